What follows belongs to an exercise in optimizing a design on an open flow for small area and a short achievable clock period; a production flow would make more cautious choices. RTL that was checked went through simulation tests only; none was proved equivalent to the original. The runs stand in the order in which they began. Some may have run side by side, so a run need not build on the results above it, and the first need not be the original design. The series may have gaps, and a smaller design here may also do less where the tests do not look. Function not checked in runs 2 and 3: the RTL went through the layout flow alone. Power is estimated from default activity; no workload was simulated.

--- run.sh ---
#!/bin/bash
# synth_recipe.tcl (not shown) runs the flow's synth.tcl, then flattens the netlist and writes it again
# the make line also repeats each setting of config.mk as NAME=value (left out here)
make -C /OpenROAD-flow-scripts/flow DESIGN_CONFIG=/design/flow/config.mk WORK_HOME=/design/flow/orfs CLKGATE_MAP_FILE= SYNTH_SCRIPT=/design/flow/synth_recipe.tcl finish
--- config.mk ---
export PLATFORM = sky130hd
export DESIGN_NAME = exe_stage
export DESIGN_NICKNAME = exe_stage
export VERILOG_FILES = /design/flow/design.v
export SDC_FILE = /design/flow/constraint.sdc
export NUM_CORES = 4
export LEC_CHECK = 0
export CAP_MARGIN = 20
export CORE_MARGIN = 2
export CORE_UTILIZATION = 40
export PLACE_DENSITY = 0.6
export SLEW_MARGIN = 20
--- constraint.sdc ---
create_clock -name core_clock -period 9.0 [get_ports {clk}]
set_input_delay 1.8000 -clock core_clock [delete_from_list [all_inputs] [get_ports {clk}]]
set_output_delay 1.8000 -clock core_clock [all_outputs]
set_load 0.01 [all_outputs]
--- design.v ---
module detector_de_flags(
			Enable,
			Data,
			Signal_A,
			Signal_B,
			Signal_Result,
			Seletion_Sum_Sub,
			Overflow,
			Zero
			);
input wire [31:0] Data;
input wire Enable, Signal_A, Signal_B, Signal_Result, Seletion_Sum_Sub;
wire or_Data;
output wire Overflow, Zero;
assign Overflow = (
						~Signal_A & ~Signal_B & Signal_Result & ~Seletion_Sum_Sub |	
						Signal_A & Signal_B & ~Signal_Result & ~Seletion_Sum_Sub | 
						~Signal_A & Signal_B & Signal_Result & Seletion_Sum_Sub |
						Signal_A & ~Signal_B & ~Signal_Result & Seletion_Sum_Sub
						) & Enable;
assign or_Data = |Data[31:0];					
assign Zero = ~or_Data;
endmodule
module extensor_de_sinal(In, Out);
input wire [15:0] In;
output wire [31:0] Out;
localparam qtdBits = 16;
assign Out[31:0] = { {qtdBits{In[15]}} , In};
endmodule
module ula_32_bits(
			Selection,
			Enable,
			Data_A,
			Data_B,
			Data_out,
			Signal,
			Overflow,
			Carry_out,
			Zero,
			Ready,
			Data_prev,
			Signal_prev,
			Carry_prev
			);
parameter 
				Opcode_not 				= 5'd0,
				Opcode_and 				= 5'd1,
				Opcode_and_not_A 		= 5'd2,
				Opcode_and_not_B 		= 5'd3,
				Opcode_nand 			= 5'd4,
				Opcode_or 				= 5'd5,
				Opcode_or_not_A 		= 5'd6,
				Opcode_or_not_B 		= 5'd7,
				Opcode_nor 				= 5'd8,
				Opcode_xor 				= 5'd9,
				Opcode_xnor 			= 5'd10,
				Opcode_add 				= 5'd11,
				Opcode_add_inc 		= 5'd12,
				Opcode_inc_A 			= 5'd13,
				Opcode_sub 				= 5'd14,
				Opcode_sub_dec 		= 5'd15,
				Opcode_dec_A 			= 5'd16,
				Opcode_lsl 				= 5'd17,
				Opcode_rsl 				= 5'd18,
				Opcode_asr 				= 5'd19
				;
input [31:0] Data_A, Data_B;
input [4:0] Selection;
input Enable;
input [31:0] Data_prev;
input Signal_prev, Carry_prev;
reg [32:0] S;
reg Seletion_Sum_Sub_reg, Enable_overflow_reg;
wire Seletion_Sum_Sub, Enable_overflow, Overflow_wire, Zero_wire, Signal_A, Signal_B, Signal_Result;
output reg [31:0] Data_out;
output reg Overflow, Signal, Carry_out, Zero, Ready;
always @(*) begin
	if(Selection == Opcode_add | Selection == Opcode_add_inc | Selection == Opcode_inc_A | 
		Selection == Opcode_sub | Selection == Opcode_sub_dec |Selection == Opcode_dec_A) begin
		Enable_overflow_reg = 1'b1;
	end
	else begin
		Enable_overflow_reg = 1'b0;
	end
	if(Selection == Opcode_add | Selection == Opcode_add_inc | Selection == Opcode_inc_A) begin
		Seletion_Sum_Sub_reg = 1'b0;
	end
	else begin
		Seletion_Sum_Sub_reg = 1'b1;
	end
end
assign Enable_overflow = Enable_overflow_reg;
assign Seletion_Sum_Sub = Seletion_Sum_Sub_reg;
assign Signal_A = Data_A[31];
assign Signal_B = Data_B[31];
assign Signal_Result = Data_out[31];
detector_de_flags U1 (Enable_overflow, Data_out, Signal_A, Signal_B, Signal_Result, Seletion_Sum_Sub, 
				Overflow_wire, Zero_wire);
always @( * ) begin
	Overflow = Overflow_wire;
	Zero = Zero_wire;
	Data_out = Data_prev;
	Signal = Signal_prev;
	Carry_out = Carry_prev;
	S = 33'd0;
	if(Enable)begin
		case (Selection)
			Opcode_not: begin
				Data_out = ~Data_A;
			end
			Opcode_and: begin
				Data_out = Data_A & Data_B;
			end
			Opcode_and_not_A: begin
				Data_out = ~Data_A & Data_B;
			end
			Opcode_and_not_B: begin
				Data_out = Data_A & ~Data_B;
			end
			Opcode_nand: begin
				Data_out = ~(Data_A & Data_B);
			end
			Opcode_or: begin
				Data_out = Data_A | Data_B;
			end
			Opcode_or_not_A: begin
				Data_out = ~Data_A | Data_B;
			end
			Opcode_or_not_B: begin
				Data_out = Data_A | ~Data_B;
			end
			Opcode_nor: begin
				Data_out = ~(Data_A | Data_B);			
			end
			Opcode_xor: begin
				Data_out = Data_A ^ Data_B;
			end
			Opcode_xnor: begin
				Data_out = ~(Data_A ^ Data_B);
			end
			Opcode_add: begin
				S[32:0] = Data_A[31:0] + Data_B[31:0];
				Carry_out = S[32];
				Signal = S[31];
				Data_out[31:0] = S[31:0];
			end
			Opcode_add_inc: begin
				S[32:0] = Data_A[31:0] + Data_B[31:0] + 31'd1;
				Carry_out = S[32];		
				Signal = S[31];
				Data_out[31:0] = S[31:0];
			end
			Opcode_inc_A: begin
				S[32:0] = Data_A[31:0] + 31'd1;
				Carry_out = S[32];
				Signal = S[31];
				Data_out[31:0] = S[31:0];
				if(Data_A[31] == 0 && Data_out[31] == 1) begin
					Overflow = 1'b1;
				end
			end
			Opcode_sub: begin
				S[32:0] = Data_A[31:0] - Data_B[31:0];
				Carry_out = S[32];
				Signal = S[31];
				Data_out[31:0] = S[31:0];
			end
			Opcode_sub_dec: begin
				S[32:0] = Data_A[31:0] - Data_B[31:0] - 31'd1;
				Carry_out = S[32];		
				Signal = S[31];
				Data_out[31:0] = S[31:0];
			end
			Opcode_dec_A: begin
				S[32:0] = Data_A[31:0] - 31'd1;
				Carry_out = S[32];
				Signal = S[31];
				Data_out[31:0] = S[31:0];
				if(Data_A[31] == 1 && Data_out[31] == 0) begin
					Overflow = 1'b1;
				end
			end
			Opcode_lsl: begin
				Data_out[31:0] = Data_A[31:0] << Data_B[31:0];
			end
			Opcode_rsl: begin
				Data_out[31:0] = Data_A[31:0] >> Data_B[31:0];
			end			
			Opcode_rsl: begin
				Data_out[31:0] = Data_A[31:0] >>> Data_B[31:0];
			end
		endcase
		Ready = 1'b1;
	end
	else begin
		Ready = 1'b0;
	end
end	
endmodule
module unidade_de_controle_ULA(
			Opula,
			Selection,
			Selection_prev
			);
input wire [4:0] Opula;
output reg [4:0] Selection;
input wire [4:0] Selection_prev;
parameter
		Opula_add		= 5'b00000,
		Opula_addinc	= 5'b00001,
		Opula_inca		= 5'b00010,
		Opula_subdec	= 5'b00011,
		Opula_sub		= 5'b00100,
		Opula_deca		= 5'b00101,
		Opula_lsl		= 5'b00110,
		Opula_rsl		= 5'b00111,
		Opula_zeros		= 5'b01000,
		Opula_and		= 5'b01001,
		Opula_andnota	= 5'b01010,
		Opula_andnotb	= 5'b01011,
		Opula_passa		= 5'b01100,
		Opula_passb		= 5'b01101,
		Opula_xor		= 5'b01110,
		Opula_or			= 5'b01111,
		Opula_nand		= 5'b10000,
		Opula_xnor		= 5'b10001,
		Opula_passnota	= 5'b10010,
		Opula_ornota	= 5'b10011,
		Opula_ornotb	= 5'b10100,
		Opula_nor		= 5'b10101,
		Opula_ones		= 5'b10110,
		Opula_asr		= 5'b10110
		;
parameter 
		Opcode_not 				= 5'd0,
		Opcode_and 				= 5'd1,
		Opcode_and_not_A 		= 5'd2,
		Opcode_and_not_B 		= 5'd3,
		Opcode_nand 			= 5'd4,
		Opcode_or 				= 5'd5,
		Opcode_or_not_A 		= 5'd6,
		Opcode_or_not_B 		= 5'd7,
		Opcode_nor 				= 5'd8,
		Opcode_xor 				= 5'd9,
		Opcode_xnor 			= 5'd10,
		Opcode_add 				= 5'd11,
		Opcode_add_inc 		= 5'd12,
		Opcode_inc_A 			= 5'd13,
		Opcode_sub 				= 5'd14,
		Opcode_sub_dec 		= 5'd15,
		Opcode_dec_A 			= 5'd16,
		Opcode_lsl 				= 5'd17,
		Opcode_rsl 				= 5'd18,
		Opcode_asr				= 5'd19
		;	
always @( * ) begin
	Selection = Selection_prev;
	case(Opula)
		Opula_add: begin
			Selection = Opcode_add;
		end
		Opula_addinc: begin
			Selection = Opcode_add_inc;
		end
		Opula_inca: begin
			Selection = Opcode_inc_A;
		end
		Opula_subdec: begin
			Selection = Opcode_sub_dec;
		end
		Opula_sub: begin
			Selection = Opcode_sub;
		end
		Opula_deca: begin
			Selection = Opcode_dec_A;
		end
		Opula_lsl: begin
			Selection = Opcode_lsl;
		end
		Opula_rsl: begin
			Selection = Opcode_rsl;
		end
		Opula_zeros: begin
			Selection = Opcode_add;
		end
		Opula_and: begin
			Selection = Opcode_and;
		end
		Opula_andnota: begin
			Selection = Opcode_and_not_A;
		end
		Opula_andnotb: begin
			Selection = Opcode_and_not_B;
		end
		Opula_passa: begin
			Selection = Opcode_add;
		end
		Opula_passb: begin
			Selection = Opcode_or;
		end
		Opula_xor: begin
			Selection = Opcode_xor;
		end
		Opula_or: begin
			Selection = Opcode_or;
		end
		Opula_nand: begin
			Selection = Opcode_nand;
		end
		Opula_xnor: begin
			Selection = Opcode_xnor;
		end
		Opula_passnota: begin
			Selection = Opcode_not;
		end
		Opula_ornota: begin
			Selection = Opcode_or_not_A;
		end
		Opula_ornotb: begin
			Selection = Opcode_or_not_B;
		end
		Opula_nor: begin
			Selection = Opcode_nor;
		end
		Opula_ones: begin
			Selection = Opcode_add;
		end
		Opula_asr: begin
			Selection = Opcode_asr;
		end
	endcase
end
endmodule	
module testador_salto(
			Enable_FontePC,
			Opcode_Jump,
			Op,
			Cond_to_jump,
			Signal_Result,
			Carry_out,
			Overflow,
			Zero,
			Branch,
			Branch_prev
			);
localparam 
	COND_TO_JUMP_NEG				 		= 3'b000,
	COND_TO_JUMP_ZERO						= 3'b001,
	COND_TO_JUMP_CARRY					= 3'b010,
	COND_TO_JUMP_NEG_ZERO 				= 3'b011,
	COND_TO_JUMP_OVERFLOW				= 3'b100
	;
localparam
	JUMP_CONDICIONAL		= 3'b101,
	JUMP_INCONDICIONAL	= 3'b110,
	JUMP_REGISTER			= 3'b111
	;
input wire Enable_FontePC, Op, Signal_Result, Carry_out, Overflow, Zero;
input wire [3:0] Cond_to_jump;
input wire [2:0] Opcode_Jump;
output reg Branch; 
input wire Branch_prev;
always@ ( * ) begin
	Branch = Branch_prev;
	if(Enable_FontePC) begin
		case(Opcode_Jump)
			JUMP_CONDICIONAL: begin
				if(Op) begin
					case ( Cond_to_jump )
						COND_TO_JUMP_NEG: begin
							if(Signal_Result) begin
								Branch = 1'b1;
							end
							else begin
								Branch = 1'b0;
							end
						end
						COND_TO_JUMP_ZERO: begin
							if(Zero) begin
								Branch = 1'b1;
							end
							else begin
								Branch = 1'b0;
							end
						end
						COND_TO_JUMP_CARRY: begin
							if(Carry_out) begin
								Branch = 1'b1;
							end
							else begin
								Branch = 1'b0;
							end
						end
						COND_TO_JUMP_NEG_ZERO: begin
							if(Signal_Result | Zero) begin
								Branch = 1'b1;
							end
							else begin
								Branch = 1'b0;
							end
						end
						COND_TO_JUMP_OVERFLOW: begin
							if(Overflow) begin
								Branch = 1'b1;
							end
							else begin
								Branch = 1'b0;
							end
						end
					endcase
				end
				else begin
					case (Cond_to_jump)
						COND_TO_JUMP_NEG: begin
							if(Signal_Result) begin
								Branch = 1'b0;
							end
							else begin
								Branch = 1'b1;
							end
						end
						COND_TO_JUMP_ZERO: begin
							if(Zero) begin
								Branch = 1'b0;
							end
							else begin
								Branch = 1'b1;
							end
						end
						COND_TO_JUMP_CARRY: begin
							if(Carry_out) begin
								Branch = 1'b0;
							end
							else begin
								Branch = 1'b1;
							end
						end
						COND_TO_JUMP_NEG_ZERO: begin
							if(Signal_Result | Zero) begin
								Branch = 1'b0;
							end
							else begin
								Branch = 1'b1;
							end
						end
						COND_TO_JUMP_OVERFLOW: begin
							if(Overflow) begin
								Branch = 1'b0;
							end
							else begin
								Branch = 1'b1;
							end
						end
					endcase
				end			
			end
			JUMP_INCONDICIONAL: begin
				Branch = 1'b1;
			end
			JUMP_REGISTER: begin
				Branch = 1'b1;
			end
		endcase
	end
	else begin
		Branch = 1'b0;
	end
end
endmodule
module STAGE_EXE(
	Clock_in,
	PC_NEXT_INS_IN,
	PC_NEXT_INS_OUT,
	B_R_Out_1, 
	B_R_Out_2,
	B_R_Data_Write,
	EXTENSOR_DE_SINAL_OUT,
		ULA_Enable,
		ULA_OUT,
		ULA_MUX_Fonte,
		INSTRUC_R_OPULA,
	INSTRUC_OPCODE,
	INSTRUC_BRANCH_COND,
	Enable_FontePC,
	INSTRUC_BRANCH_OP,
	Branch,
	ULA_FLAG_Zero,
	ULA_FLAG_Carry_out,
	ULA_FLAG_Signal,
	ULA_FLAG_Overflow,
	ULA_OUT_Ready,
	ULA_Selection,
	ULA_OUT_prev,
	ULA_Signal_prev,
	ULA_Carry_prev,
	ULA_Selection_prev,
	Branch_prev
	);
input wire Clock_in;	
input wire [2:0] INSTRUC_OPCODE;
input wire [4:0] INSTRUC_R_OPULA;
input wire [3:0] INSTRUC_BRANCH_COND;
input wire INSTRUC_BRANCH_OP;
input wire ULA_MUX_Fonte;
wire [31:0] ULA_IN_A;
reg [31:0] ULA_IN_B;
output wire [31:0] ULA_OUT;
input wire ULA_Enable;
output wire [4:0] ULA_Selection;
output wire ULA_FLAG_Zero, ULA_FLAG_Carry_out, ULA_FLAG_Signal, ULA_FLAG_Overflow, ULA_OUT_Ready;
input wire [31:0] ULA_OUT_prev;
input wire ULA_Signal_prev, ULA_Carry_prev, Branch_prev;
input wire [4:0] ULA_Selection_prev;
wire [4:0] UNIDADE_CONTR_ULA_OPULA;
wire [4:0] UNIDADE_CONTR_ULA_Selection;
input wire [31:0] PC_NEXT_INS_IN;
output reg [31:0] PC_NEXT_INS_OUT;
input wire [31:0] EXTENSOR_DE_SINAL_OUT;
input wire [31:0] B_R_Out_1, B_R_Out_2;
output wire [31:0] B_R_Data_Write;
input wire Enable_FontePC;
wire [2:0] Opcode_Jump;
wire Op;
wire [3:0] Cond_to_jump;
wire Signal_Result, Carry_out, Overflow, Zero;
output wire Branch;
assign ULA_IN_A = B_R_Out_1;
assign B_R_Data_Write = B_R_Out_2;
assign UNIDADE_CONTR_ULA_OPULA = INSTRUC_R_OPULA;
assign ULA_Selection = UNIDADE_CONTR_ULA_Selection;
assign Cond_to_jump = INSTRUC_BRANCH_COND;
assign Opcode_Jump = INSTRUC_OPCODE;
assign Op = INSTRUC_BRANCH_OP;
assign Signal_Result = ULA_FLAG_Signal;
assign Overflow = ULA_FLAG_Overflow;
assign Carry_out = ULA_FLAG_Carry_out;
assign Zero = ULA_FLAG_Zero;
unidade_de_controle_ULA UNIDADE_CONTR_ULA (UNIDADE_CONTR_ULA_OPULA,UNIDADE_CONTR_ULA_Selection,
			ULA_Selection_prev);
ula_32_bits ULA ( ULA_Selection, ULA_Enable, ULA_IN_A, ULA_IN_B, ULA_OUT, ULA_FLAG_Signal,
			ULA_FLAG_Overflow, ULA_FLAG_Carry_out,ULA_FLAG_Zero, ULA_OUT_Ready,
			ULA_OUT_prev, ULA_Signal_prev, ULA_Carry_prev);
testador_salto TESTADOR_DE_SALTOS (Enable_FontePC, Opcode_Jump, Op, Cond_to_jump,
			Signal_Result, Carry_out, Overflow,	Zero,	Branch, Branch_prev);
always @( * ) begin
	if (ULA_MUX_Fonte) begin
		ULA_IN_B = B_R_Out_2;
	end
	else begin
		ULA_IN_B = EXTENSOR_DE_SINAL_OUT;
	end
	PC_NEXT_INS_OUT = PC_NEXT_INS_IN + EXTENSOR_DE_SINAL_OUT;
end
endmodule
module exe_stage (
	input  wire        clk,
	input  wire        rst,
	input  wire [31:0] instr,
	input  wire [31:0] rs1,
	input  wire [31:0] rs2,
	input  wire [31:0] pc_next,
	output reg  [31:0] result,
	output reg         flag_n,
	output reg         flag_c,
	output reg         flag_v,
	output reg         flag_z,
	output reg         ready,
	output reg         branch,
	output reg  [31:0] target
	);
localparam
	Opcode_NOP        = 3'b000,
	Opcode_LOGICAL    = 3'b001,
	Opcode_CONSTANT   = 3'b010,
	Opcode_MEM_LOAD   = 3'b011,
	Opcode_MEM_STORE  = 3'b100,
	Opcode_BRANCH     = 3'b101,
	Opcode_JUMP       = 3'b110,
	Opcode_JUMP_R     = 3'b111;
wire [2:0] opcode = instr[31:29];
reg uc_ula_fonte, uc_enable_ula, uc_pc_fontepc;
always @(*) begin
	uc_ula_fonte  = 1'b0;
	uc_enable_ula = 1'b0;
	uc_pc_fontepc = 1'b0;
	case (opcode)
		Opcode_LOGICAL:  begin uc_enable_ula = 1'b1; end
		Opcode_CONSTANT: begin uc_enable_ula = 1'b1; uc_ula_fonte = 1'b1; end
		Opcode_BRANCH:   begin uc_pc_fontepc = 1'b1; end
		Opcode_JUMP:     begin uc_enable_ula = 1'b1; uc_pc_fontepc = 1'b1; end
		Opcode_JUMP_R:   begin uc_enable_ula = 1'b1; uc_pc_fontepc = 1'b1; end
		default: ;
	endcase
end
reg  [4:0]  sel_q;
wire [4:0]  sel_d;
wire [31:0] ula_out, target_d, br_data, imm_ext;
extensor_de_sinal extensor (instr[15:0], imm_ext);
wire        n_d, v_d, c_d, z_d, ready_d, branch_d;
STAGE_EXE stage_exe (
	.Clock_in(clk),
	.PC_NEXT_INS_IN(pc_next),
	.PC_NEXT_INS_OUT(target_d),
	.B_R_Out_1(rs1),
	.B_R_Out_2(rs2),
	.B_R_Data_Write(br_data),
	.EXTENSOR_DE_SINAL_OUT(imm_ext),
	.ULA_Enable(uc_enable_ula),
	.ULA_OUT(ula_out),
	.ULA_MUX_Fonte(uc_ula_fonte),
	.INSTRUC_R_OPULA(instr[28:24]),
	.INSTRUC_OPCODE(opcode),
	.INSTRUC_BRANCH_COND(instr[23:20]),
	.Enable_FontePC(uc_pc_fontepc),
	.INSTRUC_BRANCH_OP(instr[24]),
	.Branch(branch_d),
	.ULA_FLAG_Zero(z_d),
	.ULA_FLAG_Carry_out(c_d),
	.ULA_FLAG_Signal(n_d),
	.ULA_FLAG_Overflow(v_d),
	.ULA_OUT_Ready(ready_d),
	.ULA_Selection(sel_d),
	.ULA_OUT_prev(result),
	.ULA_Signal_prev(flag_n),
	.ULA_Carry_prev(flag_c),
	.ULA_Selection_prev(sel_q),
	.Branch_prev(branch)
	);
always @(posedge clk) begin
	if (rst) begin
		result <= 32'd0;
		flag_n <= 1'b0;
		flag_c <= 1'b0;
		flag_v <= 1'b0;
		flag_z <= 1'b0;
		ready  <= 1'b0;
		branch <= 1'b0;
		target <= 32'd0;
		sel_q  <= 5'd0;
	end
	else begin
		result <= ula_out;
		flag_n <= n_d;
		flag_c <= c_d;
		flag_v <= v_d;
		flag_z <= z_d;
		ready  <= ready_d;
		branch <= branch_d;
		target <= target_d;
		sel_q  <= sel_d;
	end
end
endmodule
==> summary.log, run 1 <==
[setup_path] capturing element type of the critical path register
[global_routing] largest net degree at the start of global routing 63
[sta] highest clock rate 115 MHz
[drt] drt first pass iters 8
[pwr] VDD IR-drop max 0.0000948 V
[setup_path] data arrival time at the worst-slack endpoint 8.98 ns
[floorplan] floorplan die width 228 um
[synth] Seq cells post-synth 75
[global_routing] number of global-route vias before repair 25831
[drt] number of design-rule violations left by the first detailed-router iteration 3447
[sta] Total Negative Setup Slacks 0 ns
[setup_path] sequence of cells on the critical path clkdlybuf4s50_1, or3b_2, a21oi_4, inv_2, ha_1, inv_1, a2111oi_4, nor4_1, o41a_1, o211ai_1, a211oi_1, o2111ai_2, or4_1, or4b_1, nand2_1, a21oi_1, nor3_2, a21oi_1, or3_1, or4_1, nor4_2, or3_1, nand3_1
[setup_path] critical path required time 9.30 ns
[setup_path] Worst Setup EP branch
[sta] clock skew after layout 0.0440 ns
[global_routing] most utilized layer in the global route result met2
[global_routing] combined global-route utilization of all metal layers 0.431
[clock_network] insertion delay to the later sink of the worst-skew pair 0.45 ns
[drt] total length of routed wires 117000 um
[synth] part of the Yosys area used for sequential elements 0.0748
[clock_network] Clk pin slew, worst setup/hold paths 0.07 ns
[synth] number of synthesized flops with an enable pin 0
[floorplan] die area 52000 sq um
[setup_path] worst setup path start instr[29]
[global_routing] routing usage on met3 0.128
[setup_path] Worst R2R Path Depth 23
[setup_path] startpoint of the lowest-slack register-to-register path sel_q[4]
[setup_path] type of the worst setup path input pin to register
[drt] routed vias 27522
[sta] pin slew with the least headroom to its limit 1.18 ns
[drt] final antenna-violating net count 0
[job] count of maximum capacitance violations 0
[setup_path] cell family with the largest share of critical-path delay simple AND/OR/NAND/NOR gates
[global_routing] met2 track utilization from global routing 0.650
[drt] per-cell via count in the routed design 6.91
[cells_and_area] most common cell after layout, fill and taps aside sky130_fd_sc_hd__nor2_1
[synth] cell count after synthesis 3034
[pwr] Lkg Pwr 0.00949 uW
[floorplan] Starting Density 0.402
[synth] Synth Warn # 5
[setup_path] slack of the worst reg-to-reg path 2.71 ns
[synth] commonest register cell after synthesis sky130_fd_sc_hd__dfxtp_1
[floorplan] number of ports placed on the die boundary 200
[setup_path] Slowest cell on crit path sky130_fd_sc_hd__or4_1
[floorplan] overall die height 228 um
[drt] average routed wire per standard cell 29.3 um
[clock_network] clock sink total 75
[worst_hold_path] beginning of the worst hold path result[17]
[drt] remaining design rule violation count 0
[cells_and_area] Layout area overhead 22.7%
[sta] normalized max-slew margin 0.205
[cells_and_area] Filler Cell Count 5127
[placement] detailed placer's ending HPWL 93100 um
[synth] Unique masters post-synth 109
[setup_path] largest fanout of any net on the critical path 7
[clock_network] deepest clock path buffer count 2
[cells_and_area] share of final-layout standard cells stronger than drive strength 1 0.124
[setup_path] total stage count of the critical path 23
[synth] post-synthesis async set-or-reset flop share 0
[clock_network] number of H-tree levels 3
[cells_and_area] final layout net count 3586
[floorplan] FP Rows 82
[cells_and_area] commonest cells after routing, fill and taps aside sky130_fd_sc_hd__nor2_1 (315), sky130_fd_sc_hd__buf_4 (279), sky130_fd_sc_hd__nand2_1 (266), sky130_fd_sc_hd__a21oi_1 (243), sky130_fd_sc_hd__clkdlybuf4s50_1 (194)
[clock_network] Inserted Clock Buffers 9
[sta] crit path time final 8.68 ns
[global_routing] wire length of the first global-routing pass 170000 um
[setup_path] largest stage delay on the critical path 0.66 ns
[pwr] power per cell area 116 nW/um^2
[placement] IO Port Bufs 195
[sta] hold violation count in the final report 0
[pwr] Power, Total 2850 uW
[synth] Cell Area, Synth 20100 sq um
[sta] final setup violation count 0
[setup_path] end of the worst register-to-register path branch
[synth] total nets after synthesis 3321
[setup_path] startpoint type of the worst setup path input pin
[sta] RSZ-0062 raised after global routing no
[global_routing] global-route track usage on met1 0.530
[synth] average cell area after synthesis 6.61 sq um
[global_routing] number of antenna violations at the first check in global routing 6
[setup_path] worst path buffer plus inverter count 3
[sta] max-slew violation total from the final report 0
[clock_network] CTS tree built
[sta] fraction of the cycle the final worst path needs 0.965
[worst_hold_path] class of the most critical hold timing path register to register
[run_status] outcome finished clean
[clock_network] Root Buffer sky130_fd_sc_hd__clkbuf_16
[floorplan] Core Area 49900 sq um
[placement] last weighted congestion value of the routability-driven placer 1.06
[global_routing] Overflow after GRT 0
## how the worst min path moves through the flow
stage	cells past startpoint	endpoint
after floorplan	2	result[15]
after global placement	2	result[14]
after detailed placement	2	result[17]
after CTS	2	result[17]
after global routing	2	result[17]
final	2	result[17]
## sequential cells by signal, indices dropped and copies added (netlist names)
register and flops:
branch 1, flag_c 1, ready 1, flag_z 1, flag_n 1, flag_v 1, result 32, sel_q 5
target 32
## stage by stage
stage	cell area, sq um	hold WS [ns]	util	cells	worst slack (ns)
finish	24600	0.540	0.494	3981	0.319
global route	24600	0.582	0.493	3976	0.0129
CTS	24600	0.540	0.493	3975	0.288
detailed placement	24200	0.521	0.486	3959	-0.107
global placement	24200	0.513	0.486	3959	0.0134
floorplan	20100	0.544	-	3034	0.254
## timing repair
item / in CTS / in global routing
setup endpoints to repair: 0 / 2
gates resized for setup: 0 / 4
hold endpoints to repair: 0 / 0
hold buffers: 0 / 0
buffers inserted: 0 / 1
## power breakdown
group,internal (uW),switching [uW]
Combinational,748,1260
Clock,226,219
Sequential,376,19.8
## synth_stat cells (all sizes together), types with 24 or more instances
cell type | number | area, sq um
nor4 | 71 | 505
a31oi | 32 | 200
o21ai | 164 | 821
a21oi | 249 | 1250
a21o | 55 | 413
nand4 | 40 | 250
mux2i | 75 | 751
nor3 | 150 | 761
nand3 | 127 | 636
o211ai | 56 | 420
xnor2 | 91 | 797
o2111ai | 28 | 264
inv | 120 | 450
or4 | 28 | 210
o22ai | 36 | 225
nand2 | 266 | 998
nor2 | 318 | 1200
buf | 41 | 191
nor2b | 32 | 200
a211oi | 103 | 813
and3 | 29 | 181
a2111oi | 34 | 342
dfxtp | 75 | 1500
o221ai | 31 | 272
or3 | 27 | 169
nand2b | 24 | 150
clkbuf | 184 | 691
xor2 | 26 | 228
ha | 156 | 1950
## kinds of logic after synthesis
group / Yosys count / share of synthesized area
simple gates: 1205 / 0.299
fa+ha+maj: 158 / 0.0988
compound gates: 1043 / 0.363
buf+inv: 350 / 0.0673
xor+xnor: 117 / 0.0511
flops: 75 / 0.0748
mux: 86 / 0.0458
## worst register-to-register path: cells and delay by family, from the launching register on
family / cells / cell delay, ns
simple gates: 14 / 3.41
compound gates: 4 / 1.46
flops: 1 / 0.31
buf+inv: 5 / 1.01
## layer usage
layer	vias to the layer above	routed length [um]	part of all wire
li1	12066	-	-
met1	13103	45000	0.39
met2	1892	48700	0.42
met3	453	13600	0.12
met4	8	9080	0.078
met5	-	209	0.0018
## cell type report
type | instances | area [sq um] | area share
diodes | 5 | 12.5 | 0.000508
clock buffers | 10 | 239 | 0.00971
clock inverters | 6 | 72.6 | 0.00295
inverters | 125 | 469 | 0.0191
multi-input cells | 2609 | 17300 | 0.705
flip-flops and latches | 75 | 1500 | 0.0610
well taps | 672 | 841 | 0.0342
repair buffers | 479 | 4130 | 0.168
==> inputs of run 2 (changes only) <==
==> design.v (replaced) <==
module exe_stage (
	input  wire        clk,
	input  wire        rst,
	input  wire [31:0] instr,
	input  wire [31:0] rs1,
	input  wire [31:0] rs2,
	input  wire [31:0] pc_next,
	output reg  [31:0] result,
	output reg         flag_n,
	output reg         flag_c,
	output reg         flag_v,
	output reg         flag_z,
	output reg         ready,
	output reg         branch,
	output reg  [31:0] target
	);
wire [2:0]  op    = instr[31:29];
wire [4:0]  opula = instr[28:24];
wire [3:0]  cond  = instr[23:20];
wire        bop   = instr[24];
wire [31:0] imm   = {{16{instr[15]}}, instr[15:0]};
wire en   = (op == 3'b001) | (op == 3'b010) | (op[2] & op[1]);
wire pcen = op[2] & (op[1] | op[0]);
wire [31:0] A = rs1;
wire [31:0] B = (op == 3'b010) ? rs2 : imm;
reg  [4:0] sel_q;
reg        rst_q;    
wire       opula_def = ~(opula[4] & (opula[3] | (opula[2] & opula[1] & opula[0])));
wire [4:0] s = opula_def ? opula : sel_q;
reg arith, sub, zb, invb, cin, shl, shr, sg, sp, oi;
always @(*) begin
	arith = 1'b0; sub = 1'b0; zb = 1'b0; invb = 1'b0; cin = 1'b0;
	shl = 1'b0; shr = 1'b0; sg = 1'b0; sp = 1'b0; oi = 1'b0;
	case (s)
		5'd0, 5'd8, 5'd12, 5'd22: begin arith = 1'b1; sp = 1'b1; end                
		5'd1:  begin arith = 1'b1; sp = 1'b1; cin = 1'b1; end                      
		5'd2:  begin arith = 1'b1; sp = 1'b1; cin = 1'b1; zb = 1'b1; end           
		5'd3:  begin arith = 1'b1; sp = 1'b1; sub = 1'b1; invb = 1'b1; end         
		5'd4:  begin arith = 1'b1; sp = 1'b1; sub = 1'b1; invb = 1'b1; cin = 1'b1; end  
		5'd5:  begin arith = 1'b1; sp = 1'b1; sub = 1'b1; invb = 1'b1; zb = 1'b1; end   
		5'd6:  shl = 1'b1;
		5'd7:  shr = 1'b1;
		5'd9:  begin sg = 1'b1; end                                       
		5'd10: begin invb = 1'b1; sg = 1'b1; sp = 1'b1; oi = 1'b1; end    
		5'd11: begin invb = 1'b1; sg = 1'b1; end                          
		5'd13, 5'd15: begin sg = 1'b1; sp = 1'b1; end                     
		5'd14: begin sp = 1'b1; end                                       
		5'd16: begin sg = 1'b1; oi = 1'b1; end                            
		5'd17: begin sp = 1'b1; oi = 1'b1; end                            
		5'd18: begin zb = 1'b1; invb = 1'b1; sp = 1'b1; end               
		5'd19: begin invb = 1'b1; sg = 1'b1; oi = 1'b1; end               
		5'd20: begin invb = 1'b1; sg = 1'b1; sp = 1'b1; end               
		5'd21: begin sg = 1'b1; sp = 1'b1; oi = 1'b1; end                 
		default: ;
	endcase
end
wire [31:0] Bp = (B & {32{~zb}}) ^ {32{invb}};
wire [32:0] sum = {1'b0, A} + {1'b0, Bp} + {32'd0, cin};
wire [31:0] g = A & Bp;
wire [31:0] p = A ^ Bp;
wire [31:0] lu = ((g & {32{sg}}) | (p & {32{sp}})) ^ {32{oi}};
function [31:0] rev32(input [31:0] x);
	integer k;
	for (k = 0; k < 32; k = k + 1) rev32[k] = x[31 - k];
endfunction
wire        big = |B[31:5];
wire [31:0] sh_in = shl ? rev32(A) : A;
wire [31:0] sh = sh_in >> B[4:0];
wire [31:0] shres = big ? 32'd0 : (shl ? rev32(sh) : sh);
wire [31:0] alu = arith ? sum[31:0] : ((shl | shr) ? shres : lu);
wire [31:0] R   = en ? alu : result;
wire ar_en = en & arith;
wire n_d = ar_en ? sum[31] : flag_n;
wire c_d = ar_en ? (sum[32] ^ sub) : flag_c;
wire z_d = en ? ~|alu : (flag_z | rst_q);
wire v_d = arith & (A[31] ^ R[31]) & ((A[31] ^ B[31] ^ ~sub) | (en & zb & (A[31] ^ ~sub)));
wire zq = flag_z | rst_q;
wire v_q = arith & (A[31] ^ result[31]) & (A[31] ^ B[31] ^ ~sub);
reg  br_d;
always @(*) begin
	br_d = branch;
	if (!pcen)
		br_d = 1'b0;
	else if (op[1])
		br_d = 1'b1;
	else
		case (cond)
			4'd0: br_d = flag_n == bop;
			4'd1: br_d = zq == bop;
			4'd2: br_d = flag_c == bop;
			4'd3: br_d = (flag_n | zq) == bop;
			4'd4: br_d = v_q == bop;
			default: ;
		endcase
end
wire [31:0] target_d = pc_next + imm;
always @(posedge clk) begin
	rst_q <= rst;
	if (rst) begin
		result <= 32'd0;
		flag_n <= 1'b0;
		flag_c <= 1'b0;
		flag_v <= 1'b0;
		flag_z <= 1'b0;
		ready  <= 1'b0;
		branch <= 1'b0;
		target <= 32'd0;
		sel_q  <= 5'd18;
	end
	else begin
		result <= R;
		flag_n <= n_d;
		flag_c <= c_d;
		flag_v <= v_d;
		flag_z <= z_d;
		ready  <= en;
		branch <= br_d;
		target <= target_d;
		sel_q  <= s;
	end
end
endmodule
==> run 2 against run 1 <==
Still clean. Area after synthesis is 47% lower. Non-clock buffer count is 241 lower. Global-route usage is 9.1 points lower. Setup slack better by 0.75 ns. Critical path depth up 1. Utilization grew 1.8 points. Synthesized cell count is 50% lower. Critical path type unchanged. Critical endpoint is now flag_v. Largest cell class unchanged.
==> summary.log, run 2 <==
[setup_path] largest stage delay on the critical path 0.59 ns
[floorplan] overall die height 167 um
[setup_path] startpoint of the lowest-slack register-to-register path sel_q[0]
[setup_path] cell family with the largest share of critical-path delay compound AO/OA/AOI/OAI gates
[cells_and_area] share of final-layout standard cells stronger than drive strength 1 0.0659
[sta] max-slew violation total from the final report 0
[drt] per-cell via count in the routed design 6.44
[clock_network] CTS tree built
[job] count of maximum capacitance violations 0
[pwr] Power, Total 2370 uW
[synth] commonest cells in the synthesized netlist sky130_fd_sc_hd__nor2_1 (172), sky130_fd_sc_hd__nand2_1 (157), sky130_fd_sc_hd__a21oi_1 (125)
[setup_path] most frequent CP cell sky130_fd_sc_hd__a21oi_1
[drt] final antenna-violating net count 0
[setup_path] capturing element type of the critical path register
[synth] part of the Yosys area used for sequential elements 0.143
[synth] Unique masters post-synth 81
[global_routing] wire length of the first global-routing pass 73800 um
[cells_and_area] Layout area overhead 25.5%
[sta] highest clock rate 126 MHz
[sta] RSZ-0062 raised after global routing no
[drt] drt first pass iters 26
[drt] number of design-rule violations left by the first detailed-router iteration 1856
[drt] remaining design rule violation count 0
[worst_hold_path] class of the most critical hold timing path register to register
[sta] pin slew with the least headroom to its limit 1.22 ns
[sta] clock skew after layout 0.00885 ns
[synth] number of synthesized flops with an enable pin 0
[global_routing] number of antenna violations at the first check in global routing 0
[synth] average cell area after synthesis 7.06 sq um
[synth] post-synthesis async set-or-reset flop share 0
[setup_path] worst path buffer plus inverter count 3
[drt] WL met1 20700 um
[worst_hold_path] beginning of the worst hold path result[6]
[setup_path] largest fanout of any net on the critical path 31
[synth] biggest area contributors in the synthesized netlist sky130_fd_sc_hd__dfxtp_1 (14%), sky130_fd_sc_hd__ha_1 (8.3%), sky130_fd_sc_hd__xor2_1 (6.1%)
[pwr] VDD IR-drop max 0.0000827 V
[pwr] power per cell area 177 nW/um^2
[global_routing] combined global-route utilization of all metal layers 0.339
[clock_network] Inserted Clock Buffers 9
[setup_path] worst setup path start instr[26]
[cells_and_area] antenna diode instance count 0
[setup_path] startpoint type of the worst setup path input pin
[cells_and_area] commonest cells after routing, fill and taps aside sky130_fd_sc_hd__clkdlybuf4s50_1 (194), sky130_fd_sc_hd__nor2_1 (172), sky130_fd_sc_hd__nand2_1 (157), sky130_fd_sc_hd__a21oi_1 (122)
[clock_network] number of H-tree levels 3
[sta] fraction of the cycle the final worst path needs 0.881
[synth] total nets after synthesis 1714
[floorplan] FP Rows 59
[global_routing] number of global-route vias before repair 12135
[drt] average routed wire per standard cell 24.2 um
[sta] hold violation count in the final report 0
[placement] last weighted congestion value of the routability-driven placer 1.00
[floorplan] number of ports placed on the die boundary 200
[clock_network] Root Buffer sky130_fd_sc_hd__clkbuf_16
[pwr] Lkg Pwr 0.00534 uW
[sta] normalized max-slew margin 0.177
[synth] Cell Area, Synth 10700 sq um
[sta] crit path time final 7.93 ns
[drt] routed vias 12897
[cells_and_area] final layout net count 1868
[cells_and_area] most common cell after layout, fill and taps aside sky130_fd_sc_hd__clkdlybuf4s50_1
[synth] dominant cell type by area after synthesis sky130_fd_sc_hd__dfxtp_1
[synth] commonest register cell after synthesis sky130_fd_sc_hd__dfxtp_1
[setup_path] sequence of cells on the critical path clkdlybuf4s50_1, a21oi_1, o32ai_1, inv_1, ha_1, a21oi_1, nor2_1, a21oi_1, o32ai_4, buf_12, xor2_1, ha_1, a222oi_1, nor4b_1, o21ai_0, a31oi_1, o211ai_1, a41oi_1, o211ai_1, o311a_1, nand3_1, mux2i_1, or3_1, a21oi_1
[clock_network] insertion delay to the later sink of the worst-skew pair 0.35 ns
[floorplan] Core Area 26100 sq um
[drt] met3 WL 4420 um
[clock_network] deepest clock path buffer count 2
[clock_network] Clk pin slew, worst setup/hold paths 0.07 ns
[placement] IO Port Bufs 195
[setup_path] Slowest cell on crit path sky130_fd_sc_hd__clkdlybuf4s50_1
[drt] highest metal used met4
[floorplan] Starting Density 0.408
[global_routing] Overflow after GRT 0
[drt] met2 wire len 21300 um
[synth] fraction of synthesized cell area taken by the top area cell type 0.143
[drt] total length of routed wires 48500 um
[synth] cell count after synthesis 1510
[clock_network] clock sink total 76
[setup_path] type of the worst setup path input pin to register
[sta] Total Negative Setup Slacks 0 ns
[setup_path] critical path required time 9.28 ns
[clock_network] Setup Fix Bufs, Post-CTS 0
[floorplan] floorplan die width 167 um
[run_status] outcome finished clean
[synth] cell with the most instances after synthesis sky130_fd_sc_hd__nor2_1
[clock_network] PostCTS Resize Cnt 0
[global_routing] largest net degree at the start of global routing 73
[placement] detailed placer's ending HPWL 38800 um
[setup_path] data arrival time at the worst-slack endpoint 8.21 ns
[synth] Seq cells post-synth 76
[sta] final setup violation count 0
[cells_and_area] largest registers ranked by flip-flop count result x32, target x32, sel_q x5
[clock_network] hold buffer count at CTS 0
[floorplan] die area 28000 sq um
[synth] Synth Warn # 1
[run 2: through the flow]
step / instance area [sq um] / std cells / utilization / setup slack [ns] / hold slack (ns)
3_3_place_gp: 13100 / 1988 / 0.500 / 0.872 / 0.446
4_1_cts: 13400 / 2004 / 0.512 / 1.15 / 0.461
6_report: 13400 / 2004 / 0.512 / 1.07 / 0.454
2_1_floorplan: 10700 / 1510 / - / 1.50 / 0.476
5_1_grt: 13400 / 2004 / 0.512 / 0.696 / 0.475
3_5_place_dp: 13100 / 1988 / 0.500 / 0.829 / 0.450
[run 2: cell families after synthesis]
| family | count (synthesis) | share of synthesized area |
|---|---|---|
| AO/OA/AOI/OAI | 505 | 0.325 |
| buffers and inverters | 125 | 0.0478 |
| multiplexers | 48 | 0.0544 |
| AND/OR/NAND/NOR | 572 | 0.251 |
| XOR/XNOR | 110 | 0.0904 |
| adder cells (fa/ha/maj) | 74 | 0.0890 |
| flip-flops | 76 | 0.143 |
[run 2: worst paths after layout]
path / endpoint / slack, ns / cells after the start
max: flag_v / 1.07 / 24
min: result[6] / 0.45 / 2
max reg2reg: flag_v / 2.88 / 22
min reg2reg: result[6] / 0.45 / 2
[run 2: layout make-up]
class,count,area [sq um]
fill,2646,12800
multi-input combinational,1309,8720
timing repair buffer,238,2290
sequential,76,1520
tap,335,419
clock buffer,9,225
inverter,30,113
clock inverter,7,80.1
[run 2: where the power goes]
group,switching (uW),leakage (uW),internal (uW)
logic,950,0.00456,616
registers,22.2,0.000631,386
clock network,174,0.000149,220
[run 2: per-layer routing]
metal	global-route usage	vias to the layer above
li1	-	5987
met1	0.461	6056
met2	0.534	721
met3	0.0659	133
met4	0.127	0
met5	0	-
[run 2: worst reg2reg max path: stages, from the launching register on]
cell                       delay (ns)
sky130_fd_sc_hd__dfxtp_1         0.30
sky130_fd_sc_hd__o32ai_1         0.57
sky130_fd_sc_hd__inv_1           0.18
sky130_fd_sc_hd__ha_1            0.27
sky130_fd_sc_hd__a21oi_1         0.13
sky130_fd_sc_hd__nor2_1          0.05
sky130_fd_sc_hd__a21oi_1         0.22
sky130_fd_sc_hd__o32ai_4         0.15
sky130_fd_sc_hd__buf_12          0.22
sky130_fd_sc_hd__xor2_1          0.20
sky130_fd_sc_hd__ha_1            0.39
sky130_fd_sc_hd__a222oi_1        0.38
sky130_fd_sc_hd__nor4b_1         0.50
sky130_fd_sc_hd__o21ai_0         0.33
sky130_fd_sc_hd__a31oi_1         0.32
sky130_fd_sc_hd__o211ai_1        0.19
sky130_fd_sc_hd__a41oi_1         0.37
sky130_fd_sc_hd__o211ai_1        0.19
sky130_fd_sc_hd__o311a_1         0.36
sky130_fd_sc_hd__nand3_1         0.11
sky130_fd_sc_hd__mux2i_1         0.12
sky130_fd_sc_hd__or3_1           0.37
sky130_fd_sc_hd__a21oi_1         0.12
==> inputs of run 3 (changes only) <==
==> flow/run.sh (new file) <==
#!/bin/bash
set -o pipefail
cp standard.sh standard_sh.txt
export BUFFER_PORTS_ARGS="-buffer_cell sky130_fd_sc_hd__buf_2"
bash standard.sh > standard.log 2>&1
==> standard.sh (new file) <==
#!/bin/bash
# synth_recipe.tcl (not shown) runs the flow's synth.tcl, then flattens the netlist and writes it again
# the make line also repeats each setting of config.mk as NAME=value (left out here)
make -C /OpenROAD-flow-scripts/flow DESIGN_CONFIG=/design/flow/config.mk WORK_HOME=/design/flow/orfs CLKGATE_MAP_FILE= SYNTH_SCRIPT=/design/flow/synth_recipe.tcl "${@:-finish}"
removed: run.sh
==> run 3 against run 2 <==
Via count is 0.77% lower. Fmax is 2.1% lower. Worst hold slack got worse by 0.0053 ns.
==> summary.log, run 3 <==
[run_status] outcome finished clean
[sta] highest clock rate 123 MHz
[placement] detailed placer's ending HPWL 36700 um
[cells_and_area] largest registers ranked by flip-flop count result x32, target x32, sel_q x5
[global_routing] Overflow after GRT 0
[sta] fraction of the cycle the final worst path needs 0.900
[sta] crit path time final 8.10 ns
[clock_network] clock sink total 76
[cells_and_area] antenna diode instance count 0
[synth] cell count after synthesis 1510
[sta] clock skew after layout 0.0122 ns
[global_routing] number of antenna violations at the first check in global routing 0
[pwr] Clk network pwr share 0.174
[setup_path] startpoint type of the worst setup path input pin
[synth] Unique masters post-synth 81
[floorplan] number of ports placed on the die boundary 200
[synth] part of the Yosys area used for sequential elements 0.143
[setup_path] critical path required time 9.29 ns
[global_routing] largest net degree at the start of global routing 73
[pwr] VDD IR-drop max 0.0000814 V
[global_routing] most utilized layer in the global route result met2
[setup_path] Worst R2R Path Depth 23
[floorplan] overall die height 167 um
[setup_path] Worst Setup EP flag_z
[sta] final setup violation count 0
[pwr] Sequential Power Share 0.181
[setup_path] startpoint of the lowest-slack register-to-register path sel_q[0]
[sta] pin slew with the least headroom to its limit 1.20 ns
[floorplan] Starting Density 0.408
[floorplan] FP Rows 59
[sta] normalized max-slew margin 0.203
[drt] routed vias 12798
[synth] commonest register cell after synthesis sky130_fd_sc_hd__dfxtp_1
[synth] commonest cells in the synthesized netlist sky130_fd_sc_hd__nor2_1 (172), sky130_fd_sc_hd__nand2_1 (157), sky130_fd_sc_hd__a21oi_1 (125)
[floorplan] Core Area 26100 sq um
[setup_path] Slowest cell on crit path sky130_fd_sc_hd__o32ai_1
[sta] max-slew violation total from the final report 0
[clock_network] Setup Fix Bufs, Post-CTS 0
[global_routing] number of global-route vias before repair 11793
[sta] hold violation count in the final report 0
[setup_path] capturing element type of the critical path register
[global_routing] wire length of the first global-routing pass 70100 um
[cells_and_area] commonest cells after routing, fill and taps aside sky130_fd_sc_hd__buf_2 (195), sky130_fd_sc_hd__nor2_1 (172), sky130_fd_sc_hd__nand2_1 (157), sky130_fd_sc_hd__a21oi_1 (122)
[setup_path] worst setup path start instr[28]
[pwr] switching pwr 1110 uW
[synth] post-synthesis async set-or-reset flop share 0
[pwr] Lkg Pwr 0.00538 uW
[clock_network] Clk pin slew, worst setup/hold paths 0.07 ns
[global_routing] met2 track utilization from global routing 0.488
[cells_and_area] Layout Utilization 0.471
[setup_path] largest fanout of any net on the critical path 14
[clock_network] deepest clock path buffer count 2
[floorplan] floorplan die width 167 um
[drt] remaining design rule violation count 0
[setup_path] data arrival time at the worst-slack endpoint 8.39 ns
[synth] dominant cell type by area after synthesis sky130_fd_sc_hd__dfxtp_1
[drt] final antenna-violating net count 0
[cells_and_area] Layout area overhead 15.5%
[worst_hold_path] class of the most critical hold timing path register to register
[global_routing] global-route track usage on met1 0.437
[cells_and_area] design area 12300 sq um
[synth] Cell Area, Synth 10700 sq um
[synth] biggest area contributors in the synthesized netlist sky130_fd_sc_hd__dfxtp_1 (14%), sky130_fd_sc_hd__ha_1 (8.3%), sky130_fd_sc_hd__xor2_1 (6.1%)
[synth] fraction of synthesized cell area taken by the top area cell type 0.143
[pwr] cell internal power dissipation 1140 uW
[drt] drt first pass iters 16
[drt] per-cell via count in the routed design 6.42
[clock_network] insertion delay to the later sink of the worst-skew pair 0.34 ns
[cells_and_area] final layout net count 1858
[synth] Seq cells post-synth 76
[setup_path] type of the worst setup path input pin to register
[clock_network] Inserted Clock Buffers 9
[sta] Total Negative Setup Slacks 0 ns
[clock_network] hold buffer count at CTS 0
[setup_path] slack of the worst reg-to-reg path 2.38 ns
[drt] number of design-rule violations left by the first detailed-router iteration 1339
[global_routing] routing usage on met3 0.0655
[floorplan] die area 28000 sq um
[synth] cell with the most instances after synthesis sky130_fd_sc_hd__nor2_1
[clock_network] PostCTS Resize Cnt 0
[placement] placed cell areas 12000 sq um
[sta] RSZ-0062 raised after global routing no
[setup_path] end of the worst register-to-register path flag_z
[cells_and_area] most common cell after layout, fill and taps aside sky130_fd_sc_hd__buf_2
[clock_network] Root Buffer sky130_fd_sc_hd__clkbuf_16
[pwr] switching portion of total power 0.494
[job] count of maximum capacitance violations 0
[synth] number of synthesized flops with an enable pin 0
[placement] last weighted congestion value of the routability-driven placer 1.01
[drt] average routed wire per standard cell 23.1 um
[drt] total length of routed wires 46100 um
[pwr] combinational share of power 0.645
[synth] total nets after synthesis 1714
[synth] Synth Warn # 1
[pwr] power per cell area 183 nW/um^2
[synth] average cell area after synthesis 7.06 sq um
[clock_network] number of H-tree levels 3
[cells_and_area] share of final-layout standard cells stronger than drive strength 1 0.178
[global_routing] combined global-route utilization of all metal layers 0.321
[setup_path] largest stage delay on the critical path 0.88 ns
[placement] IO Port Bufs 195
[clock_network] CTS tree built
## run 3: how the worst min path moves through the flow
stage / start / to / slack (ns) / cells after the start
after detailed placement: result[6] / result[6] / 0.44 / 2
after global placement: result[6] / result[6] / 0.44 / 2
final: result[6] / result[6] / 0.45 / 2
after floorplan: result[16] / result[16] / 0.48 / 2
after global routing: result[25] / result[25] / 0.47 / 2
after CTS: result[6] / result[6] / 0.45 / 2
## run 3: metrics by stage
| step | setup slack [ns] | cells | total power (uW) | hold slack (ns) |
|---|---|---|---|---|
| 2_1_floorplan | 1.50 | 1510 | 1360 | 0.476 |
| 3_3_place_gp | 0.836 | 1978 | 1810 | 0.441 |
| 3_5_place_dp | 0.678 | 1978 | 1810 | 0.444 |
| 4_1_cts | 1.04 | 1994 | 2220 | 0.453 |
| 5_1_grt | 0.412 | 1994 | 2390 | 0.472 |
| 6_report | 0.900 | 1994 | 2250 | 0.449 |
## run 3: kinds of logic (layout without fill, tap and decap cells)
group,Yosys count,in the layout,synth area share
AO/OA/AOI/OAI,505,505,0.325
XOR/XNOR,110,110,0.0904
adder cells (fa/ha/maj),74,74,0.0890
buffers and inverters,125,274,0.0478
flip-flops,76,76,0.143
multiplexers,48,48,0.0544
AND/OR/NAND/NOR,572,572,0.251
## run 3: cell type report
class / instances / area (sq um)
clock buffer: 10 / 239
clock inverter: 6 / 68.8
fill: 2738 / 13800
inverter: 30 / 113
multi-input combinational: 1309 / 8720
sequential: 76 / 1520
tap: 335 / 419
timing repair buffer: 228 / 1220
## run 3: power groups by stage
stage | Sequential (uW) | Clock (uW) | Combinational [uW]
after detailed placement | 415 | 0 | 1400
after CTS | 407 | 404 | 1410
after global placement | 415 | 0 | 1400
final | 407 | 392 | 1450
after floorplan | 437 | 0 | 924
after global routing | 414 | 412 | 1560
## run 3: metal layers
| metal | vias up | wire length, um |
|---|---|---|
| li1 | 5970 | - |
| met1 | 5957 | 19600 |
| met2 | 752 | 19700 |
| met3 | 119 | 4560 |
| met4 | 0 | 2210 |
| met5 | - | 0 |
## run 3: critical path, delay by kind of cell
family	cells	cell delay (ns)
AOI/OAI and AO/OA	10	3.35
adders and majority gates	2	0.66
and+or+nand+nor	7	1.47
buffers and inverters	4	0.78
xor gates and xnor gates	2	0.33
==> inputs of run 4 (changes only) <==
==> design.v (replaced) <==
module add_alu (
	input  wire [31:0] a,
	input  wire [31:0] b,
	input  wire        cin,
	output wire [31:0] s,
	output wire        cout
	);
wire [31:0] p = a ^ b;
wire [31:0] g = a & b;
wire gc0 = g[0] | (p[0] & cin);
wire G0_1 = g[1] | (p[1] & gc0);
wire G0_3 = g[3] | (p[3] & g[2]);
wire P0_3 = p[3] & p[2];
wire G0_5 = g[5] | (p[5] & g[4]);
wire P0_5 = p[5] & p[4];
wire G0_7 = g[7] | (p[7] & g[6]);
wire P0_7 = p[7] & p[6];
wire G0_9 = g[9] | (p[9] & g[8]);
wire P0_9 = p[9] & p[8];
wire G0_11 = g[11] | (p[11] & g[10]);
wire P0_11 = p[11] & p[10];
wire G0_13 = g[13] | (p[13] & g[12]);
wire P0_13 = p[13] & p[12];
wire G0_15 = g[15] | (p[15] & g[14]);
wire P0_15 = p[15] & p[14];
wire G0_17 = g[17] | (p[17] & g[16]);
wire P0_17 = p[17] & p[16];
wire G0_19 = g[19] | (p[19] & g[18]);
wire P0_19 = p[19] & p[18];
wire G0_21 = g[21] | (p[21] & g[20]);
wire P0_21 = p[21] & p[20];
wire G0_23 = g[23] | (p[23] & g[22]);
wire P0_23 = p[23] & p[22];
wire G0_25 = g[25] | (p[25] & g[24]);
wire P0_25 = p[25] & p[24];
wire G0_27 = g[27] | (p[27] & g[26]);
wire P0_27 = p[27] & p[26];
wire G0_29 = g[29] | (p[29] & g[28]);
wire P0_29 = p[29] & p[28];
wire G0_31 = g[31] | (p[31] & g[30]);
wire P0_31 = p[31] & p[30];
wire G1_2 = g[2] | (p[2] & G0_1);
wire G1_3 = G0_3 | (P0_3 & G0_1);
wire G1_6 = g[6] | (p[6] & G0_5);
wire P1_6 = p[6] & P0_5;
wire G1_7 = G0_7 | (P0_7 & G0_5);
wire P1_7 = P0_7 & P0_5;
wire G1_10 = g[10] | (p[10] & G0_9);
wire P1_10 = p[10] & P0_9;
wire G1_11 = G0_11 | (P0_11 & G0_9);
wire P1_11 = P0_11 & P0_9;
wire G1_14 = g[14] | (p[14] & G0_13);
wire P1_14 = p[14] & P0_13;
wire G1_15 = G0_15 | (P0_15 & G0_13);
wire P1_15 = P0_15 & P0_13;
wire G1_18 = g[18] | (p[18] & G0_17);
wire P1_18 = p[18] & P0_17;
wire G1_19 = G0_19 | (P0_19 & G0_17);
wire P1_19 = P0_19 & P0_17;
wire G1_22 = g[22] | (p[22] & G0_21);
wire P1_22 = p[22] & P0_21;
wire G1_23 = G0_23 | (P0_23 & G0_21);
wire P1_23 = P0_23 & P0_21;
wire G1_26 = g[26] | (p[26] & G0_25);
wire P1_26 = p[26] & P0_25;
wire G1_27 = G0_27 | (P0_27 & G0_25);
wire P1_27 = P0_27 & P0_25;
wire G1_30 = g[30] | (p[30] & G0_29);
wire P1_30 = p[30] & P0_29;
wire G1_31 = G0_31 | (P0_31 & G0_29);
wire P1_31 = P0_31 & P0_29;
wire G2_4 = g[4] | (p[4] & G1_3);
wire G2_5 = G0_5 | (P0_5 & G1_3);
wire G2_6 = G1_6 | (P1_6 & G1_3);
wire G2_7 = G1_7 | (P1_7 & G1_3);
wire G2_12 = g[12] | (p[12] & G1_11);
wire P2_12 = p[12] & P1_11;
wire G2_13 = G0_13 | (P0_13 & G1_11);
wire P2_13 = P0_13 & P1_11;
wire G2_14 = G1_14 | (P1_14 & G1_11);
wire P2_14 = P1_14 & P1_11;
wire G2_15 = G1_15 | (P1_15 & G1_11);
wire P2_15 = P1_15 & P1_11;
wire G2_20 = g[20] | (p[20] & G1_19);
wire P2_20 = p[20] & P1_19;
wire G2_21 = G0_21 | (P0_21 & G1_19);
wire P2_21 = P0_21 & P1_19;
wire G2_22 = G1_22 | (P1_22 & G1_19);
wire P2_22 = P1_22 & P1_19;
wire G2_23 = G1_23 | (P1_23 & G1_19);
wire P2_23 = P1_23 & P1_19;
wire G2_28 = g[28] | (p[28] & G1_27);
wire P2_28 = p[28] & P1_27;
wire G2_29 = G0_29 | (P0_29 & G1_27);
wire P2_29 = P0_29 & P1_27;
wire G2_30 = G1_30 | (P1_30 & G1_27);
wire P2_30 = P1_30 & P1_27;
wire G2_31 = G1_31 | (P1_31 & G1_27);
wire P2_31 = P1_31 & P1_27;
wire G3_8 = g[8] | (p[8] & G2_7);
wire G3_9 = G0_9 | (P0_9 & G2_7);
wire G3_10 = G1_10 | (P1_10 & G2_7);
wire G3_11 = G1_11 | (P1_11 & G2_7);
wire G3_12 = G2_12 | (P2_12 & G2_7);
wire G3_13 = G2_13 | (P2_13 & G2_7);
wire G3_14 = G2_14 | (P2_14 & G2_7);
wire G3_15 = G2_15 | (P2_15 & G2_7);
wire G3_24 = g[24] | (p[24] & G2_23);
wire P3_24 = p[24] & P2_23;
wire G3_25 = G0_25 | (P0_25 & G2_23);
wire P3_25 = P0_25 & P2_23;
wire G3_26 = G1_26 | (P1_26 & G2_23);
wire P3_26 = P1_26 & P2_23;
wire G3_27 = G1_27 | (P1_27 & G2_23);
wire P3_27 = P1_27 & P2_23;
wire G3_28 = G2_28 | (P2_28 & G2_23);
wire P3_28 = P2_28 & P2_23;
wire G3_29 = G2_29 | (P2_29 & G2_23);
wire P3_29 = P2_29 & P2_23;
wire G3_30 = G2_30 | (P2_30 & G2_23);
wire P3_30 = P2_30 & P2_23;
wire G3_31 = G2_31 | (P2_31 & G2_23);
wire P3_31 = P2_31 & P2_23;
wire G4_16 = g[16] | (p[16] & G3_15);
wire G4_17 = G0_17 | (P0_17 & G3_15);
wire G4_18 = G1_18 | (P1_18 & G3_15);
wire G4_19 = G1_19 | (P1_19 & G3_15);
wire G4_20 = G2_20 | (P2_20 & G3_15);
wire G4_21 = G2_21 | (P2_21 & G3_15);
wire G4_22 = G2_22 | (P2_22 & G3_15);
wire G4_23 = G2_23 | (P2_23 & G3_15);
wire G4_24 = G3_24 | (P3_24 & G3_15);
wire G4_25 = G3_25 | (P3_25 & G3_15);
wire G4_26 = G3_26 | (P3_26 & G3_15);
wire G4_27 = G3_27 | (P3_27 & G3_15);
wire G4_28 = G3_28 | (P3_28 & G3_15);
wire G4_29 = G3_29 | (P3_29 & G3_15);
wire G4_30 = G3_30 | (P3_30 & G3_15);
wire G4_31 = G3_31 | (P3_31 & G3_15);
wire [31:0] c = {G4_30, G4_29, G4_28, G4_27, G4_26, G4_25, G4_24, G4_23, G4_22, G4_21, G4_20, G4_19, G4_18, G4_17, G4_16, G3_15, G3_14, G3_13, G3_12, G3_11, G3_10, G3_9, G3_8, G2_7, G2_6, G2_5, G2_4, G1_3, G1_2, G0_1, gc0, cin};
assign s = p ^ c;
assign cout = G4_31;
endmodule
module add_tgt (
	input  wire [31:0] a,
	input  wire [31:0] b,
	input  wire        cin,
	output wire [31:0] s,
	output wire        cout
	);
wire [31:0] p = a ^ b;
wire [31:0] g = a & b;
wire gc0 = g[0] | (p[0] & cin);
wire G0_1 = g[1] | (p[1] & gc0);
wire G0_3 = g[3] | (p[3] & g[2]);
wire P0_3 = p[3] & p[2];
wire G0_5 = g[5] | (p[5] & g[4]);
wire P0_5 = p[5] & p[4];
wire G0_7 = g[7] | (p[7] & g[6]);
wire P0_7 = p[7] & p[6];
wire G0_9 = g[9] | (p[9] & g[8]);
wire P0_9 = p[9] & p[8];
wire G0_11 = g[11] | (p[11] & g[10]);
wire P0_11 = p[11] & p[10];
wire G0_13 = g[13] | (p[13] & g[12]);
wire P0_13 = p[13] & p[12];
wire G0_15 = g[15] | (p[15] & g[14]);
wire P0_15 = p[15] & p[14];
wire G0_17 = g[17] | (p[17] & g[16]);
wire P0_17 = p[17] & p[16];
wire G0_19 = g[19] | (p[19] & g[18]);
wire P0_19 = p[19] & p[18];
wire G0_21 = g[21] | (p[21] & g[20]);
wire P0_21 = p[21] & p[20];
wire G0_23 = g[23] | (p[23] & g[22]);
wire P0_23 = p[23] & p[22];
wire G0_25 = g[25] | (p[25] & g[24]);
wire P0_25 = p[25] & p[24];
wire G0_27 = g[27] | (p[27] & g[26]);
wire P0_27 = p[27] & p[26];
wire G0_29 = g[29] | (p[29] & g[28]);
wire P0_29 = p[29] & p[28];
wire G0_31 = g[31] | (p[31] & g[30]);
wire P0_31 = p[31] & p[30];
wire G1_3 = G0_3 | (P0_3 & G0_1);
wire G1_7 = G0_7 | (P0_7 & G0_5);
wire P1_7 = P0_7 & P0_5;
wire G1_11 = G0_11 | (P0_11 & G0_9);
wire P1_11 = P0_11 & P0_9;
wire G1_15 = G0_15 | (P0_15 & G0_13);
wire P1_15 = P0_15 & P0_13;
wire G1_19 = G0_19 | (P0_19 & G0_17);
wire P1_19 = P0_19 & P0_17;
wire G1_23 = G0_23 | (P0_23 & G0_21);
wire P1_23 = P0_23 & P0_21;
wire G1_27 = G0_27 | (P0_27 & G0_25);
wire P1_27 = P0_27 & P0_25;
wire G1_31 = G0_31 | (P0_31 & G0_29);
wire P1_31 = P0_31 & P0_29;
wire G2_7 = G1_7 | (P1_7 & G1_3);
wire G2_15 = G1_15 | (P1_15 & G1_11);
wire P2_15 = P1_15 & P1_11;
wire G2_23 = G1_23 | (P1_23 & G1_19);
wire P2_23 = P1_23 & P1_19;
wire G2_31 = G1_31 | (P1_31 & G1_27);
wire P2_31 = P1_31 & P1_27;
wire G3_15 = G2_15 | (P2_15 & G2_7);
wire G3_31 = G2_31 | (P2_31 & G2_23);
wire P3_31 = P2_31 & P2_23;
wire G4_31 = G3_31 | (P3_31 & G3_15);
wire G5_23 = G2_23 | (P2_23 & G3_15);
wire G6_11 = G1_11 | (P1_11 & G2_7);
wire G6_19 = G1_19 | (P1_19 & G3_15);
wire G6_27 = G1_27 | (P1_27 & G5_23);
wire G7_5 = G0_5 | (P0_5 & G1_3);
wire G7_9 = G0_9 | (P0_9 & G2_7);
wire G7_13 = G0_13 | (P0_13 & G6_11);
wire G7_17 = G0_17 | (P0_17 & G3_15);
wire G7_21 = G0_21 | (P0_21 & G6_19);
wire G7_25 = G0_25 | (P0_25 & G5_23);
wire G7_29 = G0_29 | (P0_29 & G6_27);
wire G8_2 = g[2] | (p[2] & G0_1);
wire G8_4 = g[4] | (p[4] & G1_3);
wire G8_6 = g[6] | (p[6] & G7_5);
wire G8_8 = g[8] | (p[8] & G2_7);
wire G8_10 = g[10] | (p[10] & G7_9);
wire G8_12 = g[12] | (p[12] & G6_11);
wire G8_14 = g[14] | (p[14] & G7_13);
wire G8_16 = g[16] | (p[16] & G3_15);
wire G8_18 = g[18] | (p[18] & G7_17);
wire G8_20 = g[20] | (p[20] & G6_19);
wire G8_22 = g[22] | (p[22] & G7_21);
wire G8_24 = g[24] | (p[24] & G5_23);
wire G8_26 = g[26] | (p[26] & G7_25);
wire G8_28 = g[28] | (p[28] & G6_27);
wire G8_30 = g[30] | (p[30] & G7_29);
wire [31:0] c = {G8_30, G7_29, G8_28, G6_27, G8_26, G7_25, G8_24, G5_23, G8_22, G7_21, G8_20, G6_19, G8_18, G7_17, G8_16, G3_15, G8_14, G7_13, G8_12, G6_11, G8_10, G7_9, G8_8, G2_7, G8_6, G7_5, G8_4, G1_3, G8_2, G0_1, gc0, cin};
assign s = p ^ c;
assign cout = G4_31;
endmodule
module exe_stage (
	input  wire        clk,
	input  wire        rst,
	input  wire [31:0] instr,
	input  wire [31:0] rs1,
	input  wire [31:0] rs2,
	input  wire [31:0] pc_next,
	output reg  [31:0] result,
	output reg         flag_n,
	output reg         flag_c,
	output reg         flag_v,
	output reg         flag_z,
	output reg         ready,
	output reg         branch,
	output reg  [31:0] target
	);
wire [2:0]  op    = instr[31:29];
wire [4:0]  opula = instr[28:24];
wire [3:0]  cond  = instr[23:20];
wire        bop   = instr[24];
wire [31:0] imm   = {{16{instr[15]}}, instr[15:0]};
wire en   = (op == 3'b001) | (op == 3'b010) | (op[2] & op[1]);
wire pcen = op[2] & (op[1] | op[0]);
wire [31:0] A = rs1;
wire [31:0] B = (op == 3'b010) ? rs2 : imm;
reg        rst_q;    
wire       opula_def = ~(opula[4] & (opula[3] | (opula[2] & opula[1] & opula[0])));
reg [9:0] dec;
always @(*) begin
	case (opula)
		5'd0, 5'd8, 5'd12, 5'd22:
		       dec = 10'b1_0_0_0_0_0_0_0_1_0;    
		5'd1:  dec = 10'b1_0_0_0_1_0_0_0_1_0;    
		5'd2:  dec = 10'b1_0_1_0_1_0_0_0_1_0;    
		5'd3:  dec = 10'b1_1_0_1_0_0_0_0_1_0;    
		5'd4:  dec = 10'b1_1_0_1_1_0_0_0_1_0;    
		5'd5:  dec = 10'b1_1_1_1_0_0_0_0_1_0;    
		5'd6:  dec = 10'b0_0_0_0_0_1_0_0_0_0;    
		5'd7:  dec = 10'b0_0_0_0_0_0_1_0_0_0;    
		5'd9:  dec = 10'b0_0_0_0_0_0_0_1_0_0;    
		5'd10: dec = 10'b0_0_0_1_0_0_0_1_1_1;    
		5'd11: dec = 10'b0_0_0_1_0_0_0_1_0_0;    
		5'd13, 5'd15:
		       dec = 10'b0_0_0_0_0_0_0_1_1_0;    
		5'd14: dec = 10'b0_0_0_0_0_0_0_0_1_0;    
		5'd16: dec = 10'b0_0_0_0_0_0_0_1_0_1;    
		5'd17: dec = 10'b0_0_0_0_0_0_0_0_1_1;    
		5'd18: dec = 10'b0_0_1_1_0_0_0_0_1_0;    
		5'd19: dec = 10'b0_0_0_1_0_0_0_1_0_1;    
		5'd20: dec = 10'b0_0_0_1_0_0_0_1_1_0;    
		5'd21: dec = 10'b0_0_0_0_0_0_0_1_1_1;    
		default: dec = 10'b0;
	endcase
end
localparam [9:0] DEC_NOT = 10'b0_0_1_1_0_0_0_0_1_0;
reg  [9:0] ctrl_q;
wire [9:0] ctrl = opula_def ? dec : ctrl_q;
wire arith = ctrl[9], sub = ctrl[8], zb = ctrl[7], invb = ctrl[6], cin = ctrl[5],
     shl = ctrl[4], shr = ctrl[3], sg = ctrl[2], sp = ctrl[1], oi = ctrl[0];
wire [31:0] Bp = (B & {32{~zb}}) ^ {32{invb}};
wire [32:0] sum;
add_alu u_sum (.a(A), .b(Bp), .cin(cin), .s(sum[31:0]), .cout(sum[32]));
wire [31:0] g = A & Bp;
wire [31:0] p = A ^ Bp;
wire [31:0] lu = ((g & {32{sg}}) | (p & {32{sp}})) ^ {32{oi}};
function [31:0] rev32(input [31:0] x);
	integer k;
	for (k = 0; k < 32; k = k + 1) rev32[k] = x[31 - k];
endfunction
wire        big = |B[31:5];
wire [31:0] sh_in = shl ? rev32(A) : A;
wire [31:0] sh = sh_in >> B[4:0];
wire [31:0] shres = big ? 32'd0 : (shl ? rev32(sh) : sh);
wire [31:0] alu = arith ? sum[31:0] : ((shl | shr) ? shres : lu);
wire [31:0] R   = en ? alu : result;
wire ar_en = en & arith;
wire n_d = ar_en ? sum[31] : flag_n;
wire c_d = ar_en ? (sum[32] ^ sub) : flag_c;
wire [31:0] kz = {A[30:0] | Bp[30:0], cin};
wire        zsum = ~|(p ^ kz);
wire        zalu = arith ? zsum : ~|(((shl | shr) ? shres : lu));
wire z_d = en ? zalu : (flag_z | rst_q);
wire v_d = arith & (A[31] ^ R[31]) & ((A[31] ^ B[31] ^ ~sub) | (en & zb & (A[31] ^ ~sub)));
wire zq = flag_z | rst_q;
wire v_q = arith & (A[31] ^ result[31]) & (A[31] ^ B[31] ^ ~sub);
reg  br_d;
always @(*) begin
	br_d = branch;
	if (!pcen)
		br_d = 1'b0;
	else if (op[1])
		br_d = 1'b1;
	else
		case (cond)
			4'd0: br_d = flag_n == bop;
			4'd1: br_d = zq == bop;
			4'd2: br_d = flag_c == bop;
			4'd3: br_d = (flag_n | zq) == bop;
			4'd4: br_d = v_q == bop;
			default: ;
		endcase
end
wire [31:0] target_d;
wire        target_co;
add_tgt u_tgt (.a(pc_next), .b(imm), .cin(1'b0), .s(target_d), .cout(target_co));
always @(posedge clk) begin
	rst_q <= rst;
	if (rst) begin
		result <= 32'd0;
		flag_n <= 1'b0;
		flag_c <= 1'b0;
		flag_v <= 1'b0;
		flag_z <= 1'b0;
		ready  <= 1'b0;
		branch <= 1'b0;
		target <= 32'd0;
		ctrl_q <= DEC_NOT;
	end
	else begin
		result <= R;
		flag_n <= n_d;
		flag_c <= c_d;
		flag_v <= v_d;
		flag_z <= z_d;
		ready  <= en;
		branch <= br_d;
		target <= target_d;
		ctrl_q <= ctrl;
	end
end
endmodule
==> run.sh (new file) <==
#!/bin/bash
# synth_recipe.tcl (not shown) runs the flow's synth.tcl, then flattens the netlist and writes it again
# the make line also repeats each setting of config.mk as NAME=value (left out here)
make -C /OpenROAD-flow-scripts/flow DESIGN_CONFIG=/design/flow/config.mk WORK_HOME=/design/flow/orfs CLKGATE_MAP_FILE= SYNTH_SCRIPT=/design/flow/synth_recipe.tcl finish
removed: flow/run.sh
removed: standard.sh
==> run 4 against run 3 <==
Non-clock buffer count is 2 lower. Clock power rose by 8.7%. Flip-flop and latch count rose by 5. Final cell count is essentially flat. Highest routed layer unchanged. Sequential power grew 4.9%. Global-route usage increased by 0.30 points. Critical path depth is 3 lower. Wire length increased by 5.1%. First-iteration DRC count is 0.30% lower. Critical path type unchanged. Fmax rose by 7.9%. Combinational power down 9%.
==> summary.log, run 4 <==
[sta] clock skew after layout 0.00613 ns
[sta] pin slew with the least headroom to its limit 1.11 ns
[cells_and_area] largest registers ranked by flip-flop count result x32, target x32, ctrl_q x10
[setup_path] largest stage delay on the critical path 0.80 ns
[setup_path] sequence of cells on the critical path clkdlybuf4s50_1, ha_1, nor2_1, nor3_1, a211oi_1, nor3_2, xnor2_1, inv_1, fa_1, fa_1, nor2b_1, o21ai_0, a21boi_0, o311a_1, a31oi_1, o32ai_1, buf_4, o211a_1, o31ai_1, a211oi_1, o221ai_1, mux2i_1
[pwr] VDD IR-drop max 0.0000969 V
[floorplan] Starting Density 0.406
[setup_path] capturing element type of the critical path register
[sta] highest clock rate 133 MHz
[setup_path] data arrival time at the worst-slack endpoint 7.74 ns
[floorplan] FP Rows 61
[pwr] combinational share of power 0.607
[placement] last weighted congestion value of the routability-driven placer 0.990
[drt] number of design-rule violations left by the first detailed-router iteration 1335
[pwr] cell internal power dissipation 1190 uW
[pwr] Sequential Power Share 0.197
[clock_network] Setup Fix Bufs, Post-CTS 0
[sta] Total Negative Setup Slacks 0 ns
[floorplan] number of ports placed on the die boundary 200
[cells_and_area] antenna diode instance count 0
[drt] final antenna-violating net count 0
[pwr] Lkg Pwr 0.00569 uW
[clock_network] Inserted Clock Buffers 9
[placement] detailed placer's ending HPWL 39000 um
[clock_network] clock sink total 81
[clock_network] CTS tree built
[synth] total nets after synthesis 1725
[global_routing] Overflow after GRT 0
[run_status] outcome finished clean
[drt] routed vias 12136
[cells_and_area] area of the multi-input gates 8950 sq um
[drt] total length of routed wires 48400 um
[synth] post-synthesis async set-or-reset flop share 0
[cells_and_area] area used by sequential logic in the layout 1620 sq um
[clock_network] deepest clock path buffer count 2
[drt] average routed wire per standard cell 24.3 um
[cells_and_area] most common cell after layout, fill and taps aside sky130_fd_sc_hd__clkdlybuf4s50_1
[cells_and_area] commonest cells after routing, fill and taps aside sky130_fd_sc_hd__clkdlybuf4s50_1 (194), sky130_fd_sc_hd__nor2_1 (129), sky130_fd_sc_hd__nand2_1 (114), sky130_fd_sc_hd__ha_1 (99), sky130_fd_sc_hd__a21oi_1 (89)
[sta] RSZ-0062 raised after global routing no
[synth] Unique masters post-synth 93
[sta] final worst-path setup slack 1.49 ns
[synth] dominant cell type by area after synthesis sky130_fd_sc_hd__dfxtp_1
[placement] IO Port Bufs 195
[sta] max-slew violation total from the final report 0
[cells_and_area] final layout net count 1861
[setup_path] largest fanout of any net on the critical path 13
[global_routing] wire length of the first global-routing pass 71400 um
[global_routing] number of antenna violations at the first check in global routing 0
[floorplan] Core Area 27800 sq um
[synth] Seq cells post-synth 81
[sta] final setup violation count 0
[global_routing] combined global-route utilization of all metal layers 0.324
[synth] Cell Area, Synth 11300 sq um
[synth] commonest cells in the synthesized netlist sky130_fd_sc_hd__nor2_1 (129), sky130_fd_sc_hd__nand2_1 (114), sky130_fd_sc_hd__ha_1 (99)
[pwr] Power, Total 2170 uW
[floorplan] floorplan die width 172 um
[global_routing] largest net degree at the start of global routing 71
[pwr] switching pwr 978 uW
[setup_path] worst path buffer plus inverter count 3
[pwr] switching portion of total power 0.451
[clock_network] Clk pin slew, worst setup/hold paths 0.07 ns
[setup_path] type of the worst setup path input pin to register
[floorplan] overall die height 172 um
[synth] cell count after synthesis 1474
[synth] average cell area after synthesis 7.66 sq um
[sta] crit path time final 7.51 ns
[sta] normalized max-slew margin 0.259
[synth] cell with the most instances after synthesis sky130_fd_sc_hd__nor2_1
[pwr] Clk network pwr share 0.196
[pwr] power per cell area 157 nW/um^2
[clock_network] PostCTS Resize Cnt 0
[floorplan] die area 29600 sq um
[global_routing] number of global-route vias before repair 11305
[setup_path] Slowest cell on crit path sky130_fd_sc_hd__clkdlybuf4s50_1
[sta] hold violation count in the final report 0
[setup_path] startpoint type of the worst setup path input pin
[drt] remaining design rule violation count 0
[clock_network] number of H-tree levels 3
[synth] biggest area contributors in the synthesized netlist sky130_fd_sc_hd__dfxtp_1 (14%), sky130_fd_sc_hd__ha_1 (11%), sky130_fd_sc_hd__xor2_1 (6.4%)
[synth] fraction of synthesized cell area taken by the top area cell type 0.144
[setup_path] critical path required time 9.23 ns
[clock_network] hold buffer count at CTS 0
[worst_hold_path] class of the most critical hold timing path register to register
[cells_and_area] Filler Cell Count 2845
[synth] number of synthesized flops with an enable pin 0
[job] count of maximum capacitance violations 0
[clock_network] Root Buffer sky130_fd_sc_hd__clkbuf_16
[drt] drt first pass iters 7
[synth] Synth Warn # 1
[setup_path] slack of the worst reg-to-reg path 4.05 ns
[sta] fraction of the cycle the final worst path needs 0.834
[synth] commonest register cell after synthesis sky130_fd_sc_hd__dfxtp_1
[clock_network] insertion delay to the later sink of the worst-skew pair 0.35 ns
[synth] part of the Yosys area used for sequential elements 0.144
[cells_and_area] Layout area overhead 22.7%
[drt] per-cell via count in the routed design 6.09
[cells_and_area] share of final-layout standard cells stronger than drive strength 1 0.0638
[setup_path] cell family with the largest share of critical-path delay compound AO/OA/AOI/OAI gates
[placement] worst-case setup slack after placement 1.22 ns
[run 4: area by class of cell]
cell class | count | area share
Tap cell | 378 | 0.0341
Clock inverter | 6 | 0.00704
Multi-Input combinational cell | 1216 | 0.646
Sequential cell | 81 | 0.117
Clock buffer | 10 | 0.0172
Timing Repair Buffer | 226 | 0.158
Inverter | 76 | 0.0206
[run 4: logic make-up (layout without fill, tap and decap cells)]
family          Yosys count  count (layout)  synth area share
simple gates            460             460             0.198
compound gates          449             449             0.282
buf+inv                 177             318            0.0696
xor+xnor                130             130             0.101
fa+ha+maj               121             121             0.149
flops                    81              81             0.144
mux                      56              56            0.0575
[run 4: stage by stage]
step | instances | hold WS [ns] | util | cell area [sq um]
after floorplan | 1474 | 0.455 | - | 11300
after global placement | 1977 | 0.442 | 0.486 | 13500
after detailed placement | 1977 | 0.447 | 0.486 | 13500
after CTS | 1993 | 0.454 | 0.498 | 13800
after global routing | 1993 | 0.475 | 0.499 | 13900
final | 1993 | 0.451 | 0.499 | 13900
[run 4: worst paths after layout]
| check | start | endpoint | cells past startpoint |
|---|---|---|---|
| hold / removal | result[2] | result[2] | 2 |
| setup / recovery | instr[25] | flag_v | 22 |
| hold reg to reg | result[2] | result[2] | 2 |
| setup reg to reg | ctrl_q[6] | flag_v | 18 |
[run 4: routing by layer]
layer,up-vias,global-route usage,share of wire
li1,5680,-,-
met5,-,0,0
met2,644,0.480,0.42
met1,5729,0.472,0.46
met4,0,0.121,0.039
met3,83,0.0476,0.084
[run 4: tightest hold or removal path, cell delays in order (launching register included)]
cell and delay, ns:
sky130_fd_sc_hd__dfxtp_1 0.31, sky130_fd_sc_hd__nand2_1 0.05, sky130_fd_sc_hd__a21oi_1 0.05
[run 4: power groups by stage]
| stage | Sequential, uW | Clock, uW | Combinational [uW] |
|---|---|---|---|
| after detailed placement | 435 | 0 | 1280 |
| final | 427 | 426 | 1320 |
| after global placement | 435 | 0 | 1270 |
| after global routing | 433 | 444 | 1410 |
| after CTS | 427 | 436 | 1280 |
| after floorplan | 455 | 0 | 773 |
==> inputs of run 5 (changes only) <==
==> design.v (replaced) <==
module add_alu (
	input  wire [31:0] a,
	input  wire [31:0] b,
	input  wire        cin,
	output wire [31:0] s,
	output wire [31:0] c,
	output wire        cout
	);
wire [31:0] p = a ^ b;
wire [31:0] g = a & b;
wire gc0 = g[0] | (p[0] & cin);
wire G0_1 = g[1] | (p[1] & gc0);
wire G0_3 = g[3] | (p[3] & g[2]);
wire P0_3 = p[3] & p[2];
wire G0_5 = g[5] | (p[5] & g[4]);
wire P0_5 = p[5] & p[4];
wire G0_7 = g[7] | (p[7] & g[6]);
wire P0_7 = p[7] & p[6];
wire G0_9 = g[9] | (p[9] & g[8]);
wire P0_9 = p[9] & p[8];
wire G0_11 = g[11] | (p[11] & g[10]);
wire P0_11 = p[11] & p[10];
wire G0_13 = g[13] | (p[13] & g[12]);
wire P0_13 = p[13] & p[12];
wire G0_15 = g[15] | (p[15] & g[14]);
wire P0_15 = p[15] & p[14];
wire G0_17 = g[17] | (p[17] & g[16]);
wire P0_17 = p[17] & p[16];
wire G0_19 = g[19] | (p[19] & g[18]);
wire P0_19 = p[19] & p[18];
wire G0_21 = g[21] | (p[21] & g[20]);
wire P0_21 = p[21] & p[20];
wire G0_23 = g[23] | (p[23] & g[22]);
wire P0_23 = p[23] & p[22];
wire G0_25 = g[25] | (p[25] & g[24]);
wire P0_25 = p[25] & p[24];
wire G0_27 = g[27] | (p[27] & g[26]);
wire P0_27 = p[27] & p[26];
wire G0_29 = g[29] | (p[29] & g[28]);
wire P0_29 = p[29] & p[28];
wire G0_31 = g[31] | (p[31] & g[30]);
wire P0_31 = p[31] & p[30];
wire G1_2 = g[2] | (p[2] & G0_1);
wire G1_3 = G0_3 | (P0_3 & G0_1);
wire G1_6 = g[6] | (p[6] & G0_5);
wire P1_6 = p[6] & P0_5;
wire G1_7 = G0_7 | (P0_7 & G0_5);
wire P1_7 = P0_7 & P0_5;
wire G1_10 = g[10] | (p[10] & G0_9);
wire P1_10 = p[10] & P0_9;
wire G1_11 = G0_11 | (P0_11 & G0_9);
wire P1_11 = P0_11 & P0_9;
wire G1_14 = g[14] | (p[14] & G0_13);
wire P1_14 = p[14] & P0_13;
wire G1_15 = G0_15 | (P0_15 & G0_13);
wire P1_15 = P0_15 & P0_13;
wire G1_18 = g[18] | (p[18] & G0_17);
wire P1_18 = p[18] & P0_17;
wire G1_19 = G0_19 | (P0_19 & G0_17);
wire P1_19 = P0_19 & P0_17;
wire G1_22 = g[22] | (p[22] & G0_21);
wire P1_22 = p[22] & P0_21;
wire G1_23 = G0_23 | (P0_23 & G0_21);
wire P1_23 = P0_23 & P0_21;
wire G1_26 = g[26] | (p[26] & G0_25);
wire P1_26 = p[26] & P0_25;
wire G1_27 = G0_27 | (P0_27 & G0_25);
wire P1_27 = P0_27 & P0_25;
wire G1_30 = g[30] | (p[30] & G0_29);
wire P1_30 = p[30] & P0_29;
wire G1_31 = G0_31 | (P0_31 & G0_29);
wire P1_31 = P0_31 & P0_29;
wire G2_4 = g[4] | (p[4] & G1_3);
wire G2_5 = G0_5 | (P0_5 & G1_3);
wire G2_6 = G1_6 | (P1_6 & G1_3);
wire G2_7 = G1_7 | (P1_7 & G1_3);
wire G2_12 = g[12] | (p[12] & G1_11);
wire P2_12 = p[12] & P1_11;
wire G2_13 = G0_13 | (P0_13 & G1_11);
wire P2_13 = P0_13 & P1_11;
wire G2_14 = G1_14 | (P1_14 & G1_11);
wire P2_14 = P1_14 & P1_11;
wire G2_15 = G1_15 | (P1_15 & G1_11);
wire P2_15 = P1_15 & P1_11;
wire G2_20 = g[20] | (p[20] & G1_19);
wire P2_20 = p[20] & P1_19;
wire G2_21 = G0_21 | (P0_21 & G1_19);
wire P2_21 = P0_21 & P1_19;
wire G2_22 = G1_22 | (P1_22 & G1_19);
wire P2_22 = P1_22 & P1_19;
wire G2_23 = G1_23 | (P1_23 & G1_19);
wire P2_23 = P1_23 & P1_19;
wire G2_28 = g[28] | (p[28] & G1_27);
wire P2_28 = p[28] & P1_27;
wire G2_29 = G0_29 | (P0_29 & G1_27);
wire P2_29 = P0_29 & P1_27;
wire G2_30 = G1_30 | (P1_30 & G1_27);
wire P2_30 = P1_30 & P1_27;
wire G2_31 = G1_31 | (P1_31 & G1_27);
wire P2_31 = P1_31 & P1_27;
wire G3_8 = g[8] | (p[8] & G2_7);
wire G3_9 = G0_9 | (P0_9 & G2_7);
wire G3_10 = G1_10 | (P1_10 & G2_7);
wire G3_11 = G1_11 | (P1_11 & G2_7);
wire G3_12 = G2_12 | (P2_12 & G2_7);
wire G3_13 = G2_13 | (P2_13 & G2_7);
wire G3_14 = G2_14 | (P2_14 & G2_7);
wire G3_15 = G2_15 | (P2_15 & G2_7);
wire G3_24 = g[24] | (p[24] & G2_23);
wire P3_24 = p[24] & P2_23;
wire G3_25 = G0_25 | (P0_25 & G2_23);
wire P3_25 = P0_25 & P2_23;
wire G3_26 = G1_26 | (P1_26 & G2_23);
wire P3_26 = P1_26 & P2_23;
wire G3_27 = G1_27 | (P1_27 & G2_23);
wire P3_27 = P1_27 & P2_23;
wire G3_28 = G2_28 | (P2_28 & G2_23);
wire P3_28 = P2_28 & P2_23;
wire G3_29 = G2_29 | (P2_29 & G2_23);
wire P3_29 = P2_29 & P2_23;
wire G3_30 = G2_30 | (P2_30 & G2_23);
wire P3_30 = P2_30 & P2_23;
wire G3_31 = G2_31 | (P2_31 & G2_23);
wire P3_31 = P2_31 & P2_23;
wire G4_16 = g[16] | (p[16] & G3_15);
wire G4_17 = G0_17 | (P0_17 & G3_15);
wire G4_18 = G1_18 | (P1_18 & G3_15);
wire G4_19 = G1_19 | (P1_19 & G3_15);
wire G4_20 = G2_20 | (P2_20 & G3_15);
wire G4_21 = G2_21 | (P2_21 & G3_15);
wire G4_22 = G2_22 | (P2_22 & G3_15);
wire G4_23 = G2_23 | (P2_23 & G3_15);
wire G4_24 = G3_24 | (P3_24 & G3_15);
wire G4_25 = G3_25 | (P3_25 & G3_15);
wire G4_26 = G3_26 | (P3_26 & G3_15);
wire G4_27 = G3_27 | (P3_27 & G3_15);
wire G4_28 = G3_28 | (P3_28 & G3_15);
wire G4_29 = G3_29 | (P3_29 & G3_15);
wire G4_30 = G3_30 | (P3_30 & G3_15);
wire G4_31 = G3_31 | (P3_31 & G3_15);
assign c = {G4_30, G4_29, G4_28, G4_27, G4_26, G4_25, G4_24, G4_23, G4_22, G4_21, G4_20, G4_19, G4_18, G4_17, G4_16, G3_15, G3_14, G3_13, G3_12, G3_11, G3_10, G3_9, G3_8, G2_7, G2_6, G2_5, G2_4, G1_3, G1_2, G0_1, gc0, cin};
assign s = p ^ c;
assign cout = G4_31;
endmodule
module add_tgt (
	input  wire [15:0] a,
	input  wire [15:0] b,
	input  wire        cin,
	output wire [15:0] s,
	output wire [15:0] c,
	output wire        cout
	);
wire [15:0] p = a ^ b;
wire [15:0] g = a & b;
wire gc0 = g[0] | (p[0] & cin);
wire G0_1 = g[1] | (p[1] & gc0);
wire G0_3 = g[3] | (p[3] & g[2]);
wire P0_3 = p[3] & p[2];
wire G0_5 = g[5] | (p[5] & g[4]);
wire P0_5 = p[5] & p[4];
wire G0_7 = g[7] | (p[7] & g[6]);
wire P0_7 = p[7] & p[6];
wire G0_9 = g[9] | (p[9] & g[8]);
wire P0_9 = p[9] & p[8];
wire G0_11 = g[11] | (p[11] & g[10]);
wire P0_11 = p[11] & p[10];
wire G0_13 = g[13] | (p[13] & g[12]);
wire P0_13 = p[13] & p[12];
wire G0_15 = g[15] | (p[15] & g[14]);
wire P0_15 = p[15] & p[14];
wire G1_3 = G0_3 | (P0_3 & G0_1);
wire G1_7 = G0_7 | (P0_7 & G0_5);
wire P1_7 = P0_7 & P0_5;
wire G1_11 = G0_11 | (P0_11 & G0_9);
wire P1_11 = P0_11 & P0_9;
wire G1_15 = G0_15 | (P0_15 & G0_13);
wire P1_15 = P0_15 & P0_13;
wire G2_7 = G1_7 | (P1_7 & G1_3);
wire G2_15 = G1_15 | (P1_15 & G1_11);
wire P2_15 = P1_15 & P1_11;
wire G3_15 = G2_15 | (P2_15 & G2_7);
wire G4_11 = G1_11 | (P1_11 & G2_7);
wire G5_5 = G0_5 | (P0_5 & G1_3);
wire G5_9 = G0_9 | (P0_9 & G2_7);
wire G5_13 = G0_13 | (P0_13 & G4_11);
wire G6_2 = g[2] | (p[2] & G0_1);
wire G6_4 = g[4] | (p[4] & G1_3);
wire G6_6 = g[6] | (p[6] & G5_5);
wire G6_8 = g[8] | (p[8] & G2_7);
wire G6_10 = g[10] | (p[10] & G5_9);
wire G6_12 = g[12] | (p[12] & G4_11);
wire G6_14 = g[14] | (p[14] & G5_13);
assign c = {G6_14, G5_13, G6_12, G4_11, G6_10, G5_9, G6_8, G2_7, G6_6, G5_5, G6_4, G1_3, G6_2, G0_1, gc0, cin};
assign s = p ^ c;
assign cout = G3_15;
endmodule
module exe_stage (
	input  wire        clk,
	input  wire        rst,
	input  wire [31:0] instr,
	input  wire [31:0] rs1,
	input  wire [31:0] rs2,
	input  wire [31:0] pc_next,
	output reg  [31:0] result,
	output reg         flag_n,
	output reg         flag_c,
	output reg         flag_v,
	output reg         flag_z,
	output reg         ready,
	output reg         branch,
	output reg  [31:0] target
	);
wire [2:0]  op    = instr[31:29];
wire [4:0]  opula = instr[28:24];
wire [3:0]  cond  = instr[23:20];
wire        bop   = instr[24];
wire        s15   = instr[15];
wire [31:0] imm   = {{16{s15}}, instr[15:0]};
wire en   = (op == 3'b001) | (op == 3'b010) | (op[2] & op[1]);
wire pcen = op[2] & (op[1] | op[0]);
wire op2  = (op == 3'b010);           
localparam [8:0] C_ADD   = 9'b1_____0___0__0___0___0___0__1__0;
localparam [8:0] C_ADDI  = 9'b1_____0___0__1___0___0___0__1__0;
localparam [8:0] C_INCA  = 9'b1_____0___1__1___0___0___0__1__0;
localparam [8:0] C_SUBD  = 9'b1_____1___0__0___0___0___0__1__0;
localparam [8:0] C_SUB   = 9'b1_____1___0__1___0___0___0__1__0;
localparam [8:0] C_DECA  = 9'b1_____1___1__0___0___0___0__1__0;
localparam [8:0] C_LSL   = 9'b0_____0___0__0___1___0___0__0__0;
localparam [8:0] C_RSL   = 9'b0_____0___0__0___0___1___0__0__0;
localparam [8:0] C_AND   = 9'b0_____0___0__0___0___0___1__0__0;
localparam [8:0] C_ANDNA = 9'b0_____1___0__0___0___0___1__1__1;   
localparam [8:0] C_ANDNB = 9'b0_____1___0__0___0___0___1__0__0;   
localparam [8:0] C_OR    = 9'b0_____0___0__0___0___0___1__1__0;
localparam [8:0] C_XOR   = 9'b0_____0___0__0___0___0___0__1__0;
localparam [8:0] C_NAND  = 9'b0_____0___0__0___0___0___1__0__1;
localparam [8:0] C_XNOR  = 9'b0_____0___0__0___0___0___0__1__1;
localparam [8:0] C_NOTA  = 9'b0_____1___1__0___0___0___0__1__0;   
localparam [8:0] C_ORNA  = 9'b0_____1___0__0___0___0___1__0__1;   
localparam [8:0] C_ORNB  = 9'b0_____1___0__0___0___0___1__1__0;   
localparam [8:0] C_NOR   = 9'b0_____0___0__0___0___0___1__1__1;
reg [8:0] dec;
always @(*) begin
	case (opula)
		5'd0, 5'd8, 5'd12, 5'd22: dec = C_ADD;
		5'd1:  dec = C_ADDI;
		5'd2:  dec = C_INCA;
		5'd3:  dec = C_SUBD;
		5'd4:  dec = C_SUB;
		5'd5:  dec = C_DECA;
		5'd6:  dec = C_LSL;
		5'd7:  dec = C_RSL;
		5'd9:  dec = C_AND;
		5'd10: dec = C_ANDNA;
		5'd11: dec = C_ANDNB;
		5'd13, 5'd15: dec = C_OR;
		5'd14: dec = C_XOR;
		5'd16: dec = C_NAND;
		5'd17: dec = C_XNOR;
		5'd18: dec = C_NOTA;
		5'd19: dec = C_ORNA;
		5'd20: dec = C_ORNB;
		5'd21: dec = C_NOR;
		default: dec = 9'b0;
	endcase
end
wire      opula_def = ~(opula[4] & (opula[3] | (opula[2] & opula[1] & opula[0])));
reg [8:0] ctrl_q;
wire [8:0] ctrl = opula_def ? dec : ctrl_q;
wire arith = ctrl[8], invb = ctrl[7], zb = ctrl[6], cin = ctrl[5];
wire shl = ctrl[4], shr = ctrl[3], sg = ctrl[2], sp = ctrl[1], oi = ctrl[0];
wire sub = invb;       
wire shift = shl | shr;
wire [31:0] A  = rs1;
wire [31:0] B  = op2 ? rs2 : imm;
wire [31:0] Bp = (op2 ? rs2 & {32{~zb}} : imm & {32{~zb}}) ^ {32{invb}};
wire [31:0] sum;
wire [31:0] carry;                            
wire        cout;
add_alu u_add (.a(A), .b(Bp), .cin(cin), .s(sum), .c(carry), .cout(cout));
wire [31:0] g = A & Bp;
wire [31:0] p = A ^ Bp;
wire [31:0] lu = ((g & {32{sg}}) | (p & {32{sp}})) ^ {32{oi}};
wire [31:0] X  = lu ^ (carry & {32{arith}});
wire [31:0] kz   = {g[30:0] | p[30:0], cin};
wire        zsum = ~|(p ^ kz);
function [31:0] rev32(input [31:0] x);
	integer k;
	for (k = 0; k < 32; k = k + 1) rev32[k] = x[31 - k];
endfunction
wire        big = |B[31:5];
wire [4:0]  k   = B[4:0];
wire [31:0] s0  = shl ? rev32(A) : A;
wire [31:0] s1  = k[0] ? {1'b0,  s0[31:1]}  : s0;
wire [31:0] s2  = k[1] ? {2'b0,  s1[31:2]}  : s1;
wire [31:0] s3  = k[2] ? {4'b0,  s2[31:4]}  : s2;
wire [31:0] s4  = k[3] ? {8'b0,  s3[31:8]}  : s3;
wire [31:0] sr  = k[4] ? {16'b0, s4[31:16]} : s4;
wire kX = ~rst & en & ~shift;
wire kL = ~rst & en & shl & ~big;
wire kR = ~rst & en & shr & ~big;
wire kH = ~rst & ~en;
wire [31:0] D = (X & {32{kX}}) | (rev32(sr) & {32{kL}}) | (sr & {32{kR}}) | (result & {32{kH}});
reg  rst_q;                                    
wire zq  = flag_z | rst_q;                     
wire ae  = en & arith;
wire n_d = ~rst & (ae ? sum[31] : flag_n);
wire c_d = ~rst & (ae ? cout ^ sub : flag_c);
wire zsh = big | ~|sr;
wire zlu = ~|lu;
wire z_d = ~rst & (en ? (arith ? zsum : (shift ? zsh : zlu)) : zq);
wire xv  = A[31] ^ B[31] ^ ~sub;               
wire v_d = ~rst & arith & (en ? (A[31] ^ sum[31]) & (xv | (zb & (A[31] ^ ~sub)))
                              : (A[31] ^ result[31]) & xv);
wire v_q = arith & (A[31] ^ result[31]) & xv;
reg  br;
always @(*) begin
	case (cond)
		4'd0: br = flag_n == bop;
		4'd1: br = zq == bop;
		4'd2: br = flag_c == bop;
		4'd3: br = (flag_n | zq) == bop;
		4'd4: br = v_q == bop;
		default: br = branch;
	endcase
end
wire br_d = ~rst & pcen & (op[1] | br);
wire [15:0] t_lo;
wire        c16;
add_tgt u_tgt (.a(pc_next[15:0]), .b(instr[15:0]), .cin(1'b0), .s(t_lo), .c(), .cout(c16));
wire        up = c16 & ~s15;
wire        dn = ~c16 & s15;
reg  [15:0] t_hi;
integer j;
always @(*) begin
	for (j = 0; j < 16; j = j + 1)
		t_hi[j] = pc_next[16 + j] ^ ((up & ((j == 0) | &(pc_next[16 +: 16] | ~({16{1'b1}} >> (16 - j)))))
		                            | (dn & ((j == 0) | ~|(pc_next[16 +: 16] & ({16{1'b1}} >> (16 - j))))));
end
wire [31:0] target_d = {t_hi, t_lo} & {32{~rst}};
always @(posedge clk) begin
	rst_q  <= rst;
	result <= D;
	flag_n <= n_d;
	flag_c <= c_d;
	flag_v <= v_d;
	flag_z <= z_d;
	ready  <= ~rst & en;
	branch <= br_d;
	target <= target_d;
	ctrl_q <= rst ? C_NOTA : ctrl;
end
endmodule
==> flow/run.sh (new file) <==
#!/bin/bash
# The standard layout (standard.sh), changed in three ways:
#  - synthesis maps with flow/abc_map.script (see flow/synth.tcl);
#  - full adders are not extracted into fa/ha cells before ABC
#    (ADDER_MAP_FILE empty), so the prefix adders keep their structure;
#  - the port buffers are buf_2 cells instead of the clkdlybuf4s50 delay
#    cell that buffer_ports picks by default.
set -o pipefail
export FLOW_FLOW_DIR="$PWD/flow"
export BUFFER_PORTS_ARGS="-buffer_cell sky130_fd_sc_hd__buf_2"
bash standard.sh ADDER_MAP_FILE= SYNTH_SCRIPT="$PWD/flow/synth.tcl" finish 2>&1 | tee make.log
==> flow/abc_map.script (new file) <==
strash
dch
map -D 2500
buffer -p
upsize -D 2500
dnsize -D 2500
==> flow/synth.tcl (new file) <==
# The standard flow's synthesis script (synth_recipe.tcl) with one change: the ABC pass
# uses flow/abc_map.script (delay-targeted mapping with area recovery)
# instead of ORFS's abc_speed.script. Registers are mapped before ABC runs,
# so they are the same as in the standard synthesis.
proc synth {args} { yosys synth -nofsm -noshare {*}$args }
proc fix_abc_args {name1 name2 op} {
  global abc_args
  set i [lsearch $abc_args -script]
  lset abc_args [expr {$i + 1}] $::env(FLOW_FLOW_DIR)/abc_map.script
}
trace add variable ::abc_args write fix_abc_args
source $::env(SCRIPTS_DIR)/synth.tcl
# left out here: clear keep_hierarchy, flatten, clean up, hide names made inside functions, write 1_2_yosys.v
==> standard.sh (new file) <==
#!/bin/bash
# synth_recipe.tcl (not shown) runs the flow's synth.tcl, then flattens the netlist and writes it again
# the make line also repeats each setting of config.mk as NAME=value (left out here)
make -C /OpenROAD-flow-scripts/flow DESIGN_CONFIG=/design/flow/config.mk WORK_HOME=/design/flow/orfs CLKGATE_MAP_FILE= SYNTH_SCRIPT=/design/flow/synth_recipe.tcl "${@:-finish}"
--- a/config.mk
+++ b/config.mk
@@ -9,4 +9,5 @@
 export CORE_MARGIN = 2
 export CORE_UTILIZATION = 40
 export PLACE_DENSITY = 0.6
+export SETUP_SLACK_MARGIN = 3
 export SLEW_MARGIN = 20
removed: run.sh
==> run 5 against run 4 <==
Critical path depth shrank 1. Flip-flop and latch count shrank 1. Via count shrank 5.7%. Area after synthesis shrank 15%. Die area shrank 14%. Largest cell class unchanged. Final cell count grew 5.8%. Setup slack gained 1.8 ns. Power shrank 20%. Clock-buffer cell count shrank 1. Wire length shrank 22%.
==> summary.log, run 5 <==
[sta] highest clock rate 177 MHz
[clock_network] Clk pin slew, worst setup/hold paths 0.07 ns
[floorplan] die area 25300 sq um
[placement] IO Port Bufs 195
[drt] per-cell via count in the routed design 5.43
[synth] Unique masters post-synth 77
[sta] crit path time final 5.66 ns
[sta] pin slew with the least headroom to its limit 1.02 ns
[placement] detailed placer's ending HPWL 30300 um
[clock_network] number of H-tree levels 3
[drt] highest metal used met4
[cells_and_area] most common cell after layout, fill and taps aside sky130_fd_sc_hd__nand2_1
[pwr] Sequential Power Share 0.240
[job] count of maximum capacitance violations 0
[synth] dominant cell type by area after synthesis sky130_fd_sc_hd__dfxtp_1
[setup_path] largest fanout of any net on the critical path 36
[sta] clock skew after layout 0.00850 ns
[synth] commonest register cell after synthesis sky130_fd_sc_hd__dfxtp_1
[global_routing] Overflow after GRT 0
[placement] worst-case setup slack after placement 2.79 ns
[sta] normalized max-slew margin 0.322
[worst_hold_path] hold path cells 2
[cells_and_area] commonest cells after routing, fill and taps aside sky130_fd_sc_hd__nand2_1 (356), sky130_fd_sc_hd__nor2_1 (206), sky130_fd_sc_hd__buf_2 (195), sky130_fd_sc_hd__inv_1 (159), sky130_fd_sc_hd__o21ai_0 (144)
[synth] dominant combinational cell family by area after synthesis simple AND/OR/NAND/NOR gates
[sta] max-slew violation total from the final report 0
[pwr] Lkg Pwr 0.00525 uW
[clock_network] CTS tree built
[clock_network] deepest clock path buffer count 2
[synth] cell count after synthesis 1640
[synth] part of the Yosys area used for sequential elements 0.166
[drt] total length of routed wires 37600 um
[drt] met3 WL 3370 um
[drt] final antenna-violating net count 0
[cells_and_area] largest registers ranked by flip-flop count result x32, target x32, ctrl_q x9
[sta] Total Negative Setup Slacks 0 ns
[worst_hold_path] class of the most critical hold timing path register to register
[synth] Synth Warn # 1
[cells_and_area] antenna diode instance count 0
[global_routing] largest net degree at the start of global routing 64
[synth] Seq cells post-synth 80
[pwr] switching pwr 824 uW
[synth] Cell Area, Synth 9620 sq um
[cells_and_area] final layout net count 1915
[clock_network] Setup Fix Bufs, Post-CTS 0
[sta] final setup violation count 0
[synth] fraction of synthesized cell area in xor and xnor cells 0.0850
[sta] hold violation count in the final report 0
[cells_and_area] Filler Cell Count 2624
[setup_path] Worst R2R Path Depth 18
[drt] met2 wire len 16100 um
[sta] fraction of the cycle the final worst path needs 0.629
[drt] WL met1 16600 um
[synth] fraction of synthesized cell area taken by the top area cell type 0.166
[sta] final worst-path setup slack 3.34 ns
[sta] RSZ-0062 raised after global routing yes
[setup_path] capturing element type of the critical path register
[pwr] VDD IR-drop max 0.0000756 V
[setup_path] critical path required time 9.23 ns
[clock_network] clock sink total 80
[setup_path] type of the worst setup path input pin to register
[global_routing] wire length of the first global-routing pass 58100 um
[drt] routed vias 11448
[floorplan] Core Area 23500 sq um
[placement] placed instance count 2093
[clock_network] Root Buffer sky130_fd_sc_hd__clkbuf_16
[synth] biggest area contributors in the synthesized netlist sky130_fd_sc_hd__dfxtp_1 (17%), sky130_fd_sc_hd__nand2_1 (14%), sky130_fd_sc_hd__nor2_1 (8.1%)
[synth] post-synthesis async set-or-reset flop share 0
[synth] Synth Area in Simple Gates 0.341
[clock_network] insertion delay to the later sink of the worst-skew pair 0.36 ns
[drt] remaining design rule violation count 0
[global_routing] combined global-route utilization of all metal layers 0.289
[synth] cell with the most instances after synthesis sky130_fd_sc_hd__nand2_1
[synth] fraction of synthesized area in multiplexers 0.00728
[global_routing] number of antenna violations at the first check in global routing 0
[placement] last weighted congestion value of the routability-driven placer 1.02
[pwr] Clk network pwr share 0.232
[cells_and_area] share of final-layout standard cells stronger than drive strength 1 0.179
[synth] total nets after synthesis 1770
[floorplan] FP Rows 56
[cells_and_area] Layout area overhead 15.2%
[pwr] power per cell area 157 nW/um^2
[synth] number of synthesized flops with an enable pin 0
[pwr] combinational share of power 0.528
[synth] fraction of the mapped netlist area in compound gates 0.290
[floorplan] floorplan die width 159 um
[pwr] cell internal power dissipation 913 uW
[cells_and_area] final cell count without fillers 2109
[floorplan] Starting Density 0.409
[synth] commonest cells in the synthesized netlist sky130_fd_sc_hd__nand2_1 (356), sky130_fd_sc_hd__nor2_1 (208), sky130_fd_sc_hd__inv_1 (160)
[pwr] Power, Total 1740 uW
[synth] average cell area after synthesis 5.87 sq um
[drt] average routed wire per standard cell 17.8 um
[run_status] outcome finished clean
[synth] adder and majority cell fraction of the synthesized area 0.00221
[floorplan] overall die height 159 um
[setup_path] data arrival time at the worst-slack endpoint 5.89 ns
[drt] drt first pass iters 7
[drt] number of design-rule violations left by the first detailed-router iteration 1002
[clock_network] Inserted Clock Buffers 9
[pwr] switching portion of total power 0.474
[setup_path] startpoint type of the worst setup path input pin
[global_routing] number of global-route vias before repair 10506
[floorplan] number of ports placed on the die boundary 200
==> run 5: worst paths after layout <==
kind	from	to	slack, ns
setup reg to reg	ctrl_q[7]	result[11]	5.35
hold reg to reg	result[12]	result[12]	0.51
hold / removal	result[12]	result[12]	0.51
setup / recovery	instr[29]	result[11]	3.34
==> run 5: layout make-up <==
cell class,instances,area (sq um),share of cell area
multi-input cells,1306,7010,0.632
flip-flops and latches,80,1600,0.144
repair buffers,210,1090,0.0985
inverters,178,674,0.0608
well taps,319,399,0.0360
clock buffers,9,225,0.0203
clock inverters,7,85.1,0.00767
==> run 5: through the flow <==
stage                     utilization  hold WS, ns  cell area [sq um]
after global routing            0.471        0.525              11100
after floorplan                     -        0.465               9620
after global placement          0.457        0.485              10800
after CTS                       0.470        0.506              11100
final                           0.471        0.506              11100
after detailed placement        0.457        0.490              10800
==> run 5: power by group through the flow <==
stage	Clock [uW]	Combinational, uW	Sequential, uW
6_report	403	917	416
5_1_grt	424	1000	421
4_1_cts	410	900	416
3_5_place_dp	0	897	423
3_3_place_gp	0	893	423
2_1_floorplan	0	604	440
==> run 5: worst max-delay path, cell delays in order <==
cell and delay (ns):
sky130_fd_sc_hd__buf_2 0.13, sky130_fd_sc_hd__nor3_4 0.37, sky130_fd_sc_hd__buf_6 0.33, sky130_fd_sc_hd__nand2_1 0.10, sky130_fd_sc_hd__o21ai_2 0.07, sky130_fd_sc_hd__buf_4 0.37, sky130_fd_sc_hd__inv_4 0.21, sky130_fd_sc_hd__o21ai_0 0.25
sky130_fd_sc_hd__nand2_2 0.10, sky130_fd_sc_hd__nor2_2 0.18, sky130_fd_sc_hd__a21oi_2 0.10, sky130_fd_sc_hd__o21ai_2 0.16, sky130_fd_sc_hd__a21oi_2 0.09, sky130_fd_sc_hd__o21ai_2 0.19, sky130_fd_sc_hd__a21oi_4 0.10, sky130_fd_sc_hd__o21bai_4 0.20
sky130_fd_sc_hd__inv_1 0.08, sky130_fd_sc_hd__o21ai_0 0.33, sky130_fd_sc_hd__o21ai_0 0.24, sky130_fd_sc_hd__o21ai_0 0.34, sky130_fd_sc_hd__nand3_1 0.10
==> run 5: cell families after synthesis <==
group / after synthesis
buffers and inverters: 254
AND/OR/NAND/NOR: 750
AO/OA/AOI/OAI: 457
flip-flops: 80
adder cells (fa/ha/maj): 2
XOR/XNOR: 90
multiplexers: 7
==> run 5: repair_timing <==
item | in CTS | in global routing
hold buffers | 0 | 0
gates resized for setup | 0 | 6
endpoints found under the setup margin | 0 | 10
==> run 5: metal layers <==
metal / track usage / vias to the layer above
li1: - / 5806
met2: 0.449 / 495
met1: 0.387 / 5079
met3: 0.0659 / 68
met5: 0 / -
met4: 0.118 / 0
==> inputs of run 6 (changes only) <==
--- a/config.mk
+++ b/config.mk
@@ -9,5 +9,5 @@
 export CORE_MARGIN = 2
 export CORE_UTILIZATION = 40
 export PLACE_DENSITY = 0.6
-export SETUP_SLACK_MARGIN = 3
+export SETUP_SLACK_MARGIN = 4
 export SLEW_MARGIN = 20
==> run 6 against run 5 <==
Still clean. Clock-buffer cell count unchanged. Area after synthesis unchanged. Setup slack better by 0.72 ns. Flip-flop and latch count unchanged. Global-route usage up 0.86 points. Final area up 11%. Sequential power about the same. Power up 7.5%. Synthesized cell count unchanged. Fmax up 15%. Critical path type unchanged. Largest cell class unchanged.
==> summary.log, run 6 <==
[run_status] outcome finished clean
[drt] drt first pass iters 6
[setup_path] end of the worst register-to-register path flag_z
[sta] pin slew with the least headroom to its limit 1.07 ns
[global_routing] number of antenna violations at the first check in global routing 0
[sta] max-slew violation total from the final report 0
[worst_hold_path] class of the most critical hold timing path register to register
[setup_path] worst path buffer plus inverter count 8
[synth] average cell area after synthesis 5.87 sq um
[synth] Seq cells post-synth 80
[floorplan] floorplan die width 159 um
[placement] IO Port Bufs 195
[clock_network] number of H-tree levels 3
[floorplan] number of ports placed on the die boundary 200
[cells_and_area] antenna diode instance count 0
[clock_network] hold buffer count at CTS 0
[sta] fraction of the cycle the final worst path needs 0.549
[global_routing] global-route track usage on met1 0.394
[global_routing] Overflow after GRT 0
[sta] hold violation count in the final report 0
[setup_path] Slowest cell on crit path sky130_fd_sc_hd__xor2_1
[setup_path] startpoint of the lowest-slack register-to-register path ctrl_q[4]
[drt] number of design-rule violations left by the first detailed-router iteration 1090
[floorplan] Core Area 23500 sq um
[clock_network] CTS tree built
[drt] total length of routed wires 40700 um
[synth] commonest register cell after synthesis sky130_fd_sc_hd__dfxtp_1
[floorplan] Starting Density 0.409
[sta] final setup violation count 0
[cells_and_area] most common cell after layout, fill and taps aside sky130_fd_sc_hd__nand2_1
[worst_hold_path] beginning of the worst hold path result[3]
[global_routing] routing usage on met3 0.0651
[synth] total nets after synthesis 1770
[setup_path] capturing element type of the critical path register
[setup_path] cell family with the largest share of critical-path delay compound AO/OA/AOI/OAI gates
[sta] normalized max-slew margin 0.286
[setup_path] largest fanout of any net on the critical path 8
[placement] detailed placer's ending HPWL 30300 um
[synth] part of the Yosys area used for sequential elements 0.166
[placement] last weighted congestion value of the routability-driven placer 1.02
[sta] crit path time final 4.94 ns
[floorplan] die area 25300 sq um
[cells_and_area] commonest cells after routing, fill and taps aside sky130_fd_sc_hd__nand2_1 (349), sky130_fd_sc_hd__nor2_1 (195), sky130_fd_sc_hd__buf_2 (190), sky130_fd_sc_hd__inv_1 (156), sky130_fd_sc_hd__o21ai_0 (133)
[setup_path] startpoint type of the worst setup path input pin
[clock_network] Inserted Clock Buffers 9
[cells_and_area] final layout net count 2001
[sta] highest clock rate 202 MHz
[global_routing] combined global-route utilization of all metal layers 0.298
[drt] average routed wire per standard cell 18.5 um
[sta] clock skew after layout 0.0102 ns
[global_routing] wire length of the first global-routing pass 59600 um
[synth] Cell Area, Synth 9620 sq um
[sta] RSZ-0062 raised after global routing yes
[synth] commonest cells in the synthesized netlist sky130_fd_sc_hd__nand2_1 (356), sky130_fd_sc_hd__nor2_1 (208), sky130_fd_sc_hd__inv_1 (160)
[synth] post-synthesis async set-or-reset flop share 0
[synth] number of synthesized flops with an enable pin 0
[synth] fraction of synthesized cell area taken by the top area cell type 0.166
[cells_and_area] Layout area overhead 28.3%
[cells_and_area] share of final-layout standard cells stronger than drive strength 1 0.240
[placement] placed cell areas 10800 sq um
[clock_network] Clk pin slew, worst setup/hold paths 0.07 ns
[pwr] power per cell area 151 nW/um^2
[setup_path] worst setup path start instr[30]
[drt] remaining design rule violation count 0
[clock_network] insertion delay to the later sink of the worst-skew pair 0.36 ns
[worst_hold_path] hold path cells 2
[clock_network] clock sink total 80
[synth] dominant cell type by area after synthesis sky130_fd_sc_hd__dfxtp_1
[job] count of maximum capacitance violations 0
[synth] cell count after synthesis 1640
[sta] worst hold slack 0.506 ns
[setup_path] data arrival time at the worst-slack endpoint 5.14 ns
[drt] routed vias 12079
[synth] Synth Warn # 1
[drt] final antenna-violating net count 0
[cells_and_area] design area 12300 sq um
[pwr] Lkg Pwr 0.00585 uW
[floorplan] FP Rows 56
[cells_and_area] Layout Utilization 0.524
[setup_path] largest stage delay on the critical path 0.23 ns
[drt] per-cell via count in the routed design 5.50
[global_routing] largest net degree at the start of global routing 37
[setup_path] type of the worst setup path input pin to register
[clock_network] Root Buffer sky130_fd_sc_hd__clkbuf_16
[synth] Unique masters post-synth 77
[global_routing] most utilized layer in the global route result met2
[floorplan] overall die height 159 um
[synth] cell with the most instances after synthesis sky130_fd_sc_hd__nand2_1
[synth] biggest area contributors in the synthesized netlist sky130_fd_sc_hd__dfxtp_1 (17%), sky130_fd_sc_hd__nand2_1 (14%), sky130_fd_sc_hd__nor2_1 (8.1%)
[setup_path] slack of the worst reg-to-reg path 5.78 ns
[cells_and_area] largest registers ranked by flip-flop count result x32, target x32, ctrl_q x9
[setup_path] critical path required time 9.20 ns
[sta] Total Negative Setup Slacks 0 ns
[worst_hold_path] endpoint of the worst hold path result[3]
[clock_network] deepest clock path buffer count 2
[pwr] VDD IR-drop max 0.0000759 V
[global_routing] number of global-route vias before repair 10703
[setup_path] Worst R2R Path Depth 15
[global_routing] met2 track utilization from global routing 0.464
## run 6: cell counts after synthesis
Identical to the previous run, type by type.
## run 6: kinds of logic (layout without fill, tap and decap cells)
group / Yosys count / in the layout / synth area share
simple gates: 750 / 756 / 0.341
buf+inv: 254 / 484 / 0.108
mux: 7 / 7 / 0.00728
flops: 80 / 80 / 0.166
compound gates: 457 / 457 / 0.290
xor+xnor: 90 / 90 / 0.0850
fa+ha+maj: 2 / 2 / 0.00221
## run 6: area by class of cell
cell class	count	area, sq um
repair inverters	1	7.51
repair buffers	289	1930
fillers	2508	11200
well taps	319	399
clock buffers	9	225
inverters	178	693
flip-flops and latches	80	1600
multi-input cells	1312	7400
clock inverters	7	85.1
## run 6: what timing repair did
item | in CTS | in global routing
gates resized for setup | 32 | 87
setup buffers | 7 | 67
setup endpoints to repair | 36 | 30
endpoints found under the hold margin | 0 | 0
pin swaps | 4 | 39
cloned | 5 | 7
## run 6: metrics by stage
step / total power (uW) / worst slack [ns] / instances
6_report: 1870 / 4.06 / 2195
5_1_grt: 1970 / 3.93 / 2195
4_1_cts: 1740 / 3.99 / 2121
3_5_place_dp: 1320 / 2.79 / 2093
3_3_place_gp: 1320 / 2.83 / 2093
2_1_floorplan: 1040 / 4.46 / 1640
## run 6: where the power goes
group | total [uW] | switching, uW | internal [uW]
Clock | 407 | 185 | 222
Combinational | 1040 | 674 | 371
Sequential | 416 | 20.0 | 396
Total | 1870 | 879 | 989
## run 6: worst min-delay path: cells and delay by family (launching register included)
kind	cells	cell delay (ns)
AOI/OAI and AO/OA	2	0.15
DFF	1	0.32
## run 6: worst max-delay path by stage
stage,to,cells after the start
after floorplan,result[26],24
after global routing,result[26],24
after CTS,result[23],23
after detailed placement,flag_z,21
after global placement,flag_z,19
final,result[19],27
## run 6: routing by layer
metal	up-vias	routed length, um
met4	0	1930
met2	573	17800
li1	5992	-
met1	5424	17100
met3	90	3950
met5	-	0
==> inputs of run 7 (changes only) <==
==> flow/run.sh (replaced) <==
#!/bin/bash
# The standard layout (standard.sh), changed in three ways:
#  - synthesis maps with flow/abc_map.script (see flow/synth.tcl);
#  - full adders are not extracted into fa/ha cells before ABC
#    (ADDER_MAP_FILE empty), so the prefix adders keep their structure;
#  - the port buffers are buf_1 cells instead of the clkdlybuf4s50 delay
#    cell that buffer_ports picks by default.
set -o pipefail
export FLOW_FLOW_DIR="$PWD/flow"
export BUFFER_PORTS_ARGS="-buffer_cell sky130_fd_sc_hd__buf_1"
bash standard.sh ADDER_MAP_FILE= SYNTH_SCRIPT="$PWD/flow/synth.tcl" finish 2>&1 | tee make.log
--- a/config.mk
+++ b/config.mk
@@ -9,5 +9,6 @@
 export CORE_MARGIN = 2
 export CORE_UTILIZATION = 40
 export PLACE_DENSITY = 0.6
-export SETUP_SLACK_MARGIN = 4
+export SETUP_SLACK_MARGIN = 4.5
 export SLEW_MARGIN = 20
+export TNS_END_PERCENT = 0
==> run 7 against run 6 <==
Setup slack improved by 0.050 ns. Die area did not move. Largest power group unchanged. Non-clock buffer count shrank 14. Clock-buffer cell count unchanged. Fmax rose by 1.0%. Flip-flop and latch count is the same. Still clean. First-iteration DRC count up 12%. Sequential power is essentially flat. Synthesized cell count did not move. Clock skew about the same.
==> summary.log, run 7 <==
[clock_network] number of H-tree levels 3
[sta] clock skew after layout 0.0106 ns
[sta] pin slew with the least headroom to its limit 1.04 ns
[placement] IO Port Bufs 195
[setup_path] sequence of cells on the critical path buf_2, nand2_1, nor3_1, nand2_2, nand2_8, nand2_1, o21ai_0, inv_1, o21ai_0, nor2_1, a31oi_1, a21oi_1, o21ai_0, nand2_1, o21ai_1, nor4_2, nand4_1, o21bai_2, a21oi_1, o32ai_1
[job] count of maximum capacitance violations 0
[sta] highest clock rate 204 MHz
[setup_path] slack of the worst reg-to-reg path 5.86 ns
[cells_and_area] Layout area overhead 24.3%
[sta] fraction of the cycle the final worst path needs 0.543
[placement] last weighted congestion value of the routability-driven placer 1.05
[clock_network] Root Buffer sky130_fd_sc_hd__clkbuf_16
[synth] commonest cells in the synthesized netlist sky130_fd_sc_hd__nand2_1 (356), sky130_fd_sc_hd__nor2_1 (208), sky130_fd_sc_hd__inv_1 (160)
[pwr] Clk network pwr share 0.205
[sta] crit path time final 4.89 ns
[cells_and_area] largest registers ranked by flip-flop count result x32, target x32, ctrl_q x9
[cells_and_area] commonest cells after routing, fill and taps aside sky130_fd_sc_hd__nand2_1 (353), sky130_fd_sc_hd__nor2_1 (195), sky130_fd_sc_hd__buf_1 (189), sky130_fd_sc_hd__inv_1 (153), sky130_fd_sc_hd__o21ai_0 (127)
[sta] Total Negative Setup Slacks 0 ns
[synth] commonest register cell after synthesis sky130_fd_sc_hd__dfxtp_1
[drt] final antenna-violating net count 0
[floorplan] die area 25300 sq um
[clock_network] insertion delay to the later sink of the worst-skew pair 0.36 ns
[sta] final worst-path setup slack 4.11 ns
[setup_path] cell family with the largest share of critical-path delay compound AO/OA/AOI/OAI gates
[placement] detailed placer's ending HPWL 29700 um
[cells_and_area] final layout net count 1987
[pwr] VDD IR-drop max 0.0000836 V
[sta] max-slew violation total from the final report 0
[synth] fraction of synthesized cell area taken by the top area cell type 0.166
[floorplan] Core Area 23500 sq um
[synth] post-synthesis async set-or-reset flop share 0
[setup_path] largest fanout of any net on the critical path 16
[pwr] Sequential Power Share 0.230
[pwr] Lkg Pwr 0.00517 uW
[clock_network] hold buffer count at CTS 0
[pwr] switching portion of total power 0.481
[clock_network] deepest clock path buffer count 2
[sta] RSZ-0062 raised after global routing yes
[pwr] switching pwr 871 uW
[setup_path] critical path required time 9.21 ns
[pwr] Power, Total 1810 uW
[synth] average cell area after synthesis 5.87 sq um
[setup_path] capturing element type of the critical path register
[synth] Synth Warn # 1
[synth] cell with the most instances after synthesis sky130_fd_sc_hd__nand2_1
[placement] worst-case setup slack after placement 2.63 ns
[floorplan] number of ports placed on the die boundary 200
[run_status] outcome finished clean
[global_routing] number of antenna violations at the first check in global routing 0
[global_routing] wire length of the first global-routing pass 61300 um
[floorplan] overall die height 159 um
[synth] cell count after synthesis 1640
[setup_path] Slowest cell on crit path sky130_fd_sc_hd__a31oi_1
[clock_network] Clk pin slew, worst setup/hold paths 0.07 ns
[synth] part of the Yosys area used for sequential elements 0.166
[clock_network] CTS tree built
[drt] per-cell via count in the routed design 5.49
[cells_and_area] share of final-layout standard cells stronger than drive strength 1 0.142
[cells_and_area] antenna diode instance count 0
[setup_path] largest stage delay on the critical path 0.35 ns
[pwr] power per cell area 151 nW/um^2
[synth] dominant cell type by area after synthesis sky130_fd_sc_hd__dfxtp_1
[clock_network] clock sink total 80
[sta] final setup violation count 0
[floorplan] floorplan die width 159 um
[synth] total nets after synthesis 1770
[sta] hold violation count in the final report 0
[synth] number of synthesized flops with an enable pin 0
[drt] total length of routed wires 40300 um
[clock_network] Inserted Clock Buffers 9
[floorplan] FP Rows 56
[drt] drt first pass iters 5
[synth] Unique masters post-synth 77
[sta] normalized max-slew margin 0.305
[drt] number of design-rule violations left by the first detailed-router iteration 1223
[drt] routed vias 11963
[pwr] cell internal power dissipation 940 uW
[cells_and_area] most common cell after layout, fill and taps aside sky130_fd_sc_hd__nand2_1
[setup_path] data arrival time at the worst-slack endpoint 5.11 ns
[worst_hold_path] class of the most critical hold timing path register to register
[synth] Seq cells post-synth 80
[drt] remaining design rule violation count 0
[pwr] combinational share of power 0.564
[global_routing] largest net degree at the start of global routing 33
[setup_path] startpoint type of the worst setup path input pin
[global_routing] Overflow after GRT 0
[setup_path] type of the worst setup path input pin to register
[synth] biggest area contributors in the synthesized netlist sky130_fd_sc_hd__dfxtp_1 (17%), sky130_fd_sc_hd__nand2_1 (14%), sky130_fd_sc_hd__nor2_1 (8.1%)
[global_routing] number of global-route vias before repair 11131
[setup_path] worst path buffer plus inverter count 2
[global_routing] combined global-route utilization of all metal layers 0.305
[drt] average routed wire per standard cell 18.5 um
[synth] Cell Area, Synth 9620 sq um
[floorplan] Starting Density 0.409
run 7: kinds of logic (layout without fill, tap and decap cells):
logic type,after synthesis,count (layout),synth area share
AND/OR/NAND/NOR,750,755,0.341
AO/OA/AOI/OAI,457,457,0.290
buffers and inverters,254,471,0.108
XOR/XNOR,90,90,0.0850
flip-flops,80,80,0.166
multiplexers,7,7,0.00728
adder cells (fa/ha/maj),2,2,0.00221
run 7: area by class of cell:
class	instances	area [sq um]
clock buffer	9	225
clock inverter	7	60.1
fill	2539	11600
inverter	178	697
multi-input combinational	1311	7410
sequential	80	1600
tap	319	399
timing repair buffer	275	1550
timing repair inverter	2	15.0
run 7: what timing repair did:
| action | CTS | global route |
|---|---|---|
| endpoints found under the hold margin | 0 | 0 |
| setup buffers | 45 | 14 |
| gates resized for setup | 79 | 50 |
| gates cloned | 8 | 3 |
| setup endpoints to repair | 44 | 57 |
| pin swaps | 17 | 17 |
run 7: layer usage:
metal / up-vias / part of all wire / GRT usage
met5: - / 0 / 0
met3: 104 / 0.10 / 0.0805
met1: 5344 / 0.42 / 0.391
met2: 563 / 0.42 / 0.469
li1: 5952 / - / -
met4: 0 / 0.058 / 0.164
run 7: worst register-to-register path: cells and delay by family, from the launching register on:
kind / cells / cell delay, ns
xor gates and xnor gates: 1 / 0.20
and+or+nand+nor: 12 / 1.84
DFF: 1 / 0.33
AOI/OAI and AO/OA: 4 / 0.62
run 7: worst paths after layout:
path / cells after the start / from / to
min: 2 / result[1] / result[1]
min reg2reg: 2 / result[1] / result[1]
max: 20 / instr[26] / flag_z
max reg2reg: 17 / ctrl_q[6] / result[19]
run 7: power by group through the flow:
stage | Combinational (uW) | Clock (uW) | Sequential (uW)
after global routing | 1110 | 394 | 422
after CTS | 960 | 379 | 417
after floorplan | 604 | 0 | 440
after detailed placement | 875 | 0 | 424
final | 1020 | 372 | 417
after global placement | 870 | 0 | 425
run 7: through the flow:
step / hold WS (ns) / cells / utilization / instance area, sq um
floorplan: 0.465 / 1640 / - / 9620
detailed placement: 0.481 / 2095 / 0.447 / 10500
finish: 0.502 / 2181 / 0.508 / 12000
global route: 0.517 / 2181 / 0.508 / 12000
CTS: 0.496 / 2164 / 0.494 / 11600
global placement: 0.483 / 2095 / 0.447 / 10500
==> inputs of run 8 (changes only) <==
--- a/design.v
+++ b/design.v
@@ -279,8 +279,8 @@
 add_alu u_add (.a(A), .b(Bp), .cin(cin), .s(sum), .c(carry), .cout(cout));
 wire [31:0] g = A & Bp;
 wire [31:0] p = A ^ Bp;
-wire [31:0] lu = ((g & {32{sg}}) | (p & {32{sp}})) ^ {32{oi}};
-wire [31:0] X  = lu ^ (carry & {32{arith}});
+wire [31:0] t  = (g & {32{sg}}) | (p & {32{sp}});
+wire [31:0] X  = t ^ ({32{oi}} | (carry & {32{arith}}));
 wire [31:0] kz   = {g[30:0] | p[30:0], cin};
 wire        zsum = ~|(p ^ kz);
 function [31:0] rev32(input [31:0] x);
@@ -306,7 +306,7 @@
 wire n_d = ~rst & (ae ? sum[31] : flag_n);
 wire c_d = ~rst & (ae ? cout ^ sub : flag_c);
 wire zsh = big | ~|sr;
-wire zlu = ~|lu;
+wire zlu = oi ? &t : ~|t;
 wire z_d = ~rst & (en ? (arith ? zsum : (shift ? zsh : zlu)) : zq);
 wire xv  = A[31] ^ B[31] ^ ~sub;               
 wire v_d = ~rst & arith & (en ? (A[31] ^ sum[31]) & (xv | (zb & (A[31] ^ ~sub)))
==> run 8 against run 7 <==
Final cell count is 2.7% lower. First-iteration DRC count fell by 11%. Critical endpoint is now result[13]. Final area decreased by 0.90%. Via count up 4.4%. Utilization grew 1.4 points. Wire length increased by 7.7%. Largest power group unchanged. Largest cell class unchanged. Still clean.
==> summary.log, run 8 <==
[synth] part of the Yosys area used for sequential elements 0.172
[sta] fraction of the cycle the final worst path needs 0.569
[setup_path] slack of the worst reg-to-reg path 5.55 ns
[setup_path] type of the worst setup path input pin to register
[clock_network] Root Buffer sky130_fd_sc_hd__clkbuf_16
[pwr] VDD IR-drop max 0.0000988 V
[synth] Synth Warn # 1
[drt] routed vias 12492
[global_routing] combined global-route utilization of all metal layers 0.354
[cells_and_area] largest registers ranked by flip-flop count result x32, target x32, ctrl_q x9
[cells_and_area] commonest cells after routing, fill and taps aside sky130_fd_sc_hd__nand2_1 (309), sky130_fd_sc_hd__buf_1 (188), sky130_fd_sc_hd__o21ai_0 (182), sky130_fd_sc_hd__nor2_1 (175), sky130_fd_sc_hd__inv_1 (165)
[placement] IO Port Bufs 195
[sta] crit path time final 5.12 ns
[floorplan] FP Rows 55
[setup_path] capturing element type of the critical path register
[sta] worst hold slack 0.503 ns
[drt] final antenna-violating net count 0
[drt] number of design-rule violations left by the first detailed-router iteration 1091
[synth] cell count after synthesis 1624
[pwr] Power, Total 1800 uW
[drt] per-cell via count in the routed design 5.88
[synth] biggest area contributors in the synthesized netlist sky130_fd_sc_hd__dfxtp_1 (17%), sky130_fd_sc_hd__nand2_1 (13%), sky130_fd_sc_hd__o21ai_0 (11%)
[drt] average routed wire per standard cell 20.4 um
[synth] dominant cell type by area after synthesis sky130_fd_sc_hd__dfxtp_1
[global_routing] Overflow after GRT 0
[drt] drt first pass iters 6
[drt] total length of routed wires 43400 um
[clock_network] Clk pin slew, worst setup/hold paths 0.07 ns
[sta] final setup violation count 0
[floorplan] floorplan die width 157 um
[floorplan] overall die height 157 um
[clock_network] clock sink total 80
[setup_path] worst path buffer plus inverter count 7
[sta] normalized max-slew margin 0.353
[setup_path] sequence of cells on the critical path buf_8, inv_4, nor3_4, buf_6, clkinvlp_4, buf_4, mux2i_2, or2_2, nand2_1, nand2_1, nor2_2, nor2_4, a21oi_1, o21ai_2, a21boi_2, buf_4, inv_2, nand2_1, a21oi_1, nand2_1, o211ai_1, o21ai_0, o211ai_1
[synth] Cell Area, Synth 9300 sq um
[floorplan] die area 24500 sq um
[setup_path] largest stage delay on the critical path 0.47 ns
[clock_network] insertion delay to the later sink of the worst-skew pair 0.35 ns
[placement] last weighted congestion value of the routability-driven placer 0.987
[sta] max-slew violation total from the final report 0
[synth] Unique masters post-synth 67
[clock_network] Inserted Clock Buffers 9
[cells_and_area] final cell count without fillers 2123
[job] count of maximum capacitance violations 0
[sta] highest clock rate 195 MHz
[global_routing] wire length of the first global-routing pass 66300 um
[global_routing] number of antenna violations at the first check in global routing 0
[clock_network] number of H-tree levels 3
[synth] total nets after synthesis 1754
[setup_path] largest fanout of any net on the critical path 4
[worst_hold_path] class of the most critical hold timing path register to register
[setup_path] critical path required time 9.21 ns
[setup_path] data arrival time at the worst-slack endpoint 5.33 ns
[synth] cell with the most instances after synthesis sky130_fd_sc_hd__nand2_1
[clock_network] hold buffer count at CTS 0
[placement] placed instance count 2050
[cells_and_area] antenna diode instance count 0
[pwr] Lkg Pwr 0.00503 uW
[cells_and_area] most common cell after layout, fill and taps aside sky130_fd_sc_hd__nand2_1
[global_routing] largest net degree at the start of global routing 35
[synth] commonest cells in the synthesized netlist sky130_fd_sc_hd__nand2_1 (325), sky130_fd_sc_hd__o21ai_0 (209), sky130_fd_sc_hd__nor2_1 (207)
[global_routing] number of global-route vias before repair 11768
[pwr] power per cell area 152 nW/um^2
[sta] hold violation count in the final report 0
[run_status] outcome finished clean
[placement] detailed placer's ending HPWL 32400 um
[sta] pin slew with the least headroom to its limit 0.964 ns
[cells_and_area] Layout area overhead 27.4%
[synth] commonest register cell after synthesis sky130_fd_sc_hd__dfxtp_1
[sta] RSZ-0062 raised after global routing yes
[setup_path] startpoint type of the worst setup path input pin
[setup_path] cell family with the largest share of critical-path delay simple AND/OR/NAND/NOR gates
[clock_network] deepest clock path buffer count 2
[synth] fraction of synthesized cell area taken by the top area cell type 0.172
[floorplan] Core Area 22700 sq um
[cells_and_area] design area 11900 sq um
[clock_network] CTS tree built
[sta] clock skew after layout 0.00552 ns
[synth] number of synthesized flops with an enable pin 0
[setup_path] Slowest cell on crit path sky130_fd_sc_hd__o21ai_0
[sta] Total Negative Setup Slacks 0 ns
[cells_and_area] final layout net count 1963
[synth] average cell area after synthesis 5.73 sq um
[placement] placed cell areas 10300 sq um
[drt] remaining design rule violation count 0
[floorplan] Starting Density 0.410
[cells_and_area] share of final-layout standard cells stronger than drive strength 1 0.145
[floorplan] number of ports placed on the die boundary 200
[synth] Seq cells post-synth 80
[setup_path] most frequent CP cell sky130_fd_sc_hd__nand2_1
[synth] post-synthesis async set-or-reset flop share 0
[run 8: metrics by stage]
stage / setup WS, ns / util
final: 3.88 / 0.522
after floorplan: 4.41 / -
after global placement: 2.09 / 0.453
after global routing: 3.67 / 0.522
after CTS: 4.02 / 0.517
after detailed placement: 2.05 / 0.453
[run 8: cell families (layout without fill, tap and decap cells)]
group / Yosys count / in the layout / synth area share
compound gates: 504 / 506 / 0.319
xor+xnor: 47 / 47 / 0.0451
fa+ha+maj: 2 / 2 / 0.00229
buf+inv: 259 / 470 / 0.111
flops: 80 / 80 / 0.172
mux: 19 / 19 / 0.0204
simple gates: 713 / 714 / 0.330
[run 8: cell type report]
type	count	area [sq um]
fill	2443	10900
multi-input combinational	1288	7300
sequential	80	1600
timing repair buffer	266	1520
inverter	185	748
tap	285	357
clock buffer	11	243
clock inverter	5	63.8
timing repair inverter	3	21.3
[run 8: layer usage]
layer,share of wire,global-route usage,up-vias
met5,0,0,-
met4,0.057,0.176,0
met3,0.082,0.0587,140
met2,0.45,0.590,610
met1,0.41,0.441,5752
li1,-,-,5990
[run 8: power breakdown]
part | leakage, uW | internal [uW] | total, uW | switching, uW
registers | 0.000663 | 392 | 412 | 19.8
clock network | 0.000146 | 226 | 412 | 186
logic | 0.00422 | 329 | 977 | 648
total | 0.00503 | 947 | 1800 | 854
[run 8: path summary, 6_finish.rpt]
| path | startpoint | end | depth (start not counted) |
|---|---|---|---|
| worst max-delay path | instr[30] | result[13] | 23 |
| worst min register to register | result[1] | result[1] | 2 |
| worst max register to register | ctrl_q[4] | flag_z | 20 |
| worst min-delay path | result[1] | result[1] | 2 |
[run 8: worst min-delay path: stages, from the launching register on]
cell and delay (ns):
sky130_fd_sc_hd__dfxtp_1 0.33, sky130_fd_sc_hd__a22oi_1 0.08, sky130_fd_sc_hd__nand2_1 0.06
[run 8: timing repair]
action / 4_1_cts / 5_1_grt
pin swaps: 46 / 7
gates cloned: 13 / 0
endpoints found under the setup margin: 46 / 57
gates resized for setup: 179 / 25
setup buffers: 41 / 3
==> inputs of run 9 (changes only) <==
--- a/design.v
+++ b/design.v
@@ -272,15 +272,17 @@
 wire shift = shl | shr;
 wire [31:0] A  = rs1;
 wire [31:0] B  = op2 ? rs2 : imm;
-wire [31:0] Bp = (op2 ? rs2 & {32{~zb}} : imm & {32{~zb}}) ^ {32{invb}};
+wire        mR = op2 & ~zb;
+wire        mI = ~op2 & ~zb;
+wire [31:0] Bp = ((rs2 & {32{mR}}) | (imm & {32{mI}})) ^ {32{invb}};
 wire [31:0] sum;
 wire [31:0] carry;                            
 wire        cout;
 add_alu u_add (.a(A), .b(Bp), .cin(cin), .s(sum), .c(carry), .cout(cout));
 wire [31:0] g = A & Bp;
 wire [31:0] p = A ^ Bp;
-wire [31:0] t  = (g & {32{sg}}) | (p & {32{sp}});
-wire [31:0] X  = t ^ ({32{oi}} | (carry & {32{arith}}));
+wire [31:0] lu = ((g & {32{sg}}) | (p & {32{sp}})) ^ {32{oi}};
+wire [31:0] X  = lu ^ (carry & {32{arith}});
 wire [31:0] kz   = {g[30:0] | p[30:0], cin};
 wire        zsum = ~|(p ^ kz);
 function [31:0] rev32(input [31:0] x);
@@ -306,7 +308,7 @@
 wire n_d = ~rst & (ae ? sum[31] : flag_n);
 wire c_d = ~rst & (ae ? cout ^ sub : flag_c);
 wire zsh = big | ~|sr;
-wire zlu = oi ? &t : ~|t;
+wire zlu = ~|lu;
 wire z_d = ~rst & (en ? (arith ? zsum : (shift ? zsh : zlu)) : zq);
 wire xv  = A[31] ^ B[31] ^ ~sub;               
 wire v_d = ~rst & arith & (en ? (A[31] ^ sum[31]) & (xv | (zb & (A[31] ^ ~sub)))
==> run 9 against run 8 <==
Flip-flop and latch count stayed put. Synthesized cell count is 0.12% lower. Clock skew increased by 0.0085 ns. Still clean on timing, DRC and antenna. Clock power increased by 5.6%. Critical endpoint is now flag_z. Final cell count increased by 3.3%. Worst hold slack got worse by 0.012 ns. Global-route usage is 2.1 points lower. Power up 10%. Clock-buffer cell count down 2. Final area increased by 9.3%.
==> summary.log, run 9 <==
[drt] total length of routed wires 43100 um
[setup_path] capturing element type of the critical path register
[synth] cell count after synthesis 1622
[global_routing] combined global-route utilization of all metal layers 0.332
[sta] worst hold slack 0.490 ns
[cells_and_area] Filler Cell Count 2387
[floorplan] overall die height 158 um
[synth] number of synthesized flops with an enable pin 0
[placement] IO Port Bufs 195
[clock_network] insertion delay to the later sink of the worst-skew pair 0.36 ns
[synth] commonest cells in the synthesized netlist sky130_fd_sc_hd__nand2_1 (349), sky130_fd_sc_hd__nor2_1 (208), sky130_fd_sc_hd__o21ai_0 (178)
[drt] per-cell via count in the routed design 5.70
[global_routing] number of antenna violations at the first check in global routing 1
[pwr] Power, Total 1980 uW
[clock_network] CTS tree built
[global_routing] Overflow after GRT 0
[sta] fraction of the cycle the final worst path needs 0.548
[setup_path] critical path required time 9.28 ns
[clock_network] deepest clock path buffer count 2
[sta] RSZ-0062 raised after global routing yes
[clock_network] Inserted Clock Buffers 9
[sta] clock skew after layout 0.0140 ns
[synth] fraction of synthesized cell area taken by the top area cell type 0.169
[clock_network] Root Buffer sky130_fd_sc_hd__clkbuf_16
[cells_and_area] area of the multi-input gates 7940 sq um
[global_routing] largest net degree at the start of global routing 42
[synth] dominant cell type by area after synthesis sky130_fd_sc_hd__dfxtp_1
[sta] hold violation count in the final report 0
[clock_network] clock sink total 80
[sta] final worst-path setup slack 4.07 ns
[global_routing] wire length of the first global-routing pass 63100 um
[synth] biggest area contributors in the synthesized netlist sky130_fd_sc_hd__dfxtp_1 (17%), sky130_fd_sc_hd__nand2_1 (14%), sky130_fd_sc_hd__o21ai_0 (9.4%)
[sta] Total Negative Setup Slacks 0 ns
[floorplan] FP Rows 56
[pwr] VDD IR-drop max 0.0000860 V
[synth] total nets after synthesis 1752
[drt] number of design-rule violations left by the first detailed-router iteration 1115
[floorplan] floorplan die width 158 um
[placement] worst-case setup slack after placement 2.43 ns
[sta] normalized max-slew margin 0.390
[synth] Unique masters post-synth 65
[cells_and_area] share of final-layout standard cells stronger than drive strength 1 0.216
[synth] average cell area after synthesis 5.83 sq um
[cells_and_area] most common cell after layout, fill and taps aside sky130_fd_sc_hd__nand2_1
[pwr] Lkg Pwr 0.00537 uW
[placement] last weighted congestion value of the routability-driven placer 1.01
[setup_path] startpoint type of the worst setup path input pin
[worst_hold_path] class of the most critical hold timing path register to register
[drt] drt first pass iters 6
[drt] routed vias 12501
[sta] crit path time final 4.93 ns
[clock_network] hold buffer count at CTS 0
[synth] Synth Warn # 1
[sta] max-slew violation total from the final report 0
[synth] adder and majority cell fraction of the synthesized area 0.00225
[sta] final setup violation count 0
[floorplan] Starting Density 0.405
[sta] highest clock rate 203 MHz
[pwr] power per cell area 153 nW/um^2
[cells_and_area] Layout area overhead 37.0%
[synth] part of the Yosys area used for sequential elements 0.169
[floorplan] number of ports placed on the die boundary 200
[floorplan] Core Area 23300 sq um
[synth] Cell Area, Synth 9460 sq um
[synth] Seq cells post-synth 80
[synth] fraction of synthesized cell area in xor and xnor cells 0.0831
[cells_and_area] final layout net count 1998
[drt] final antenna-violating net count 0
[synth] Synth Area in Simple Gates 0.347
[synth] commonest register cell after synthesis sky130_fd_sc_hd__dfxtp_1
[drt] average routed wire per standard cell 19.7 um
[setup_path] largest fanout of any net on the critical path 11
[cells_and_area] area used by sequential logic in the layout 1600 sq um
[synth] cell with the most instances after synthesis sky130_fd_sc_hd__nand2_1
[global_routing] number of global-route vias before repair 11287
[synth] dominant combinational cell family by area after synthesis simple AND/OR/NAND/NOR gates
[job] count of maximum capacitance violations 0
[run_status] outcome finished clean
[cells_and_area] largest registers ranked by flip-flop count result x32, target x32, ctrl_q x9
[synth] fraction of the mapped netlist area in compound gates 0.289
[clock_network] number of H-tree levels 3
[sta] pin slew with the least headroom to its limit 0.913 ns
[setup_path] type of the worst setup path input pin to register
[drt] remaining design rule violation count 0
[setup_path] data arrival time at the worst-slack endpoint 5.22 ns
[synth] fraction of synthesized area in multiplexers 0.0106
[placement] detailed placer's ending HPWL 31300 um
[cells_and_area] antenna diode instance count 0
[cells_and_area] Layout Utilization 0.555
[cells_and_area] commonest cells after routing, fill and taps aside sky130_fd_sc_hd__nand2_1 (324), sky130_fd_sc_hd__buf_1 (187), sky130_fd_sc_hd__nor2_1 (178), sky130_fd_sc_hd__inv_1 (140), sky130_fd_sc_hd__o21ai_0 (129)
[synth] post-synthesis async set-or-reset flop share 0
[clock_network] Clk pin slew, worst setup/hold paths 0.07 ns
[floorplan] die area 24900 sq um
[run 9: changes by cell type after synthesis, moves of 7 or more]
cell / change
sky130_fd_sc_hd__a31oi_1: +17
sky130_fd_sc_hd__xnor2_1: +13
sky130_fd_sc_hd__o21a_1: +7
sky130_fd_sc_hd__xor2_1: +27
sky130_fd_sc_hd__nand3_1: +9
sky130_fd_sc_hd__mux2i_1: -9
sky130_fd_sc_hd__nand4_1: -9
sky130_fd_sc_hd__a22oi_1: -8
sky130_fd_sc_hd__nor3_1: -11
sky130_fd_sc_hd__a21oi_1: -25
sky130_fd_sc_hd__nand2_1: +24
sky130_fd_sc_hd__o21ai_0: -31
sky130_fd_sc_hd__nor4_1: +10
sky130_fd_sc_hd__inv_1: -22
[run 9: through the flow]
stage                     std cells  cell area, sq um
after floorplan                1622              9470
after global placement         2082             10400
after detailed placement       2082             10400
after CTS                      2157             11900
after global routing           2192             13000
final                          2192             13000
[run 9: timing repair]
action,in CTS,in global routing
cloned,8,2
resized for setup,153,205
endpoints found under the setup margin,45,53
pin swaps,42,63
setup buffers,51,33
[run 9: where the power goes]
part	switching, uW	leakage (uW)	internal (uW)	total (uW)
Sequential	20.0	0.000662	394	414
Combinational	710	0.00455	421	1130
Clock	185	0.000160	250	435
[run 9: worst paths after layout]
path | startpoint | end | slack [ns] | cells after the start
max reg2reg | ctrl_q[4] | flag_z | 5.73 | 19
max | instr[29] | flag_z | 4.07 | 21
min | result[26] | result[26] | 0.49 | 2
min reg2reg | result[26] | result[26] | 0.49 | 2
[run 9: cells by family (layout without fill, tap and decap cells)]
family / after synthesis / count (layout)
buffers and inverters: 238 / 488
multiplexers: 10 / 10
AND/OR/NAND/NOR: 749 / 749
flip-flops: 80 / 80
XOR/XNOR: 88 / 88
adder cells (fa/ha/maj): 2 / 2
AO/OA/AOI/OAI: 455 / 456
[run 9: routing by layer]
layer  global-route usage  routed length [um]
met4                0.160                2390
met5                    0                   0
met1                0.431               17400
met3               0.0624                4270
met2                0.529               19100
[run 9: layout make-up]
cell class / count / share of cell area
inverter: 167 / 0.0559
timing repair inverter: 2 / 0.000773
sequential: 80 / 0.124
timing repair buffer: 303 / 0.150
clock buffer: 9 / 0.0174
tap: 319 / 0.0308
multi-input combinational: 1305 / 0.613
clock inverter: 7 / 0.00831
[run 9: worst max-delay path, stage by stage]
cell	delay, ns
sky130_fd_sc_hd__buf_8	0.10
sky130_fd_sc_hd__nor3_4	0.23
sky130_fd_sc_hd__buf_12	0.15
sky130_fd_sc_hd__clkinv_8	0.05
sky130_fd_sc_hd__or2_4	0.24
sky130_fd_sc_hd__o21a_4	0.13
sky130_fd_sc_hd__buf_12	0.15
sky130_fd_sc_hd__buf_4	0.18
sky130_fd_sc_hd__nand2_1	0.08
sky130_fd_sc_hd__o21ai_1	0.14
sky130_fd_sc_hd__o21ai_0	0.24
sky130_fd_sc_hd__or2_1	0.15
sky130_fd_sc_hd__or2_2	0.13
sky130_fd_sc_hd__nor2_2	0.07
sky130_fd_sc_hd__nor4_1	0.39
sky130_fd_sc_hd__nand2_1	0.13
sky130_fd_sc_hd__nor4_2	0.23
sky130_fd_sc_hd__a41oi_2	0.19
sky130_fd_sc_hd__nor2_2	0.17
sky130_fd_sc_hd__o31ai_4	0.09
sky130_fd_sc_hd__o21ai_1	0.16
==> inputs of run 10 (changes only) <==
--- a/design.v
+++ b/design.v
@@ -272,9 +272,7 @@
 wire shift = shl | shr;
 wire [31:0] A  = rs1;
 wire [31:0] B  = op2 ? rs2 : imm;
-wire        mR = op2 & ~zb;
-wire        mI = ~op2 & ~zb;
-wire [31:0] Bp = ((rs2 & {32{mR}}) | (imm & {32{mI}})) ^ {32{invb}};
+wire [31:0] Bp = (op2 ? rs2 & {32{~zb}} : imm & {32{~zb}}) ^ {32{invb}};
 wire [31:0] sum;
 wire [31:0] carry;                            
 wire        cout;
==> flow/abc_map.script (replaced) <==
strash
&get -n
&st
&syn2
&dch
&nf -D 2500
&put
buffer -p
upsize -D 2500
dnsize -D 2500
stime -p
==> run 10 against run 9 <==
Utilization shrank 3.0 points. Worst hold slack better by 0.021 ns. Sequential power is 1% higher. Die area shrank 0.54%. Wire length shrank 7.1%. Clock-buffer cell count unchanged. Flip-flop and latch count unchanged. Still clean. Sequential share of layout area up 0.75 points. Final area shrank 5.7%. Critical path depth is 5 lower. Global-route usage shrank 2.2 points.
==> summary.log, run 10 <==
[synth] Unique masters post-synth 92
[sta] fraction of the cycle the final worst path needs 0.578
[global_routing] wire length of the first global-routing pass 58900 um
[setup_path] startpoint type of the worst setup path input pin
[drt] remaining design rule violation count 0
[floorplan] FP Rows 56
[synth] number of synthesized flops with an enable pin 0
[sta] worst hold slack 0.511 ns
[sta] final worst-path setup slack 3.80 ns
[synth] fraction of synthesized cell area taken by the top area cell type 0.170
[setup_path] worst path buffer plus inverter count 2
[sta] Total Negative Setup Slacks 0 ns
[drt] final antenna-violating net count 0
[setup_path] cell family with the largest share of critical-path delay compound AO/OA/AOI/OAI gates
[run_status] outcome finished clean
[cells_and_area] most common cell after layout, fill and taps aside sky130_fd_sc_hd__buf_1
[pwr] Lkg Pwr 0.00440 uW
[synth] average cell area after synthesis 7.07 sq um
[placement] IO Port Bufs 195
[sta] normalized max-slew margin 0.369
[cells_and_area] Layout area overhead 29.8%
[sta] pin slew with the least headroom to its limit 0.946 ns
[setup_path] startpoint of the lowest-slack register-to-register path ctrl_q[7]
[pwr] cell internal power dissipation 1050 uW
[drt] routed vias 11263
[clock_network] clock sink total 80
[setup_path] most frequent CP cell sky130_fd_sc_hd__buf_6
[pwr] Clk network pwr share 0.216
[synth] commonest cells in the synthesized netlist sky130_fd_sc_hd__nor2_1 (182), sky130_fd_sc_hd__nand2_1 (155), sky130_fd_sc_hd__o21ai_0 (103)
[placement] placed instance count 1783
[synth] dominant cell type by area after synthesis sky130_fd_sc_hd__dfxtp_1
[global_routing] global-route track usage on met1 0.411
[setup_path] slack of the worst reg-to-reg path 5.31 ns
[clock_network] Inserted Clock Buffers 9
[clock_network] Root Buffer sky130_fd_sc_hd__clkbuf_16
[drt] drt first pass iters 9
[global_routing] number of antenna violations at the first check in global routing 0
[pwr] combinational share of power 0.571
[setup_path] largest fanout of any net on the critical path 17
[cells_and_area] final cell count without fillers 1871
[placement] last weighted congestion value of the routability-driven placer 0.933
[cells_and_area] commonest cells after routing, fill and taps aside sky130_fd_sc_hd__buf_1 (184), sky130_fd_sc_hd__nor2_1 (172), sky130_fd_sc_hd__nand2_1 (149), sky130_fd_sc_hd__o21ai_0 (99), sky130_fd_sc_hd__dfxtp_1 (80)
[synth] Seq cells post-synth 80
[global_routing] Overflow after GRT 0
[global_routing] combined global-route utilization of all metal layers 0.310
[setup_path] critical path required time 9.23 ns
[synth] part of the Yosys area used for sequential elements 0.170
[synth] cell with the most instances after synthesis sky130_fd_sc_hd__nor2_1
[setup_path] type of the worst setup path input pin to register
[placement] worst-case setup slack after placement 2.27 ns
[synth] Synth Warn # 1
[sta] RSZ-0062 raised after global routing yes
[worst_hold_path] beginning of the worst hold path result[30]
[cells_and_area] final layout net count 1677
[drt] average routed wire per standard cell 21.4 um
[global_routing] most utilized layer in the global route result met2
[synth] Cell Area, Synth 9410 sq um
[pwr] VDD IR-drop max 0.0000884 V
[drt] per-cell via count in the routed design 6.02
[sta] final setup violation count 0
[pwr] switching portion of total power 0.466
[cells_and_area] antenna diode instance count 0
[sta] clock skew after layout 0.0127 ns
[drt] number of design-rule violations left by the first detailed-router iteration 1356
[clock_network] number of H-tree levels 3
[global_routing] number of global-route vias before repair 10267
[pwr] Sequential Power Share 0.212
[floorplan] number of ports placed on the die boundary 200
[floorplan] die area 24800 sq um
[worst_hold_path] hold path cells 2
[sta] hold violation count in the final report 0
[setup_path] Worst R2R Path Depth 16
[pwr] power per cell area 161 nW/um^2
[setup_path] largest stage delay on the critical path 0.37 ns
[setup_path] Slowest cell on crit path sky130_fd_sc_hd__or3b_1
[placement] detailed placer's ending HPWL 28800 um
[synth] cell count after synthesis 1331
[cells_and_area] largest registers ranked by flip-flop count result x32, target x32, ctrl_q x9
[synth] total nets after synthesis 1461
[setup_path] sequence of cells on the critical path buf_6, or3b_1, o32a_1, o21a_4, buf_6, xnor2_2, or2_4, and4_2, a22o_4, nor4b_2, nor3_2, a21bo_4, a21oi_4, a211oi_4, xor2_2, o21ai_2
[clock_network] CTS tree built
[floorplan] floorplan die width 157 um
[placement] placed cell areas 10400 sq um
[synth] biggest area contributors in the synthesized netlist sky130_fd_sc_hd__dfxtp_1 (17%), sky130_fd_sc_hd__xnor2_1 (7.8%), sky130_fd_sc_hd__nor2_1 (7.3%)
[setup_path] capturing element type of the critical path register
[pwr] switching pwr 918 uW
[clock_network] hold buffer count at CTS 0
[cells_and_area] share of final-layout standard cells stronger than drive strength 1 0.183
[floorplan] overall die height 157 um
[global_routing] routing usage on met3 0.0823
[synth] post-synthesis async set-or-reset flop share 0
[clock_network] deepest clock path buffer count 2
[sta] max-slew violation total from the final report 0
[drt] total length of routed wires 40000 um
[job] count of maximum capacitance violations 0
[sta] crit path time final 5.20 ns
[clock_network] insertion delay to the later sink of the worst-skew pair 0.37 ns
[worst_hold_path] class of the most critical hold timing path register to register
[floorplan] Core Area 23300 sq um
[global_routing] met2 track utilization from global routing 0.483
[cells_and_area] design area 12200 sq um
[setup_path] end of the worst register-to-register path result[29]
[floorplan] Starting Density 0.404
[clock_network] Clk pin slew, worst setup/hold paths 0.07 ns
[sta] highest clock rate 192 MHz
[global_routing] largest net degree at the start of global routing 48
[synth] commonest register cell after synthesis sky130_fd_sc_hd__dfxtp_1
[worst_hold_path] endpoint of the worst hold path result[30]
[setup_path] data arrival time at the worst-slack endpoint 5.43 ns
run 10: changes by cell type after synthesis, moves of 26 or more:
cell / previous run / this run
sky130_fd_sc_hd__inv_1: 153 / 23
sky130_fd_sc_hd__nor2_1: 208 / 182
sky130_fd_sc_hd__a222oi_1: 0 / 27
sky130_fd_sc_hd__xnor2_1: 34 / 84
sky130_fd_sc_hd__o21ai_0: 178 / 103
sky130_fd_sc_hd__nand3_1: 62 / 21
sky130_fd_sc_hd__a22oi_1: 45 / 12
sky130_fd_sc_hd__nand2_1: 349 / 155
sky130_fd_sc_hd__mux2i_1: 10 / 40
run 10: metal layers:
metal  part of all wire  vias to the layer above
met5                  0                        -
met4              0.041                        0
met3               0.11                       76
met2               0.43                      629
met1               0.42                     5250
li1                   -                     5308
run 10: worst min-delay path, cell delays in order (launching register included):
cell and delay [ns]:
sky130_fd_sc_hd__dfxtp_1 0.34, sky130_fd_sc_hd__a222oi_1 0.06, sky130_fd_sc_hd__o21ai_0 0.08
run 10: layout make-up:
class / instances / area (sq um)
clock inverters: 7 / 85.1
fillers: 2364 / 11100
repair buffers: 276 / 1640
well taps: 319 / 399
clock buffers: 9 / 225
multi-input cells: 1157 / 8170
flip-flops and latches: 80 / 1600
inverters: 23 / 86.3
run 10: what timing repair did:
action                                  in CTS  in global routing
setup buffers                               49                 13
pin swaps                                   34                 28
gates resized for setup                     98                 63
endpoints found under the setup margin      45                 44
cloned                                       9                  1
run 10: metrics by stage:
step	total power, uW	utilization
after floorplan	1090	-
after global placement	1370	0.448
after detailed placement	1370	0.448
after CTS	1890	0.508
after global routing	2060	0.525
final	1970	0.525
run 10: cells by family (layout without fill, tap and decap cells):
| kind of cell | Yosys count | count (layout) | synth area share |
|---|---|---|---|
| AO/OA/AOI/OAI | 410 | 412 | 0.301 |
| multiplexers | 45 | 48 | 0.0488 |
| flip-flops | 80 | 80 | 0.170 |
| AND/OR/NAND/NOR | 539 | 540 | 0.272 |
| XOR/XNOR | 151 | 151 | 0.151 |
| adder cells (fa/ha/maj) | 6 | 6 | 0.00665 |
| buffers and inverters | 100 | 315 | 0.0498 |
run 10: power groups by stage:
stage	combinational [uW]	clock [uW]	sequential [uW]
2_1_floorplan	648	0	440
3_3_place_gp	943	0	426
3_5_place_dp	945	0	426
4_1_cts	1050	425	418
5_1_grt	1200	436	422
6_report	1130	426	418
run 10: worst max path at each step:
stage	from	to	slack, ns	cells past startpoint
global route	instr[27]	flag_v	3.66	18
global placement	instr[28]	result[28]	2.33	16
CTS	instr[31]	result[29]	3.91	20
finish	instr[27]	result[29]	3.80	16
detailed placement	instr[28]	result[28]	2.27	16
floorplan	instr[28]	flag_v	4.14	17
==> inputs of run 11 (changes only) <==
--- a/design.v
+++ b/design.v
@@ -307,7 +307,10 @@
 wire c_d = ~rst & (ae ? cout ^ sub : flag_c);
 wire zsh = big | ~|sr;
 wire zlu = ~|lu;
-wire z_d = ~rst & (en ? (arith ? zsum : (shift ? zsh : zlu)) : zq);
+wire kZA = ~rst & en & arith;
+wire kZS = ~rst & en & shift;
+wire kZL = ~rst & en & ~arith & ~shift;
+wire z_d = (kZA & zsum) | (kZS & zsh) | (kZL & zlu) | (kH & zq);
 wire xv  = A[31] ^ B[31] ^ ~sub;               
 wire v_d = ~rst & arith & (en ? (A[31] ^ sum[31]) & (xv | (zb & (A[31] ^ ~sub)))
                               : (A[31] ^ result[31]) & xv);
==> flow/abc_map.script (replaced) <==
strash
dch
map -D 2500
buffer -p
upsize -D 2500
dnsize -D 2500
==> run 11 against run 10 <==
Still clean on timing, DRC and antenna. Clock-buffer cell count unchanged. Via count grew 11%. Register-to-register slack better by 0.39 ns.
==> summary.log, run 11 <==
[worst_hold_path] class of the most critical hold timing path register to register
[sta] Total Negative Setup Slacks 0 ns
[sta] hold violation count in the final report 0
[synth] cell with the most instances after synthesis sky130_fd_sc_hd__nand2_1
[synth] Seq cells post-synth 80
[clock_network] clock sink total 80
[pwr] cell internal power dissipation 1030 uW
[drt] total length of routed wires 44100 um
[synth] Cell Area, Synth 9230 sq um
[synth] total nets after synthesis 1753
[cells_and_area] antenna diode instance count 0
[setup_path] Worst R2R Path Depth 19
[global_routing] number of global-route vias before repair 11234
[cells_and_area] Layout area overhead 38.8%
[sta] highest clock rate 204 MHz
[pwr] switching portion of total power 0.473
[cells_and_area] share of final-layout standard cells stronger than drive strength 1 0.189
[clock_network] Root Buffer sky130_fd_sc_hd__clkbuf_16
[sta] clock skew after layout 0.00995 ns
[floorplan] number of ports placed on the die boundary 200
[pwr] Sequential Power Share 0.211
[synth] cell count after synthesis 1623
[sta] crit path time final 4.91 ns
[setup_path] type of the worst setup path input pin to register
[synth] commonest cells in the synthesized netlist sky130_fd_sc_hd__nand2_1 (352), sky130_fd_sc_hd__nor2_1 (213), sky130_fd_sc_hd__inv_1 (200)
[sta] worst hold slack 0.497 ns
[worst_hold_path] hold path cells 2
[synth] average cell area after synthesis 5.69 sq um
[setup_path] startpoint type of the worst setup path input pin
[pwr] combinational share of power 0.582
[drt] drt first pass iters 6
[pwr] switching pwr 929 uW
[pwr] Lkg Pwr 0.00549 uW
[sta] fraction of the cycle the final worst path needs 0.545
[drt] remaining design rule violation count 0
[drt] average routed wire per standard cell 20.2 um
[sta] max-slew violation total from the final report 0
[drt] number of design-rule violations left by the first detailed-router iteration 1137
[floorplan] Core Area 22600 sq um
[clock_network] Inserted Clock Buffers 9
[global_routing] largest net degree at the start of global routing 34
[synth] dominant cell type by area after synthesis sky130_fd_sc_hd__dfxtp_1
[floorplan] floorplan die width 156 um
[drt] per-cell via count in the routed design 5.72
[synth] fraction of synthesized cell area taken by the top area cell type 0.173
[sta] normalized max-slew margin 0.264
[cells_and_area] largest registers ranked by flip-flop count result x32, target x32, ctrl_q x9
[synth] number of synthesized flops with an enable pin 0
[sta] pin slew with the least headroom to its limit 1.10 ns
[clock_network] hold buffer count at CTS 0
[setup_path] critical path required time 9.22 ns
[synth] biggest area contributors in the synthesized netlist sky130_fd_sc_hd__dfxtp_1 (17%), sky130_fd_sc_hd__nand2_1 (14%), sky130_fd_sc_hd__nor2_1 (8.7%)
[setup_path] largest fanout of any net on the critical path 18
[synth] post-synthesis async set-or-reset flop share 0
[setup_path] capturing element type of the critical path register
[sta] final worst-path setup slack 4.09 ns
[pwr] Clk network pwr share 0.208
[synth] commonest register cell after synthesis sky130_fd_sc_hd__dfxtp_1
[sta] RSZ-0062 raised after global routing yes
[global_routing] number of antenna violations at the first check in global routing 0
[cells_and_area] most common cell after layout, fill and taps aside sky130_fd_sc_hd__nand2_1
[placement] worst-case setup slack after placement 2.38 ns
[synth] Unique masters post-synth 61
[cells_and_area] design area 12800 sq um
[global_routing] combined global-route utilization of all metal layers 0.351
[pwr] power per cell area 153 nW/um^2
[run_status] outcome finished clean
[cells_and_area] final layout net count 2018
[cells_and_area] Layout Utilization 0.566
[synth] part of the Yosys area used for sequential elements 0.173
[global_routing] Overflow after GRT 0
[placement] IO Port Bufs 195
[placement] detailed placer's ending HPWL 32300 um
[job] count of maximum capacitance violations 0
[floorplan] die area 24300 sq um
[placement] last weighted congestion value of the routability-driven placer 1.05
[clock_network] CTS tree built
[placement] placed cell areas 10200 sq um
[pwr] VDD IR-drop max 0.0000828 V
[floorplan] FP Rows 55
[clock_network] deepest clock path buffer count 2
[drt] final antenna-violating net count 0
[clock_network] Clk pin slew, worst setup/hold paths 0.08 ns
[drt] routed vias 12465
[floorplan] overall die height 156 um
[global_routing] wire length of the first global-routing pass 65100 um
[clock_network] insertion delay to the later sink of the worst-skew pair 0.36 ns
[synth] Synth Warn # 1
[cells_and_area] commonest cells after routing, fill and taps aside sky130_fd_sc_hd__nand2_1 (327), sky130_fd_sc_hd__buf_1 (187), sky130_fd_sc_hd__inv_1 (183), sky130_fd_sc_hd__nor2_1 (170), sky130_fd_sc_hd__o21ai_0 (116)
[floorplan] Starting Density 0.408
[setup_path] data arrival time at the worst-slack endpoint 5.13 ns
[clock_network] number of H-tree levels 3
[sta] final setup violation count 0
[run 11: layout make-up]
| class | count | area (sq um) |
|---|---|---|
| Clock buffer | 9 | 225 |
| Multi-Input combinational cell | 1270 | 7530 |
| Timing Repair Buffer | 322 | 2200 |
| Fill cell | 2290 | 9820 |
| Sequential cell | 80 | 1600 |
| Tap cell | 285 | 357 |
| Inverter | 203 | 798 |
| Clock inverter | 7 | 85.1 |
| Timing Repair inverter | 2 | 12.5 |
[run 11: worst paths after layout]
kind / from / end / slack, ns
worst min register to register: result[0] / result[0] / 0.50
worst max-delay path: instr[30] / flag_v / 4.09
worst min-delay path: result[0] / result[0] / 0.50
worst max register to register: ctrl_q[6] / flag_v / 5.70
[run 11: power by group through the flow]
stage | clock [uW] | sequential, uW | combinational, uW
final | 408 | 413 | 1140
after global routing | 430 | 418 | 1220
after CTS | 413 | 413 | 1000
after detailed placement | 0 | 421 | 851
after global placement | 0 | 421 | 850
after floorplan | 0 | 437 | 561
[run 11: metrics by stage]
step                      instances  power [uW]
after floorplan                1623         999
after global placement         2054        1270
after detailed placement       2054        1270
after CTS                      2143        1830
after global routing           2178        2070
final                          2178        1960
[run 11: critical path, cell delays in order]
cell and delay [ns]:
sky130_fd_sc_hd__buf_8 0.08, sky130_fd_sc_hd__inv_4 0.03, sky130_fd_sc_hd__nor3_4 0.25, sky130_fd_sc_hd__buf_6 0.19
sky130_fd_sc_hd__buf_4 0.13, sky130_fd_sc_hd__o21ai_4 0.06, sky130_fd_sc_hd__buf_12 0.13, sky130_fd_sc_hd__clkinvlp_4 0.10
sky130_fd_sc_hd__buf_12 0.16, sky130_fd_sc_hd__o21ai_4 0.07, sky130_fd_sc_hd__nand2_4 0.11, sky130_fd_sc_hd__nand2_4 0.08
sky130_fd_sc_hd__a21oi_4 0.21, sky130_fd_sc_hd__o21ai_4 0.08, sky130_fd_sc_hd__nand3_2 0.10, sky130_fd_sc_hd__a21oi_4 0.08
sky130_fd_sc_hd__a21oi_4 0.22, sky130_fd_sc_hd__o21ai_4 0.08, sky130_fd_sc_hd__buf_12 0.15, sky130_fd_sc_hd__a31o_4 0.25
sky130_fd_sc_hd__nand2_4 0.06, sky130_fd_sc_hd__nand2_4 0.07, sky130_fd_sc_hd__buf_4 0.15, sky130_fd_sc_hd__a21boi_4 0.18
sky130_fd_sc_hd__nor2_1 0.06, sky130_fd_sc_hd__o21ai_1 0.14, sky130_fd_sc_hd__a21oi_1 0.08
[run 11: timing repair]
item,4_1_cts,5_1_grt
cloned,11,2
setup endpoints to repair,49,57
pin swaps,42,55
setup buffers,62,33
gates resized for setup,163,154
[run 11: cell families (layout without fill, tap and decap cells)]
logic type,count (synthesis),after routing,synth area share
and+or+nand+nor,709,709,0.317
AOI/OAI and AO/OA,470,470,0.305
buffers and inverters,273,543,0.117
xor gates and xnor gates,81,81,0.0768
DFF,80,80,0.173
muxes,8,8,0.00867
adders and majority gates,2,2,0.00217
[run 11: per-layer routing]
metal,global-route usage,wire (um)
met5,0,0
met4,0.182,2490
met3,0.0744,4400
met2,0.558,19400
met1,0.448,17800
==> inputs of run 12 (changes only) <==
--- a/design.v
+++ b/design.v
@@ -307,10 +307,7 @@
 wire c_d = ~rst & (ae ? cout ^ sub : flag_c);
 wire zsh = big | ~|sr;
 wire zlu = ~|lu;
-wire kZA = ~rst & en & arith;
-wire kZS = ~rst & en & shift;
-wire kZL = ~rst & en & ~arith & ~shift;
-wire z_d = (kZA & zsum) | (kZS & zsh) | (kZL & zlu) | (kH & zq);
+wire z_d = ~rst & (en ? (arith ? zsum : (shift ? zsh : zlu)) : zq);
 wire xv  = A[31] ^ B[31] ^ ~sub;               
 wire v_d = ~rst & arith & (en ? (A[31] ^ sum[31]) & (xv | (zb & (A[31] ^ ~sub)))
                               : (A[31] ^ result[31]) & xv);
==> flow/abc_map.script (replaced) <==
strash
dch
map -D 2000
buffer -p
upsize -D 2000
dnsize -D 2000
--- a/config.mk
+++ b/config.mk
@@ -9,6 +9,6 @@
 export CORE_MARGIN = 2
 export CORE_UTILIZATION = 40
 export PLACE_DENSITY = 0.6
-export SETUP_SLACK_MARGIN = 4.5
+export SETUP_SLACK_MARGIN = 5
 export SLEW_MARGIN = 20
 export TNS_END_PERCENT = 0
==> run 12 against run 11 <==
Still clean on timing, DRC and antenna. Clock skew down 0.0017 ns. Critical path type unchanged. Flip-flop and latch count stayed put. Non-clock buffer count is 9 higher. Combinational power increased by 9%. Area after synthesis increased by 9.6%. Via count up 7.4%. First-iteration DRC count increased by 28%. Fmax grew 4.9%. Setup slack improved by 0.23 ns. Critical path depth is 2 lower. Power grew 4.7%.
==> summary.log, run 12 <==
[clock_network] hold buffer count at CTS 0
[global_routing] wire length of the first global-routing pass 68000 um
[synth] commonest cells in the synthesized netlist sky130_fd_sc_hd__nand2_1 (457), sky130_fd_sc_hd__nor2_1 (167), sky130_fd_sc_hd__inv_1 (155)
[sta] max-slew violation total from the final report 0
[sta] pin slew with the least headroom to its limit 0.930 ns
[floorplan] number of ports placed on the die boundary 200
[floorplan] floorplan die width 163 um
[pwr] Sequential Power Share 0.202
[sta] final worst-path setup slack 4.32 ns
[sta] normalized max-slew margin 0.379
[cells_and_area] most common cell after layout, fill and taps aside sky130_fd_sc_hd__nand2_1
[sta] hold violation count in the final report 0
[drt] total length of routed wires 44400 um
[clock_network] Clk pin slew, worst setup/hold paths 0.07 ns
[sta] highest clock rate 214 MHz
[global_routing] number of antenna violations at the first check in global routing 1
[drt] number of design-rule violations left by the first detailed-router iteration 1460
[sta] clock skew after layout 0.00829 ns
[cells_and_area] share of final-layout standard cells stronger than drive strength 1 0.214
[synth] post-synthesis async set-or-reset flop share 0
[setup_path] cell family with the largest share of critical-path delay buffers and inverters
[clock_network] insertion delay to the later sink of the worst-skew pair 0.36 ns
[worst_hold_path] class of the most critical hold timing path register to register
[pwr] VDD IR-drop max 0.0000759 V
[placement] detailed placer's ending HPWL 32200 um
[setup_path] slack of the worst reg-to-reg path 5.80 ns
[setup_path] startpoint type of the worst setup path input pin
[floorplan] Core Area 25000 sq um
[pwr] power per cell area 150 nW/um^2
[placement] worst-case setup slack after placement 2.53 ns
[synth] dominant cell type by area after synthesis sky130_fd_sc_hd__nand2_1
[cells_and_area] commonest cells after routing, fill and taps aside sky130_fd_sc_hd__nand2_1 (413), sky130_fd_sc_hd__buf_1 (187), sky130_fd_sc_hd__nor2_1 (145), sky130_fd_sc_hd__inv_1 (143), sky130_fd_sc_hd__buf_4 (102)
[synth] Cell Area, Synth 10100 sq um
[cells_and_area] Layout area overhead 35.7%
[setup_path] worst path buffer plus inverter count 12
[floorplan] Starting Density 0.404
[cells_and_area] largest registers ranked by flip-flop count result x32, target x32, ctrl_q x9
[synth] average cell area after synthesis 5.78 sq um
[setup_path] largest fanout of any net on the critical path 7
[pwr] switching portion of total power 0.476
[sta] worst hold slack 0.494 ns
[setup_path] worst setup path start instr[30]
[clock_network] clock sink total 80
[cells_and_area] antenna diode instance count 0
[placement] last weighted congestion value of the routability-driven placer 0.983
[sta] Total Negative Setup Slacks 0 ns
[global_routing] largest net degree at the start of global routing 47
[drt] routed vias 13383
[sta] final setup violation count 0
[floorplan] overall die height 163 um
[drt] final antenna-violating net count 0
[drt] remaining design rule violation count 0
[sta] RSZ-0062 raised after global routing yes
[clock_network] CTS tree built
[synth] total nets after synthesis 1881
[pwr] cell internal power dissipation 1080 uW
[synth] biggest area contributors in the synthesized netlist sky130_fd_sc_hd__nand2_1 (17%), sky130_fd_sc_hd__dfxtp_1 (16%), sky130_fd_sc_hd__o21ai_0 (7.6%)
[synth] cell with the most instances after synthesis sky130_fd_sc_hd__nand2_1
[global_routing] combined global-route utilization of all metal layers 0.329
[setup_path] capturing element type of the critical path register
[run_status] outcome finished clean
[drt] drt first pass iters 6
[cells_and_area] final layout net count 2148
[job] count of maximum capacitance violations 0
[pwr] Clk network pwr share 0.197
[floorplan] die area 26600 sq um
[setup_path] startpoint of the lowest-slack register-to-register path ctrl_q[4]
[setup_path] total stage count of the critical path 25
[placement] IO Port Bufs 195
[sta] crit path time final 4.68 ns
[pwr] Lkg Pwr 0.00600 uW
[global_routing] Overflow after GRT 0
[clock_network] Inserted Clock Buffers 9
[setup_path] Worst Setup EP flag_v
[synth] Seq cells post-synth 80
[drt] per-cell via count in the routed design 5.69
[sta] fraction of the cycle the final worst path needs 0.520
[synth] Synth Warn # 1
[setup_path] data arrival time at the worst-slack endpoint 4.90 ns
[pwr] combinational share of power 0.601
[synth] commonest register cell after synthesis sky130_fd_sc_hd__dfxtp_1
[synth] number of synthesized flops with an enable pin 0
[drt] average routed wire per standard cell 18.9 um
[clock_network] deepest clock path buffer count 2
[synth] Unique masters post-synth 79
[setup_path] Slowest cell on crit path sky130_fd_sc_hd__o31ai_4
[setup_path] critical path required time 9.22 ns
[synth] part of the Yosys area used for sequential elements 0.158
[synth] fraction of synthesized cell area taken by the top area cell type 0.170
[pwr] switching pwr 978 uW
[floorplan] FP Rows 58
[cells_and_area] Filler Cell Count 2542
[setup_path] Worst R2R Path Depth 20
[clock_network] number of H-tree levels 3
[setup_path] largest stage delay on the critical path 0.24 ns
[setup_path] type of the worst setup path input pin to register
[setup_path] most frequent CP cell sky130_fd_sc_hd__buf_12
[clock_network] Root Buffer sky130_fd_sc_hd__clkbuf_16
[global_routing] number of global-route vias before repair 12346
[setup_path] end of the worst register-to-register path flag_z
[synth] cell count after synthesis 1751
## run 12: cell types whose count changed in the layout (fill, tap and decap cells not counted), moves of 10 or more
cell,before,now
sky130_fd_sc_hd__nor2_1,170,145
sky130_fd_sc_hd__nand3_1,41,92
sky130_fd_sc_hd__a22oi_1,38,28
sky130_fd_sc_hd__o21ai_2,14,32
sky130_fd_sc_hd__nand2_1,327,413
sky130_fd_sc_hd__nand2_2,21,45
sky130_fd_sc_hd__nand4_1,12,29
sky130_fd_sc_hd__a21oi_1,97,85
sky130_fd_sc_hd__a31oi_1,17,5
sky130_fd_sc_hd__inv_1,183,143
sky130_fd_sc_hd__o21ai_0,116,99
## run 12: worst min path at each step
stage / from / slack, ns / end / cells past startpoint
final: ctrl_q[2] / 0.49 / ctrl_q[2] / 2
after global routing: ctrl_q[2] / 0.53 / ctrl_q[2] / 2
after CTS: ctrl_q[2] / 0.50 / ctrl_q[2] / 2
after detailed placement: ctrl_q[2] / 0.48 / ctrl_q[2] / 2
after global placement: ctrl_q[2] / 0.47 / ctrl_q[2] / 2
after floorplan: ctrl_q[5] / 0.50 / ctrl_q[5] / 2
## run 12: kinds of logic after synthesis
kind of cell / synth area share
adder cells (fa/ha/maj): 0.000989
buffers and inverters: 0.104
flip-flops: 0.158
XOR/XNOR: 0.0694
multiplexers: 0.00594
AO/OA/AOI/OAI: 0.290
AND/OR/NAND/NOR: 0.371
## run 12: stage by stage
step           cells  total power (uW)  instance area [sq um]  utilization
2_1_floorplan   1751              1140                  10400            -
5_1_grt         2353              2180                  13700        0.548
4_1_cts         2337              1980                  13300        0.532
3_5_place_dp    2217              1400                  11300        0.450
6_report        2353              2060                  13700        0.548
3_3_place_gp    2217              1390                  11300        0.450
## run 12: power groups by stage
stage	Clock, uW	Combinational (uW)	Sequential (uW)
after floorplan	0	709	436
after CTS	409	1150	415
after global placement	0	968	423
after global routing	422	1340	418
final	405	1240	415
after detailed placement	0	975	423
## run 12: worst min-delay path, cell delays in order, from the launching register on
cell and delay (ns):
sky130_fd_sc_hd__dfxtp_1 0.32, sky130_fd_sc_hd__a21oi_2 0.06, sky130_fd_sc_hd__nor2_1 0.08
## run 12: cell type report
cell class | instances | area, sq um | area share
clock buffer | 9 | 225 | 0.0164
clock inverter | 7 | 78.8 | 0.00574
inverter | 177 | 717 | 0.0522
multi-input combinational | 1415 | 8390 | 0.611
sequential | 80 | 1600 | 0.117
tap | 330 | 413 | 0.0301
timing repair buffer | 331 | 2270 | 0.166
timing repair inverter | 4 | 27.5 | 0.00201
## run 12: repair_timing
| action | CTS | global route |
|---|---|---|
| buffers inserted | 88 | 15 |
| endpoints found under the setup margin | 58 | 60 |
| gates cloned | 16 | 1 |
| gates resized for setup | 230 | 71 |
| pin swaps | 60 | 35 |
## run 12: layer usage
metal | up-vias | track usage | share of wire
li1 | 6506 | - | -
met1 | 6114 | 0.425 | 0.42
met2 | 641 | 0.536 | 0.45
met3 | 122 | 0.0627 | 0.086
met4 | 0 | 0.142 | 0.049
met5 | - | 0 | 0
==> inputs of run 13 (changes only) <==
==> flow/abc_map.script (replaced) <==
strash
dch
map -D 2500
buffer -p
upsize -D 2500
dnsize -D 2500
--- a/config.mk
+++ b/config.mk
@@ -9,6 +9,6 @@
 export CORE_MARGIN = 2
 export CORE_UTILIZATION = 40
 export PLACE_DENSITY = 0.6
-export SETUP_SLACK_MARGIN = 5
+export SETUP_SLACK_MARGIN = 4
 export SLEW_MARGIN = 20
 export TNS_END_PERCENT = 0
==> run 13 against run 12 <==
Register-to-register slack better by 0.05 ns. Still clean on timing, DRC and antenna. Utilization decreased by 2.9 points. Final cell count fell by 6.8%. Largest power group unchanged.
==> summary.log, run 13 <==
[floorplan] Core Area 23500 sq um
[synth] dominant cell type by area after synthesis sky130_fd_sc_hd__dfxtp_1
[cells_and_area] most common cell after layout, fill and taps aside sky130_fd_sc_hd__nand2_1
[setup_path] largest fanout of any net on the critical path 9
[clock_network] Root Buffer sky130_fd_sc_hd__clkbuf_16
[synth] number of synthesized flops with an enable pin 0
[synth] Synth Warn # 1
[worst_hold_path] class of the most critical hold timing path register to register
[setup_path] largest stage delay on the critical path 0.31 ns
[setup_path] data arrival time at the worst-slack endpoint 5.20 ns
[floorplan] floorplan die width 159 um
[clock_network] CTS tree built
[sta] normalized max-slew margin 0.261
[floorplan] number of ports placed on the die boundary 200
[pwr] VDD IR-drop max 0.0000881 V
[sta] Total Negative Setup Slacks 0 ns
[setup_path] sequence of cells on the critical path clkbuf_4, inv_2, nor2_1, o21ai_2, o21ai_4, nor2_8, buf_12, buf_4, xnor2_1, nor2_1, a21oi_2, o221a_1, nor3_2, nor2_2, nand3_4, a21boi_4, nor2_2, a22oi_2, a21oi_1, o21ai_1, nand3_1
[job] count of maximum capacitance violations 0
[synth] cell count after synthesis 1640
[synth] biggest area contributors in the synthesized netlist sky130_fd_sc_hd__dfxtp_1 (17%), sky130_fd_sc_hd__nand2_1 (14%), sky130_fd_sc_hd__nor2_1 (8.1%)
[setup_path] Slowest cell on crit path sky130_fd_sc_hd__o21ai_4
[synth] commonest register cell after synthesis sky130_fd_sc_hd__dfxtp_1
[setup_path] worst path buffer plus inverter count 4
[pwr] Power, Total 1850 uW
[global_routing] number of global-route vias before repair 10935
[drt] remaining design rule violation count 0
[drt] total length of routed wires 41300 um
[drt] drt first pass iters 6
[synth] average cell area after synthesis 5.87 sq um
[synth] part of the Yosys area used for sequential elements 0.166
[setup_path] capturing element type of the critical path register
[clock_network] deepest clock path buffer count 2
[sta] pin slew with the least headroom to its limit 1.11 ns
[setup_path] critical path required time 9.25 ns
[synth] Unique masters post-synth 77
[sta] final setup violation count 0
[sta] crit path time final 4.95 ns
[global_routing] wire length of the first global-routing pass 61600 um
[global_routing] combined global-route utilization of all metal layers 0.308
[synth] cell with the most instances after synthesis sky130_fd_sc_hd__nand2_1
[placement] detailed placer's ending HPWL 30100 um
[worst_hold_path] hold path cells 2
[placement] IO Port Bufs 195
[cells_and_area] final layout net count 1999
[clock_network] insertion delay to the later sink of the worst-skew pair 0.36 ns
[sta] fraction of the cycle the final worst path needs 0.550
[synth] total nets after synthesis 1770
[sta] highest clock rate 202 MHz
[clock_network] Clk pin slew, worst setup/hold paths 0.07 ns
[global_routing] number of antenna violations at the first check in global routing 0
[synth] commonest cells in the synthesized netlist sky130_fd_sc_hd__nand2_1 (356), sky130_fd_sc_hd__nor2_1 (208), sky130_fd_sc_hd__inv_1 (160)
[setup_path] Worst R2R Path Depth 17
[pwr] Lkg Pwr 0.00533 uW
[cells_and_area] antenna diode instance count 0
[synth] Seq cells post-synth 80
[cells_and_area] Layout area overhead 27.1%
[clock_network] clock sink total 80
[sta] RSZ-0062 raised after global routing yes
[synth] post-synthesis async set-or-reset flop share 0
[setup_path] startpoint type of the worst setup path input pin
[synth] Cell Area, Synth 9620 sq um
[placement] placed cell areas 10500 sq um
[cells_and_area] commonest cells after routing, fill and taps aside sky130_fd_sc_hd__nand2_1 (346), sky130_fd_sc_hd__nor2_1 (187), sky130_fd_sc_hd__buf_1 (187), sky130_fd_sc_hd__inv_1 (156), sky130_fd_sc_hd__o21ai_0 (131)
[sta] worst hold slack 0.504 ns
[drt] average routed wire per standard cell 18.8 um
[sta] hold violation count in the final report 0
[floorplan] overall die height 159 um
[cells_and_area] largest registers ranked by flip-flop count result x32, target x32, ctrl_q x9
[clock_network] Inserted Clock Buffers 9
[cells_and_area] design area 12200 sq um
[clock_network] number of H-tree levels 3
[setup_path] type of the worst setup path input pin to register
[floorplan] FP Rows 56
[setup_path] total stage count of the critical path 21
[drt] per-cell via count in the routed design 5.56
[sta] max-slew violation total from the final report 0
[floorplan] Starting Density 0.409
[floorplan] die area 25300 sq um
[drt] final antenna-violating net count 0
[drt] routed vias 12199
[drt] number of design-rule violations left by the first detailed-router iteration 1210
[cells_and_area] share of final-layout standard cells stronger than drive strength 1 0.157
[pwr] power per cell area 151 nW/um^2
[placement] last weighted congestion value of the routability-driven placer 1.03
[run_status] outcome finished clean
[global_routing] largest net degree at the start of global routing 33
[global_routing] Overflow after GRT 0
[setup_path] cell family with the largest share of critical-path delay compound AO/OA/AOI/OAI gates
[synth] fraction of synthesized cell area taken by the top area cell type 0.166
[sta] clock skew after layout 0.00988 ns
## run 13: area by class of cell
type	instances	area [sq um]
Clock buffer	9	225
Fill cell	2542	11300
Timing Repair inverter	1	7.51
Tap cell	319	399
Timing Repair Buffer	289	1720
Sequential cell	80	1600
Clock inverter	7	62.6
Multi-Input combinational cell	1310	7530
Inverter	178	688
## run 13: path summary, 6_finish.rpt
path                            startpoint         end  slack, ns
worst max register to register   ctrl_q[6]  result[29]       5.85
worst min-delay path             result[1]   result[1]       0.50
worst min register to register   result[1]   result[1]       0.50
worst max-delay path             instr[28]  result[26]       4.05
## run 13: worst min-delay path: cells and delay by family, from the launching register on
family	cells	cell delay (ns)
simple gates	1	0.05
flops	1	0.34
compound gates	1	0.08
## run 13: timing repair
action,4_1_cts,5_1_grt
endpoints found under the setup margin,36,30
setup buffers,32,40
hold buffers,0,0
gates resized for setup,64,100
pin swaps,13,40
gates cloned,9,2
## run 13: stage by stage
| step | setup slack [ns] | utilization | std cells |
|---|---|---|---|
| finish | 4.05 | 0.519 | 2193 |
| floorplan | 4.46 | - | 1640 |
| detailed placement | 2.66 | 0.447 | 2094 |
| CTS | 3.99 | 0.489 | 2151 |
| global route | 3.86 | 0.519 | 2193 |
| global placement | 2.64 | 0.447 | 2094 |
## run 13: cells by family (layout without fill, tap and decap cells)
family,Yosys count,after routing,share of synthesized area
compound gates,457,457,0.290
xor+xnor,90,90,0.0850
fa+ha+maj,2,2,0.00221
buf+inv,254,484,0.108
flops,80,80,0.166
mux,7,7,0.00728
simple gates,750,754,0.341
## run 13: where the power goes
group          switching [uW]  internal (uW)
Sequential               21.8            396
Combinational             689            370
Clock                     181            194
## run 13: metal layers
layer / wire (um) / track usage
met5: 0 / 0
met4: 2160 / 0.138
met1: 17700 / 0.405
met2: 18300 / 0.492
met3: 3110 / 0.0555
==> inputs of run 14 (changes only) <==
--- a/design.v
+++ b/design.v
@@ -10,133 +10,231 @@
 wire [31:0] g = a & b;
 wire gc0 = g[0] | (p[0] & cin);
 wire G0_1 = g[1] | (p[1] & gc0);
+wire G0_2 = g[2] | (p[2] & g[1]);
+wire P0_2 = p[2] & p[1];
 wire G0_3 = g[3] | (p[3] & g[2]);
 wire P0_3 = p[3] & p[2];
+wire G0_4 = g[4] | (p[4] & g[3]);
+wire P0_4 = p[4] & p[3];
 wire G0_5 = g[5] | (p[5] & g[4]);
 wire P0_5 = p[5] & p[4];
+wire G0_6 = g[6] | (p[6] & g[5]);
+wire P0_6 = p[6] & p[5];
 wire G0_7 = g[7] | (p[7] & g[6]);
 wire P0_7 = p[7] & p[6];
+wire G0_8 = g[8] | (p[8] & g[7]);
+wire P0_8 = p[8] & p[7];
 wire G0_9 = g[9] | (p[9] & g[8]);
 wire P0_9 = p[9] & p[8];
+wire G0_10 = g[10] | (p[10] & g[9]);
+wire P0_10 = p[10] & p[9];
 wire G0_11 = g[11] | (p[11] & g[10]);
 wire P0_11 = p[11] & p[10];
+wire G0_12 = g[12] | (p[12] & g[11]);
+wire P0_12 = p[12] & p[11];
 wire G0_13 = g[13] | (p[13] & g[12]);
 wire P0_13 = p[13] & p[12];
+wire G0_14 = g[14] | (p[14] & g[13]);
+wire P0_14 = p[14] & p[13];
 wire G0_15 = g[15] | (p[15] & g[14]);
 wire P0_15 = p[15] & p[14];
+wire G0_16 = g[16] | (p[16] & g[15]);
+wire P0_16 = p[16] & p[15];
 wire G0_17 = g[17] | (p[17] & g[16]);
 wire P0_17 = p[17] & p[16];
+wire G0_18 = g[18] | (p[18] & g[17]);
+wire P0_18 = p[18] & p[17];
 wire G0_19 = g[19] | (p[19] & g[18]);
 wire P0_19 = p[19] & p[18];
+wire G0_20 = g[20] | (p[20] & g[19]);
+wire P0_20 = p[20] & p[19];
 wire G0_21 = g[21] | (p[21] & g[20]);
 wire P0_21 = p[21] & p[20];
+wire G0_22 = g[22] | (p[22] & g[21]);
+wire P0_22 = p[22] & p[21];
 wire G0_23 = g[23] | (p[23] & g[22]);
 wire P0_23 = p[23] & p[22];
+wire G0_24 = g[24] | (p[24] & g[23]);
+wire P0_24 = p[24] & p[23];
 wire G0_25 = g[25] | (p[25] & g[24]);
 wire P0_25 = p[25] & p[24];
+wire G0_26 = g[26] | (p[26] & g[25]);
+wire P0_26 = p[26] & p[25];
 wire G0_27 = g[27] | (p[27] & g[26]);
 wire P0_27 = p[27] & p[26];
+wire G0_28 = g[28] | (p[28] & g[27]);
+wire P0_28 = p[28] & p[27];
 wire G0_29 = g[29] | (p[29] & g[28]);
 wire P0_29 = p[29] & p[28];
+wire G0_30 = g[30] | (p[30] & g[29]);
+wire P0_30 = p[30] & p[29];
 wire G0_31 = g[31] | (p[31] & g[30]);
 wire P0_31 = p[31] & p[30];
-wire G1_2 = g[2] | (p[2] & G0_1);
+wire G1_2 = G0_2 | (P0_2 & gc0);
 wire G1_3 = G0_3 | (P0_3 & G0_1);
-wire G1_6 = g[6] | (p[6] & G0_5);
-wire P1_6 = p[6] & P0_5;
+wire G1_4 = G0_4 | (P0_4 & G0_2);
+wire P1_4 = P0_4 & P0_2;
+wire G1_5 = G0_5 | (P0_5 & G0_3);
+wire P1_5 = P0_5 & P0_3;
+wire G1_6 = G0_6 | (P0_6 & G0_4);
+wire P1_6 = P0_6 & P0_4;
 wire G1_7 = G0_7 | (P0_7 & G0_5);
 wire P1_7 = P0_7 & P0_5;
-wire G1_10 = g[10] | (p[10] & G0_9);
-wire P1_10 = p[10] & P0_9;
+wire G1_8 = G0_8 | (P0_8 & G0_6);
+wire P1_8 = P0_8 & P0_6;
+wire G1_9 = G0_9 | (P0_9 & G0_7);
+wire P1_9 = P0_9 & P0_7;
+wire G1_10 = G0_10 | (P0_10 & G0_8);
+wire P1_10 = P0_10 & P0_8;
 wire G1_11 = G0_11 | (P0_11 & G0_9);
 wire P1_11 = P0_11 & P0_9;
-wire G1_14 = g[14] | (p[14] & G0_13);
-wire P1_14 = p[14] & P0_13;
+wire G1_12 = G0_12 | (P0_12 & G0_10);
+wire P1_12 = P0_12 & P0_10;
+wire G1_13 = G0_13 | (P0_13 & G0_11);
+wire P1_13 = P0_13 & P0_11;
+wire G1_14 = G0_14 | (P0_14 & G0_12);
+wire P1_14 = P0_14 & P0_12;
 wire G1_15 = G0_15 | (P0_15 & G0_13);
 wire P1_15 = P0_15 & P0_13;
-wire G1_18 = g[18] | (p[18] & G0_17);
-wire P1_18 = p[18] & P0_17;
+wire G1_16 = G0_16 | (P0_16 & G0_14);
+wire P1_16 = P0_16 & P0_14;
+wire G1_17 = G0_17 | (P0_17 & G0_15);
+wire P1_17 = P0_17 & P0_15;
+wire G1_18 = G0_18 | (P0_18 & G0_16);
+wire P1_18 = P0_18 & P0_16;
 wire G1_19 = G0_19 | (P0_19 & G0_17);
 wire P1_19 = P0_19 & P0_17;
-wire G1_22 = g[22] | (p[22] & G0_21);
-wire P1_22 = p[22] & P0_21;
+wire G1_20 = G0_20 | (P0_20 & G0_18);
+wire P1_20 = P0_20 & P0_18;
+wire G1_21 = G0_21 | (P0_21 & G0_19);
+wire P1_21 = P0_21 & P0_19;
+wire G1_22 = G0_22 | (P0_22 & G0_20);
+wire P1_22 = P0_22 & P0_20;
 wire G1_23 = G0_23 | (P0_23 & G0_21);
 wire P1_23 = P0_23 & P0_21;
-wire G1_26 = g[26] | (p[26] & G0_25);
-wire P1_26 = p[26] & P0_25;
+wire G1_24 = G0_24 | (P0_24 & G0_22);
+wire P1_24 = P0_24 & P0_22;
+wire G1_25 = G0_25 | (P0_25 & G0_23);
+wire P1_25 = P0_25 & P0_23;
+wire G1_26 = G0_26 | (P0_26 & G0_24);
+wire P1_26 = P0_26 & P0_24;
 wire G1_27 = G0_27 | (P0_27 & G0_25);
 wire P1_27 = P0_27 & P0_25;
-wire G1_30 = g[30] | (p[30] & G0_29);
-wire P1_30 = p[30] & P0_29;
+wire G1_28 = G0_28 | (P0_28 & G0_26);
+wire P1_28 = P0_28 & P0_26;
+wire G1_29 = G0_29 | (P0_29 & G0_27);
+wire P1_29 = P0_29 & P0_27;
+wire G1_30 = G0_30 | (P0_30 & G0_28);
+wire P1_30 = P0_30 & P0_28;
 wire G1_31 = G0_31 | (P0_31 & G0_29);
 wire P1_31 = P0_31 & P0_29;
-wire G2_4 = g[4] | (p[4] & G1_3);
-wire G2_5 = G0_5 | (P0_5 & G1_3);
-wire G2_6 = G1_6 | (P1_6 & G1_3);
+wire G2_4 = G1_4 | (P1_4 & gc0);
+wire G2_5 = G1_5 | (P1_5 & G0_1);
+wire G2_6 = G1_6 | (P1_6 & G1_2);
 wire G2_7 = G1_7 | (P1_7 & G1_3);
-wire G2_12 = g[12] | (p[12] & G1_11);
-wire P2_12 = p[12] & P1_11;
-wire G2_13 = G0_13 | (P0_13 & G1_11);
-wire P2_13 = P0_13 & P1_11;
-wire G2_14 = G1_14 | (P1_14 & G1_11);
-wire P2_14 = P1_14 & P1_11;
+wire G2_8 = G1_8 | (P1_8 & G1_4);
+wire P2_8 = P1_8 & P1_4;
+wire G2_9 = G1_9 | (P1_9 & G1_5);
+wire P2_9 = P1_9 & P1_5;
+wire G2_10 = G1_10 | (P1_10 & G1_6);
+wire P2_10 = P1_10 & P1_6;
+wire G2_11 = G1_11 | (P1_11 & G1_7);
+wire P2_11 = P1_11 & P1_7;
+wire G2_12 = G1_12 | (P1_12 & G1_8);
+wire P2_12 = P1_12 & P1_8;
+wire G2_13 = G1_13 | (P1_13 & G1_9);
+wire P2_13 = P1_13 & P1_9;
+wire G2_14 = G1_14 | (P1_14 & G1_10);
+wire P2_14 = P1_14 & P1_10;
 wire G2_15 = G1_15 | (P1_15 & G1_11);
 wire P2_15 = P1_15 & P1_11;
-wire G2_20 = g[20] | (p[20] & G1_19);
-wire P2_20 = p[20] & P1_19;
-wire G2_21 = G0_21 | (P0_21 & G1_19);
-wire P2_21 = P0_21 & P1_19;
-wire G2_22 = G1_22 | (P1_22 & G1_19);
-wire P2_22 = P1_22 & P1_19;
+wire G2_16 = G1_16 | (P1_16 & G1_12);
+wire P2_16 = P1_16 & P1_12;
+wire G2_17 = G1_17 | (P1_17 & G1_13);
+wire P2_17 = P1_17 & P1_13;
+wire G2_18 = G1_18 | (P1_18 & G1_14);
+wire P2_18 = P1_18 & P1_14;
+wire G2_19 = G1_19 | (P1_19 & G1_15);
+wire P2_19 = P1_19 & P1_15;
+wire G2_20 = G1_20 | (P1_20 & G1_16);
+wire P2_20 = P1_20 & P1_16;
+wire G2_21 = G1_21 | (P1_21 & G1_17);
+wire P2_21 = P1_21 & P1_17;
+wire G2_22 = G1_22 | (P1_22 & G1_18);
+wire P2_22 = P1_22 & P1_18;
 wire G2_23 = G1_23 | (P1_23 & G1_19);
 wire P2_23 = P1_23 & P1_19;
-wire G2_28 = g[28] | (p[28] & G1_27);
-wire P2_28 = p[28] & P1_27;
-wire G2_29 = G0_29 | (P0_29 & G1_27);
-wire P2_29 = P0_29 & P1_27;
-wire G2_30 = G1_30 | (P1_30 & G1_27);
-wire P2_30 = P1_30 & P1_27;
+wire G2_24 = G1_24 | (P1_24 & G1_20);
+wire P2_24 = P1_24 & P1_20;
+wire G2_25 = G1_25 | (P1_25 & G1_21);
+wire P2_25 = P1_25 & P1_21;
+wire G2_26 = G1_26 | (P1_26 & G1_22);
+wire P2_26 = P1_26 & P1_22;
+wire G2_27 = G1_27 | (P1_27 & G1_23);
+wire P2_27 = P1_27 & P1_23;
+wire G2_28 = G1_28 | (P1_28 & G1_24);
+wire P2_28 = P1_28 & P1_24;
+wire G2_29 = G1_29 | (P1_29 & G1_25);
+wire P2_29 = P1_29 & P1_25;
+wire G2_30 = G1_30 | (P1_30 & G1_26);
+wire P2_30 = P1_30 & P1_26;
 wire G2_31 = G1_31 | (P1_31 & G1_27);
 wire P2_31 = P1_31 & P1_27;
-wire G3_8 = g[8] | (p[8] & G2_7);
-wire G3_9 = G0_9 | (P0_9 & G2_7);
-wire G3_10 = G1_10 | (P1_10 & G2_7);
-wire G3_11 = G1_11 | (P1_11 & G2_7);
-wire G3_12 = G2_12 | (P2_12 & G2_7);
-wire G3_13 = G2_13 | (P2_13 & G2_7);
-wire G3_14 = G2_14 | (P2_14 & G2_7);
+wire G3_8 = G2_8 | (P2_8 & gc0);
+wire G3_9 = G2_9 | (P2_9 & G0_1);
+wire G3_10 = G2_10 | (P2_10 & G1_2);
+wire G3_11 = G2_11 | (P2_11 & G1_3);
+wire G3_12 = G2_12 | (P2_12 & G2_4);
+wire G3_13 = G2_13 | (P2_13 & G2_5);
+wire G3_14 = G2_14 | (P2_14 & G2_6);
 wire G3_15 = G2_15 | (P2_15 & G2_7);
-wire G3_24 = g[24] | (p[24] & G2_23);
-wire P3_24 = p[24] & P2_23;
-wire G3_25 = G0_25 | (P0_25 & G2_23);
-wire P3_25 = P0_25 & P2_23;
-wire G3_26 = G1_26 | (P1_26 & G2_23);
-wire P3_26 = P1_26 & P2_23;
-wire G3_27 = G1_27 | (P1_27 & G2_23);
-wire P3_27 = P1_27 & P2_23;
-wire G3_28 = G2_28 | (P2_28 & G2_23);
-wire P3_28 = P2_28 & P2_23;
-wire G3_29 = G2_29 | (P2_29 & G2_23);
-wire P3_29 = P2_29 & P2_23;
-wire G3_30 = G2_30 | (P2_30 & G2_23);
-wire P3_30 = P2_30 & P2_23;
+wire G3_16 = G2_16 | (P2_16 & G2_8);
+wire P3_16 = P2_16 & P2_8;
+wire G3_17 = G2_17 | (P2_17 & G2_9);
+wire P3_17 = P2_17 & P2_9;
+wire G3_18 = G2_18 | (P2_18 & G2_10);
+wire P3_18 = P2_18 & P2_10;
+wire G3_19 = G2_19 | (P2_19 & G2_11);
+wire P3_19 = P2_19 & P2_11;
+wire G3_20 = G2_20 | (P2_20 & G2_12);
+wire P3_20 = P2_20 & P2_12;
+wire G3_21 = G2_21 | (P2_21 & G2_13);
+wire P3_21 = P2_21 & P2_13;
+wire G3_22 = G2_22 | (P2_22 & G2_14);
+wire P3_22 = P2_22 & P2_14;
+wire G3_23 = G2_23 | (P2_23 & G2_15);
+wire P3_23 = P2_23 & P2_15;
+wire G3_24 = G2_24 | (P2_24 & G2_16);
+wire P3_24 = P2_24 & P2_16;
+wire G3_25 = G2_25 | (P2_25 & G2_17);
+wire P3_25 = P2_25 & P2_17;
+wire G3_26 = G2_26 | (P2_26 & G2_18);
+wire P3_26 = P2_26 & P2_18;
+wire G3_27 = G2_27 | (P2_27 & G2_19);
+wire P3_27 = P2_27 & P2_19;
+wire G3_28 = G2_28 | (P2_28 & G2_20);
+wire P3_28 = P2_28 & P2_20;
+wire G3_29 = G2_29 | (P2_29 & G2_21);
+wire P3_29 = P2_29 & P2_21;
+wire G3_30 = G2_30 | (P2_30 & G2_22);
+wire P3_30 = P2_30 & P2_22;
 wire G3_31 = G2_31 | (P2_31 & G2_23);
 wire P3_31 = P2_31 & P2_23;
-wire G4_16 = g[16] | (p[16] & G3_15);
-wire G4_17 = G0_17 | (P0_17 & G3_15);
-wire G4_18 = G1_18 | (P1_18 & G3_15);
-wire G4_19 = G1_19 | (P1_19 & G3_15);
-wire G4_20 = G2_20 | (P2_20 & G3_15);
-wire G4_21 = G2_21 | (P2_21 & G3_15);
-wire G4_22 = G2_22 | (P2_22 & G3_15);
-wire G4_23 = G2_23 | (P2_23 & G3_15);
-wire G4_24 = G3_24 | (P3_24 & G3_15);
-wire G4_25 = G3_25 | (P3_25 & G3_15);
-wire G4_26 = G3_26 | (P3_26 & G3_15);
-wire G4_27 = G3_27 | (P3_27 & G3_15);
-wire G4_28 = G3_28 | (P3_28 & G3_15);
-wire G4_29 = G3_29 | (P3_29 & G3_15);
-wire G4_30 = G3_30 | (P3_30 & G3_15);
+wire G4_16 = G3_16 | (P3_16 & gc0);
+wire G4_17 = G3_17 | (P3_17 & G0_1);
+wire G4_18 = G3_18 | (P3_18 & G1_2);
+wire G4_19 = G3_19 | (P3_19 & G1_3);
+wire G4_20 = G3_20 | (P3_20 & G2_4);
+wire G4_21 = G3_21 | (P3_21 & G2_5);
+wire G4_22 = G3_22 | (P3_22 & G2_6);
+wire G4_23 = G3_23 | (P3_23 & G2_7);
+wire G4_24 = G3_24 | (P3_24 & G3_8);
+wire G4_25 = G3_25 | (P3_25 & G3_9);
+wire G4_26 = G3_26 | (P3_26 & G3_10);
+wire G4_27 = G3_27 | (P3_27 & G3_11);
+wire G4_28 = G3_28 | (P3_28 & G3_12);
+wire G4_29 = G3_29 | (P3_29 & G3_13);
+wire G4_30 = G3_30 | (P3_30 & G3_14);
 wire G4_31 = G3_31 | (P3_31 & G3_15);
 assign c = {G4_30, G4_29, G4_28, G4_27, G4_26, G4_25, G4_24, G4_23, G4_22, G4_21, G4_20, G4_19, G4_18, G4_17, G4_16, G3_15, G3_14, G3_13, G3_12, G3_11, G3_10, G3_9, G3_8, G2_7, G2_6, G2_5, G2_4, G1_3, G1_2, G0_1, gc0, cin};
 assign s = p ^ c;
--- a/config.mk
+++ b/config.mk
@@ -9,6 +9,6 @@
 export CORE_MARGIN = 2
 export CORE_UTILIZATION = 40
 export PLACE_DENSITY = 0.6
-export SETUP_SLACK_MARGIN = 4
+export SETUP_SLACK_MARGIN = 4.5
 export SLEW_MARGIN = 20
 export TNS_END_PERCENT = 0
==> run 14 against run 13 <==
Wire length increased by 20%. Die area increased by 1.1%. First-iteration DRC count rose by 52%. Sequential share of layout area decreased by 2.0 points. Fmax rose by 0.17%. Setup slack improved by 0.0087 ns. Worst hold slack worse by 0.0026 ns. Power up 20%. Non-clock buffer count is 87 higher. Synthesized cell count up 5.8%. Clock-buffer cell count rose by 1. Largest cell class unchanged. Largest power group unchanged.
==> summary.log, run 14 <==
[synth] fraction of synthesized cell area taken by the top area cell type 0.165
[cells_and_area] Layout area overhead 48.5%
[clock_network] hold buffer count at CTS 0
[drt] final antenna-violating net count 0
[global_routing] number of antenna violations at the first check in global routing 0
[pwr] power per cell area 154 nW/um^2
[global_routing] Overflow after GRT 0
[sta] clock skew after layout 0.0135 ns
[floorplan] number of ports placed on the die boundary 200
[run_status] outcome finished clean
[floorplan] FP Rows 57
[sta] fraction of the cycle the final worst path needs 0.549
[synth] total nets after synthesis 1865
[pwr] VDD IR-drop max 0.0000956 V
[cells_and_area] commonest cells after routing, fill and taps aside sky130_fd_sc_hd__nand2_1 (354), sky130_fd_sc_hd__buf_1 (187), sky130_fd_sc_hd__inv_1 (181), sky130_fd_sc_hd__nor2_1 (153), sky130_fd_sc_hd__buf_4 (147)
[synth] Unique masters post-synth 66
[sta] final setup violation count 0
[drt] routed vias 13936
[synth] cell count after synthesis 1735
[setup_path] startpoint type of the worst setup path input pin
[drt] per-cell via count in the routed design 5.83
[worst_hold_path] class of the most critical hold timing path register to register
[setup_path] most frequent CP cell sky130_fd_sc_hd__buf_4
[floorplan] die area 25600 sq um
[synth] biggest area contributors in the synthesized netlist sky130_fd_sc_hd__dfxtp_1 (16%), sky130_fd_sc_hd__nand2_1 (15%), sky130_fd_sc_hd__o21ai_0 (11%)
[synth] Cell Area, Synth 9740 sq um
[sta] normalized max-slew margin 0.351
[setup_path] Slowest cell on crit path sky130_fd_sc_hd__a21oi_4
[cells_and_area] most common cell after layout, fill and taps aside sky130_fd_sc_hd__nand2_1
[setup_path] data arrival time at the worst-slack endpoint 5.17 ns
[sta] Total Negative Setup Slacks 0 ns
[global_routing] largest net degree at the start of global routing 34
[cells_and_area] share of final-layout standard cells stronger than drive strength 1 0.248
[setup_path] capturing element type of the critical path register
[drt] total length of routed wires 49500 um
[synth] part of the Yosys area used for sequential elements 0.165
[clock_network] Root Buffer sky130_fd_sc_hd__clkbuf_16
[global_routing] combined global-route utilization of all metal layers 0.363
[placement] detailed placer's ending HPWL 34500 um
[synth] commonest cells in the synthesized netlist sky130_fd_sc_hd__nand2_1 (383), sky130_fd_sc_hd__o21ai_0 (209), sky130_fd_sc_hd__nor2_1 (203)
[sta] highest clock rate 202 MHz
[synth] average cell area after synthesis 5.61 sq um
[sta] worst hold slack 0.501 ns
[setup_path] largest fanout of any net on the critical path 8
[synth] Synth Warn # 1
[pwr] Power, Total 2230 uW
[pwr] Lkg Pwr 0.00612 uW
[cells_and_area] largest registers ranked by flip-flop count result x32, target x32, ctrl_q x9
[setup_path] critical path required time 9.23 ns
[drt] remaining design rule violation count 0
[global_routing] number of global-route vias before repair 12808
[global_routing] routing usage on met3 0.0813
[setup_path] largest stage delay on the critical path 0.25 ns
[sta] hold violation count in the final report 0
[global_routing] most utilized layer in the global route result met2
[floorplan] Core Area 24100 sq um
[clock_network] number of H-tree levels 3
[sta] max-slew violation total from the final report 0
[cells_and_area] antenna diode instance count 0
[floorplan] floorplan die width 160 um
[global_routing] met2 track utilization from global routing 0.566
[placement] IO Port Bufs 195
[placement] last weighted congestion value of the routability-driven placer 0.956
[sta] RSZ-0062 raised after global routing yes
[clock_network] Inserted Clock Buffers 9
[clock_network] clock sink total 80
[global_routing] global-route track usage on met1 0.468
[floorplan] overall die height 160 um
[floorplan] Starting Density 0.404
[setup_path] type of the worst setup path input pin to register
[synth] cell with the most instances after synthesis sky130_fd_sc_hd__nand2_1
[sta] crit path time final 4.94 ns
[synth] number of synthesized flops with an enable pin 0
[drt] number of design-rule violations left by the first detailed-router iteration 1845
[cells_and_area] final layout net count 2190
[clock_network] CTS tree built
[drt] average routed wire per standard cell 20.7 um
[synth] post-synthesis async set-or-reset flop share 0
[sta] pin slew with the least headroom to its limit 0.972 ns
[synth] commonest register cell after synthesis sky130_fd_sc_hd__dfxtp_1
[job] count of maximum capacitance violations 0
[global_routing] wire length of the first global-routing pass 72600 um
[synth] dominant cell type by area after synthesis sky130_fd_sc_hd__dfxtp_1
[drt] drt first pass iters 6
[clock_network] deepest clock path buffer count 2
[clock_network] Clk pin slew, worst setup/hold paths 0.06 ns
[clock_network] insertion delay to the later sink of the worst-skew pair 0.36 ns
[synth] Seq cells post-synth 80
==> run 14: cell count changes after synthesis, moves of 9 or more <==
| cell | delta |
|---|---|
| sky130_fd_sc_hd__inv_1 | +41 |
| sky130_fd_sc_hd__o221ai_1 | +9 |
| sky130_fd_sc_hd__nand2_1 | +27 |
| sky130_fd_sc_hd__xor2_1 | -35 |
| sky130_fd_sc_hd__o21ai_0 | +65 |
| sky130_fd_sc_hd__a31oi_1 | -18 |
| sky130_fd_sc_hd__xnor2_1 | +24 |
==> run 14: logic make-up after synthesis <==
family | share of synthesized area
compound gates | 0.315
xor+xnor | 0.0675
fa+ha+maj | 0.00206
buf+inv | 0.116
flops | 0.165
mux | 0.00925
simple gates | 0.325
==> run 14: final cells by class <==
cell class                      instances  area (sq um)
Tap cell                              324           405
Sequential cell                        80          1600
Clock buffer                           10           229
Inverter                              213           858
Clock inverter                          6           115
Timing Repair Buffer                  376          2620
Multi-Input combinational cell       1375          8590
Fill cell                            2371          9650
Timing Repair inverter                  5          32.5
==> run 14: path summary, 6_finish.rpt <==
check / start / end / depth (start not counted) / slack [ns]
setup / recovery: instr[25] / result[3] / 28 / 4.06
hold / removal: result[14] / result[14] / 2 / 0.50
setup reg to reg: ctrl_q[4] / result[3] / 22 / 5.71
hold reg to reg: result[14] / result[14] / 2 / 0.50
==> run 14: power by group <==
part	switching [uW]	internal, uW
Sequential	21.6	395
Combinational	844	522
Clock	175	274
==> run 14: timing repair <==
item                                    CTS  global route
setup buffers                           132            26
gates cloned                             18             4
pin swaps                                91            76
resized for setup                       335           144
endpoints found under the setup margin   47            48
==> run 14: worst max-delay path, delay by kind of cell <==
family	cells	cell delay [ns]
AOI/OAI and AO/OA	8	1.15
buffers and inverters	13	1.53
and+or+nand+nor	7	0.66
==> run 14: per-stage QoR <==
step	setup slack, ns	area, sq um	utilization	instances
floorplan	4.35	9830	-	1735
global placement	2.31	10700	0.445	2193
detailed placement	2.20	10700	0.445	2193
CTS	4.26	13600	0.564	2359
global route	3.95	14500	0.600	2389
finish	4.06	14500	0.600	2389
==> run 14: per-layer routing <==
layer | share of wire | up-vias | wire [um]
met4 | 0.063 | 0 | 3130
li1 | - | 6514 | -
met3 | 0.11 | 188 | 5490
met2 | 0.43 | 905 | 21400
met1 | 0.39 | 6329 | 19500
met5 | 0 | - | 0
==> inputs of run 15 (changes only) <==
--- a/design.v
+++ b/design.v
@@ -10,233 +10,89 @@
 wire [31:0] g = a & b;
 wire gc0 = g[0] | (p[0] & cin);
 wire G0_1 = g[1] | (p[1] & gc0);
-wire G0_2 = g[2] | (p[2] & g[1]);
-wire P0_2 = p[2] & p[1];
 wire G0_3 = g[3] | (p[3] & g[2]);
 wire P0_3 = p[3] & p[2];
-wire G0_4 = g[4] | (p[4] & g[3]);
-wire P0_4 = p[4] & p[3];
 wire G0_5 = g[5] | (p[5] & g[4]);
 wire P0_5 = p[5] & p[4];
-wire G0_6 = g[6] | (p[6] & g[5]);
-wire P0_6 = p[6] & p[5];
 wire G0_7 = g[7] | (p[7] & g[6]);
 wire P0_7 = p[7] & p[6];
-wire G0_8 = g[8] | (p[8] & g[7]);
-wire P0_8 = p[8] & p[7];
 wire G0_9 = g[9] | (p[9] & g[8]);
 wire P0_9 = p[9] & p[8];
-wire G0_10 = g[10] | (p[10] & g[9]);
-wire P0_10 = p[10] & p[9];
 wire G0_11 = g[11] | (p[11] & g[10]);
 wire P0_11 = p[11] & p[10];
-wire G0_12 = g[12] | (p[12] & g[11]);
-wire P0_12 = p[12] & p[11];
 wire G0_13 = g[13] | (p[13] & g[12]);
 wire P0_13 = p[13] & p[12];
-wire G0_14 = g[14] | (p[14] & g[13]);
-wire P0_14 = p[14] & p[13];
 wire G0_15 = g[15] | (p[15] & g[14]);
 wire P0_15 = p[15] & p[14];
-wire G0_16 = g[16] | (p[16] & g[15]);
-wire P0_16 = p[16] & p[15];
 wire G0_17 = g[17] | (p[17] & g[16]);
 wire P0_17 = p[17] & p[16];
-wire G0_18 = g[18] | (p[18] & g[17]);
-wire P0_18 = p[18] & p[17];
 wire G0_19 = g[19] | (p[19] & g[18]);
 wire P0_19 = p[19] & p[18];
-wire G0_20 = g[20] | (p[20] & g[19]);
-wire P0_20 = p[20] & p[19];
 wire G0_21 = g[21] | (p[21] & g[20]);
 wire P0_21 = p[21] & p[20];
-wire G0_22 = g[22] | (p[22] & g[21]);
-wire P0_22 = p[22] & p[21];
 wire G0_23 = g[23] | (p[23] & g[22]);
 wire P0_23 = p[23] & p[22];
-wire G0_24 = g[24] | (p[24] & g[23]);
-wire P0_24 = p[24] & p[23];
 wire G0_25 = g[25] | (p[25] & g[24]);
 wire P0_25 = p[25] & p[24];
-wire G0_26 = g[26] | (p[26] & g[25]);
-wire P0_26 = p[26] & p[25];
 wire G0_27 = g[27] | (p[27] & g[26]);
 wire P0_27 = p[27] & p[26];
-wire G0_28 = g[28] | (p[28] & g[27]);
-wire P0_28 = p[28] & p[27];
 wire G0_29 = g[29] | (p[29] & g[28]);
 wire P0_29 = p[29] & p[28];
-wire G0_30 = g[30] | (p[30] & g[29]);
-wire P0_30 = p[30] & p[29];
 wire G0_31 = g[31] | (p[31] & g[30]);
 wire P0_31 = p[31] & p[30];
-wire G1_2 = G0_2 | (P0_2 & gc0);
 wire G1_3 = G0_3 | (P0_3 & G0_1);
-wire G1_4 = G0_4 | (P0_4 & G0_2);
-wire P1_4 = P0_4 & P0_2;
-wire G1_5 = G0_5 | (P0_5 & G0_3);
-wire P1_5 = P0_5 & P0_3;
-wire G1_6 = G0_6 | (P0_6 & G0_4);
-wire P1_6 = P0_6 & P0_4;
 wire G1_7 = G0_7 | (P0_7 & G0_5);
 wire P1_7 = P0_7 & P0_5;
-wire G1_8 = G0_8 | (P0_8 & G0_6);
-wire P1_8 = P0_8 & P0_6;
-wire G1_9 = G0_9 | (P0_9 & G0_7);
-wire P1_9 = P0_9 & P0_7;
-wire G1_10 = G0_10 | (P0_10 & G0_8);
-wire P1_10 = P0_10 & P0_8;
 wire G1_11 = G0_11 | (P0_11 & G0_9);
 wire P1_11 = P0_11 & P0_9;
-wire G1_12 = G0_12 | (P0_12 & G0_10);
-wire P1_12 = P0_12 & P0_10;
-wire G1_13 = G0_13 | (P0_13 & G0_11);
-wire P1_13 = P0_13 & P0_11;
-wire G1_14 = G0_14 | (P0_14 & G0_12);
-wire P1_14 = P0_14 & P0_12;
 wire G1_15 = G0_15 | (P0_15 & G0_13);
 wire P1_15 = P0_15 & P0_13;
-wire G1_16 = G0_16 | (P0_16 & G0_14);
-wire P1_16 = P0_16 & P0_14;
-wire G1_17 = G0_17 | (P0_17 & G0_15);
-wire P1_17 = P0_17 & P0_15;
-wire G1_18 = G0_18 | (P0_18 & G0_16);
-wire P1_18 = P0_18 & P0_16;
 wire G1_19 = G0_19 | (P0_19 & G0_17);
 wire P1_19 = P0_19 & P0_17;
-wire G1_20 = G0_20 | (P0_20 & G0_18);
-wire P1_20 = P0_20 & P0_18;
-wire G1_21 = G0_21 | (P0_21 & G0_19);
-wire P1_21 = P0_21 & P0_19;
-wire G1_22 = G0_22 | (P0_22 & G0_20);
-wire P1_22 = P0_22 & P0_20;
 wire G1_23 = G0_23 | (P0_23 & G0_21);
 wire P1_23 = P0_23 & P0_21;
-wire G1_24 = G0_24 | (P0_24 & G0_22);
-wire P1_24 = P0_24 & P0_22;
-wire G1_25 = G0_25 | (P0_25 & G0_23);
-wire P1_25 = P0_25 & P0_23;
-wire G1_26 = G0_26 | (P0_26 & G0_24);
-wire P1_26 = P0_26 & P0_24;
 wire G1_27 = G0_27 | (P0_27 & G0_25);
 wire P1_27 = P0_27 & P0_25;
-wire G1_28 = G0_28 | (P0_28 & G0_26);
-wire P1_28 = P0_28 & P0_26;
-wire G1_29 = G0_29 | (P0_29 & G0_27);
-wire P1_29 = P0_29 & P0_27;
-wire G1_30 = G0_30 | (P0_30 & G0_28);
-wire P1_30 = P0_30 & P0_28;
 wire G1_31 = G0_31 | (P0_31 & G0_29);
 wire P1_31 = P0_31 & P0_29;
-wire G2_4 = G1_4 | (P1_4 & gc0);
-wire G2_5 = G1_5 | (P1_5 & G0_1);
-wire G2_6 = G1_6 | (P1_6 & G1_2);
 wire G2_7 = G1_7 | (P1_7 & G1_3);
-wire G2_8 = G1_8 | (P1_8 & G1_4);
-wire P2_8 = P1_8 & P1_4;
-wire G2_9 = G1_9 | (P1_9 & G1_5);
-wire P2_9 = P1_9 & P1_5;
-wire G2_10 = G1_10 | (P1_10 & G1_6);
-wire P2_10 = P1_10 & P1_6;
-wire G2_11 = G1_11 | (P1_11 & G1_7);
-wire P2_11 = P1_11 & P1_7;
-wire G2_12 = G1_12 | (P1_12 & G1_8);
-wire P2_12 = P1_12 & P1_8;
-wire G2_13 = G1_13 | (P1_13 & G1_9);
-wire P2_13 = P1_13 & P1_9;
-wire G2_14 = G1_14 | (P1_14 & G1_10);
-wire P2_14 = P1_14 & P1_10;
 wire G2_15 = G1_15 | (P1_15 & G1_11);
 wire P2_15 = P1_15 & P1_11;
-wire G2_16 = G1_16 | (P1_16 & G1_12);
-wire P2_16 = P1_16 & P1_12;
-wire G2_17 = G1_17 | (P1_17 & G1_13);
-wire P2_17 = P1_17 & P1_13;
-wire G2_18 = G1_18 | (P1_18 & G1_14);
-wire P2_18 = P1_18 & P1_14;
-wire G2_19 = G1_19 | (P1_19 & G1_15);
-wire P2_19 = P1_19 & P1_15;
-wire G2_20 = G1_20 | (P1_20 & G1_16);
-wire P2_20 = P1_20 & P1_16;
-wire G2_21 = G1_21 | (P1_21 & G1_17);
-wire P2_21 = P1_21 & P1_17;
-wire G2_22 = G1_22 | (P1_22 & G1_18);
-wire P2_22 = P1_22 & P1_18;
 wire G2_23 = G1_23 | (P1_23 & G1_19);
 wire P2_23 = P1_23 & P1_19;
-wire G2_24 = G1_24 | (P1_24 & G1_20);
-wire P2_24 = P1_24 & P1_20;
-wire G2_25 = G1_25 | (P1_25 & G1_21);
-wire P2_25 = P1_25 & P1_21;
-wire G2_26 = G1_26 | (P1_26 & G1_22);
-wire P2_26 = P1_26 & P1_22;
-wire G2_27 = G1_27 | (P1_27 & G1_23);
-wire P2_27 = P1_27 & P1_23;
-wire G2_28 = G1_28 | (P1_28 & G1_24);
-wire P2_28 = P1_28 & P1_24;
-wire G2_29 = G1_29 | (P1_29 & G1_25);
-wire P2_29 = P1_29 & P1_25;
-wire G2_30 = G1_30 | (P1_30 & G1_26);
-wire P2_30 = P1_30 & P1_26;
 wire G2_31 = G1_31 | (P1_31 & G1_27);
 wire P2_31 = P1_31 & P1_27;
-wire G3_8 = G2_8 | (P2_8 & gc0);
-wire G3_9 = G2_9 | (P2_9 & G0_1);
-wire G3_10 = G2_10 | (P2_10 & G1_2);
-wire G3_11 = G2_11 | (P2_11 & G1_3);
-wire G3_12 = G2_12 | (P2_12 & G2_4);
-wire G3_13 = G2_13 | (P2_13 & G2_5);
-wire G3_14 = G2_14 | (P2_14 & G2_6);
 wire G3_15 = G2_15 | (P2_15 & G2_7);
-wire G3_16 = G2_16 | (P2_16 & G2_8);
-wire P3_16 = P2_16 & P2_8;
-wire G3_17 = G2_17 | (P2_17 & G2_9);
-wire P3_17 = P2_17 & P2_9;
-wire G3_18 = G2_18 | (P2_18 & G2_10);
-wire P3_18 = P2_18 & P2_10;
-wire G3_19 = G2_19 | (P2_19 & G2_11);
-wire P3_19 = P2_19 & P2_11;
-wire G3_20 = G2_20 | (P2_20 & G2_12);
-wire P3_20 = P2_20 & P2_12;
-wire G3_21 = G2_21 | (P2_21 & G2_13);
-wire P3_21 = P2_21 & P2_13;
-wire G3_22 = G2_22 | (P2_22 & G2_14);
-wire P3_22 = P2_22 & P2_14;
-wire G3_23 = G2_23 | (P2_23 & G2_15);
-wire P3_23 = P2_23 & P2_15;
-wire G3_24 = G2_24 | (P2_24 & G2_16);
-wire P3_24 = P2_24 & P2_16;
-wire G3_25 = G2_25 | (P2_25 & G2_17);
-wire P3_25 = P2_25 & P2_17;
-wire G3_26 = G2_26 | (P2_26 & G2_18);
-wire P3_26 = P2_26 & P2_18;
-wire G3_27 = G2_27 | (P2_27 & G2_19);
-wire P3_27 = P2_27 & P2_19;
-wire G3_28 = G2_28 | (P2_28 & G2_20);
-wire P3_28 = P2_28 & P2_20;
-wire G3_29 = G2_29 | (P2_29 & G2_21);
-wire P3_29 = P2_29 & P2_21;
-wire G3_30 = G2_30 | (P2_30 & G2_22);
-wire P3_30 = P2_30 & P2_22;
 wire G3_31 = G2_31 | (P2_31 & G2_23);
 wire P3_31 = P2_31 & P2_23;
-wire G4_16 = G3_16 | (P3_16 & gc0);
-wire G4_17 = G3_17 | (P3_17 & G0_1);
-wire G4_18 = G3_18 | (P3_18 & G1_2);
-wire G4_19 = G3_19 | (P3_19 & G1_3);
-wire G4_20 = G3_20 | (P3_20 & G2_4);
-wire G4_21 = G3_21 | (P3_21 & G2_5);
-wire G4_22 = G3_22 | (P3_22 & G2_6);
-wire G4_23 = G3_23 | (P3_23 & G2_7);
-wire G4_24 = G3_24 | (P3_24 & G3_8);
-wire G4_25 = G3_25 | (P3_25 & G3_9);
-wire G4_26 = G3_26 | (P3_26 & G3_10);
-wire G4_27 = G3_27 | (P3_27 & G3_11);
-wire G4_28 = G3_28 | (P3_28 & G3_12);
-wire G4_29 = G3_29 | (P3_29 & G3_13);
-wire G4_30 = G3_30 | (P3_30 & G3_14);
 wire G4_31 = G3_31 | (P3_31 & G3_15);
-assign c = {G4_30, G4_29, G4_28, G4_27, G4_26, G4_25, G4_24, G4_23, G4_22, G4_21, G4_20, G4_19, G4_18, G4_17, G4_16, G3_15, G3_14, G3_13, G3_12, G3_11, G3_10, G3_9, G3_8, G2_7, G2_6, G2_5, G2_4, G1_3, G1_2, G0_1, gc0, cin};
+wire G5_23 = G2_23 | (P2_23 & G3_15);
+wire G6_11 = G1_11 | (P1_11 & G2_7);
+wire G6_19 = G1_19 | (P1_19 & G3_15);
+wire G6_27 = G1_27 | (P1_27 & G5_23);
+wire G7_5 = G0_5 | (P0_5 & G1_3);
+wire G7_9 = G0_9 | (P0_9 & G2_7);
+wire G7_13 = G0_13 | (P0_13 & G6_11);
+wire G7_17 = G0_17 | (P0_17 & G3_15);
+wire G7_21 = G0_21 | (P0_21 & G6_19);
+wire G7_25 = G0_25 | (P0_25 & G5_23);
+wire G7_29 = G0_29 | (P0_29 & G6_27);
+wire G8_2 = g[2] | (p[2] & G0_1);
+wire G8_4 = g[4] | (p[4] & G1_3);
+wire G8_6 = g[6] | (p[6] & G7_5);
+wire G8_8 = g[8] | (p[8] & G2_7);
+wire G8_10 = g[10] | (p[10] & G7_9);
+wire G8_12 = g[12] | (p[12] & G6_11);
+wire G8_14 = g[14] | (p[14] & G7_13);
+wire G8_16 = g[16] | (p[16] & G3_15);
+wire G8_18 = g[18] | (p[18] & G7_17);
+wire G8_20 = g[20] | (p[20] & G6_19);
+wire G8_22 = g[22] | (p[22] & G7_21);
+wire G8_24 = g[24] | (p[24] & G5_23);
+wire G8_26 = g[26] | (p[26] & G7_25);
+wire G8_28 = g[28] | (p[28] & G6_27);
+wire G8_30 = g[30] | (p[30] & G7_29);
+assign c = {G8_30, G7_29, G8_28, G6_27, G8_26, G7_25, G8_24, G5_23, G8_22, G7_21, G8_20, G6_19, G8_18, G7_17, G8_16, G3_15, G8_14, G7_13, G8_12, G6_11, G8_10, G7_9, G8_8, G2_7, G8_6, G7_5, G8_4, G1_3, G8_2, G0_1, gc0, cin};
 assign s = p ^ c;
 assign cout = G4_31;
 endmodule
==> run 15 against run 14 <==
Still clean on timing, DRC and antenna. Sequential share of layout area rose by 1.4 points. Highest routed layer is now met5. Worst hold slack improved by 0.0051 ns. Power fell by 14%. Critical endpoint is now result[29]. Final area fell by 11%. Largest power group unchanged.
==> summary.log, run 15 <==
[synth] number of synthesized flops with an enable pin 0
[synth] average cell area after synthesis 5.81 sq um
[drt] per-cell via count in the routed design 5.75
[sta] max-slew violation total from the final report 0
[cells_and_area] largest registers ranked by flip-flop count result x32, target x32, ctrl_q x9
[sta] crit path time final 5.03 ns
[synth] Cell Area, Synth 9450 sq um
[synth] post-synthesis async set-or-reset flop share 0
[sta] final setup violation count 0
[drt] final antenna-violating net count 0
[floorplan] floorplan die width 158 um
[worst_hold_path] hold path cells 2
[clock_network] Inserted Clock Buffers 9
[placement] detailed placer's ending HPWL 30100 um
[cells_and_area] final layout net count 2024
[placement] IO Port Bufs 195
[drt] average routed wire per standard cell 19.3 um
[pwr] Lkg Pwr 0.00541 uW
[sta] fraction of the cycle the final worst path needs 0.558
[sta] RSZ-0062 raised after global routing yes
[synth] Unique masters post-synth 67
[cells_and_area] final cell count without fillers 2218
[synth] biggest area contributors in the synthesized netlist sky130_fd_sc_hd__dfxtp_1 (17%), sky130_fd_sc_hd__nand2_1 (15%), sky130_fd_sc_hd__o21ai_0 (10%)
[placement] placed instance count 2086
[setup_path] data arrival time at the worst-slack endpoint 5.26 ns
[synth] fraction of synthesized cell area taken by the top area cell type 0.169
[floorplan] die area 24900 sq um
[setup_path] Worst R2R Path Depth 21
[clock_network] number of H-tree levels 3
[floorplan] number of ports placed on the die boundary 200
[cells_and_area] Layout Utilization 0.551
[run_status] outcome finished clean
[sta] final worst-path setup slack 3.97 ns
[cells_and_area] antenna diode instance count 0
[setup_path] capturing element type of the critical path register
[clock_network] insertion delay to the later sink of the worst-skew pair 0.36 ns
[cells_and_area] Layout area overhead 36.0%
[drt] number of design-rule violations left by the first detailed-router iteration 1191
[synth] dominant cell type by area after synthesis sky130_fd_sc_hd__dfxtp_1
[pwr] Power, Total 1930 uW
[synth] cell with the most instances after synthesis sky130_fd_sc_hd__nand2_1
[synth] part of the Yosys area used for sequential elements 0.169
[cells_and_area] share of final-layout standard cells stronger than drive strength 1 0.201
[sta] clock skew after layout 0.00673 ns
[setup_path] largest fanout of any net on the critical path 7
[synth] commonest register cell after synthesis sky130_fd_sc_hd__dfxtp_1
[setup_path] type of the worst setup path input pin to register
[floorplan] FP Rows 56
[global_routing] largest net degree at the start of global routing 39
[floorplan] Starting Density 0.405
[job] count of maximum capacitance violations 0
[worst_hold_path] class of the most critical hold timing path register to register
[sta] pin slew with the least headroom to its limit 1.06 ns
[cells_and_area] commonest cells after routing, fill and taps aside sky130_fd_sc_hd__nand2_1 (344), sky130_fd_sc_hd__buf_1 (187), sky130_fd_sc_hd__inv_1 (160), sky130_fd_sc_hd__nor2_1 (148), sky130_fd_sc_hd__o21ai_0 (112)
[sta] hold violation count in the final report 0
[global_routing] wire length of the first global-routing pass 64100 um
[placement] last weighted congestion value of the routability-driven placer 0.978
[cells_and_area] most common cell after layout, fill and taps aside sky130_fd_sc_hd__nand2_1
[sta] Total Negative Setup Slacks 0 ns
[synth] cell count after synthesis 1628
[clock_network] CTS tree built
[pwr] power per cell area 150 nW/um^2
[clock_network] Root Buffer sky130_fd_sc_hd__clkbuf_16
[drt] total length of routed wires 42700 um
[synth] Synth Warn # 1
[floorplan] Core Area 23300 sq um
[drt] remaining design rule violation count 0
[placement] worst-case setup slack after placement 2.26 ns
[drt] drt first pass iters 6
[sta] normalized max-slew margin 0.295
[synth] commonest cells in the synthesized netlist sky130_fd_sc_hd__nand2_1 (369), sky130_fd_sc_hd__o21ai_0 (193), sky130_fd_sc_hd__nor2_1 (181)
[global_routing] number of global-route vias before repair 11739
[sta] highest clock rate 199 MHz
[synth] Seq cells post-synth 80
[clock_network] clock sink total 80
[setup_path] startpoint type of the worst setup path input pin
[drt] routed vias 12750
[global_routing] number of antenna violations at the first check in global routing 1
[clock_network] deepest clock path buffer count 2
[global_routing] combined global-route utilization of all metal layers 0.334
[pwr] VDD IR-drop max 0.000102 V
[clock_network] Clk pin slew, worst setup/hold paths 0.07 ns
[synth] total nets after synthesis 1758
[global_routing] Overflow after GRT 0
[floorplan] overall die height 158 um
[cells_and_area] Filler Cell Count 2376
[setup_path] critical path required time 9.24 ns
run 15: changes by cell type after synthesis, moves of 14 or more:
cell / before / now
sky130_fd_sc_hd__o21ai_1: 26 / 7
sky130_fd_sc_hd__nor2_1: 203 / 181
sky130_fd_sc_hd__a21oi_1: 132 / 107
sky130_fd_sc_hd__nand2_1: 383 / 369
sky130_fd_sc_hd__inv_1: 201 / 173
sky130_fd_sc_hd__o21ai_0: 209 / 193
sky130_fd_sc_hd__xor2_1: 37 / 55
run 15: logic make-up after synthesis:
kind of cell    count (synthesis)  synth area share
compound gates                466             0.297
xor+xnor                       85            0.0796
fa+ha+maj                       2           0.00212
buf+inv                       254             0.111
flops                          80             0.169
mux                            12            0.0127
simple gates                  729             0.329
run 15: worst paths after layout:
| check | end | slack (ns) | from |
|---|---|---|---|
| max reg2reg | result[29] | 5.56 | ctrl_q[7] |
| max | result[29] | 3.97 | instr[30] |
| min reg2reg | result[1] | 0.51 | result[1] |
| min | result[1] | 0.51 | result[1] |
run 15: per-layer routing:
| layer | global-route usage | up-vias | part of all wire |
|---|---|---|---|
| li1 | - | 6053 | - |
| met1 | 0.407 | 5902 | 0.39 |
| met5 | 0 | - | 0.00037 |
| met4 | 0.175 | 2 | 0.055 |
| met2 | 0.551 | 647 | 0.46 |
| met3 | 0.0734 | 146 | 0.099 |
run 15: timing repair:
action,CTS,global route
hold buffers,0,0
gates resized for setup,190,148
cloned,19,1
endpoints found under the hold margin,0,0
setup endpoints to repair,47,54
setup buffers,58,38
pin swaps,42,56
run 15: power by group:
group / leakage (uW) / switching, uW / total, uW / internal, uW
Combinational: 0.00459 / 682 / 1060 / 382
Clock: 0.000164 / 178 / 452 / 274
Sequential: 0.000662 / 18.7 / 412 / 394
run 15: per-stage QoR:
step | hold WS, ns | area, sq um
after floorplan | 0.479 | 9480
after global placement | 0.483 | 10400
after detailed placement | 0.490 | 10400
after CTS | 0.505 | 12100
after global routing | 0.519 | 12900
final | 0.506 | 12900
run 15: critical path, stage by stage:
cell and delay [ns]:
sky130_fd_sc_hd__buf_8 0.08, sky130_fd_sc_hd__inv_4 0.04, sky130_fd_sc_hd__nor3_4 0.25, sky130_fd_sc_hd__buf_6 0.15, sky130_fd_sc_hd__buf_12 0.12, sky130_fd_sc_hd__clkinvlp_4 0.16
sky130_fd_sc_hd__or2_0 0.24, sky130_fd_sc_hd__o21a_1 0.14, sky130_fd_sc_hd__nand2_2 0.13, sky130_fd_sc_hd__xor2_4 0.26, sky130_fd_sc_hd__nor2_4 0.07, sky130_fd_sc_hd__inv_2 0.09
sky130_fd_sc_hd__nand2_4 0.06, sky130_fd_sc_hd__nor2_4 0.15, sky130_fd_sc_hd__nand2_2 0.08, sky130_fd_sc_hd__o21a_4 0.22, sky130_fd_sc_hd__o21bai_4 0.23, sky130_fd_sc_hd__a21boi_4 0.11
sky130_fd_sc_hd__buf_4 0.15, sky130_fd_sc_hd__nor2_2 0.12, sky130_fd_sc_hd__o21ai_2 0.10, sky130_fd_sc_hd__o22ai_2 0.23, sky130_fd_sc_hd__a21oi_2 0.09, sky130_fd_sc_hd__o21ai_2 0.09
sky130_fd_sc_hd__nand3_1 0.10
run 15: final cells by class:
cell class | count | area (sq um) | area share
Clock buffer | 10 | 229 | 0.0178
Clock inverter | 6 | 115 | 0.00895
Inverter | 182 | 719 | 0.0560
Multi-Input combinational cell | 1298 | 7770 | 0.604
Sequential cell | 80 | 1600 | 0.125
Tap cell | 319 | 399 | 0.0310
Timing Repair Buffer | 316 | 1980 | 0.154
Timing Repair inverter | 7 | 50.0 | 0.00389
==> inputs of run 16 (changes only) <==
==> design.v: back to that of run 5 <==
--- a/config.mk
+++ b/config.mk
@@ -7,8 +7,8 @@
 export LEC_CHECK = 0
 export CAP_MARGIN = 20
 export CORE_MARGIN = 2
-export CORE_UTILIZATION = 40
-export PLACE_DENSITY = 0.6
+export CORE_UTILIZATION = 50
+export PLACE_DENSITY = 0.65
 export SETUP_SLACK_MARGIN = 4.5
 export SLEW_MARGIN = 20
 export TNS_END_PERCENT = 0
==> run 16 against run 15 <==
Non-clock buffer count is 27 lower. Combinational power about the same. Setup slack gained 0.12 ns. Critical path type unchanged. Utilization is 9.7 points higher. Global-route usage grew 4.1 points. Clock skew grew 0.0042 ns. Fmax is 2.4% higher. Register-to-register slack gained 0.19 ns. Highest routed layer is now met4. Die area fell by 18%. Via count fell by 3.0%. Sequential share of layout area rose by 0.72 points.
==> summary.log, run 16 <==
[run_status] outcome finished clean
[sta] RSZ-0062 raised after global routing yes
[sta] fraction of the cycle the final worst path needs 0.545
[cells_and_area] area of the multi-input gates 7530 sq um
[pwr] VDD IR-drop max 0.000108 V
[floorplan] die area 20400 sq um
[synth] commonest cells in the synthesized netlist sky130_fd_sc_hd__nand2_1 (356), sky130_fd_sc_hd__nor2_1 (208), sky130_fd_sc_hd__inv_1 (160)
[floorplan] Starting Density 0.513
[global_routing] largest net degree at the start of global routing 36
[sta] hold violation count in the final report 0
[cells_and_area] most common cell after layout, fill and taps aside sky130_fd_sc_hd__nand2_1
[drt] average routed wire per standard cell 18.8 um
[drt] drt first pass iters 6
[clock_network] deepest clock path buffer count 2
[clock_network] hold buffer count at CTS 0
[cells_and_area] antenna diode instance count 0
[cells_and_area] Layout area overhead 26.3%
[pwr] power per cell area 155 nW/um^2
[drt] routed vias 12372
[synth] part of the Yosys area used for sequential elements 0.166
[floorplan] Core Area 18800 sq um
[setup_path] capturing element type of the critical path register
[clock_network] Clk pin slew, worst setup/hold paths 0.07 ns
[synth] biggest area contributors in the synthesized netlist sky130_fd_sc_hd__dfxtp_1 (17%), sky130_fd_sc_hd__nand2_1 (14%), sky130_fd_sc_hd__nor2_1 (8.1%)
[clock_network] Root Buffer sky130_fd_sc_hd__clkbuf_16
[sta] pin slew with the least headroom to its limit 1.07 ns
[setup_path] data arrival time at the worst-slack endpoint 5.18 ns
[synth] fraction of synthesized cell area taken by the top area cell type 0.166
[clock_network] number of H-tree levels 3
[clock_network] CTS tree built
[global_routing] wire length of the first global-routing pass 59100 um
[sta] Total Negative Setup Slacks 0 ns
[global_routing] number of global-route vias before repair 10941
[synth] commonest register cell after synthesis sky130_fd_sc_hd__dfxtp_1
[synth] total nets after synthesis 1770
[setup_path] critical path required time 9.28 ns
[floorplan] floorplan die width 143 um
[job] count of maximum capacitance violations 0
[cells_and_area] share of final-layout standard cells stronger than drive strength 1 0.156
[synth] dominant cell type by area after synthesis sky130_fd_sc_hd__dfxtp_1
[global_routing] number of antenna violations at the first check in global routing 0
[cells_and_area] largest registers ranked by flip-flop count result x32, target x32, ctrl_q x9
[placement] last weighted congestion value of the routability-driven placer 1.03
[cells_and_area] Layout Utilization 0.648
[synth] Unique masters post-synth 77
[drt] final antenna-violating net count 0
[synth] number of synthesized flops with an enable pin 0
[floorplan] FP Rows 50
[worst_hold_path] class of the most critical hold timing path register to register
[synth] average cell area after synthesis 5.87 sq um
[pwr] Lkg Pwr 0.00534 uW
[synth] post-synthesis async set-or-reset flop share 0
[setup_path] type of the worst setup path input pin to register
[synth] Seq cells post-synth 80
[clock_network] insertion delay to the later sink of the worst-skew pair 0.37 ns
[placement] IO Port Bufs 195
[drt] remaining design rule violation count 0
[setup_path] slack of the worst reg-to-reg path 5.75 ns
[global_routing] combined global-route utilization of all metal layers 0.376
[clock_network] Inserted Clock Buffers 9
[drt] number of design-rule violations left by the first detailed-router iteration 1214
[setup_path] largest fanout of any net on the critical path 7
[clock_network] clock sink total 80
[sta] clock skew after layout 0.0109 ns
[synth] cell with the most instances after synthesis sky130_fd_sc_hd__nand2_1
[cells_and_area] area used by sequential logic in the layout 1600 sq um
[synth] Cell Area, Synth 9620 sq um
[sta] final setup violation count 0
[synth] cell count after synthesis 1640
[floorplan] number of ports placed on the die boundary 200
[drt] per-cell via count in the routed design 5.87
[sta] max-slew violation total from the final report 0
[setup_path] startpoint type of the worst setup path input pin
[synth] Synth Warn # 1
[sta] normalized max-slew margin 0.285
[cells_and_area] Filler Cell Count 1814
[cells_and_area] final layout net count 2000
[drt] total length of routed wires 39700 um
[sta] crit path time final 4.91 ns
[sta] highest clock rate 204 MHz
[placement] detailed placer's ending HPWL 29000 um
[floorplan] overall die height 143 um
[global_routing] Overflow after GRT 0
[cells_and_area] commonest cells after routing, fill and taps aside sky130_fd_sc_hd__nand2_1 (344), sky130_fd_sc_hd__buf_1 (187), sky130_fd_sc_hd__nor2_1 (186), sky130_fd_sc_hd__inv_1 (154), sky130_fd_sc_hd__o21ai_0 (128)
-- run 16: cell count changes after synthesis, sizes merged, moves of 7 or more --
cell   previous run  this run
o21a             12         3
a21oi           108       133
a22oi            37        45
o21ai           205       171
xnor2            30        14
nand2           376       367
nand4            18        11
nor2            192       220
a31oi             5        25
nor3             33        40
xor2             55        76
o22ai            38        25
-- run 16: final timing paths --
path | from | to | depth (start not counted)
setup / recovery | instr[27] | flag_z | 19
hold / removal | result[2] | result[2] | 2
setup reg to reg | ctrl_q[7] | flag_z | 17
hold reg to reg | result[2] | result[2] | 2
-- run 16: stage by stage --
step / hold slack, ns / cells / cell area, sq um / setup slack [ns] / total power [uW]
finish: 0.507 / 2109 / 12200 / 4.09 / 1880
global route: 0.532 / 2109 / 12200 / 3.94 / 1980
CTS: 0.511 / 2059 / 11300 / 4.08 / 1750
floorplan: 0.465 / 1640 / 9620 / 4.46 / 1040
detailed placement: 0.495 / 2011 / 10400 / 2.56 / 1290
global placement: 0.487 / 2011 / 10400 / 2.61 / 1290
-- run 16: per-layer routing --
metal | part of all wire | up-vias | global-route usage
met5 | 0 | - | 0
met4 | 0.068 | 0 | 0.211
met3 | 0.092 | 148 | 0.0677
met2 | 0.43 | 710 | 0.585
met1 | 0.41 | 5525 | 0.490
li1 | - | 5989 | -
-- run 16: repair_timing --
action | in CTS | in global routing
setup buffers | 25 | 46
pin swaps | 8 | 44
gates cloned | 7 | 4
resized for setup | 51 | 124
setup endpoints to repair | 40 | 53
-- run 16: layout make-up --
class | count | share of cell area
repair buffers | 289 | 0.142
flip-flops and latches | 80 | 0.132
multi-input cells | 1312 | 0.619
clock inverters | 6 | 0.00597
well taps | 234 | 0.0241
inverters | 178 | 0.0571
clock buffers | 10 | 0.0197
-- run 16: cell families after synthesis --
| kind of cell | Yosys count | share of synthesized area |
|---|---|---|
| AO/OA/AOI/OAI | 457 | 0.290 |
| XOR/XNOR | 90 | 0.0850 |
| adder cells (fa/ha/maj) | 2 | 0.00221 |
| buffers and inverters | 254 | 0.108 |
| flip-flops | 80 | 0.166 |
| multiplexers | 7 | 0.00728 |
| AND/OR/NAND/NOR | 750 | 0.341 |
-- run 16: critical path, stage by stage --
cell	delay (ns)
sky130_fd_sc_hd__clkbuf_4	0.17
sky130_fd_sc_hd__inv_4	0.11
sky130_fd_sc_hd__nand2_2	0.08
sky130_fd_sc_hd__a21oi_2	0.12
sky130_fd_sc_hd__a31oi_2	0.06
sky130_fd_sc_hd__nor2_4	0.24
sky130_fd_sc_hd__or2_4	0.24
sky130_fd_sc_hd__buf_4	0.14
sky130_fd_sc_hd__nand3_1	0.10
sky130_fd_sc_hd__nand3_1	0.21
sky130_fd_sc_hd__nand2_1	0.15
sky130_fd_sc_hd__o22ai_1	0.17
sky130_fd_sc_hd__xor2_1	0.27
sky130_fd_sc_hd__nand2_1	0.17
sky130_fd_sc_hd__nor4_4	0.37
sky130_fd_sc_hd__nand3_2	0.16
sky130_fd_sc_hd__o41ai_4	0.41
sky130_fd_sc_hd__a21oi_1	0.10
sky130_fd_sc_hd__o32ai_1	0.12
-- run 16: power by group --
part / total, uW / internal, uW / switching [uW]
Sequential: 416 / 396 / 19.8
Clock: 414 / 228 / 186
Combinational: 1050 / 369 / 684
==> inputs of run 17 (changes only) <==
--- a/config.mk
+++ b/config.mk
@@ -7,8 +7,8 @@
 export LEC_CHECK = 0
 export CAP_MARGIN = 20
 export CORE_MARGIN = 2
-export CORE_UTILIZATION = 50
-export PLACE_DENSITY = 0.65
+export CORE_UTILIZATION = 35
+export PLACE_DENSITY = 0.55
 export SETUP_SLACK_MARGIN = 4.5
 export SLEW_MARGIN = 20
 export TNS_END_PERCENT = 0
==> run 17 against run 16 <==
Power decreased by 2.9%. Wire length grew 3.8%. Largest power group unchanged. Final cell count is 3.9% higher. Worst hold slack got worse by 0.0051 ns. Via count down 2.5%. Clock skew up 0.0056 ns. Global-route usage down 9.6 points. Non-clock buffer count shrank 26. Utilization decreased by 21 points. First-iteration DRC count is 4.7% lower.
==> summary.log, run 17 <==
[global_routing] met2 track utilization from global routing 0.436
[setup_path] total stage count of the critical path 23
[sta] Total Negative Setup Slacks 0 ns
[synth] average cell area after synthesis 5.87 sq um
[drt] number of design-rule violations left by the first detailed-router iteration 1157
[pwr] switching pwr 888 uW
[setup_path] most frequent CP cell sky130_fd_sc_hd__nor2_1
[floorplan] FP Rows 60
[cells_and_area] largest registers ranked by flip-flop count result x32, target x32, ctrl_q x9
[synth] Cell Area, Synth 9620 sq um
[global_routing] wire length of the first global-routing pass 62200 um
[pwr] Sequential Power Share 0.229
[pwr] combinational share of power 0.565
[floorplan] Starting Density 0.357
[pwr] Clk network pwr share 0.207
[worst_hold_path] class of the most critical hold timing path register to register
[global_routing] global-route track usage on met1 0.372
[worst_hold_path] beginning of the worst hold path result[2]
[synth] Seq cells post-synth 80
[pwr] cell internal power dissipation 940 uW
[drt] total length of routed wires 41300 um
[synth] commonest register cell after synthesis sky130_fd_sc_hd__dfxtp_1
[sta] max-slew violation total from the final report 0
[cells_and_area] most common cell after layout, fill and taps aside sky130_fd_sc_hd__nand2_1
[sta] RSZ-0062 raised after global routing yes
[cells_and_area] commonest cells after routing, fill and taps aside sky130_fd_sc_hd__nand2_1 (352), sky130_fd_sc_hd__nor2_1 (191), sky130_fd_sc_hd__buf_1 (190), sky130_fd_sc_hd__inv_1 (156), sky130_fd_sc_hd__o21ai_0 (125)
[global_routing] number of antenna violations at the first check in global routing 1
[sta] highest clock rate 200 MHz
[sta] normalized max-slew margin 0.306
[synth] total nets after synthesis 1770
[synth] fraction of synthesized cell area taken by the top area cell type 0.166
[global_routing] most utilized layer in the global route result met2
[worst_hold_path] hold path cells 2
[sta] fraction of the cycle the final worst path needs 0.555
[setup_path] Slowest cell on crit path sky130_fd_sc_hd__xor2_1
[placement] IO Port Bufs 195
[placement] detailed placer's ending HPWL 30400 um
[drt] drt first pass iters 6
[drt] average routed wire per standard cell 18.8 um
[synth] commonest cells in the synthesized netlist sky130_fd_sc_hd__nand2_1 (356), sky130_fd_sc_hd__nor2_1 (208), sky130_fd_sc_hd__inv_1 (160)
[synth] Unique masters post-synth 77
[setup_path] sequence of cells on the critical path clkbuf_4, nand2_2, inv_2, nand2_1, a21oi_4, buf_4, nand2_4, nand3_4, buf_12, nor2_1, xor2_1, nor2_1, or2_1, nor2_2, nand2_2, a31oi_4, a21oi_2, nor3_2, nor2_1, nand3_1, nand3_2, xor2_2, o211ai_2
[setup_path] capturing element type of the critical path register
[setup_path] critical path required time 9.21 ns
[setup_path] largest stage delay on the critical path 0.31 ns
[clock_network] clock sink total 80
[pwr] VDD IR-drop max 0.0000821 V
[global_routing] routing usage on met3 0.0574
[run_status] outcome finished clean
[clock_network] Clk pin slew, worst setup/hold paths 0.06 ns
[setup_path] worst setup path start instr[25]
[setup_path] startpoint type of the worst setup path input pin
[clock_network] CTS tree built
[sta] final setup violation count 0
[clock_network] deepest clock path buffer count 2
[cells_and_area] Layout area overhead 23.6%
[pwr] power per cell area 154 nW/um^2
[sta] clock skew after layout 0.0165 ns
[pwr] switching portion of total power 0.486
[cells_and_area] share of final-layout standard cells stronger than drive strength 1 0.138
[setup_path] data arrival time at the worst-slack endpoint 5.20 ns
[floorplan] number of ports placed on the die boundary 200
[setup_path] worst path buffer plus inverter count 4
[cells_and_area] antenna diode instance count 0
[global_routing] largest net degree at the start of global routing 33
[sta] pin slew with the least headroom to its limit 1.04 ns
[setup_path] Worst R2R Path Depth 17
[drt] per-cell via count in the routed design 5.50
[synth] number of synthesized flops with an enable pin 0
[placement] last weighted congestion value of the routability-driven placer 0.968
[synth] dominant cell type by area after synthesis sky130_fd_sc_hd__dfxtp_1
[setup_path] largest fanout of any net on the critical path 9
[clock_network] Root Buffer sky130_fd_sc_hd__clkbuf_16
[global_routing] combined global-route utilization of all metal layers 0.280
[synth] Synth Warn # 1
[setup_path] startpoint of the lowest-slack register-to-register path ctrl_q[6]
[setup_path] type of the worst setup path input pin to register
[global_routing] Overflow after GRT 0
[clock_network] Inserted Clock Buffers 9
[floorplan] floorplan die width 170 um
[drt] remaining design rule violation count 0
[floorplan] die area 28800 sq um
[sta] worst hold slack 0.502 ns
[synth] post-synthesis async set-or-reset flop share 0
[clock_network] insertion delay to the later sink of the worst-skew pair 0.36 ns
[setup_path] cell family with the largest share of critical-path delay simple AND/OR/NAND/NOR gates
[pwr] Lkg Pwr 0.00511 uW
[synth] biggest area contributors in the synthesized netlist sky130_fd_sc_hd__dfxtp_1 (17%), sky130_fd_sc_hd__nand2_1 (14%), sky130_fd_sc_hd__nor2_1 (8.1%)
[clock_network] number of H-tree levels 3
[synth] cell with the most instances after synthesis sky130_fd_sc_hd__nand2_1
[synth] part of the Yosys area used for sequential elements 0.166
[synth] cell count after synthesis 1640
[floorplan] overall die height 170 um
[clock_network] hold buffer count at CTS 0
[job] count of maximum capacitance violations 0
[cells_and_area] final layout net count 1976
[drt] routed vias 12062
[floorplan] Core Area 27000 sq um
[sta] hold violation count in the final report 0
[global_routing] number of global-route vias before repair 10985
[sta] crit path time final 4.99 ns
[drt] final antenna-violating net count 0
==> run 17: per-layer routing <==
metal,vias up,part of all wire,routed length (um)
li1,5950,-,-
met1,5421,0.43,17800
met2,592,0.43,17800
met3,97,0.089,3690
met4,2,0.047,1940
met5,-,0.00029,12
==> run 17: worst reg2reg max path, stage by stage, from the launching register on <==
cell and delay, ns:
sky130_fd_sc_hd__dfxtp_1 0.33, sky130_fd_sc_hd__nand2_4 0.11, sky130_fd_sc_hd__nand3_4 0.14, sky130_fd_sc_hd__buf_12 0.18, sky130_fd_sc_hd__nor2_1 0.13, sky130_fd_sc_hd__xor2_1 0.31
sky130_fd_sc_hd__nor2_1 0.14, sky130_fd_sc_hd__or2_1 0.29, sky130_fd_sc_hd__nor2_2 0.19, sky130_fd_sc_hd__nand2_2 0.11, sky130_fd_sc_hd__a31oi_4 0.17, sky130_fd_sc_hd__a21oi_2 0.10
sky130_fd_sc_hd__nor3_2 0.23, sky130_fd_sc_hd__nor2_1 0.09, sky130_fd_sc_hd__nand3_1 0.12, sky130_fd_sc_hd__nand3_2 0.11, sky130_fd_sc_hd__xor2_2 0.25, sky130_fd_sc_hd__o211ai_2 0.09
==> run 17: stage by stage <==
step	setup slack (ns)	cell area, sq um	power, uW	cells	utilization
finish	4.01	11900	1830	2192	0.441
floorplan	4.46	9620	1040	1640	-
CTS	4.12	11600	1770	2179	0.432
global placement	2.48	10500	1300	2114	0.391
detailed placement	2.54	10500	1300	2114	0.391
global route	3.82	11900	1940	2192	0.441
==> run 17: cell families (layout without fill, tap and decap cells) <==
family                     count (synthesis)  in the layout  synth area share
buffers and inverters                    254            460             0.108
muxes                                      7              7           0.00728
DFF                                       80             80             0.166
and+or+nand+nor                          750            755             0.341
AOI/OAI and AO/OA                        457            457             0.290
adders and majority gates                  2              2           0.00221
xor gates and xnor gates                  90             90            0.0850
==> run 17: path summary, 6_finish.rpt <==
kind	slack, ns	to
hold / removal	0.50	result[2]
hold reg to reg	0.50	result[2]
setup / recovery	4.01	result[29]
setup reg to reg	5.76	result[29]
==> run 17: final cells by class <==
| cell class | count | area, sq um |
|---|---|---|
| inverters | 178 | 697 |
| clock inverters | 7 | 60.1 |
| repair buffers | 263 | 1420 |
| flip-flops and latches | 80 | 1600 |
| multi-input cells | 1311 | 7440 |
| clock buffers | 9 | 225 |
| repair inverters | 3 | 23.8 |
| fillers | 2980 | 15100 |
| well taps | 341 | 427 |
==> run 17: power groups by stage <==
stage	sequential [uW]	combinational, uW	clock (uW)
detailed placement	425	879	0
finish	418	1030	377
CTS	417	971	383
global placement	425	875	0
floorplan	440	604	0
global route	422	1120	396
==> run 17: what timing repair did <==
item,4_1_cts,5_1_grt
resized for setup,83,48
gates cloned,9,2
buffers inserted,40,11
pin swaps,16,16
endpoints found under the setup margin,44,56

==> afterwards: timing with drivers on the ports <==
In the flow no input, the clock included, has a driving cell. The finished layouts below were timed again as built, in two steps. Step 1: set_driving_cell puts a clkbuf_16 on clk and a buf_2 on each other input, an assumption about the parent block. Step 2 moves the port delays by t, midway between the first and last clock arrival at a register: inputs arrive t later, outputs are due t later. That takes back most of the time a late clock gives input paths. Three values: ideal, step 1, step 2; two values: the first two.
| run | t (ns) | setup slack, ns | hold WS [ns] | worst setup path at the end | pins driven straight from the clock port |
|---|---|---|---|---|---|
| run 1 | 0.485 | 0.319 / 0.357 / -0.127 | 0.540 / 0.540 / 0.540 | input to register | 1 |
| run 2 | 0.392 | 1.068 / 1.087 / 0.695 | 0.454 / 0.454 / 0.454 | input to register | 1 |
| run 3 | 0.395 | 0.900 / 0.930 / 0.536 | 0.449 / 0.449 / 0.449 | input to register | 1 |
| run 4 | 0.399 | 1.490 / 1.512 / 1.113 | 0.451 / 0.451 / 0.451 | input to register | 1 |
| run 5 | 0.404 | 3.335 / 3.365 / 2.961 | 0.506 / 0.506 / 0.506 | input to register | 1 |
| run 6 | 0.407 | 4.059 / 4.076 / 3.669 | 0.506 / 0.506 / 0.506 | input to register | 1 |
| run 7 | 0.405 | 4.109 / 4.138 / 3.732 | 0.502 / 0.502 / 0.502 | input to register | 1 |
| run 8 | 0.396 | 3.875 / 3.872 / 3.476 | 0.503 / 0.503 / 0.503 | input to register | 1 |
| run 9 | 0.401 | 4.065 / 4.061 / 3.660 | 0.490 / 0.490 / 0.490 | input to register | 1 |
| run 10 | 0.412 | 3.797 / 3.811 / 3.399 | 0.511 / 0.511 / 0.511 | input to register | 1 |
| run 11 | 0.405 | 4.095 / 4.093 / 3.688 | 0.497 / 0.497 / 0.497 | input to register | 1 |
| run 12 | 0.405 | 4.322 / 4.334 / 3.928 | 0.494 / 0.494 / 0.494 | input to register | 1 |
| run 13 | 0.402 | 4.046 / 4.072 / 3.670 | 0.504 / 0.504 / 0.504 | input to register | 1 |
| run 14 | 0.401 | 4.055 / 4.036 / 3.635 | 0.501 / 0.501 / 0.501 | input to register | 1 |
| run 15 | 0.402 | 3.974 / 3.973 / 3.572 | 0.506 / 0.506 / 0.506 | input to register | 1 |
| run 16 | 0.410 | 4.094 / 4.111 / 3.701 | 0.507 / 0.507 / 0.507 | input to register | 1 |
| run 17 | 0.406 | 4.007 / 4.036 / 3.630 | 0.502 / 0.502 / 0.502 | input to register | 1 |
Met with ideal ports but missed after step 2: setup timing in run 1. For run 1, which loses most, drivers alone change the setup slack by +0.038 ns; drivers and shift together by -0.446 ns.
